What follows belongs to an exercise in optimizing a design on an open flow for small area; a production flow would make more cautious choices. RTL that was checked went through simulation tests only; none was proved equivalent to the original. Runs are listed by start time; runs that overlapped did not see each other's results, and the first one shown may already differ from the original design. Some runs may be left out. An edit can pass the tests and still lose a function that they never use. No functional check of the RTL was part of runs 3, 4, 11 and 12. Power and IR drop assume default switching activity.

--- config.mk ---
export PLATFORM = sky130hd
export DESIGN_NAME = stopwatch
export DESIGN_NICKNAME = stopwatch
export VERILOG_FILES = /design/flow/design.v
export SDC_FILE = /design/flow/constraint.sdc
export NUM_CORES = 8
export LEC_CHECK = 0
export CAP_MARGIN = 20
export CORE_MARGIN = 2
export CORE_UTILIZATION = 40
export SLEW_MARGIN = 20
--- constraint.sdc ---
create_clock -name core_clock -period 10.0 [get_ports {clk}]
set_input_delay 2.0000 -clock core_clock [delete_from_list [all_inputs] [get_ports {clk}]]
set_output_delay 2.0000 -clock core_clock [all_outputs]
set_load 0.01 [all_outputs]
--- design.v ---
module stopwatch(clk, rst, key_reset, key_start_pause, key_display_stop,
 hex0, hex1, hex2, hex3, hex4, hex5, hex6, hex7,
 led0, led1, led2);
	input clk, rst, key_reset, key_start_pause, key_display_stop;
	output [6:0] hex0, hex1, hex2, hex3, hex4, hex5, hex6, hex7;
	output led0, led1, led2;
	reg counter_work;  
	reg display_work;  
	parameter TENMSECOND_TIME = 3;  
	parameter DELAY_TIME = 10;  
	reg [3:0] hour_display_high;
	reg [3:0] hour_display_low;
	reg [3:0] minute_display_high;
	reg [3:0] minute_display_low;
	reg [3:0] second_display_high;
	reg [3:0] second_display_low;
	reg [3:0] msecond_display_high;
	reg [3:0] msecond_display_low;
	reg [3:0] hour_counter_high;
	reg [3:0] hour_counter_low;
	reg [3:0] minute_counter_high;
	reg [3:0] minute_counter_low;
	reg [3:0] second_counter_high;
	reg [3:0] second_counter_low;
	reg [3:0] msecond_counter_high;
	reg [3:0] msecond_counter_low;
	reg [31:0] counter_50M;
	reg start;
	reg start_1_time;
	reg start_2_time;
	reg [31:0] counter_start;
	reg display;
	reg display_1_time;
	reg display_2_time;
	reg [31:0] counter_display;
	reg reset_time_1;
	reg reset_time_2;
	reg reset_1_time;
	reg reset_2_time;
	reg [31:0] counter_reset;
	sevenseg LED8_hour_display_high(hour_display_high, hex7);
	sevenseg LED8_hour_display_low(hour_display_low, hex6);
	sevenseg LED8_minute_display_high(minute_display_high, hex5);
	sevenseg LED8_minute_display_low(minute_display_low, hex4);
	sevenseg LED8_second_display_high(second_display_high, hex3);
	sevenseg LED8_second_display_low(second_display_low, hex2);
	sevenseg LED8_msecond_display_high(msecond_display_high, hex1);
	sevenseg LED8_msecond_display_low(msecond_display_low, hex0);
	always @ (posedge clk)
		begin
			if (rst) begin
				counter_start <= 0;
			end
			else begin
				if (counter_start == DELAY_TIME) counter_start <= 1;
				else counter_start <= counter_start + 1;
			end
		end
	always @ (posedge clk)
		begin
			if (rst) begin
				start_2_time <= 0;
				start <= 0;
			end
			else begin
				start_2_time <= start_1_time;
				if (!start_1_time && start_2_time) start <= ~start;
			end
		end
	always @ (posedge clk)
		begin
			if (rst) begin
				start_1_time <= 0;
			end
			else begin
				if (counter_start == DELAY_TIME) start_1_time <= key_start_pause;
			end
		end
	always @ (posedge clk)
		begin
			if (rst) begin
				counter_display <= 0;
			end
			else begin
				if (counter_display == DELAY_TIME) counter_display <= 1;
				else counter_display <= counter_display + 1;
			end
		end
	always @ (posedge clk)
		begin
			if (rst) begin
				display_2_time <= 0;
				display <= 0;
			end
			else begin
				display_2_time <= display_1_time;
				if (!display_1_time && display_2_time) begin
					display <= ~display;
				end
			end
		end
	always @ (posedge clk)
		begin
			if (rst) begin
				display_1_time <= 0;
			end
			else begin
				if (counter_display == DELAY_TIME) display_1_time <= key_display_stop;
			end
		end
	always @ (posedge clk)
		begin
			if (rst) begin
				counter_reset <= 0;
			end
			else begin
				if (counter_reset == DELAY_TIME) counter_reset <= 1;
				else counter_reset <= counter_reset + 1;
			end
		end
	always @ (posedge clk)
		begin
			if (rst) begin
				reset_2_time <= 0;
				reset_time_1 <= 0;
			end
			else begin
				reset_2_time <= reset_1_time;
				if (!reset_1_time && reset_2_time) begin
					if (!counter_work) reset_time_1 <= ~reset_time_1;
				end
			end
		end
	always @ (posedge clk)
		begin
			if (rst) begin
				reset_1_time <= 0;
			end
			else begin
				if (counter_reset == DELAY_TIME) reset_1_time <= key_reset;
			end
		end
	always @ (posedge clk)
		begin
			if (rst) begin
				counter_work <= 0;
				display_work <= 0;
				counter_50M <= 0;
				reset_time_2 <= 0;
				msecond_counter_low <= 0;
				msecond_counter_high <= 0;
				msecond_display_low <= 0;
				msecond_display_high <= 0;
				second_counter_low <= 0;
				second_counter_high <= 0;
				second_display_low <= 0;
				second_display_high <= 0;
				minute_counter_low <= 0;
				minute_counter_high <= 0;
				minute_display_low <= 0;
				minute_display_high <= 0;
				hour_counter_low <= 0;
				hour_counter_high <= 0;
				hour_display_low <= 0;
				hour_display_high <= 0;
			end
			else begin
				counter_work <= start;
				display_work <= display;
				if (reset_time_1 != reset_time_2) begin
					msecond_counter_low <= 0;
					msecond_counter_high <= 0;
					second_counter_low <= 0;
					second_counter_high <= 0;
					minute_counter_low <= 0;
					minute_counter_high <= 0;
					hour_counter_low <= 0;
					hour_counter_high <= 0;
					reset_time_2 <= reset_time_1;
				end
				if (counter_work) begin
					if (counter_50M == TENMSECOND_TIME - 1) begin
						counter_50M <= 0;
						if (msecond_counter_low == 9) begin
							msecond_counter_low <= 0;
							if (msecond_counter_high == 9) begin
								msecond_counter_high <= 0;
								if (second_counter_low == 9) begin
									second_counter_low <= 0;
									if (second_counter_high == 5) begin
										second_counter_high <= 0;
										if (minute_counter_low == 9) begin
											minute_counter_low <= 0;
											if (minute_counter_high == 5) begin
												minute_counter_high <= 0;
												if (hour_counter_low == 9) begin
													hour_counter_low <= 0;
													if (hour_counter_high == 5) begin
														hour_counter_high <= 0;
													end
													else
														hour_counter_high <= hour_counter_high + 1;
												end
												else
													hour_counter_low <= hour_counter_low + 1;
											end
											else
												minute_counter_high <= minute_counter_high + 1;
										end
										else
											minute_counter_low <= minute_counter_low + 1;
									end
									else
										second_counter_high <= second_counter_high + 1;
								end
								else
									second_counter_low <= second_counter_low + 1;
							end
							else
								msecond_counter_high <= msecond_counter_high + 1;
						end
						else
							msecond_counter_low <= msecond_counter_low + 1;
					end
					else
						counter_50M <= counter_50M + 1;
				end
				if (!display_work) begin
					msecond_display_low <= msecond_counter_low;
					msecond_display_high <= msecond_counter_high;
					second_display_low <= second_counter_low;
					second_display_high <= second_counter_high;
					minute_display_low <= minute_counter_low;
					minute_display_high <= minute_counter_high;
					hour_display_low <= hour_counter_low;
					hour_display_high <= hour_counter_high;
				end
			end
		end
	assign led0 = ~key_display_stop;  
	assign led1 = ~key_start_pause;
	assign led2 = ~key_reset;
endmodule
module sevenseg(data, ledsegments);
	input [3:0] data;
	output [6:0] ledsegments;
	reg [6:0] ledsegments;
	always @ (*)
		case(data)
			0:ledsegments = 7'b100_0000;
			1:ledsegments = 7'b111_1001;
			2:ledsegments = 7'b010_0100;
			3:ledsegments = 7'b011_0000;
			4:ledsegments = 7'b001_1001;
			5:ledsegments = 7'b001_0010;
			6:ledsegments = 7'b000_0010;
			7:ledsegments = 7'b111_1000;
			8:ledsegments = 7'b000_0000;
			9:ledsegments = 7'b001_0000;
			default:ledsegments = 7'b111_1111;
		endcase
endmodule
--- run.sh ---
#!/bin/bash
# synth_recipe.tcl (not shown) runs the flow's synth.tcl, then flattens the netlist and writes it again
# the make line also repeats each setting of config.mk as NAME=value (left out here)
make -C /OpenROAD-flow-scripts/flow DESIGN_CONFIG=/design/flow/config.mk WORK_HOME=/design/flow/orfs CLKGATE_MAP_FILE= SYNTH_SCRIPT=/design/flow/synth_recipe.tcl finish
==> results of run 1 <==
## worst max path at each step
stage / startpoint / cells past startpoint / endpoint
2_1_floorplan: key_display_stop / 1 / led0
3_3_place_gp: key_start_pause / 3 / led1
3_5_place_dp: key_start_pause / 3 / led1
4_1_cts: key_display_stop / 3 / led0
5_1_grt: key_start_pause / 3 / led1
6_report: key_display_stop / 3 / led0
## report_power, final
group          leakage [nW]  switching [mW]  internal (mW)
Sequential             2.10         0.00399           1.04
Combinational          2.39          0.0207        0.00830
Clock                 0.477           0.404          0.667
Total                  4.96           0.428           1.71
## layout by cell type, fill, tap and decap left out, drive strengths merged, types with 20 or more instances in the layout
cell type	Yosys	layout
dfxtp	260	260
nand2	116	116
mux2i	45	45
and3	20	20
clkbuf	41	40
nor4	42	42
o21ai	41	41
xnor2	56	56
nor2	193	193
inv	59	59
xor2	69	69
clkdlybuf4s50	0	62
nand3	54	54
a21oi	68	68
nand4	54	54
ha	48	48
nor3	34	34
## state kept, by name (all words and copies together), names as in the netlist, 7 cells and up
register         count
hex3                 7
hex0                 7
counter_start       32
hex1                 7
hex4                 7
hex7                 7
counter_display     32
counter_50M         32
hex5                 7
hex2                 7
hex6                 7
counter_reset       32
## routing by layer
| metal | up-vias | global-route usage [%] |
|---|---|---|
| met5 | - | 0 |
| met4 | 0 | 3.962 |
| met3 | 34 | 2.228 |
| met2 | 132 | 25.26 |
| met1 | 4328 | 20.24 |
| li1 | 4852 | - |
## worst register-to-register path, cell delays in order, from the launching register on
cell      delay [ns]
dfxtp_1         0.50
nor4b_2         0.28
nand4_1         0.38
or4_1           0.78
a31o_1          0.26
a211oi_2        0.20
## logic make-up after synthesis
kind of cell | Yosys count
multiplexers | 59
AND/OR/NAND/NOR | 601
AO/OA/AOI/OAI | 162
buffers and inverters | 115
adder cells (fa/ha/maj) | 48
XOR/XNOR | 125
flip-flops | 260
## cell type report
class | instances | area, µm²
clock inverters | 10 | 152.6
fillers | 2892 | 15700
clock buffers | 40 | 817.0
flip-flops and latches | 260 | 5206
inverters | 60 | 225.2
well taps | 390 | 488.0
repair buffers | 69 | 670.6
multi-input cells | 995 | 6377
## per-stage QoR
| step | hold slack [ns] | cell area, µm² |
|---|---|---|
| final | 0.4735 | 13940 |
| after global routing | 0.4969 | 13940 |
| after CTS | 0.4797 | 13930 |
| after detailed placement | 0.4701 | 12960 |
| after global placement | 0.4580 | 12960 |
| after floorplan | 0.4544 | 12010 |
==> run summary, run 1 <==
CTS tree=yes; top cell type by total area after synthesis=dfxtp_1; die area=0.03144 mm²; port bufs=63; Slew @ Worst Pin=0.9672 ns; adder-cell share of the synthesized area=4.999%; CTS H-tree lvls=1; share of cells above drive strength 1=7.252%; Min Clock Period, post-route=5.013 ns; Die Y=177.3 µm; GP Congestion=0.7615; CTS Sinks=260; yosys warns=2; largest net degree at the start of global routing=49; critical path's slowest cell=clkdlybuf4s50_1; crit share post-route=50.13%; Compound-Gate Fraction of Synth Area=7.988%; leak pwr=4.963 nW; Post-synth EDFFs=0; HP Class=register to register; Reg clk slew, reported paths=0.06 ns; Hold Fails Final Rpt=0; critical path class=primary input to output port; Seq/Total Area, Yosys=43.32%; flop-to-flop setup slack=7.52 ns; crit path DAT=3.01 ns; Top Layer Used=met4; mean area per synthesized cell=8.769 µm²; hold depth=1; Area contributors post-synth=dfxtp_1, nor2_1, xor2_1; largest family of logic cells by synthesized area=simple AND/OR/NAND/NOR gates; Slew Viols, Final=0; Vias=9,346; GRT Overall Usage=15.06%; Main synth FF type=dfxtp_1; RSZ-0062 raised after global routing=no; Synth Area in XOR/XNOR=9.113%; hold path start=display; num rows=63; capturing point of the worst reg2reg path=hour_counter_low[3]; Max clock buf depth=3; first-pass GRT wire length=40,700 µm; number of global-route vias before repair=8,625; core area=0.02964 mm²; Final Skew=0.01018 ns; Yosys reg bits=260; count leader, synth=dfxtp_1; critical path's most frequent cell=clkdlybuf4s50_1; Clock Latency Late Sink=0.54 ns; WL met3=706 µm; CP Cell Sequence=clkdlybuf4s50_1 -> inv_1 -> clkdlybuf4s50_1; Syn Nets=1,423; Via density=5.124; total grt overflow=0; initial antenna violation count=0; Max Cap Viol=0; met2 wire length=10,630 µm; cts hold-fix bufs=0; FMAX=199.5 MHz; outcome=no timing/DRC/antenna violations; Area growth, synth to finish=16.01%; Mapped Area=0.01201 mm²; Max stage delay on crit path=0.53 ns; setup TNS=0 ns; num ports=64; Starting Density=40.54%; worst setup margin=4.987 ns; pwr dens=153.8 mW/mm²; critical path's top delay family=buffers and inverters; number of diodes=0; Synth Instances=1,370; area share of the largest cell type after synthesis=43.32%; drt pass-1 iters=5; worst slack, placed=4.979 ns; DR WL/cell=12.70 µm; Synth cell types=64; Post-CTS Setup Bufs=0; synth cell count leaders=dfxtp_1, nor2_1, nand2_1; VDD IR max=121.2 µV; CP Capture Type=output port; Die Wd=177.3 µm; Required @ worst endpoint=8.00 ns; Nets=1,468; drt drc=0; Post-Synth Simple-Gate Area=25.81%; DP Wirelength=15,660 µm; CP bufs+invs=3; post-cts resize count=0; Slew headroom=34.98%; asr flop ratio synth=0%; WHS Endpoint=display_work; total power after layout=2.143 mW; Routed Antenna Nets=0; 1st-iter DRT viols=487; worst r2r src=counter_work; mux contribution to synthesized area=5.061%; Root Driver=clkbuf_16; final cell utilization of the core=47.02%; final WL=23,160 µm; Layout Cells excl Fill=1,824; dpl cells=1,774; R2R cell count=5; setup violators final=0; crit path max fanout=2; cts bufs inserted=29; Met1 Wirelength=11,310 µm; crit start category=primary input
==> run 2: changes to the inputs <==
==> design.v (replaced) <==
module stopwatch(clk, rst, key_reset, key_start_pause, key_display_stop,
 hex0, hex1, hex2, hex3, hex4, hex5, hex6, hex7,
 led0, led1, led2);
	input clk, rst, key_reset, key_start_pause, key_display_stop;
	output [6:0] hex0, hex1, hex2, hex3, hex4, hex5, hex6, hex7;
	output led0, led1, led2;
	reg [3:0] ph;
	wire smp = (ph == 4'd10);
	wire apl = (ph == 4'd2);
	always @(posedge clk)
		if (rst) ph <= 0;
		else ph <= smp ? 4'd1 : ph + 4'd1;
	reg s_s, s_d, s_r;
	reg p_s, p_d, p_r;
	always @(posedge clk)
		if (rst) begin
			s_s <= 0; s_d <= 0; s_r <= 0;
			p_s <= 0; p_d <= 0; p_r <= 0;
		end else if (smp) begin
			s_s <= key_start_pause; s_d <= key_display_stop; s_r <= key_reset;
			p_s <= s_s & ~key_start_pause;
			p_d <= s_d & ~key_display_stop;
			p_r <= s_r & ~key_reset;
		end
	reg run, frz;
	always @(posedge clk)
		if (rst) begin
			run <= 0; frz <= 0;
		end else if (apl) begin
			run <= run ^ p_s;
			frz <= frz ^ p_d;
		end
	wire clr = apl & p_r & ~run;
	reg [1:0] pre;
	always @(posedge clk)
		if (rst) pre <= 0;
		else if (run) pre <= (pre == 2'd2) ? 2'd0 : pre + 2'd1;
	reg [3:0] c0, c1, c2, c4, c6;
	reg [2:0] c3, c5, c7;
	wire e0 = run & (pre == 2'd2);
	wire e1 = e0 & (c0 == 4'd9);
	wire e2 = e1 & (c1 == 4'd9);
	wire e3 = e2 & (c2 == 4'd9);
	wire e4 = e3 & (c3 == 3'd5);
	wire e5 = e4 & (c4 == 4'd9);
	wire e6 = e5 & (c5 == 3'd5);
	wire e7 = e6 & (c6 == 4'd9);
	always @(posedge clk)
		if (rst | clr) begin
			c0 <= 0; c1 <= 0; c2 <= 0; c3 <= 0; c4 <= 0; c5 <= 0; c6 <= 0; c7 <= 0;
		end else begin
			if (e0) c0 <= (c0 == 4'd9) ? 4'd0 : c0 + 4'd1;
			if (e1) c1 <= (c1 == 4'd9) ? 4'd0 : c1 + 4'd1;
			if (e2) c2 <= (c2 == 4'd9) ? 4'd0 : c2 + 4'd1;
			if (e3) c3 <= (c3 == 3'd5) ? 3'd0 : c3 + 3'd1;
			if (e4) c4 <= (c4 == 4'd9) ? 4'd0 : c4 + 4'd1;
			if (e5) c5 <= (c5 == 3'd5) ? 3'd0 : c5 + 3'd1;
			if (e6) c6 <= (c6 == 4'd9) ? 4'd0 : c6 + 4'd1;
			if (e7) c7 <= (c7 == 3'd5) ? 3'd0 : c7 + 3'd1;
		end
	reg [3:0] d0, d1, d2, d4, d6;
	reg [2:0] d3, d5, d7;
	always @(posedge clk)
		if (rst) begin
			d0 <= 0; d1 <= 0; d2 <= 0; d3 <= 0; d4 <= 0; d5 <= 0; d6 <= 0; d7 <= 0;
		end else if (!frz) begin
			d0 <= c0; d1 <= c1; d2 <= c2; d3 <= c3; d4 <= c4; d5 <= c5; d6 <= c6; d7 <= c7;
		end
	sevenseg u0(d0, hex0);
	sevenseg u1(d1, hex1);
	sevenseg u2(d2, hex2);
	sevenseg u3({1'b0, d3}, hex3);
	sevenseg u4(d4, hex4);
	sevenseg u5({1'b0, d5}, hex5);
	sevenseg u6(d6, hex6);
	sevenseg u7({1'b0, d7}, hex7);
	assign led0 = ~key_display_stop;
	assign led1 = ~key_start_pause;
	assign led2 = ~key_reset;
endmodule
module sevenseg(data, ledsegments);
	input [3:0] data;
	output reg [6:0] ledsegments;
	always @(*)
		case (data)
			4'd0: ledsegments = 7'b100_0000;
			4'd1: ledsegments = 7'b111_1001;
			4'd2: ledsegments = 7'b010_0100;
			4'd3: ledsegments = 7'b011_0000;
			4'd4: ledsegments = 7'b001_1001;
			4'd5: ledsegments = 7'b001_0010;
			4'd6: ledsegments = 7'b000_0010;
			4'd7: ledsegments = 7'b111_1000;
			4'd8: ledsegments = 7'b000_0000;
			4'd9: ledsegments = 7'b001_0000;
			default: ledsegments = 7'bxxx_xxxx;
		endcase
endmodule
==> run 2 against run 1 <==
Effect of this change: via count shrank 57%; die area shrank 54%; sequential share of layout area grew 0.64 points; still clean; first-iteration DRC count shrank 69%; critical path depth is the same; highest routed layer unchanged; synthesized cell count shrank 58%; fmax shrank 0.45%; critical path type unchanged; clock power shrank 42%; design area shrank 52%; critical endpoint unchanged.
==> run summary, run 2 <==
cts hold-fix bufs=0 (unchanged); Nets=675 (was 1,468); asr flop ratio synth=0% (unchanged); number of diodes=0 (unchanged); critical path's top delay family=buffers and inverters (unchanged); Max Cap Viol=0 (unchanged); num rows=42 (was 63); Via density=4.879 (was 5.124); Hold Fails Final Rpt=0 (unchanged); stages on the worst setup path=3 (unchanged); Area growth, synth to finish=24.46% (was 16.01%); yosys warns=2 (unchanged); most frequent cells in the layout=dfxtp_1, clkdlybuf4s50_1, a21oi_1 (was dfxtp_1, nor2_1, nand2_1); crit start category=primary input (unchanged); crit path max fanout=2 (unchanged); critical path class=primary input to output port (unchanged); CP bufs+invs=3 (unchanged); largest net degree at the start of global routing=56 (was 49); outcome=no timing/DRC/antenna violations (unchanged); setup violators final=0 (unchanged); die area=0.01450 mm² (was 0.03144 mm²); Routed Antenna Nets=0 (unchanged); Comb pwr share=1.1% (was 1.4%); critical path's slowest cell=clkdlybuf4s50_1 (unchanged); Clock Latency Late Sink=0.41 ns (was 0.54 ns); share of cells above drive strength 1=8.607% (was 7.252%); core area=0.01324 mm² (was 0.02964 mm²); CTS tree=yes (unchanged); Max stage delay on crit path=0.53 ns (about the same); Clock power frac=54.3% (was 50.0%); drt pass-1 iters=4 (was 5); area share of the largest cell type after synthesis=47.27% (was 43.32%); final instance area=0.006748 mm² (was 0.01394 mm²); Sw Ratio=18.92% (was 19.99%); Max clock buf depth=2 (was 3); GP Congestion=0.7833 (was 0.7615); leak pwr=2.753 nW (was 4.963 nW); count leader, synth=dfxtp_1 (unchanged); number of global-route vias before repair=3,922 (was 8,625); Synth Instances=573 (was 1,370); R2R cell count=6 (was 5); port bufs=63 (unchanged); Die Y=120.4 µm (was 177.3 µm); RSZ-0062 raised after global routing=no (unchanged); Slew Viols, Final=0 (unchanged); HP Class=register to register (unchanged); Seq/Total Area, Yosys=47.27% (was 43.32%); internal power=930.9 µW (was 1.715 mW); DP Wirelength=6607 µm (was 15,660 µm); Reg clk slew, reported paths=0.05 ns (was 0.06 ns); drt drc=0 (unchanged); DR WL/cell=12.03 µm (was 12.70 µm); top cell type by total area after synthesis=dfxtp_1 (unchanged); Final Skew=0.007438 ns (was 0.01018 ns); setup TNS=0 ns (unchanged); crit share post-route=50.35% (was 50.13%); Main synth FF type=dfxtp_1 (unchanged); VDD IR max=108.7 µV (was 121.2 µV); Post-CTS Setup Bufs=0 (unchanged); CP Capture Type=output port (unchanged); Starting Density=40.94% (was 40.54%); Multi-input gate area=0.002575 mm² (was 0.006377 mm²); capturing point of the worst reg2reg path=hex1[3] (was hour_counter_low[3]); Die Wd=120.4 µm (was 177.3 µm); Yosys reg bits=128 (was 260); initial antenna violation count=0 (unchanged); CTS Sinks=128 (was 260); Synth cell types=46 (was 64); cts bufs inserted=17 (was 29); Fin Hold WS=0.4533 ns (was 0.4735 ns); FMAX=198.6 MHz (was 199.5 MHz); first-pass GRT wire length=17,290 µm (was 40,700 µm); crit path launch=key_display_stop (unchanged); num ports=64 (unchanged); mean area per synthesized cell=9.462 µm² (was 8.769 µm²); Min Clock Period, post-route=5.035 ns (was 5.013 ns); CP endpoint=led0 (unchanged); Net Sw Power=217.2 µW (was 428.4 µW); Seq pwr share=44.6% (was 48.7%); total grt overflow=0 (unchanged); Slew @ Worst Pin=0.9579 ns (was 0.9672 ns); FILL cells=1,259 (was 2,892); Root Driver=clkbuf_16 (unchanged); CTS H-tree lvls=4 (was 1); Syn Nets=620 (was 1,423); flop-to-flop setup slack=7.51 ns (was 7.52 ns); Area contributors post-synth=dfxtp_1, ha_1, mux2i_1 (was dfxtp_1, nor2_1, xor2_1); 1st-iter DRT viols=149 (was 487); final WL=9805 µm (was 23,160 µm); critical path's most frequent cell=clkdlybuf4s50_1 (unchanged); GRT Overall Usage=14.66% (was 15.06%); synth cell count leaders=dfxtp_1, a21oi_1, inv_1 (was dfxtp_1, nor2_1, nand2_1); total power after layout=1.148 mW (was 2.143 mW); Post-synth EDFFs=0 (unchanged); crit path DAT=3.04 ns (was 3.01 ns); Required @ worst endpoint=8.00 ns (about the same); Mapped Area=0.005421 mm² (was 0.01201 mm²); pwr dens=170.1 mW/mm² (was 153.8 mW/mm²); worst r2r src=frz (was counter_work); post-cts resize count=0 (unchanged); area taken by flip-flops and latches=0.002564 mm² (was 0.005206 mm²); commonest non-fill, non-tap cell in the layout=dfxtp_1 (unchanged); Vias=3,976 (was 9,346); Slew headroom=36.14% (was 34.98%); CP Cell Sequence=clkdlybuf4s50_1 -> inv_1 -> clkdlybuf4s50_1 (unchanged); placed inst area=0.006150 mm² (was 0.01296 mm²)
-- run 2: cell count changes after synthesis, moves of 46 or more --
cell     change
nand4_1     -49
dfxtp_1    -132
xnor2_1     -54
nor2_1     -155
xor2_1      -61
nand3_1     -46
nand2_1     -73
-- run 2: cell families (layout without fill, tap and decap cells) --
| kind of cell | after synthesis | after routing | synth area share (%) |
|---|---|---|---|
| buffers and inverters | 71 | 137 | 5.239 |
| adder cells (fa/ha/maj) | 42 | 42 | 9.693 |
| AND/OR/NAND/NOR | 198 | 198 | 20.56 |
| AO/OA/AOI/OAI | 88 | 88 | 8.955 |
| multiplexers | 36 | 36 | 6.670 |
| flip-flops | 128 | 128 | 47.27 |
| XOR/XNOR | 10 | 10 | 1.616 |
-- run 2: power by group through the flow --
stage / logic (mW) / clock network (mW) / registers (mW)
final: 0.0123 / 0.623 / 0.512
after floorplan: 0.00789 / 0 / 0.523
after detailed placement: 0.0127 / 0 / 0.523
after CTS: 0.0127 / 0.637 / 0.512
after global placement: 0.0121 / 0 / 0.523
after global routing: 0.0138 / 0.660 / 0.512
-- run 2: worst min path at each step --
stage          from  end  slack (ns)  depth (start not counted)
2_1_floorplan   p_r  p_r        0.43                          2
3_3_place_gp    s_s  s_s        0.44                          2
3_5_place_dp    p_r  p_r        0.45                          2
4_1_cts         p_r  p_r        0.45                          2
5_1_grt         p_d  p_d        0.48                          2
6_report        p_r  p_r        0.45                          2
-- run 2: layout make-up --
class                      instances  share of cell area, %
timing repair buffer              63                  9.271
sequential                       128                  37.99
clock inverter                     5                  1.520
multi-input combinational        374                  38.16
clock buffer                      25                  7.343
tap                              176                  3.263
inverter                          44                  2.448
-- run 2: per-stage QoR --
stage	cells	util, %	worst slack [ns]
global placement	785	46.44	4.982
global route	815	50.95	4.911
detailed placement	785	46.44	4.966
CTS	815	50.95	4.964
finish	815	50.95	4.965
floorplan	573	-	5.915
-- run 2: per-layer routing --
metal  track usage [%]  vias to the layer above  wire length, µm
li1                  -                     2050                -
met1             16.43                     1859             4466
met2             25.49                       50             4828
met3             4.434                       17              317
met4             6.686                        0              193
met5                 0                        -                0
-- run 2: worst reg2reg max path, cell delays in order, from the launching register on --
cell     delay, ns
dfxtp_2       0.96
mux2i_1       0.22
nor2_1        0.28
inv_1         0.15
ha_1          0.31
or3_1         0.35
a21oi_1       0.14
==> run 3: changes to the inputs <==
--- a/design.v
+++ b/design.v
@@ -82,17 +82,11 @@
 	input [3:0] data;
-	output reg [6:0] ledsegments;
-	always @(*)
-		case (data)
-			4'd0: ledsegments = 7'b100_0000;
-			4'd1: ledsegments = 7'b111_1001;
-			4'd2: ledsegments = 7'b010_0100;
-			4'd3: ledsegments = 7'b011_0000;
-			4'd4: ledsegments = 7'b001_1001;
-			4'd5: ledsegments = 7'b001_0010;
-			4'd6: ledsegments = 7'b000_0010;
-			4'd7: ledsegments = 7'b111_1000;
-			4'd8: ledsegments = 7'b000_0000;
-			4'd9: ledsegments = 7'b001_0000;
-			default: ledsegments = 7'bxxx_xxxx;
-		endcase
+	output [6:0] ledsegments;
+	wire A = data[3], B = data[2], C = data[1], D = data[0];
+	assign ledsegments[0] = ~(A | C | (B & D) | (~B & ~D));
+	assign ledsegments[1] = ~(~B | (~C & ~D) | (C & D));
+	assign ledsegments[2] = ~(B | ~C | D);
+	assign ledsegments[3] = ~(A | (~B & ~D) | (~B & C) | (C & ~D) | (B & ~C & D));
+	assign ledsegments[4] = ~((~B & ~D) | (C & ~D));
+	assign ledsegments[5] = ~(A | (~C & ~D) | (B & ~C) | (B & ~D));
+	assign ledsegments[6] = ~(A | (~B & C) | (B & ~C) | (C & ~D));
 endmodule
--- a/config.mk
+++ b/config.mk
@@ -7,2 +7,3 @@
 export LEC_CHECK = 0
+export ABC_AREA = 1
 export CAP_MARGIN = 20
==> run 3 against run 2 <==
Effect of this change: still clean on timing, DRC and antenna; global-route usage up 0.76 points; sequential cell count shrank 56; clock skew is 0.0050 ns higher; fmax increased by 0.28%; setup slack better by 0.014 ns; cell count is 16% lower; clock power is 65% lower; design area decreased by 34%; critical path type unchanged.
==> run summary, run 3 <==
outcome=no timing/DRC/antenna violations (unchanged); Required @ worst endpoint=8.00 ns (about the same); crit start category=primary input (unchanged); dpl cells=670 (was 785); crit path DAT=3.02 ns (was 3.04 ns); Slew Viols, Final=0 (unchanged); Post-synth EDFFs=0 (unchanged); setup violators final=0 (unchanged); HP Class=register to register (unchanged); R2R cell count=9 (was 6); Vias=3,330 (was 3,976); hold depth=2 (unchanged); top cell type by total area after synthesis=dfxtp_1 (unchanged); DR WL/cell=10.46 µm (was 12.03 µm); Min Clock Period, post-route=5.021 ns (was 5.035 ns); Die Wd=98.82 µm (was 120.4 µm); drt drc=0 (unchanged); Post-CTS Setup Bufs=0 (unchanged); commonest non-fill, non-tap cell in the layout=inv_1 (was dfxtp_1); setup TNS=0 ns (unchanged); worst r2r src=ph[0] (was frz); Area contributors post-synth=dfxtp_1, a21oi_1, inv_1 (was dfxtp_1, ha_1, mux2i_1); leak pwr=1.719 nW (was 2.753 nW); Yosys reg bits=72 (was 128); critical path's slowest cell=clkdlybuf4s50_1 (unchanged); placed inst area=0.004297 mm² (was 0.006150 mm²); CTS Sinks=72 (was 128); Via density=4.861 (was 4.879); crit share post-route=50.21% (was 50.35%); Sw Ratio=20.84% (was 18.92%); CP Capture Type=output port (unchanged); yosys warns=1 (was 2); Net Sw Power=108.7 µW (was 217.2 µW); GRT Overall Usage=15.42% (was 14.66%); Max Cap Viol=0 (unchanged); FMAX=199.2 MHz (was 198.6 MHz); Layout Cells excl Fill=685 (was 815); post-cts resize count=0 (unchanged); num ports=64 (unchanged); VDD IR max=88.90 µV (was 108.7 µV); flop-to-flop setup slack=7.67 ns (was 7.51 ns); CP Cell Sequence=clkdlybuf4s50_1 -> inv_1 -> clkdlybuf4s50_1 (unchanged); Max clock buf depth=2 (unchanged); CP bufs+invs=3 (unchanged); Main synth FF type=dfxtp_1 (unchanged); Slew @ Worst Pin=0.9476 ns (was 0.9579 ns); share of cells above drive strength 1=4.853% (was 8.607%); Slew headroom=36.83% (was 36.14%); crit path max fanout=2 (unchanged); critical path class=primary input to output port (unchanged); Synth Instances=514 (was 573); Final Skew=0.01247 ns (was 0.007438 ns); most frequent cells in the layout=inv_1, dfxtp_1, a21oi_1 (was dfxtp_1, clkdlybuf4s50_1, a21oi_1); drt pass-1 iters=5 (was 4); critical path's most frequent cell=clkdlybuf4s50_1 (unchanged); total grt overflow=0 (unchanged); Hold Fails Final Rpt=0 (unchanged); Root Driver=clkbuf_8 (was clkbuf_16); pwr dens=116.3 mW/mm² (was 170.1 mW/mm²); first-pass GRT wire length=12,920 µm (was 17,290 µm); hold path start=s_r (was p_r); initial antenna violation count=0 (unchanged); Mapped Area=0.003596 mm² (was 0.005421 mm²); GP Congestion=0.8240 (was 0.7833); Nets=586 (was 675); largest net degree at the start of global routing=61 (was 56); Reg clk slew, reported paths=0.07 ns (was 0.05 ns); Syn Nets=527 (was 620); Die Y=98.82 µm (was 120.4 µm); final WL=7168 µm (was 9805 µm); number of diodes=0 (unchanged); Seq/Total Area, Yosys=40.08% (was 47.27%); Starting Density=41.23% (was 40.94%); Max stage delay on crit path=0.53 ns (about the same); capturing point of the worst reg2reg path=c4[1] (was hex1[3]); count leader, synth=inv_1 (was dfxtp_1); total power after layout=521.6 µW (was 1.148 mW); synth cell count leaders=inv_1, dfxtp_1, a21oi_1 (was dfxtp_1, a21oi_1, inv_1); Clock power frac=42.3% (was 54.3%); area share of the largest cell type after synthesis=40.08% (was 47.27%); CTS tree=yes (unchanged); Area growth, synth to finish=24.70% (was 24.46%); final instance area=0.004484 mm² (was 0.006748 mm²); port bufs=63 (unchanged); die area=0.009764 mm² (was 0.01450 mm²); Seq pwr share=55.3% (was 44.6%); 1st-iter DRT viols=133 (was 149); core area=0.008721 mm² (was 0.01324 mm²); mean area per synthesized cell=6.996 µm² (was 9.462 µm²); num rows=34 (was 42); critical path's top delay family=buffers and inverters (unchanged); Synth cell types=34 (was 46); cts hold-fix bufs=0 (unchanged); Clock Latency Late Sink=0.33 ns (was 0.41 ns); Comb pwr share=2.4% (was 1.1%); asr flop ratio synth=0% (unchanged); number of global-route vias before repair=3,066 (was 3,922); RSZ-0062 raised after global routing=no (unchanged); CTS H-tree lvls=3 (was 4); cts bufs inserted=9 (was 17); DP Wirelength=5349 µm (was 6607 µm); WHS Endpoint=s_r (was p_r); internal power=412.9 µW (was 930.9 µW); Routed Antenna Nets=0 (unchanged)
==> run 3: changes by cell type in the layout (fill, tap and decap cells not counted), sizes merged, moves of 9 or more <==
cell	before	now
nor3	10	22
dfxtp	128	72
nand2	43	66
nand3	8	17
o21ai	23	60
nor2b	11	0
a21oi	45	67
ha	42	8
mux2i	35	0
nor2	38	59
inv	44	89
or2	20	2
clkbuf	25	12
==> run 3: how the worst max path moves through the flow <==
stage                          start  endpoint  slack, ns  cells past startpoint
finish               key_start_pause      led1       4.98                      3
global route         key_start_pause      led1       4.91                      3
CTS                 key_display_stop      led0       4.97                      3
detailed placement  key_display_stop      led0       4.98                      3
global placement     key_start_pause      led1       4.98                      3
floorplan           key_display_stop      led0       5.91                      1
==> run 3: power by group through the flow <==
| stage | sequential, mW | clock, mW | combinational, mW |
|---|---|---|---|
| after global routing | 0.289 | 0.241 | 0.0144 |
| after CTS | 0.288 | 0.229 | 0.0126 |
| after floorplan | 0.295 | 0 | 0.00824 |
| final | 0.289 | 0.221 | 0.0123 |
| after detailed placement | 0.295 | 0 | 0.0126 |
| after global placement | 0.295 | 0 | 0.0122 |
==> run 3: layer usage <==
layer  up-vias  wire, µm  share of wire [%]  GRT usage (%)
met5         -         0                  0              0
met3         4       296                4.1          2.482
met1      1458      3585                 50          20.13
met4         0        57               0.80          6.112
met2        62      3229                 45          25.52
li1       1806         -                  -              -
==> run 3: kinds of logic after synthesis <==
logic type,Yosys count,share of synthesized area [%]
AND/OR/NAND/NOR,176,22.55
AO/OA/AOI/OAI,150,22.48
buffers and inverters,104,11.13
XOR/XNOR,4,0.9744
adder cells (fa/ha/maj),8,2.784
flip-flops,72,40.08
==> run 3: layout make-up <==
type / instances / area [µm²]
fill: 879 / 4237
multi-input combinational: 338 / 1754
sequential: 72 / 1443
timing repair buffer: 63 / 630.6
inverter: 89 / 334.1
clock buffer: 12 / 145.1
tap: 108 / 135.1
clock inverter: 3 / 42.54
==> run 3: tightest hold or removal path, cell delays in order, from the launching register on <==
cell	delay (ns)
dfxtp_1	0.31
nand2_1	0.06
a21oi_1	0.05
==> run 3: per-stage QoR <==
| step | hold slack, ns | worst slack, ns | utilization [%] |
|---|---|---|---|
| detailed placement | 0.4553 | 4.977 | 49.27 |
| floorplan | 0.4415 | 5.915 | - |
| CTS | 0.4667 | 4.969 | 51.42 |
| finish | 0.4651 | 4.979 | 51.42 |
| global route | 0.4837 | 4.907 | 51.42 |
| global placement | 0.4524 | 4.982 | 49.27 |
==> run 4: changes to the inputs <==
==> flow/run.sh (new file) <==
#!/bin/bash
# Standard ORFS layout with smaller port buffers and a small-buffer clock tree.
set -euo pipefail
export BUFFER_PORTS_ARGS="-buffer_cell sky130_fd_sc_hd__buf_1"
export CTS_ARGS="-sink_clustering_enable -repair_clock_nets -buf_list sky130_fd_sc_hd__clkbuf_4 -dont_use_dummy_load"
bash standard.sh > make_flow.log 2>&1
==> standard.sh (new file) <==
#!/bin/bash
# synth_recipe.tcl (not shown) runs the flow's synth.tcl, then flattens the netlist and writes it again
# the make line also repeats each setting of config.mk as NAME=value (left out here)
make -C /OpenROAD-flow-scripts/flow DESIGN_CONFIG=/design/flow/config.mk WORK_HOME=/design/flow/orfs CLKGATE_MAP_FILE= SYNTH_SCRIPT=/design/flow/synth_recipe.tcl "${@:-finish}"
removed: run.sh
==> run 4 against run 3 <==
Effect of this change: still clean on timing, DRC and antenna; hold slack gained 0.0013 ns; sequential cell count unchanged; sequential share of layout area increased by 4.2 points; total power shrank 18%; register-to-register slack about the same; clock skew up 0.022 ns; critical endpoint is now led0; largest cell class unchanged; largest power group unchanged; highest routed layer unchanged.
==> run summary, run 4 <==
Mapped Area=0.003596 mm² (unchanged); VDD IR max=45.80 µV (was 88.90 µV); Clock Latency Late Sink=0.41 ns (was 0.33 ns); asr flop ratio synth=0% (unchanged); placed inst area=0.003902 mm² (was 0.004297 mm²); Fin Hold WS=0.4664 ns (was 0.4651 ns); crit share post-route=43.04% (was 50.21%); cts hold-fix bufs=0 (unchanged); drt drc=0 (unchanged); Area contributors post-synth=dfxtp_1, a21oi_1, inv_1 (unchanged); RSZ-0062 raised after global routing=no (unchanged); most frequent cells in the layout=inv_1, dfxtp_1, a21oi_1 (unchanged); initial antenna violation count=0 (unchanged); final instance area=0.003970 mm² (was 0.004484 mm²); Post-CTS Setup Bufs=0 (unchanged); leak pwr=1.517 nW (was 1.719 nW); die area=0.009764 mm² (unchanged); cts bufs inserted=9 (unchanged); CP Capture Type=output port (unchanged); GRT Overall Usage=14.93% (was 15.42%); top cell type by total area after synthesis=dfxtp_1 (unchanged); outcome=no timing/DRC/antenna violations (unchanged); Starting Density=41.23% (unchanged); Comb pwr share=2.5% (was 2.4%); DP Wirelength=5260 µm (was 5349 µm); synth cell count leaders=inv_1, dfxtp_1, a21oi_1 (unchanged); Die Y=98.82 µm (unchanged); Clock power frac=30.0% (was 42.3%); critical path's slowest cell=buf_1 (was clkdlybuf4s50_1); Root Driver=clkbuf_4 (was clkbuf_8); GP Congestion=0.7866 (was 0.8240); Synth cell types=34 (unchanged); final cell utilization of the core=45.52% (was 51.42%); drt pass-1 iters=4 (was 5); CP Cell Sequence=buf_1 -> inv_1 -> buf_1 (was clkdlybuf4s50_1 -> inv_1 -> clkdlybuf4s50_1); Nets=586 (unchanged); pwr dens=107.6 mW/mm² (was 116.3 mW/mm²); Slew @ Worst Pin=0.9398 ns (was 0.9476 ns); internal power=332.5 µW (was 412.9 µW); crit path DAT=2.30 ns (was 3.02 ns); commonest non-fill, non-tap cell in the layout=inv_1 (unchanged); Via density=4.943 (was 4.861); Required @ worst endpoint=8.00 ns (about the same); largest net degree at the start of global routing=61 (unchanged); mean area per synthesized cell=6.996 µm² (unchanged); num ports=64 (unchanged); setup violators final=0 (unchanged); Yosys reg bits=72 (unchanged); DR WL/cell=10.48 µm (was 10.46 µm); Max clock buf depth=2 (unchanged); Die Wd=98.82 µm (unchanged); number of diodes=0 (unchanged); CTS tree=yes (unchanged); Final Skew=0.03486 ns (was 0.01247 ns); yosys warns=1 (unchanged); Hold Fails Final Rpt=0 (unchanged); port bufs=63 (unchanged); Main synth FF type=dfxtp_1 (unchanged); crit path max fanout=2 (unchanged); HP Class=register to register (unchanged); 1st-iter DRT viols=107 (was 133); core area=0.008721 mm² (unchanged); CTS H-tree lvls=3 (unchanged); final WL=7116 µm (was 7168 µm); post-cts resize count=0 (unchanged); share of cells above drive strength 1=4.203% (was 4.853%); Synth Instances=514 (unchanged); critical path's most frequent cell=buf_1 (was clkdlybuf4s50_1); first-pass GRT wire length=12,350 µm (was 12,920 µm); FMAX=232.4 MHz (was 199.2 MHz); count leader, synth=inv_1 (unchanged); critical path class=primary input to output port (unchanged); Post-synth EDFFs=0 (unchanged); area share of the largest cell type after synthesis=40.08% (unchanged); Syn Nets=527 (unchanged); setup TNS=0 ns (unchanged); Slew Viols, Final=0 (unchanged); Area growth, synth to finish=10.40% (was 24.70%); Seq pwr share=67.6% (was 55.3%); Seq/Total Area, Yosys=40.08% (unchanged); crit start category=primary input (unchanged); Min Clock Period, post-route=4.304 ns (was 5.021 ns); Sw Ratio=22.15% (was 20.84%); Net Sw Power=94.61 µW (was 108.7 µW); total grt overflow=0 (unchanged); Max stage delay on crit path=0.15 ns (was 0.53 ns); Max Cap Viol=0 (unchanged); Routed Antenna Nets=0 (unchanged); num rows=34 (unchanged); Vias=3,356 (was 3,330); Reg clk slew, reported paths=0.08 ns (was 0.07 ns); CTS Sinks=72 (unchanged); Slew headroom=37.34% (was 36.83%); number of global-route vias before repair=2,985 (was 3,066)
## run 4: cell counts after synthesis
Identical to the previous run, type by type.
## run 4: metal layers
layer  vias to the layer above  global-route usage [%]  wire [µm]
met5                         -                       0          0
met4                         0                   6.322        121
met3                        11                   2.553        262
met2                        59                   25.68       3230
met1                      1482                   18.39       3502
li1                       1804                       -          -
## run 4: logic make-up (layout without fill, tap and decap cells)
kind of cell / Yosys count / in the layout / synth area share (%)
AO/OA/AOI/OAI: 150 / 150 / 22.48
XOR/XNOR: 4 / 4 / 0.9744
adder cells (fa/ha/maj): 8 / 8 / 2.784
buffers and inverters: 104 / 161 / 11.13
flip-flops: 72 / 72 / 40.08
AND/OR/NAND/NOR: 176 / 176 / 22.55
## run 4: power by group through the flow
stage          Sequential, mW  Combinational [mW]  Clock [mW]
3_5_place_dp            0.295              0.0106           0
5_1_grt                 0.289              0.0119       0.147
6_report                0.289              0.0105       0.128
3_3_place_gp            0.295              0.0102           0
4_1_cts                 0.289              0.0107       0.135
2_1_floorplan           0.295             0.00824           0
## run 4: final cells by class
class / count / area, µm²
Timing Repair Buffer: 63 / 236.5
Sequential cell: 72 / 1443
Fill cell: 907 / 4751
Clock buffer: 9 / 67.56
Tap cell: 108 / 135.1
Multi-Input combinational cell: 338 / 1754
Inverter: 89 / 334.1
## run 4: path summary, 6_finish.rpt
path,start,to,slack (ns),cells past startpoint
worst max-delay path,key_display_stop,led0,5.70,3
worst min-delay path,s_d,s_d,0.47,2
worst max register to register,ph[0],c4[1],7.67,9
worst min register to register,s_d,s_d,0.47,2
## run 4: metrics by stage
step	instances	worst slack [ns]	total power [mW]
final	679	5.696	0.4271
after CTS	679	5.693	0.4342
after global placement	670	5.691	0.3054
after floorplan	514	5.915	0.3032
after global routing	679	5.674	0.4483
after detailed placement	670	5.563	0.3058
## run 4: critical path: cells and delay by family
kind | cells | cell delay [ns]
buffers and inverters | 3 | 0.31
==> run 5: changes to the inputs <==
==> design.v (replaced) <==
module stopwatch(clk, rst, key_reset, key_start_pause, key_display_stop,
 hex0, hex1, hex2, hex3, hex4, hex5, hex6, hex7,
 led0, led1, led2);
	input clk, rst, key_reset, key_start_pause, key_display_stop;
	output [6:0] hex0, hex1, hex2, hex3, hex4, hex5, hex6, hex7;
	output led0, led1, led2;
	reg [3:0] ph;
	wire [3:0] ph_n;
	assign ph_n[0] = (~ph[0]);
	assign ph_n[1] = (~ph[1] & ph[0]) | (~ph[3] & ph[1] & ~ph[0]);
	assign ph_n[2] = (~ph[2] & ph[1] & ph[0]) | (ph[2] & ~ph[1]) | (ph[2] & ~ph[0]);
	assign ph_n[3] = (ph[3] & ~ph[1]) | (ph[2] & ph[1] & ph[0]);
	wire smp = (ph[3] & ph[1]);
	wire ph2 = (~ph[3] & ~ph[2] & ph[1] & ~ph[0]);
	wire ph3 = (~ph[2] & ph[1] & ph[0]);
	always @(posedge clk)
		if (rst) ph <= 4'b0000;
		else ph <= ph_n;
	reg s_s, s_d, s_r;
	reg p_s, p_d, p_r;
	always @(posedge clk)
		if (rst) begin
			s_s <= 1'b0; s_d <= 1'b0; s_r <= 1'b0;
			p_s <= 1'b0; p_d <= 1'b0; p_r <= 1'b0;
		end else if (smp) begin
			s_s <= key_start_pause; s_d <= key_display_stop; s_r <= key_reset;
			p_s <= s_s & ~key_start_pause;
			p_d <= s_d & ~key_display_stop;
			p_r <= s_r & ~key_reset;
		end
	reg frz, run;
	always @(posedge clk)
		if (rst) begin
			frz <= 1'b0; run <= 1'b0;
		end else begin
			if (ph2) frz <= frz ^ p_d;
			if (ph3) run <= run ^ p_s;
		end
	wire clr = ph3 & p_r & ~run;
	reg [1:0] pre;
	wire [1:0] pre_n;
	assign pre_n[0] = (~pre[1] & ~pre[0]);
	assign pre_n[1] = (pre[0]);
	always @(posedge clk)
		if (rst) pre <= 2'b00;
		else if (run) pre <= pre_n;
	wire e0 = run & ((pre[1]));
	wire z = rst | clr;
	wire hold = frz & ~rst;
	reg [3:0] c0, d0;
	wire [3:0] t0, n0;
	wire l0 = (c0[3] & c0[0]);
	wire e1 = e0 & l0;
	assign t0[0] = (~c0[0]);
	assign t0[1] = (~c0[3] & ~c0[1] & c0[0]) | (c0[1] & ~c0[0]);
	assign t0[2] = (~c0[2] & c0[1] & c0[0]) | (c0[2] & ~c0[1]) | (c0[2] & ~c0[0]);
	assign t0[3] = (c0[3] & ~c0[0]) | (c0[2] & c0[1] & c0[0]);
	assign n0 = z ? 4'b0000 : e0 ? t0 : c0;
	always @(posedge clk) c0 <= n0;
	always @(posedge clk) if (!hold) d0 <= n0;
	assign hex0[0] = (~d0[3] & ~d0[2] & ~d0[1] & d0[0]) | (d0[2] & ~d0[1] & ~d0[0]);
	assign hex0[1] = (d0[2] & ~d0[1] & d0[0]) | (d0[2] & d0[1] & ~d0[0]);
	assign hex0[2] = (~d0[2] & d0[1] & ~d0[0]);
	assign hex0[3] = (~d0[3] & ~d0[2] & ~d0[1] & d0[0]) | (d0[2] & ~d0[1] & ~d0[0]) | (d0[2] & d0[1] & d0[0]);
	assign hex0[4] = (d0[0]) | (d0[2] & ~d0[1]);
	assign hex0[5] = (~d0[3] & ~d0[2] & d0[0]) | (~d0[2] & d0[1]) | (d0[1] & d0[0]);
	assign hex0[6] = (~d0[3] & ~d0[2] & ~d0[1]) | (d0[2] & d0[1] & d0[0]);
	reg [3:0] c1, d1;
	wire [3:0] t1, n1;
	wire l1 = (c1[3] & c1[0]);
	wire e2 = e1 & l1;
	assign t1[0] = (~c1[0]);
	assign t1[1] = (~c1[3] & ~c1[1] & c1[0]) | (c1[1] & ~c1[0]);
	assign t1[2] = (~c1[2] & c1[1] & c1[0]) | (c1[2] & ~c1[1]) | (c1[2] & ~c1[0]);
	assign t1[3] = (c1[3] & ~c1[0]) | (c1[2] & c1[1] & c1[0]);
	assign n1 = z ? 4'b0000 : e1 ? t1 : c1;
	always @(posedge clk) c1 <= n1;
	always @(posedge clk) if (!hold) d1 <= n1;
	assign hex1[0] = (~d1[3] & ~d1[2] & ~d1[1] & d1[0]) | (d1[2] & ~d1[1] & ~d1[0]);
	assign hex1[1] = (d1[2] & ~d1[1] & d1[0]) | (d1[2] & d1[1] & ~d1[0]);
	assign hex1[2] = (~d1[2] & d1[1] & ~d1[0]);
	assign hex1[3] = (~d1[3] & ~d1[2] & ~d1[1] & d1[0]) | (d1[2] & ~d1[1] & ~d1[0]) | (d1[2] & d1[1] & d1[0]);
	assign hex1[4] = (d1[0]) | (d1[2] & ~d1[1]);
	assign hex1[5] = (~d1[3] & ~d1[2] & d1[0]) | (~d1[2] & d1[1]) | (d1[1] & d1[0]);
	assign hex1[6] = (~d1[3] & ~d1[2] & ~d1[1]) | (d1[2] & d1[1] & d1[0]);
	reg [3:0] c2, d2;
	wire [3:0] t2, n2;
	wire l2 = (c2[3] & c2[0]);
	wire e3 = e2 & l2;
	assign t2[0] = (~c2[0]);
	assign t2[1] = (~c2[3] & ~c2[1] & c2[0]) | (c2[1] & ~c2[0]);
	assign t2[2] = (~c2[2] & c2[1] & c2[0]) | (c2[2] & ~c2[1]) | (c2[2] & ~c2[0]);
	assign t2[3] = (c2[3] & ~c2[0]) | (c2[2] & c2[1] & c2[0]);
	assign n2 = z ? 4'b0000 : e2 ? t2 : c2;
	always @(posedge clk) c2 <= n2;
	always @(posedge clk) if (!hold) d2 <= n2;
	assign hex2[0] = (~d2[3] & ~d2[2] & ~d2[1] & d2[0]) | (d2[2] & ~d2[1] & ~d2[0]);
	assign hex2[1] = (d2[2] & ~d2[1] & d2[0]) | (d2[2] & d2[1] & ~d2[0]);
	assign hex2[2] = (~d2[2] & d2[1] & ~d2[0]);
	assign hex2[3] = (~d2[3] & ~d2[2] & ~d2[1] & d2[0]) | (d2[2] & ~d2[1] & ~d2[0]) | (d2[2] & d2[1] & d2[0]);
	assign hex2[4] = (d2[0]) | (d2[2] & ~d2[1]);
	assign hex2[5] = (~d2[3] & ~d2[2] & d2[0]) | (~d2[2] & d2[1]) | (d2[1] & d2[0]);
	assign hex2[6] = (~d2[3] & ~d2[2] & ~d2[1]) | (d2[2] & d2[1] & d2[0]);
	reg [2:0] c3, d3;
	wire [2:0] t3, n3;
	wire l3 = (c3[2] & c3[0]);
	wire e4 = e3 & l3;
	assign t3[0] = (~c3[0]);
	assign t3[1] = (~c3[2] & ~c3[1] & c3[0]) | (c3[1] & ~c3[0]);
	assign t3[2] = (c3[1] & c3[0]) | (c3[2] & ~c3[0]);
	assign n3 = z ? 3'b000 : e3 ? t3 : c3;
	always @(posedge clk) c3 <= n3;
	always @(posedge clk) if (!hold) d3 <= n3;
	assign hex3[0] = (~d3[2] & ~d3[1] & d3[0]) | (d3[2] & ~d3[0]);
	assign hex3[1] = (d3[2] & d3[0]);
	assign hex3[2] = (d3[1] & ~d3[0]);
	assign hex3[3] = (~d3[2] & ~d3[1] & d3[0]) | (d3[2] & ~d3[0]);
	assign hex3[4] = (d3[0]) | (d3[2]);
	assign hex3[5] = (~d3[2] & d3[0]) | (d3[1]);
	assign hex3[6] = (~d3[2] & ~d3[1]);
	reg [3:0] c4, d4;
	wire [3:0] t4, n4;
	wire l4 = (c4[3] & c4[0]);
	wire e5 = e4 & l4;
	assign t4[0] = (~c4[0]);
	assign t4[1] = (~c4[3] & ~c4[1] & c4[0]) | (c4[1] & ~c4[0]);
	assign t4[2] = (~c4[2] & c4[1] & c4[0]) | (c4[2] & ~c4[1]) | (c4[2] & ~c4[0]);
	assign t4[3] = (c4[3] & ~c4[0]) | (c4[2] & c4[1] & c4[0]);
	assign n4 = z ? 4'b0000 : e4 ? t4 : c4;
	always @(posedge clk) c4 <= n4;
	always @(posedge clk) if (!hold) d4 <= n4;
	assign hex4[0] = (~d4[3] & ~d4[2] & ~d4[1] & d4[0]) | (d4[2] & ~d4[1] & ~d4[0]);
	assign hex4[1] = (d4[2] & ~d4[1] & d4[0]) | (d4[2] & d4[1] & ~d4[0]);
	assign hex4[2] = (~d4[2] & d4[1] & ~d4[0]);
	assign hex4[3] = (~d4[3] & ~d4[2] & ~d4[1] & d4[0]) | (d4[2] & ~d4[1] & ~d4[0]) | (d4[2] & d4[1] & d4[0]);
	assign hex4[4] = (d4[0]) | (d4[2] & ~d4[1]);
	assign hex4[5] = (~d4[3] & ~d4[2] & d4[0]) | (~d4[2] & d4[1]) | (d4[1] & d4[0]);
	assign hex4[6] = (~d4[3] & ~d4[2] & ~d4[1]) | (d4[2] & d4[1] & d4[0]);
	reg [2:0] c5, d5;
	wire [2:0] t5, n5;
	wire l5 = (c5[2] & c5[0]);
	wire e6 = e5 & l5;
	assign t5[0] = (~c5[0]);
	assign t5[1] = (~c5[2] & ~c5[1] & c5[0]) | (c5[1] & ~c5[0]);
	assign t5[2] = (c5[1] & c5[0]) | (c5[2] & ~c5[0]);
	assign n5 = z ? 3'b000 : e5 ? t5 : c5;
	always @(posedge clk) c5 <= n5;
	always @(posedge clk) if (!hold) d5 <= n5;
	assign hex5[0] = (~d5[2] & ~d5[1] & d5[0]) | (d5[2] & ~d5[0]);
	assign hex5[1] = (d5[2] & d5[0]);
	assign hex5[2] = (d5[1] & ~d5[0]);
	assign hex5[3] = (~d5[2] & ~d5[1] & d5[0]) | (d5[2] & ~d5[0]);
	assign hex5[4] = (d5[0]) | (d5[2]);
	assign hex5[5] = (~d5[2] & d5[0]) | (d5[1]);
	assign hex5[6] = (~d5[2] & ~d5[1]);
	reg [3:0] c6, d6;
	wire [3:0] t6, n6;
	wire l6 = (c6[3] & c6[0]);
	wire e7 = e6 & l6;
	assign t6[0] = (~c6[0]);
	assign t6[1] = (~c6[3] & ~c6[1] & c6[0]) | (c6[1] & ~c6[0]);
	assign t6[2] = (~c6[2] & c6[1] & c6[0]) | (c6[2] & ~c6[1]) | (c6[2] & ~c6[0]);
	assign t6[3] = (c6[3] & ~c6[0]) | (c6[2] & c6[1] & c6[0]);
	assign n6 = z ? 4'b0000 : e6 ? t6 : c6;
	always @(posedge clk) c6 <= n6;
	always @(posedge clk) if (!hold) d6 <= n6;
	assign hex6[0] = (~d6[3] & ~d6[2] & ~d6[1] & d6[0]) | (d6[2] & ~d6[1] & ~d6[0]);
	assign hex6[1] = (d6[2] & ~d6[1] & d6[0]) | (d6[2] & d6[1] & ~d6[0]);
	assign hex6[2] = (~d6[2] & d6[1] & ~d6[0]);
	assign hex6[3] = (~d6[3] & ~d6[2] & ~d6[1] & d6[0]) | (d6[2] & ~d6[1] & ~d6[0]) | (d6[2] & d6[1] & d6[0]);
	assign hex6[4] = (d6[0]) | (d6[2] & ~d6[1]);
	assign hex6[5] = (~d6[3] & ~d6[2] & d6[0]) | (~d6[2] & d6[1]) | (d6[1] & d6[0]);
	assign hex6[6] = (~d6[3] & ~d6[2] & ~d6[1]) | (d6[2] & d6[1] & d6[0]);
	reg [2:0] c7, d7;
	wire [2:0] t7, n7;
	wire l7 = (c7[2] & c7[0]);
	wire e8 = e7 & l7;
	assign t7[0] = (~c7[0]);
	assign t7[1] = (~c7[2] & ~c7[1] & c7[0]) | (c7[1] & ~c7[0]);
	assign t7[2] = (c7[1] & c7[0]) | (c7[2] & ~c7[0]);
	assign n7 = z ? 3'b000 : e7 ? t7 : c7;
	always @(posedge clk) c7 <= n7;
	always @(posedge clk) if (!hold) d7 <= n7;
	assign hex7[0] = (~d7[2] & ~d7[1] & d7[0]) | (d7[2] & ~d7[0]);
	assign hex7[1] = (d7[2] & d7[0]);
	assign hex7[2] = (d7[1] & ~d7[0]);
	assign hex7[3] = (~d7[2] & ~d7[1] & d7[0]) | (d7[2] & ~d7[0]);
	assign hex7[4] = (d7[0]) | (d7[2]);
	assign hex7[5] = (~d7[2] & d7[0]) | (d7[1]);
	assign hex7[6] = (~d7[2] & ~d7[1]);
	assign led0 = ~key_display_stop;
	assign led1 = ~key_start_pause;
	assign led2 = ~key_reset;
endmodule
==> flow/run.sh (replaced) <==
#!/bin/bash
set -euo pipefail
export BUFFER_PORTS_ARGS="-buffer_cell sky130_fd_sc_hd__buf_1"
export CTS_ARGS="-sink_clustering_enable -repair_clock_nets -buf_list sky130_fd_sc_hd__clkbuf_4 -dont_use_dummy_load -sink_clustering_size 10 -sink_clustering_max_diameter 60"
bash standard.sh > make_flow.log 2>&1
==> run 5 against run 4 <==
Effect of this change: critical path depth unchanged; sequential cell count did not move; still clean; largest power group unchanged; highest routed layer unchanged; clock-buffer cell count is the same; hold slack lost 0.0022 ns; design area is 9.9% lower.
==> run summary, run 5 <==
Fin Hold WS=0.4642 ns (was 0.4664 ns); die area=0.008697 mm² (was 0.009764 mm²); area share of the largest cell type after synthesis=27.33% (was 40.08%); Comb pwr share=1.8% (was 2.5%); yosys warns=1 (unchanged); commonest non-fill, non-tap cell in the layout=nand2_1 (was inv_1); Starting Density=41.24% (was 41.23%); Layout Cells excl Fill=549 (was 679); Nets=454 (was 586); VDD IR max=73.67 µV (was 45.80 µV); post-cts resize count=0 (unchanged); CTS tree=yes (unchanged); Slew Viols, Final=0 (unchanged); first-pass GRT wire length=9798 µm (was 12,350 µm); num ports=64 (unchanged); crit share post-route=42.94% (was 43.04%); crit path max fanout=3 (was 2); 1st-iter DRT viols=152 (was 107); total grt overflow=0 (unchanged); leak pwr=1.459 nW (was 1.517 nW); num rows=32 (was 34); GRT Overall Usage=14.01% (was 14.93%); Mapped Area=0.003187 mm² (was 0.003596 mm²); drt drc=0 (unchanged); number of diodes=0 (unchanged); Die Y=93.26 µm (was 98.82 µm); largest net degree at the start of global routing=22 (was 61); initial antenna violation count=0 (unchanged); RSZ-0062 raised after global routing=no (unchanged); internal power=347.4 µW (was 332.5 µW); CTS H-tree lvls=3 (unchanged); Reg clk slew, reported paths=0.09 ns (was 0.08 ns); Final Skew=0.02631 ns (was 0.03486 ns); Yosys reg bits=72 (unchanged); GP Congestion=0.7870 (was 0.7866); Post-CTS Setup Bufs=0 (unchanged); Sw Ratio=20.74% (was 22.15%); Seq pwr share=69.4% (was 67.6%); critical path class=primary input to output port (unchanged); count leader, synth=nand2_1 (was inv_1); worst setup margin=5.706 ns (was 5.696 ns); setup violators final=0 (unchanged); DP Wirelength=4065 µm (was 5260 µm); placed inst area=0.003511 mm² (was 0.003902 mm²); DR WL/cell=10.11 µm (was 10.48 µm); final instance area=0.003578 mm² (was 0.003970 mm²); Max clock buf depth=2 (unchanged); synth cell count leaders=nand2_1, inv_1, dfxtp_1 (was inv_1, dfxtp_1, a21oi_1); Area contributors post-synth=edfxtp_1, dfxtp_1, nand2_1 (was dfxtp_1, a21oi_1, inv_1); drt pass-1 iters=4 (unchanged); Vias=2,627 (was 3,356); mean area per synthesized cell=8.364 µm² (was 6.996 µm²); Min Clock Period, post-route=4.294 ns (was 4.304 ns); crit start category=primary input (unchanged); Die Wd=93.26 µm (was 98.82 µm); Area growth, synth to finish=12.29% (was 10.40%); worst slack, placed=5.704 ns (was 5.563 ns); Hold Fails Final Rpt=0 (unchanged); port bufs=63 (unchanged); top cell type by total area after synthesis=edfxtp_1 (was dfxtp_1); critical path's most frequent cell=buf_1 (unchanged); Clock Latency Late Sink=0.41 ns (about the same); dpl cells=540 (was 670); FMAX=232.9 MHz (was 232.4 MHz); Post-synth EDFFs=29 (was 0); Slew headroom=66.02% (was 37.34%); Required @ worst endpoint=8.00 ns (about the same); Via density=4.785 (was 4.943); setup TNS=0 ns (unchanged); Root Driver=clkbuf_4 (unchanged); Max stage delay on crit path=0.15 ns (about the same); HP Class=register to register (unchanged); final WL=5549 µm (was 7116 µm); Net Sw Power=90.91 µW (was 94.61 µW); Max Cap Viol=0 (unchanged); share of cells above drive strength 1=5.593% (was 4.203%); number of global-route vias before repair=2,376 (was 2,985); cts bufs inserted=9 (unchanged); Routed Antenna Nets=0 (unchanged); critical path's slowest cell=buf_1 (unchanged); cts hold-fix bufs=0 (unchanged); most frequent cells in the layout=nand2_1, buf_1, inv_1 (was inv_1, dfxtp_1, a21oi_1); Synth Instances=381 (was 514); Syn Nets=386 (was 527); pwr dens=122.5 mW/mm² (was 107.6 mW/mm²); outcome=no timing/DRC/antenna violations (unchanged); CTS Sinks=72 (unchanged); asr flop ratio synth=0% (unchanged); crit path DAT=2.29 ns (was 2.30 ns); core area=0.007727 mm² (was 0.008721 mm²); CP Capture Type=output port (unchanged); Synth cell types=29 (was 34); CP Cell Sequence=buf_1 -> inv_1 -> buf_1 (unchanged); Clock power frac=28.8% (was 30.0%); Seq/Total Area, Yosys=54.34% (was 40.08%); Main synth FF type=dfxtp_1 (unchanged); Slew @ Worst Pin=0.5092 ns (was 0.9398 ns)
==> run 5: cell count changes in the layout (fill, tap and decap cells not counted), sizes merged, moves of 8 or more <==
cell | previous run | this run
a21oi | 67 | 27
inv | 89 | 56
dfxtp | 72 | 43
edfxtp | 0 | 29
o21ai | 60 | 34
nand3 | 17 | 33
nor2 | 59 | 45
a211oi | 14 | 2
nor3 | 22 | 13
ha | 8 | 0
==> run 5: cells by family (layout without fill, tap and decap cells) <==
group	after synthesis	in the layout	share of synthesized area [%]
AND/OR/NAND/NOR	169	169	24.11
flip-flops	72	72	54.34
XOR/XNOR	1	1	0.2749
buffers and inverters	63	129	8.088
AO/OA/AOI/OAI	76	76	13.19
==> run 5: layout make-up <==
type	count	area, µm²
tap	102	127.6
sequential	72	1732
clock buffer	9	67.56
fill	758	4149
timing repair buffer	64	244.0
inverter	56	210.2
multi-input combinational	246	1197
==> run 5: final timing paths <==
kind / start / to / slack, ns / cells past startpoint
hold reg to reg: ph[0] / ph[0] / 0.46 / 1
setup reg to reg: ph[1] / d6[0] / 8.05 / 7
hold / removal: ph[0] / ph[0] / 0.46 / 1
setup / recovery: key_start_pause / led1 / 5.71 / 3
==> run 5: layer usage <==
metal / vias up / share of wire [%] / routed length, µm / GRT usage [%]
met4: 0 / 2.3 / 125 / 7.353
met3: 13 / 3.6 / 198 / 2.417
met1: 1171 / 47 / 2606 / 17.72
met5: - / 0 / 0 / 0
met2: 47 / 47 / 2618 / 22.90
li1: 1396 / - / - / -
==> run 5: critical path, delay by kind of cell <==
kind | cells | cell delay (ns)
buf+inv | 3 | 0.30
==> run 5: stage by stage <==
stage	power [mW]	util, %
floorplan	0.3166	-
global placement	0.3188	45.43
detailed placement	0.3190	45.43
CTS	0.4429	46.31
global route	0.4541	46.31
finish	0.4383	46.31
==> run 5: power by group through the flow <==
| stage | combinational [mW] | sequential (mW) | clock (mW) |
|---|---|---|---|
| 4_1_cts | 0.00800 | 0.304 | 0.131 |
| 3_3_place_gp | 0.00780 | 0.311 | 0 |
| 2_1_floorplan | 0.00570 | 0.311 | 0 |
| 5_1_grt | 0.00905 | 0.305 | 0.140 |
| 3_5_place_dp | 0.00797 | 0.311 | 0 |
| 6_report | 0.00781 | 0.304 | 0.126 |
==> run 6: changes to the inputs <==
==> design.v (replaced) <==
module stopwatch(clk, rst, key_reset, key_start_pause, key_display_stop,
 hex0, hex1, hex2, hex3, hex4, hex5, hex6, hex7,
 led0, led1, led2);
	input clk, rst, key_reset, key_start_pause, key_display_stop;
	output [6:0] hex0, hex1, hex2, hex3, hex4, hex5, hex6, hex7;
	output led0, led1, led2;
	reg [3:0] ph;
	wire [3:0] ph_n;
	assign ph_n[0] = (~ph[3] & ph[0]) | (~ph[1] & ph[0]) | (ph[3] & ph[1] & ~ph[0]) | (~ph[2] & ~ph[0]);
	assign ph_n[1] = (ph[0]);
	assign ph_n[2] = (ph[1]);
	assign ph_n[3] = (ph[2]);
	wire smp = (~ph[3] & ~ph[1]);
	wire ph2 = (~ph[3] & ph[2] & ph[0]);
	wire ph3 = (ph[3] & ph[2] & ph[1] & ph[0]);
	always @(posedge clk)
		if (rst) ph <= 4'b1001;
		else ph <= ph_n;
	reg s_s, s_d, s_r;
	reg p_s, p_d, p_r;
	always @(posedge clk)
		if (rst) begin
			s_s <= 1'b0; s_d <= 1'b0; s_r <= 1'b0;
			p_s <= 1'b0; p_d <= 1'b0; p_r <= 1'b0;
		end else if (smp) begin
			s_s <= key_start_pause; s_d <= key_display_stop; s_r <= key_reset;
			p_s <= s_s & ~key_start_pause;
			p_d <= s_d & ~key_display_stop;
			p_r <= s_r & ~key_reset;
		end
	reg frz, run;
	always @(posedge clk)
		if (rst) begin
			frz <= 1'b0; run <= 1'b0;
		end else begin
			if (ph2) frz <= frz ^ p_d;
			if (ph3) run <= run ^ p_s;
		end
	wire clr = ph3 & p_r & ~run;
	reg [1:0] pre;
	wire [1:0] pre_n;
	assign pre_n[0] = (~pre[1] & ~pre[0]);
	assign pre_n[1] = (pre[0]);
	always @(posedge clk)
		if (rst) pre <= 2'b00;
		else if (run) pre <= pre_n;
	wire e0 = run & ((pre[1]));
	wire z = rst | clr;
	wire hold = frz & ~rst;
	reg [3:0] c0, d0;
	wire [3:0] t0, n0;
	wire l0 = (~c0[3] & ~c0[1] & ~c0[0]);
	wire e1 = e0 & l0;
	assign t0[0] = (~c0[3] & c0[0]) | (c0[3] & ~c0[1] & ~c0[0]);
	assign t0[1] = (c0[0]);
	assign t0[2] = (c0[1]);
	assign t0[3] = (c0[2]);
	assign n0 = z ? 4'b1000 : e0 ? t0 : c0;
	always @(posedge clk) c0 <= n0;
	always @(posedge clk) if (!hold) d0 <= n0;
	assign hex0[0] = (~d0[3] & ~d0[1] & d0[0]) | (d0[3] & d0[1] & d0[0]);
	assign hex0[1] = (d0[3] & d0[2] & ~d0[0]);
	assign hex0[2] = (~d0[2] & d0[1] & d0[0]);
	assign hex0[3] = (d0[3] & d0[0]) | (~d0[1] & d0[0]);
	assign hex0[4] = (~d0[1] & d0[0]) | (d0[2] & d0[1]) | (~d0[3] & ~d0[1]);
	assign hex0[5] = (~d0[1] & d0[0]) | (~d0[3] & d0[0]);
	assign hex0[6] = (~d0[2] & ~d0[1]);
	reg [3:0] c1, d1;
	wire [3:0] t1, n1;
	wire l1 = (~c1[3] & ~c1[1] & ~c1[0]);
	wire e2 = e1 & l1;
	assign t1[0] = (~c1[3] & c1[0]) | (c1[3] & ~c1[1] & ~c1[0]);
	assign t1[1] = (c1[0]);
	assign t1[2] = (c1[1]);
	assign t1[3] = (c1[2]);
	assign n1 = z ? 4'b1000 : e1 ? t1 : c1;
	always @(posedge clk) c1 <= n1;
	always @(posedge clk) if (!hold) d1 <= n1;
	assign hex1[0] = (~d1[3] & ~d1[1] & d1[0]) | (d1[3] & d1[1] & d1[0]);
	assign hex1[1] = (d1[3] & d1[2] & ~d1[0]);
	assign hex1[2] = (~d1[2] & d1[1] & d1[0]);
	assign hex1[3] = (d1[3] & d1[0]) | (~d1[1] & d1[0]);
	assign hex1[4] = (~d1[1] & d1[0]) | (d1[2] & d1[1]) | (~d1[3] & ~d1[1]);
	assign hex1[5] = (~d1[1] & d1[0]) | (~d1[3] & d1[0]);
	assign hex1[6] = (~d1[2] & ~d1[1]);
	reg [3:0] c2, d2;
	wire [3:0] t2, n2;
	wire l2 = (~c2[3] & ~c2[1] & ~c2[0]);
	wire e3 = e2 & l2;
	assign t2[0] = (~c2[3] & c2[0]) | (c2[3] & ~c2[1] & ~c2[0]);
	assign t2[1] = (c2[0]);
	assign t2[2] = (c2[1]);
	assign t2[3] = (c2[2]);
	assign n2 = z ? 4'b1000 : e2 ? t2 : c2;
	always @(posedge clk) c2 <= n2;
	always @(posedge clk) if (!hold) d2 <= n2;
	assign hex2[0] = (~d2[3] & ~d2[1] & d2[0]) | (d2[3] & d2[1] & d2[0]);
	assign hex2[1] = (d2[3] & d2[2] & ~d2[0]);
	assign hex2[2] = (~d2[2] & d2[1] & d2[0]);
	assign hex2[3] = (d2[3] & d2[0]) | (~d2[1] & d2[0]);
	assign hex2[4] = (~d2[1] & d2[0]) | (d2[2] & d2[1]) | (~d2[3] & ~d2[1]);
	assign hex2[5] = (~d2[1] & d2[0]) | (~d2[3] & d2[0]);
	assign hex2[6] = (~d2[2] & ~d2[1]);
	reg [2:0] c3, d3;
	wire [2:0] t3, n3;
	wire l3 = (~c3[2] & ~c3[0]);
	wire e4 = e3 & l3;
	assign t3[0] = (~c3[2]);
	assign t3[1] = (c3[0]);
	assign t3[2] = (c3[1]);
	assign n3 = z ? 3'b001 : e3 ? t3 : c3;
	always @(posedge clk) c3 <= n3;
	always @(posedge clk) if (!hold) d3 <= n3;
	assign hex3[0] = (~d3[2] & d3[1]) | (d3[2] & ~d3[1]);
	assign hex3[1] = (~d3[2] & ~d3[0]);
	assign hex3[2] = (d3[2] & d3[0]);
	assign hex3[3] = (~d3[2] & d3[1]) | (d3[2] & ~d3[1]);
	assign hex3[4] = (~d3[0]) | (~d3[2] & d3[1]);
	assign hex3[5] = (d3[1]);
	assign hex3[6] = (~d3[2] & d3[0]);
	reg [3:0] c4, d4;
	wire [3:0] t4, n4;
	wire l4 = (~c4[3] & ~c4[1] & ~c4[0]);
	wire e5 = e4 & l4;
	assign t4[0] = (~c4[3] & c4[0]) | (c4[3] & ~c4[1] & ~c4[0]);
	assign t4[1] = (c4[0]);
	assign t4[2] = (c4[1]);
	assign t4[3] = (c4[2]);
	assign n4 = z ? 4'b1000 : e4 ? t4 : c4;
	always @(posedge clk) c4 <= n4;
	always @(posedge clk) if (!hold) d4 <= n4;
	assign hex4[0] = (~d4[3] & ~d4[1] & d4[0]) | (d4[3] & d4[1] & d4[0]);
	assign hex4[1] = (d4[3] & d4[2] & ~d4[0]);
	assign hex4[2] = (~d4[2] & d4[1] & d4[0]);
	assign hex4[3] = (d4[3] & d4[0]) | (~d4[1] & d4[0]);
	assign hex4[4] = (~d4[1] & d4[0]) | (d4[2] & d4[1]) | (~d4[3] & ~d4[1]);
	assign hex4[5] = (~d4[1] & d4[0]) | (~d4[3] & d4[0]);
	assign hex4[6] = (~d4[2] & ~d4[1]);
	reg [2:0] c5, d5;
	wire [2:0] t5, n5;
	wire l5 = (~c5[2] & ~c5[0]);
	wire e6 = e5 & l5;
	assign t5[0] = (~c5[2]);
	assign t5[1] = (c5[0]);
	assign t5[2] = (c5[1]);
	assign n5 = z ? 3'b001 : e5 ? t5 : c5;
	always @(posedge clk) c5 <= n5;
	always @(posedge clk) if (!hold) d5 <= n5;
	assign hex5[0] = (~d5[2] & d5[1]) | (d5[2] & ~d5[1]);
	assign hex5[1] = (~d5[2] & ~d5[0]);
	assign hex5[2] = (d5[2] & d5[0]);
	assign hex5[3] = (~d5[2] & d5[1]) | (d5[2] & ~d5[1]);
	assign hex5[4] = (~d5[0]) | (~d5[2] & d5[1]);
	assign hex5[5] = (d5[1]);
	assign hex5[6] = (~d5[2] & d5[0]);
	reg [3:0] c6, d6;
	wire [3:0] t6, n6;
	wire l6 = (~c6[3] & ~c6[1] & ~c6[0]);
	wire e7 = e6 & l6;
	assign t6[0] = (~c6[3] & c6[0]) | (c6[3] & ~c6[1] & ~c6[0]);
	assign t6[1] = (c6[0]);
	assign t6[2] = (c6[1]);
	assign t6[3] = (c6[2]);
	assign n6 = z ? 4'b1000 : e6 ? t6 : c6;
	always @(posedge clk) c6 <= n6;
	always @(posedge clk) if (!hold) d6 <= n6;
	assign hex6[0] = (~d6[3] & ~d6[1] & d6[0]) | (d6[3] & d6[1] & d6[0]);
	assign hex6[1] = (d6[3] & d6[2] & ~d6[0]);
	assign hex6[2] = (~d6[2] & d6[1] & d6[0]);
	assign hex6[3] = (d6[3] & d6[0]) | (~d6[1] & d6[0]);
	assign hex6[4] = (~d6[1] & d6[0]) | (d6[2] & d6[1]) | (~d6[3] & ~d6[1]);
	assign hex6[5] = (~d6[1] & d6[0]) | (~d6[3] & d6[0]);
	assign hex6[6] = (~d6[2] & ~d6[1]);
	reg [2:0] c7, d7;
	wire [2:0] t7, n7;
	wire l7 = (~c7[2] & ~c7[0]);
	wire e8 = e7 & l7;
	assign t7[0] = (~c7[2]);
	assign t7[1] = (c7[0]);
	assign t7[2] = (c7[1]);
	assign n7 = z ? 3'b001 : e7 ? t7 : c7;
	always @(posedge clk) c7 <= n7;
	always @(posedge clk) if (!hold) d7 <= n7;
	assign hex7[0] = (~d7[2] & d7[1]) | (d7[2] & ~d7[1]);
	assign hex7[1] = (~d7[2] & ~d7[0]);
	assign hex7[2] = (d7[2] & d7[0]);
	assign hex7[3] = (~d7[2] & d7[1]) | (d7[2] & ~d7[1]);
	assign hex7[4] = (~d7[0]) | (~d7[2] & d7[1]);
	assign hex7[5] = (d7[1]);
	assign hex7[6] = (~d7[2] & d7[0]);
	assign led0 = ~key_display_stop;
	assign led1 = ~key_start_pause;
	assign led2 = ~key_reset;
endmodule
==> flow/run.sh (replaced) <==
#!/bin/bash
# Own layout flow: the standard ORFS flow (standard.sh) with these changes
#  - synthesis: the standard flow's synthesis script, but ABC maps for area only (no gate
#    up-sizing or buffering for an assumed load; timing at 10 ns has ample slack)
#    and no half-adder cells are extracted before ABC
#  - port buffers: sky130_fd_sc_hd__buf_1 instead of the resizer's default pick
#  - clock tree: clkbuf_4 buffers and no dummy loads
# Each tool's output goes to the ORFS logs under orfs/logs; make's own output
# goes to flow_make.log.
set -euo pipefail
W=$(pwd)
export BUFFER_PORTS_ARGS="-buffer_cell sky130_fd_sc_hd__buf_1"
export CTS_ARGS="-sink_clustering_enable -repair_clock_nets -buf_list sky130_fd_sc_hd__clkbuf_4 -dont_use_dummy_load -sink_clustering_size 8"
export OWN_ABC_SCRIPT="$W/flow/abc_area_only.script"
export OWN_WORK="$W"
# no half/full adder extraction before ABC: ABC maps that logic as well
export ADDER_MAP_FILE=
sed "s#SYNTH_SCRIPT=[^ ]*#SYNTH_SCRIPT=$W/flow/synth.tcl#" standard.sh > own_standard.sh
grep -q "SYNTH_SCRIPT=$W/flow/synth.tcl" own_standard.sh
bash own_standard.sh > flow_make.log 2>&1
==> flow/abc_area_only.script (new file) <==
strash
dch -f
map -a
topo
==> flow/synth.tcl (new file) <==
# The standard flow's synthesis script (synth_recipe.tcl), with ABC's script replaced.
proc abc {args} {
  set i [lsearch -exact $args -script]
  if { $i >= 0 } {
    lset args [expr { $i + 1 }] $::env(OWN_ABC_SCRIPT)
  }
  yosys abc {*}$args
}
source $::env(OWN_WORK)/synth_recipe.tcl
==> run 6 against run 5 <==
Effect of this change: still clean; sequential cell count is the same; utilization up 0.89 points; clock power fell by 3%; critical path depth is 14 higher; sequential power barely moved; critical path type is now register to register; largest power group unchanged.
==> run summary, run 6 <==
setup TNS=0 ns (unchanged); Vias=2,250 (was 2,627); CP Cell Sequence=clkinv_1 -> nor2_1 -> clkinv_1 -> nor2_1 -> nand2_1 -> clkinv_1 -> nand2_1 -> nor4_1 -> clkinv_1 -> nor3_1 -> nand2_1 -> nor3_1 -> clkinv_1 -> nor4_1 -> clkinv_1 -> a21oi_1 -> o21ai_0 (was buf_1 -> inv_1 -> buf_1); placed inst area=0.003174 mm² (was 0.003511 mm²); yosys warns=1 (unchanged); total power after layout=439.8 µW (was 438.3 µW); synth cell count leaders=clkinv_1, nand2_1, dfxtp_1, nor2_1, a21oi_1 (was nand2_1, inv_1, dfxtp_1); Yosys reg bits=72 (unchanged); commonest non-fill, non-tap cell in the layout=buf_1 (was nand2_1); crit path max fanout=8 (was 3); core area=0.006869 mm² (was 0.007727 mm²); asr flop ratio synth=0% (unchanged); pwr dens=135.7 mW/mm² (was 122.5 mW/mm²); first-pass GRT wire length=7721 µm (was 9798 µm); Synth Instances=314 (was 381); most frequent cells in the layout=buf_1, clkinv_1, nand2_1 (was nand2_1, buf_1, inv_1); critical path's slowest cell=nor3_1 (was buf_1); Via density=4.717 (was 4.785); dpl cells=468 (was 540); cts hold-fix bufs=0 (unchanged); post-cts resize count=0 (unchanged); gr busiest metal=met2 (unchanged); DP Wirelength=3581 µm (was 4065 µm); CTS tree=yes (unchanged); largest net degree at the start of global routing=21 (was 22); Syn Nets=319 (was 386); setup violators final=0 (unchanged); Sw Ratio=20.41% (was 20.74%); met3 Usage GRT=3.638% (was 2.417%); outcome=no timing/DRC/antenna violations (unchanged); Mapped Area=0.002855 mm² (was 0.003187 mm²); Starting Density=41.57% (was 41.24%); R2R cell count=17 (was 7); Die Wd=88.49 µm (was 93.26 µm); VDD IR max=66.66 µV (was 73.67 µV); Slew Viols, Final=0 (unchanged); FMAX=203.6 MHz (was 232.9 MHz); Seq pwr share=69.7% (was 69.4%); 1st-iter DRT viols=41 (was 152); initial antenna violation count=0 (unchanged); num ports=64 (unchanged); number of diodes=0 (unchanged); Post-CTS Setup Bufs=0 (unchanged); Slew @ Worst Pin=0.8292 ns (was 0.5092 ns); stages on the worst setup path=17 (was 3); num rows=30 (was 32); area share of the largest cell type after synthesis=30.50% (was 27.33%); Final Skew=0.02912 ns (was 0.02631 ns); Max clock buf depth=2 (unchanged); Clock Latency Late Sink=0.41 ns (about the same); Slew headroom=44.46% (was 66.02%); Reg clk slew, reported paths=0.11 ns (was 0.09 ns); HP Class=register to register (unchanged); Seq/Total Area, Yosys=60.65% (was 54.34%); drt pass-1 iters=4 (unchanged); Post-synth EDFFs=29 (unchanged); crit path DAT=5.07 ns (was 2.29 ns); drt drc=0 (unchanged); final WL=4872 µm (was 5549 µm); Clock power frac=27.8% (was 28.8%); top cell type by total area after synthesis=edfxtp_1 (unchanged); port bufs=63 (unchanged); CTS H-tree lvls=3 (unchanged); internal power=350.0 µW (was 347.4 µW); share of cells above drive strength 1=2.625% (was 5.593%); Die Y=88.49 µm (was 93.26 µm); crit share post-route=49.12% (was 42.94%); Max Cap Viol=0 (unchanged); Layout Cells excl Fill=477 (was 549); die area=0.007830 mm² (was 0.008697 mm²); Synth cell types=18 (was 29); Routed Antenna Nets=0 (unchanged); hold depth=2 (was 1); Net Sw Power=89.76 µW (was 90.91 µW); GRT Overall Usage=13.09% (was 14.01%); Root Driver=clkbuf_4 (unchanged); cts bufs inserted=9 (unchanged); CP bufs+invs=6 (was 3); Nets=388 (was 454); critical path's most frequent cell=clkinv_1 (was buf_1); mean area per synthesized cell=9.093 µm² (was 8.364 µm²); Min Clock Period, post-route=4.912 ns (was 4.294 ns); number of global-route vias before repair=1,803 (was 2,376); Main synth FF type=dfxtp_1 (unchanged); Required @ worst endpoint=10.16 ns (was 8.00 ns); DR WL/cell=10.21 µm (was 10.11 µm); Area contributors post-synth=edfxtp_1, dfxtp_1, clkinv_1 (was edfxtp_1, dfxtp_1, nand2_1); GR Util met2=20.30% (was 22.90%); Max stage delay on crit path=0.62 ns (was 0.15 ns); Comb pwr share=2.5% (was 1.8%); critical path class=register to register (was primary input to output port); total grt overflow=0 (unchanged); Hold Fails Final Rpt=0 (unchanged); critical path's top delay family=simple AND/OR/NAND/NOR gates (was buffers and inverters); leak pwr=1.169 nW (was 1.459 nW); GP Congestion=0.7944 (was 0.7870); crit start category=register (was primary input); CP Capture Type=register (was output port); Area growth, synth to finish=13.54% (was 12.29%); CTS Sinks=72 (unchanged); GR Util met1=15.95% (was 17.72%); RSZ-0062 raised after global routing=no (unchanged); final instance area=0.003242 mm² (was 0.003578 mm²)
run 6: changes by cell type after synthesis, sizes merged, moves of 3 or more:
cell / change
or2: -3
a21oi: +7
inv: -56
nand2: -22
clkinv: +49
o211ai: -5
a311oi: +4
nor4: +3
nand3: -28
o21ai: -24
a211oi: +4
a31oi: +10
run 6: worst register-to-register path, cell delays in order, from the launching register on:
cell,delay [ns]
dfxtp_1,0.37
clkinv_1,0.13
nor2_1,0.13
clkinv_1,0.15
nor2_1,0.20
nand2_1,0.13
clkinv_1,0.13
nand2_1,0.12
nor4_1,0.42
clkinv_1,0.25
nor3_1,0.62
nand2_1,0.26
nor3_1,0.61
clkinv_1,0.23
nor4_1,0.41
clkinv_1,0.22
a21oi_1,0.16
o21ai_0,0.13
run 6: cells by family (layout without fill, tap and decap cells):
kind of cell	after synthesis	count (layout)	synth area share, %
simple gates	114	114	16.13
flops	72	72	60.65
compound gates	70	70	14.29
buf+inv	55	122	8.019
xor+xnor	3	3	0.9204
run 6: cell type report:
cell class / count / area [µm²]
inverters: 49 / 183.9
flip-flops and latches: 72 / 1732
clock buffers: 9 / 67.56
fillers: 675 / 3627
well taps: 96 / 120.1
multi-input cells: 187 / 894.6
repair buffers: 64 / 244.0
run 6: path summary, 6_finish.rpt:
path	from	endpoint	slack (ns)
worst max-delay path	run	d7[0]	5.09
worst max register to register	run	d7[0]	5.09
worst min-delay path	frz	frz	0.46
worst min register to register	frz	frz	0.46
run 6: power groups by stage:
stage | logic [mW] | registers (mW) | clock network [mW]
after floorplan | 0.00751 | 0.313 | 0
after global placement | 0.0108 | 0.313 | 0
after detailed placement | 0.0110 | 0.313 | 0
after CTS | 0.0110 | 0.307 | 0.130
after global routing | 0.0128 | 0.307 | 0.141
final | 0.0108 | 0.307 | 0.122
run 6: routing by layer:
metal  share of wire [%]  routed length [µm]
met1                  46                2252
met2                  46                2234
met3                 5.0                 243
met4                 2.9                 143
met5                   0                   0
run 6: through the flow:
stage                     hold WS (ns)  worst slack (ns)  utilization, %
after floorplan                 0.4267             5.896               -
after global placement          0.4401             5.387           46.21
after detailed placement        0.4448             5.099           46.21
after CTS                       0.4570             5.113           47.19
after global routing            0.4815             4.359           47.19
final                           0.4568             5.088           47.19
==> run 7: changes to the inputs <==
==> flow/abc_area_only.script (replaced) <==
strash
dch -f
amap
topo
==> run 7 against run 6 <==
Effect of this change: register-to-register slack got worse by 1.8 ns; utilization fell by 0.18 points; non-clock buffer count increased by 1; total power is 0.45% lower; cell count is 8.4% lower; first-iteration DRC count rose by 66%; clock-buffer cell count stayed put; critical path type unchanged; sequential share of layout area rose by 0.80 points; largest power group unchanged; setup slack got worse by 1.8 ns.
==> run summary, run 7 <==
crit start category=register (unchanged); die area=0.007676 mm² (was 0.007830 mm²); outcome=no timing/DRC/antenna violations (unchanged); initial antenna violation count=0 (unchanged); Area growth, synth to finish=14.23% (was 13.54%); Via density=4.968 (was 4.717); Root Driver=clkbuf_4 (unchanged); final WL=4873 µm (was 4872 µm); Synth Instances=273 (was 314); largest net degree at the start of global routing=30 (was 21); share of cells above drive strength 1=3.519% (was 2.625%); Seq/Total Area, Yosys=61.92% (was 60.65%); Reg clk slew, reported paths=0.10 ns (was 0.11 ns); critical path's most frequent cell=clkinv_1 (unchanged); drt drc=0 (unchanged); commonest non-fill, non-tap cell in the layout=buf_1 (unchanged); num rows=30 (unchanged); CTS H-tree lvls=3 (unchanged); CP Capture Type=register (unchanged); Vias=2,171 (was 2,250); Main synth FF type=dfxtp_1 (unchanged); Synth cell types=27 (was 18); asr flop ratio synth=0% (unchanged); CTS Sinks=72 (unchanged); critical path class=register to register (unchanged); gr busiest metal=met2 (unchanged); capturing point of the worst reg2reg path=d7[0] (unchanged); post-cts resize count=0 (unchanged); number of diodes=0 (unchanged); WHS Endpoint=frz (unchanged); largest family of logic cells by synthesized area=compound AO/OA/AOI/OAI gates (was simple AND/OR/NAND/NOR gates); number of global-route vias before repair=1,881 (was 1,803); VDD IR max=91.01 µV (was 66.66 µV); Final Skew=0.02685 ns (was 0.02912 ns); Min Clock Period, post-route=6.755 ns (was 4.912 ns); crit path max fanout=5 (was 8); Max Cap Viol=0 (unchanged); CP bufs+invs=9 (was 6); area share of the largest cell type after synthesis=31.14% (was 30.50%); GP Congestion=0.8226 (was 0.7944); Layout Cells excl Fill=437 (was 477); Nets=348 (was 388); GR Util met2=22.38% (was 20.30%); Starting Density=41.16% (was 41.57%); CTS tree=yes (unchanged); Area contributors post-synth=edfxtp_1, dfxtp_1, clkinv_1 (unchanged); Fin Hold WS=0.4600 ns (was 0.4568 ns); Slew @ Worst Pin=0.7497 ns (was 0.8292 ns); crit path DAT=6.89 ns (was 5.07 ns); GR Util met1=14.92% (was 15.95%); R2R cell count=19 (was 17); mux contribution to synthesized area=0% (unchanged); worst r2r src=run (unchanged); drt pass-1 iters=4 (unchanged); mean area per synthesized cell=10.24 µm² (was 9.093 µm²); flop-to-flop setup slack=3.24 ns (was 5.09 ns); Clock Latency Late Sink=0.39 ns (was 0.41 ns); critical path's slowest cell=nor4_1 (was nor3_1); total grt overflow=0 (unchanged); Die Wd=87.61 µm (was 88.49 µm); Hold Fails Final Rpt=0 (unchanged); CP Cell Sequence=clkinv_1 -> nor2_1 -> clkinv_1 -> nor4_1 -> clkinv_1 -> nor4_1 -> clkinv_1 -> nor4_1 -> clkinv_1 -> nor3_1 -> clkinv_1 -> nor4_1 -> clkinv_1 -> nor3_1 -> clkinv_1 -> nor4_1 -> clkinv_1 -> a21oi_1 -> o21ai_0 (was clkinv_1 -> nor2_1 -> clkinv_1 -> nor2_1 -> nand2_1 -> clkinv_1 -> nand2_1 -> nor4_1 -> clkinv_1 -> nor3_1 -> nand2_1 -> nor3_1 -> clkinv_1 -> nor4_1 -> clkinv_1 -> a21oi_1 -> o21ai_0); hold depth=2 (unchanged); hold path start=frz (unchanged); top cell type by total area after synthesis=edfxtp_1 (unchanged); Slew Viols, Final=0 (unchanged); core area=0.006794 mm² (was 0.006869 mm²); Compound-Gate Fraction of Synth Area=18.75% (was 14.29%); DP Wirelength=3572 µm (was 3581 µm); DR WL/cell=11.15 µm (was 10.21 µm); synth cell count leaders=clkinv_1, dfxtp_1, nor2_1 (was clkinv_1, nand2_1, dfxtp_1, nor2_1, a21oi_1); Max clock buf depth=2 (unchanged); num ports=64 (unchanged); setup TNS=0 ns (unchanged); GRT Overall Usage=13.36% (was 13.09%); Post-synth EDFFs=29 (unchanged); RSZ-0062 raised after global routing=no (unchanged); Post-CTS Setup Bufs=0 (unchanged); critical path's top delay family=simple AND/OR/NAND/NOR gates (unchanged); met3 Usage GRT=5.749% (was 3.638%); cts bufs inserted=9 (unchanged); pwr dens=137.1 mW/mm² (was 135.7 mW/mm²); Max stage delay on crit path=0.63 ns (was 0.62 ns); crit share post-route=67.55% (was 49.12%); Required @ worst endpoint=10.13 ns (was 10.16 ns); count leader, synth=clkinv_1; Syn Nets=278 (was 319); HP Class=register to register (unchanged); setup violators final=0 (unchanged); dpl cells=428 (was 468); yosys warns=1 (unchanged); Mapped Area=0.002796 mm² (was 0.002855 mm²); adder-cell share of the synthesized area=0% (unchanged); leak pwr=1.100 nW (was 1.169 nW); 1st-iter DRT viols=68 (was 41); Routed Antenna Nets=0 (unchanged); Yosys reg bits=72 (unchanged); Post-Synth Simple-Gate Area=11.68% (was 16.13%); port bufs=63 (unchanged); Slew headroom=49.56% (was 44.46%); Synth Area in XOR/XNOR=0% (was 0.9202%); cts hold-fix bufs=0 (unchanged); first-pass GRT wire length=7900 µm (was 7721 µm); Die Y=87.61 µm (was 88.49 µm); most frequent cells in the layout=buf_1, clkinv_1, dfxtp_1 (was buf_1, clkinv_1, nand2_1); FMAX=148.0 MHz (was 203.6 MHz)
-- run 7: cell count changes after synthesis, sizes merged, moves of 3 or more --
cell,delta
xor2,-3
a21oi,-14
a22oi,+14
o32a,+4
nand3,-4
and3,+5
o22ai,+6
o221a,+3
a31oi,-10
nand2,-42
a211oi,-4
clkinv,-4
nor3,-3
a32oi,+3
-- run 7: tightest hold or removal path, delay by kind of cell (launching register included) --
| family | cells | cell delay (ns) |
|---|---|---|
| AOI/OAI and AO/OA | 1 | 0.05 |
| buffers and inverters | 1 | 0.05 |
| DFF | 1 | 0.33 |
-- run 7: worst max path at each step --
stage	startpoint	endpoint	slack, ns	cells after the start
floorplan	run	d7[1]	4.35	19
global placement	run	d7[0]	3.66	19
detailed placement	run	d7[0]	3.29	19
CTS	run	d7[0]	3.24	19
global route	run	d7[1]	2.36	19
finish	run	d7[0]	3.24	19
-- run 7: report_power, final --
| group | internal [mW] | switching [mW] | total [mW] |
|---|---|---|---|
| clock | 0.0419 | 0.0796 | 0.121 |
| sequential | 0.305 | 0.00165 | 0.307 |
| combinational | 0.00310 | 0.00667 | 0.00978 |
| total | 0.350 | 0.0879 | 0.438 |
-- run 7: cell families after synthesis --
logic type | Yosys count
AOI/OAI and AO/OA | 76
buffers and inverters | 51
and+or+nand+nor | 74
DFF | 72
-- run 7: final cells by class --
cell class	count	area [µm²]
multi-input combinational	150	854.6
fill	642	3600
clock buffer	9	67.56
inverter	45	168.9
sequential	72	1732
tap	96	120.1
timing repair buffer	65	251.5
-- run 7: layer usage --
layer,part of all wire (%),routed length (µm),vias up
li1,-,-,1133
met1,44,2130,974
met2,49,2411,54
met3,4.7,229,10
met4,2.1,102,0
met5,0,0,-
-- run 7: stage by stage --
step	cell area, µm²	setup slack, ns	total power, mW	utilization [%]
after floorplan	2796	4.351	0.3191	-
after global placement	3127	3.664	0.3231	46.02
after detailed placement	3127	3.289	0.3232	46.02
after CTS	3194	3.242	0.4454	47.02
after global routing	3194	2.362	0.4581	47.02
final	3194	3.245	0.4378	47.02
==> run 8: changes to the inputs <==
--- a/design.v
+++ b/design.v
@@ -8,11 +8,11 @@
 	wire [3:0] ph_n;
-	assign ph_n[0] = (~ph[3] & ph[0]) | (~ph[1] & ph[0]) | (ph[3] & ph[1] & ~ph[0]) | (~ph[2] & ~ph[0]);
-	assign ph_n[1] = (ph[0]);
-	assign ph_n[2] = (ph[1]);
-	assign ph_n[3] = (ph[2]);
-	wire smp = (~ph[3] & ~ph[1]);
-	wire ph2 = (~ph[3] & ph[2] & ph[0]);
-	wire ph3 = (ph[3] & ph[2] & ph[1] & ph[0]);
+	assign ph_n[0] = (~ph[3] & ph[0]) | (~ph[2] & ~ph[1] & ph[0]) | (ph[3] & ph[1] & ~ph[0]);
+	assign ph_n[1] = (~ph[0]);
+	assign ph_n[2] = (~ph[1]);
+	assign ph_n[3] = (~ph[2]);
+	wire smp = (ph[3] & ~ph[1] & ~ph[0]);
+	wire ph2 = (~ph[3] & ph[0]);
+	wire ph3 = (~ph[2] & ~ph[1] & ph[0]);
 	always @(posedge clk)
-		if (rst) ph <= 4'b1001;
+		if (rst) ph <= 4'b0000;
 		else ph <= ph_n;
--- a/config.mk
+++ b/config.mk
@@ -8,5 +8,5 @@
 export ABC_AREA = 1
-export CAP_MARGIN = 20
+export CAP_MARGIN = 0
 export CORE_MARGIN = 2
 export CORE_UTILIZATION = 40
-export SLEW_MARGIN = 20
+export SLEW_MARGIN = 0
==> run 8 against run 7 <==
Effect of this change: still clean on timing, DRC and antenna; die area is 0.89% lower; clock power hardly changed; cell count decreased by 4.8%; sequential power barely moved; sequential cell count is the same; critical path type unchanged; highest routed layer unchanged.
==> run summary, run 8 <==
outcome=no timing/DRC/antenna violations (unchanged); crit path DAT=6.93 ns (was 6.89 ns); area share of the largest cell type after synthesis=31.44% (was 31.14%); Clock power frac=27.7% (was 27.8%); top cell type by total area after synthesis=edfxtp_1 (unchanged); crit start category=register (unchanged); Post-synth EDFFs=29 (unchanged); Min Clock Period, post-route=6.801 ns (was 6.755 ns); Area growth, synth to finish=13.23% (was 14.23%); Main synth FF type=dfxtp_1 (unchanged); Final Skew=0.02429 ns (was 0.02685 ns); number of diodes=0 (unchanged); Net Sw Power=88.78 µW (was 87.94 µW); WL met3=249 µm (was 229 µm); synth cell count leaders=nor2_1, dfxtp_1, clkinv_1 (was clkinv_1, dfxtp_1, nor2_1); cts hold-fix bufs=0 (unchanged); yosys warns=1 (unchanged); Yosys reg bits=72 (unchanged); area taken by flip-flops and latches=0.001732 mm² (unchanged); critical path's top delay family=simple AND/OR/NAND/NOR gates (unchanged); HP Class=register to register (unchanged); Seq pwr share=70.0% (about the same); met2 wire length=2124 µm (was 2411 µm); Max Cap Viol=0 (unchanged); largest net degree at the start of global routing=30 (unchanged); Via density=5.147 (was 4.968); internal power=350.0 µW (was 349.9 µW); Required @ worst endpoint=10.13 ns (about the same); mean area per synthesized cell=10.30 µm² (was 10.24 µm²); final WL=4862 µm (was 4873 µm); total grt overflow=0 (unchanged); Top Layer Used=met4 (unchanged); Clock Latency Late Sink=0.40 ns (was 0.39 ns); DP Wirelength=3493 µm (was 3572 µm); cts bufs inserted=9 (unchanged); Hold Fails Final Rpt=0 (unchanged); CTS Sinks=72 (unchanged); Die Y=87.22 µm (was 87.61 µm); crit share post-route=68.01% (was 67.55%); first-pass GRT wire length=7928 µm (was 7900 µm); critical path's most frequent cell=clkinv_1 (unchanged); Starting Density=41.00% (was 41.16%); critical path's slowest cell=nor4_1 (unchanged); Slew @ Worst Pin=0.7861 ns (was 0.7497 ns); Sw Ratio=20.23% (was 20.09%); GRT Overall Usage=13.48% (was 13.36%); Multi-input gate area=839.6 µm² (was 854.6 µm²); Slew headroom=47.11% (was 49.56%); Met1 Wirelength=2372 µm (was 2130 µm); CP bufs+invs=9 (unchanged); FILL cells=655 (was 642); GP Congestion=0.7541 (was 0.8226); most frequent cells in the layout=buf_1, nor2_1, dfxtp_1 (was buf_1, clkinv_1, dfxtp_1); CTS tree=yes (unchanged); asr flop ratio synth=0% (unchanged); Fin Hold WS=0.4296 ns (was 0.4600 ns); Routed Antenna Nets=0 (unchanged); share of cells above drive strength 1=2.976% (was 3.519%); Reg clk slew, reported paths=0.09 ns (was 0.10 ns); initial antenna violation count=0 (unchanged); setup violators final=0 (unchanged); drt pass-1 iters=4 (unchanged); CP Cell Sequence=clkinv_1 -> nor2_1 -> clkinv_1 -> nor4_1 -> clkinv_1 -> nor4_1 -> clkinv_1 -> nor4_1 -> clkinv_1 -> nor3_1 -> clkinv_1 -> nor4_1 -> clkinv_1 -> nor3_1 -> clkinv_1 -> nor4_1 -> clkinv_1 -> a21oi_1 -> o21ai_0 (unchanged); pwr dens=139.9 mW/mm² (was 137.1 mW/mm²); num rows=30 (unchanged); VDD IR max=71.64 µV (was 91.01 µV); Area contributors post-synth=edfxtp_1, dfxtp_1, nor2_1 (was edfxtp_1, dfxtp_1, clkinv_1); Slew Viols, Final=0 (unchanged); Root Driver=clkbuf_4 (unchanged); Post-CTS Setup Bufs=0 (unchanged); Vias=2,141 (was 2,171); CP Capture Type=register (unchanged); Mapped Area=0.002770 mm² (was 0.002796 mm²); count leader, synth=nor2_1 (was clkinv_1); FMAX=147.0 MHz (was 148.0 MHz); Seq/Total Area, Yosys=62.51% (was 61.92%); number of global-route vias before repair=1,822 (was 1,881); Synth cell types=23 (was 27); Comb pwr share=2.3% (was 2.2%); CTS H-tree lvls=3 (unchanged); setup TNS=0 ns (unchanged); critical path class=register to register (unchanged); Max clock buf depth=2 (unchanged); RSZ-0062 raised after global routing=no (unchanged); Max stage delay on crit path=0.65 ns (was 0.63 ns); 1st-iter DRT viols=57 (was 68); port bufs=63 (unchanged); Syn Nets=274 (was 278); commonest non-fill, non-tap cell in the layout=buf_1 (unchanged); DR WL/cell=11.69 µm (was 11.15 µm); Synth Instances=269 (was 273); Die Wd=87.22 µm (was 87.61 µm); crit path max fanout=6 (was 5); Nets=343 (was 348); core area=0.006756 mm² (was 0.006794 mm²); drt drc=0 (unchanged); post-cts resize count=0 (unchanged); num ports=64 (unchanged); die area=0.007607 mm² (was 0.007676 mm²); leak pwr=1.089 nW (was 1.100 nW)
## run 8: cell count changes in the layout (fill, tap and decap cells not counted), sizes merged, moves of 2 or more
cell    previous run  this run
nor3              10        12
o21ai             10         6
clkinv            45        41
nand4              2         0
a21oi             20        22
nor2              42        46
a311oi             4         7
nor2b              2         0
## run 8: per-layer routing
| metal | GRT usage, % | vias up |
|---|---|---|
| li1 | - | 1105 |
| met1 | 17.27 | 961 |
| met2 | 20.61 | 64 |
| met3 | 3.507 | 11 |
| met4 | 7.832 | 0 |
| met5 | 0 | - |
## run 8: final timing paths
kind	startpoint	to	slack, ns	cells after the start
setup / recovery	run	d7[0]	3.20	19
hold / removal	ph[2]	ph[3]	0.43	1
setup reg to reg	run	d7[0]	3.20	19
hold reg to reg	ph[2]	ph[3]	0.43	1
## run 8: logic make-up (layout without fill, tap and decap cells)
logic type / Yosys count / in the layout / share of synthesized area (%)
and+or+nand+nor: 76 / 76 / 11.79
AOI/OAI and AO/OA: 74 / 74 / 18.52
DFF: 72 / 72 / 62.51
buffers and inverters: 47 / 114 / 7.182
## run 8: worst register-to-register path, delay by kind of cell (launching register included)
kind | cells | cell delay (ns)
AOI/OAI and AO/OA | 2 | 0.28
buffers and inverters | 9 | 2.11
DFF | 1 | 0.43
and+or+nand+nor | 8 | 3.73
## run 8: cell type report
class,instances,area share [%]
inverter,41,4.906
multi-input combinational,150,26.77
tap,80,3.191
clock buffer,9,2.154
sequential,72,55.21
timing repair buffer,64,7.778
## run 8: per-stage QoR
stage                     instance area (µm²)  setup slack, ns  util (%)  total power [mW]  std cells
after CTS                                3137            3.138     46.43            0.4435        416
after detailed placement                 3069            3.167     45.43            0.3238        407
final                                    3137            3.199     46.43            0.4388        416
after floorplan                          2770            4.398         -            0.3199        269
after global placement                   3069            3.678     45.43            0.3238        407
after global routing                     3137            1.930     46.43            0.4588        416
## run 8: power by group through the flow
| stage | clock network, mW | logic, mW | registers, mW |
|---|---|---|---|
| final | 0.122 | 0.0101 | 0.307 |
| after global routing | 0.140 | 0.0114 | 0.307 |
| after CTS | 0.126 | 0.0102 | 0.307 |
| after detailed placement | 0 | 0.0102 | 0.314 |
| after global placement | 0 | 0.0101 | 0.314 |
| after floorplan | 0 | 0.00658 | 0.313 |
==> run 9: changes to the inputs <==
--- a/config.mk
+++ b/config.mk
@@ -8,5 +8,5 @@
 export ABC_AREA = 1
-export CAP_MARGIN = 0
+export CAP_MARGIN = 20
 export CORE_MARGIN = 2
 export CORE_UTILIZATION = 40
-export SLEW_MARGIN = 0
+export SLEW_MARGIN = 20
==> run 9 against run 8 <==
Effect of this change: global-route usage is the same; sequential share of layout area is the same; combinational power is essentially flat; utilization is the same; sequential cell count is the same; cell count is the same; fmax is the same; sequential power is essentially flat.
==> run summary, run 9 <==
Synth cell types=23 (unchanged); Vias=2,141 (unchanged); port bufs=63 (unchanged); Slew Viols, Final=0 (unchanged); Max clock buf depth=2 (unchanged); core area=0.006756 mm² (unchanged); initial antenna violation count=0 (unchanged); cts hold-fix bufs=0 (unchanged); Post-CTS Setup Bufs=0 (unchanged); DR WL/cell=11.69 µm (unchanged); Reg clk slew, reported paths=0.09 ns (about the same); Final Skew=0.02429 ns (unchanged); Max stage delay on crit path=0.65 ns (about the same); setup violators final=0 (unchanged); area share of the largest cell type after synthesis=31.44% (unchanged); Post-synth EDFFs=29 (unchanged); Via density=5.147 (unchanged); Hold Fails Final Rpt=0 (unchanged); GR Util met2=20.61% (unchanged); 1st-iter DRT viols=57 (unchanged); Seq/Total Area, Yosys=62.51% (unchanged); Root Driver=clkbuf_4 (unchanged); number of global-route vias before repair=1,822 (unchanged); leak pwr=1.089 nW (unchanged); FILL cells=655 (unchanged); Fin Hold WS=0.4296 ns (unchanged); CP bufs+invs=9 (unchanged); most frequent cells in the layout=buf_1, nor2_1, dfxtp_1 (unchanged); drt pass-1 iters=4 (unchanged); Starting Density=41.00% (unchanged); crit path DAT=6.93 ns (about the same); RSZ-0062 raised after global routing=no (unchanged); share of cells above drive strength 1=2.976% (unchanged); num ports=64 (unchanged); outcome=no timing/DRC/antenna violations (unchanged); cts bufs inserted=9 (unchanged); Area contributors post-synth=edfxtp_1, dfxtp_1, nor2_1 (unchanged); VDD IR max=71.64 µV (unchanged); Mapped Area=0.002770 mm² (unchanged); drt drc=0 (unchanged); commonest non-fill, non-tap cell in the layout=buf_1 (unchanged); DP Wirelength=3493 µm (unchanged); setup TNS=0 ns (unchanged); Synth Instances=269 (unchanged); CP Capture Type=register (unchanged); post-cts resize count=0 (unchanged); Clock Latency Late Sink=0.40 ns (about the same); crit start category=register (unchanged); Syn Nets=274 (unchanged); stages on the worst setup path=19 (unchanged); Slew @ Worst Pin=0.7861 ns (unchanged); FMAX=147.0 MHz (unchanged); Main synth FF type=dfxtp_1 (unchanged); Yosys reg bits=72 (unchanged); number of diodes=0 (unchanged); asr flop ratio synth=0% (unchanged); critical path's top delay family=simple AND/OR/NAND/NOR gates (unchanged); CP Cell Sequence=clkinv_1 -> nor2_1 -> clkinv_1 -> nor4_1 -> clkinv_1 -> nor4_1 -> clkinv_1 -> nor4_1 -> clkinv_1 -> nor3_1 -> clkinv_1 -> nor4_1 -> clkinv_1 -> nor3_1 -> clkinv_1 -> nor4_1 -> clkinv_1 -> a21oi_1 -> o21ai_0 (unchanged); Die Y=87.22 µm (unchanged); Required @ worst endpoint=10.13 ns (about the same); CTS H-tree lvls=3 (unchanged); gr busiest metal=met2 (unchanged); yosys warns=1 (unchanged); critical path's slowest cell=nor4_1 (unchanged); num rows=30 (unchanged); Max Cap Viol=0 (unchanged); critical path's most frequent cell=clkinv_1 (unchanged); count leader, synth=nor2_1 (unchanged); mean area per synthesized cell=10.30 µm² (unchanged); GP Congestion=0.7541 (unchanged); final WL=4862 µm (unchanged); Multi-input gate area=839.6 µm² (unchanged); Routed Antenna Nets=0 (unchanged); Min Clock Period, post-route=6.801 ns (unchanged); CTS Sinks=72 (unchanged); pwr dens=139.9 mW/mm² (unchanged); HP Class=register to register (unchanged); Slew headroom=47.11% (unchanged); GRT Overall Usage=13.48% (unchanged); first-pass GRT wire length=7928 µm (unchanged); Nets=343 (unchanged); total grt overflow=0 (unchanged); area taken by flip-flops and latches=0.001732 mm² (unchanged); critical path class=register to register (unchanged); crit path max fanout=6 (unchanged); largest net degree at the start of global routing=30 (unchanged); Die Wd=87.22 µm (unchanged); CTS tree=yes (unchanged); hold depth=1 (unchanged); synth cell count leaders=nor2_1, dfxtp_1, clkinv_1 (unchanged); GR Util met1=17.27% (unchanged); met3 Usage GRT=3.507% (unchanged); R2R cell count=19 (unchanged); crit share post-route=68.01% (unchanged); die area=0.007607 mm² (unchanged); top cell type by total area after synthesis=edfxtp_1 (unchanged); Area growth, synth to finish=13.23% (unchanged)
[run 9: cell counts after synthesis]
Identical to the previous run, type by type.
[run 9: stage by stage]
stage | setup slack [ns] | total power [mW] | instance area [µm²] | cells | utilization (%)
2_1_floorplan | 4.398 | 0.3199 | 2770 | 269 | -
3_3_place_gp | 3.678 | 0.3238 | 3069 | 407 | 45.43
3_5_place_dp | 3.167 | 0.3238 | 3069 | 407 | 45.43
4_1_cts | 3.138 | 0.4435 | 3137 | 416 | 46.43
5_1_grt | 1.930 | 0.4588 | 3137 | 416 | 46.43
6_report | 3.199 | 0.4388 | 3137 | 416 | 46.43
[run 9: logic make-up (layout without fill, tap and decap cells)]
family,count (synthesis),in the layout,synth area share (%)
simple gates,76,76,11.79
compound gates,74,74,18.52
flops,72,72,62.51
buf+inv,47,114,7.182
[run 9: power by group]
| group | internal [mW] | switching [mW] |
|---|---|---|
| Clock | 0.0419 | 0.0799 |
| Combinational | 0.00292 | 0.00719 |
| Sequential | 0.305 | 0.00173 |
[run 9: final cells by class]
| type | count | share of cell area [%] |
|---|---|---|
| Sequential cell | 72 | 55.21 |
| Multi-Input combinational cell | 150 | 26.77 |
| Timing Repair Buffer | 64 | 7.778 |
| Inverter | 41 | 4.906 |
| Tap cell | 80 | 3.191 |
| Clock buffer | 9 | 2.154 |
[run 9: worst paths after layout]
check | slack, ns | end | from
worst max-delay path | 3.20 | d7[0] | run
worst min-delay path | 0.43 | ph[3] | ph[2]
worst max register to register | 3.20 | d7[0] | run
worst min register to register | 0.43 | ph[3] | ph[2]
[run 9: routing by layer]
layer  part of all wire [%]  wire (µm)
met1                     49       2372
met2                     44       2124
met3                    5.1        249
met4                    2.4        116
met5                      0          0
[run 9: worst register-to-register path, delay by kind of cell, from the launching register on]
family                 cells  cell delay, ns
and+or+nand+nor            8            3.73
buffers and inverters      9            2.11
DFF                        1            0.43
AOI/OAI and AO/OA          2            0.28
==> run 10: changes to the inputs <==
--- a/config.mk
+++ b/config.mk
@@ -8,5 +8,6 @@
 export ABC_AREA = 1
-export CAP_MARGIN = 20
+export CAP_MARGIN = 0
 export CORE_MARGIN = 2
 export CORE_UTILIZATION = 40
-export SLEW_MARGIN = 20
+export GPL_TIMING_DRIVEN = 0
+export SLEW_MARGIN = 0
==> run 10 against run 9 <==
Effect of this change: still clean on timing, DRC and antenna; cell count grew 1.2%; sequential power is essentially flat; hold slack lost 0.0058 ns; critical path depth is the same; area after synthesis is the same; wire length shrank 3.8%; largest cell class unchanged; largest power group unchanged.
==> run summary, run 10 <==
core area=0.006756 mm² (unchanged); drt pass-1 iters=5 (was 4); top cell type by total area after synthesis=edfxtp_1 (unchanged); setup violators final=0 (unchanged); Vias=2,118 (was 2,141); 1st-iter DRT viols=66 (was 57); Synth cell types=23 (unchanged); CTS tree=yes (unchanged); Max clock buf depth=2 (unchanged); number of global-route vias before repair=1,752 (was 1,822); final WL=4678 µm (was 4862 µm); share of cells above drive strength 1=4.399% (was 2.976%); Seq/Total Area, Yosys=62.51% (unchanged); num rows=30 (unchanged); most frequent cells in the layout=buf_1, nor2_1, dfxtp_1 (unchanged); mean area per synthesized cell=10.30 µm² (unchanged); synth cell count leaders=nor2_1, dfxtp_1, clkinv_1 (unchanged); Synth Instances=269 (unchanged); CTS H-tree lvls=3 (unchanged); Post-synth EDFFs=29 (unchanged); area share of the largest cell type after synthesis=31.44% (unchanged); Area contributors post-synth=edfxtp_1, dfxtp_1, nor2_1 (unchanged); cts hold-fix bufs=0 (unchanged); Via density=5.031 (was 5.147); Syn Nets=274 (unchanged); Mapped Area=0.002770 mm² (unchanged); number of diodes=0 (unchanged); hold depth=1 (unchanged); setup TNS=0 ns (unchanged); Required @ worst endpoint=10.13 ns (about the same); CP Capture Type=register (unchanged); FILL cells=644 (was 655); initial antenna violation count=0 (unchanged); port bufs=63 (unchanged); commonest non-fill, non-tap cell in the layout=buf_1 (unchanged); Hold Fails Final Rpt=0 (unchanged); Slew @ Worst Pin=1.186 ns (was 0.7861 ns); Min Clock Period, post-route=6.925 ns (was 6.801 ns); count leader, synth=nor2_1 (unchanged); final instance area=0.003174 mm² (was 0.003137 mm²); Die Wd=87.22 µm (unchanged); post-cts resize count=0 (unchanged); crit path max fanout=6 (unchanged); Post-CTS Setup Bufs=0 (unchanged); DR WL/cell=11.11 µm (was 11.69 µm); Starting Density=41.00% (unchanged); leak pwr=1.117 nW (was 1.089 nW); pwr dens=138.0 mW/mm² (was 139.9 mW/mm²); Nets=348 (was 343); R2R cell count=19 (unchanged); Die Y=87.22 µm (unchanged); CTS Sinks=72 (unchanged); first-pass GRT wire length=7541 µm (was 7928 µm); FMAX=144.4 MHz (was 147.0 MHz); RSZ-0062 raised after global routing=no (unchanged); crit share post-route=69.25% (was 68.01%); yosys warns=1 (unchanged); total grt overflow=0 (unchanged); drt drc=0 (unchanged); Routed Antenna Nets=0 (unchanged); Yosys reg bits=72 (unchanged); largest net degree at the start of global routing=30 (unchanged); Slew headroom=20.77% (was 47.11%); Clock Latency Late Sink=0.40 ns (about the same); num ports=64 (unchanged); GRT Overall Usage=12.88% (was 13.48%); Slew Viols, Final=0 (unchanged); crit path DAT=7.05 ns (was 6.93 ns); HP Class=register to register (unchanged); die area=0.007607 mm² (unchanged); Final Skew=0.03511 ns (was 0.02429 ns); Main synth FF type=dfxtp_1 (unchanged); outcome=no timing/DRC/antenna violations (unchanged); asr flop ratio synth=0% (unchanged); critical path class=register to register (unchanged); Reg clk slew, reported paths=0.10 ns (was 0.09 ns); VDD IR max=64.10 µV (was 71.64 µV); placed inst area=0.003107 mm² (was 0.003069 mm²); GP Congestion=0.7952 (was 0.7541); DP Wirelength=3341 µm (was 3493 µm); Area growth, synth to finish=14.59% (was 13.23%); Max Cap Viol=0 (unchanged); total power after layout=438.1 µW (was 438.8 µW); cts bufs inserted=9 (unchanged); crit start category=register (unchanged); Root Driver=clkbuf_4 (unchanged)
## run 10: cell count changes in the layout (fill, tap and decap cells not counted)
cell   previous run  this run
buf_4             1         6
## run 10: path summary, 6_finish.rpt
check | start | end | slack [ns]
min | ph[2] | ph[3] | 0.42
max reg2reg | run | d7[0] | 3.07
min reg2reg | ph[2] | ph[3] | 0.42
max | run | d7[0] | 3.07
## run 10: per-layer routing
layer / GRT usage (%) / up-vias / part of all wire [%]
met3: 3.128 / 6 / 5.4
met4: 8.112 / 0 / 1.5
met1: 17.28 / 924 / 50
met2: 18.67 / 59 / 43
li1: - / 1129 / -
met5: 0 / - / 0
## run 10: report_power, final
part	internal, mW	switching [mW]	total (mW)
sequential	0.305	0.00168	0.307
combinational	0.00296	0.00720	0.0102
clock	0.0419	0.0791	0.121
total	0.350	0.0880	0.438
## run 10: area by class of cell
cell class | instances | area (µm²) | area share [%]
Sequential cell | 72 | 1732 | 54.55
Inverter | 41 | 153.9 | 4.848
Timing Repair Buffer | 63 | 236.5 | 7.450
Buffer | 6 | 45.04 | 1.419
Tap cell | 80 | 100.1 | 3.153
Clock buffer | 9 | 67.56 | 2.129
Multi-Input combinational cell | 150 | 839.6 | 26.45
## run 10: through the flow
step / std cells / hold slack (ns) / setup WS, ns / util [%]
final: 421 / 0.4238 / 3.075 / 46.98
after global routing: 421 / 0.4479 / 1.791 / 46.98
after CTS: 421 / 0.4253 / 3.024 / 46.98
after detailed placement: 412 / 0.4162 / 3.025 / 45.98
after global placement: 412 / 0.4089 / 3.129 / 45.98
after floorplan: 269 / 0.3898 / 4.398 / -
## run 10: cells by family after synthesis
family | synth area share, %
and+or+nand+nor | 11.79
AOI/OAI and AO/OA | 18.52
DFF | 62.51
buffers and inverters | 7.182
## run 10: worst max-delay path, cell delays in order, from the launching register on
cell	delay (ns)
dfxtp_1	0.42
clkinv_1	0.13
nor2_1	0.29
clkinv_1	0.20
nor4_1	0.58
clkinv_1	0.28
nor4_1	0.68
clkinv_1	0.28
nor4_1	0.48
clkinv_1	0.26
nor3_1	0.43
clkinv_1	0.22
nor4_1	0.40
clkinv_1	0.25
nor3_1	0.49
clkinv_1	0.27
nor4_1	0.46
clkinv_1	0.23
a21oi_1	0.17
o21ai_0	0.15
==> run 11: changes to the inputs <==
--- a/design.v
+++ b/design.v
@@ -18,22 +18,34 @@
 		else ph <= ph_n;
-	reg s_s, s_d, s_r;
-	reg p_s, p_d, p_r;
-	always @(posedge clk)
-		if (rst) begin
-			s_s <= 1'b0; s_d <= 1'b0; s_r <= 1'b0;
-			p_s <= 1'b0; p_d <= 1'b0; p_r <= 1'b0;
-		end else if (smp) begin
-			s_s <= key_start_pause; s_d <= key_display_stop; s_r <= key_reset;
-			p_s <= s_s & ~key_start_pause;
-			p_d <= s_d & ~key_display_stop;
-			p_r <= s_r & ~key_reset;
-		end
-	reg frz, run;
-	always @(posedge clk)
-		if (rst) begin
-			frz <= 1'b0; run <= 1'b0;
-		end else begin
-			if (ph2) frz <= frz ^ p_d;
-			if (ph3) run <= run ^ p_s;
-		end
+	reg s_s;
+	reg s_d;
+	reg s_r;
+	reg p_s;
+	reg p_d;
+	reg p_r;
+	reg frz;
+	reg run;
+	always @(posedge clk)
+		if (rst) s_s <= 1'b0;
+		else if (smp) s_s <= key_start_pause;
+	always @(posedge clk)
+		if (rst) s_d <= 1'b0;
+		else if (smp) s_d <= key_display_stop;
+	always @(posedge clk)
+		if (rst) s_r <= 1'b0;
+		else if (smp) s_r <= key_reset;
+	always @(posedge clk)
+		if (rst) p_s <= 1'b0;
+		else if (smp) p_s <= s_s & ~key_start_pause;
+	always @(posedge clk)
+		if (rst) p_d <= 1'b0;
+		else if (smp) p_d <= s_d & ~key_display_stop;
+	always @(posedge clk)
+		if (rst) p_r <= 1'b0;
+		else if (smp) p_r <= s_r & ~key_reset;
+	always @(posedge clk)
+		if (rst) frz <= 1'b0;
+		else if (ph2) frz <= frz ^ p_d;
+	always @(posedge clk)
+		if (rst) run <= 1'b0;
+		else if (ph3) run <= run ^ p_s;
 	wire clr = ph3 & p_r & ~run;
--- a/flow/run.sh
+++ b/flow/run.sh
@@ -12,3 +12,3 @@
 export BUFFER_PORTS_ARGS="-buffer_cell sky130_fd_sc_hd__buf_1"
-export CTS_ARGS="-sink_clustering_enable -repair_clock_nets -buf_list sky130_fd_sc_hd__clkbuf_4 -dont_use_dummy_load -sink_clustering_size 8"
+export CTS_ARGS="-sink_clustering_enable -repair_clock_nets -buf_list sky130_fd_sc_hd__clkbuf_4 -dont_use_dummy_load -sink_clustering_size 12"
 export OWN_ABC_SCRIPT="$W/flow/abc_area_only.script"
--- a/config.mk
+++ b/config.mk
@@ -8,6 +8,6 @@
 export ABC_AREA = 1
-export CAP_MARGIN = 0
+export CAP_MARGIN = 20
 export CORE_MARGIN = 2
-export CORE_UTILIZATION = 40
-export GPL_TIMING_DRIVEN = 0
-export SLEW_MARGIN = 0
+export CORE_UTILIZATION = 70
+export PLACE_DENSITY = 0.85
+export SLEW_MARGIN = 20
==> run 11 against run 10 <==
Effect of this change: clock power about the same; total power is 0.33% lower; clock skew shrank 0.019 ns; sequential share of layout area up 1.2 points; combinational power down 4%; register-to-register slack worse by 0.26 ns; fmax down 3.7%; utilization grew 36 points.
==> run summary, run 11 <==
Required @ worst endpoint=10.11 ns (was 10.13 ns); leak pwr=1.085 nW (was 1.117 nW); first-pass GRT wire length=8059 µm (was 7541 µm); cts bufs inserted=9 (unchanged); Area growth, synth to finish=11.75% (was 14.59%); CTS tree=yes (unchanged); Mapped Area=0.002780 mm² (was 0.002770 mm²); initial antenna violation count=0 (unchanged); Syn Nets=279 (was 274); WHS Endpoint=ph[3] (unchanged); Min Clock Period, post-route=7.188 ns (was 6.925 ns); Max clock buf depth=2 (unchanged); Slew headroom=42.43% (was 20.77%); GR Util met1=28.15% (was 17.28%); area share of the largest cell type after synthesis=31.32% (was 31.44%); outcome=no timing/DRC/antenna violations (unchanged); cts hold-fix bufs=0 (unchanged); Yosys reg bits=72 (unchanged); Reg clk slew, reported paths=0.09 ns (was 0.10 ns); Synth cell types=22 (was 23); Slew @ Worst Pin=0.8557 ns (was 1.186 ns); Seq/Total Area, Yosys=62.29% (was 62.51%); most frequent cells in the layout=buf_1, nor2_1, clkinv_1 (was buf_1, nor2_1, dfxtp_1); met3 Usage GRT=5.236% (was 3.128%); yosys warns=1 (unchanged); Max Cap Viol=0 (unchanged); Area contributors post-synth=edfxtp_1, dfxtp_1, nor2_1 (unchanged); number of global-route vias before repair=1,944 (was 1,752); R2R cell count=19 (unchanged); Hold Fails Final Rpt=0 (unchanged); Die Y=67.02 µm (was 87.22 µm); critical path class=register to register (unchanged); drt drc=0 (unchanged); worst r2r src=run (unchanged); gr busiest metal=met2 (unchanged); crit start category=register (unchanged); final instance area=0.003107 mm² (was 0.003174 mm²); CP Capture Type=register (unchanged); drt pass-1 iters=4 (was 5); total grt overflow=0 (unchanged); RSZ-0062 raised after global routing=no (unchanged); DR WL/cell=12.75 µm (was 11.11 µm); Clock Latency Late Sink=0.39 ns (was 0.40 ns); number of diodes=0 (unchanged); asr flop ratio synth=0% (unchanged); Main synth FF type=dfxtp_1 (unchanged); 1st-iter DRT viols=113 (was 66); synth cell count leaders=nor2_1, clkinv_1, dfxtp_1 (was nor2_1, dfxtp_1, clkinv_1); hold depth=1 (unchanged); Slew Viols, Final=0 (unchanged); GRT Overall Usage=24.41% (was 12.88%); capturing point of the worst reg2reg path=d7[0] (unchanged); HP Class=register to register (unchanged); GP Congestion=0.8560 (was 0.7952); Vias=2,231 (was 2,118); Post-CTS Setup Bufs=0 (unchanged); placed inst area=0.003039 mm² (was 0.003107 mm²); count leader, synth=nor2_1 (unchanged); Die Wd=67.02 µm (was 87.22 µm); commonest non-fill, non-tap cell in the layout=buf_1 (unchanged); num ports=64 (unchanged); VDD IR max=131.2 µV (was 64.10 µV); die area=0.004492 mm² (was 0.007607 mm²); core area=0.003744 mm² (was 0.006756 mm²); Root Driver=clkbuf_4 (unchanged); hold path start=ph[2] (unchanged); Starting Density=74.26% (was 41.00%); final cell utilization of the core=82.99% (was 46.98%); Post-synth EDFFs=29 (unchanged); GR Util met2=40.84% (was 18.67%); share of cells above drive strength 1=2.933% (was 4.399%); CTS H-tree lvls=3 (unchanged); largest net degree at the start of global routing=26 (was 30); Via density=5.735 (was 5.031); port bufs=63 (unchanged); Routed Antenna Nets=0 (unchanged); DP Wirelength=3560 µm (was 3341 µm); crit path DAT=7.30 ns (was 7.05 ns); FMAX=139.1 MHz (was 144.4 MHz); num rows=22 (was 30); crit share post-route=71.89% (was 69.25%); crit path max fanout=6 (unchanged); CTS Sinks=72 (unchanged); Final Skew=0.01658 ns (was 0.03511 ns); flop-to-flop setup slack=2.81 ns (was 3.07 ns); setup violators final=0 (unchanged); mean area per synthesized cell=10.15 µm² (was 10.30 µm²); final WL=4961 µm (was 4678 µm); pwr dens=140.5 mW/mm² (was 138.0 mW/mm²); Synth Instances=274 (was 269); Nets=348 (unchanged); top cell type by total area after synthesis=edfxtp_1 (unchanged); post-cts resize count=0 (unchanged); setup TNS=0 ns (unchanged)
==> run 11: cell type report <==
class	count	area (µm²)
Sequential cell	72	1732
Fill cell	250	636.9
Inverter	45	168.9
Tap cell	48	60.06
Multi-Input combinational cell	151	834.6
Timing Repair Buffer	64	244.0
Clock buffer	9	67.56
==> run 11: stage by stage <==
step                setup WS [ns]  hold WS [ns]  cells  total power [mW]
CTS                         2.891        0.4285    389            0.4380
detailed placement          3.040        0.4181    380            0.3237
floorplan                   4.399        0.3898    274            0.3196
global placement            3.799        0.4048    380            0.3231
global route                1.744        0.4438    389            0.4546
finish                      2.812        0.4246    389            0.4366
==> run 11: how the worst max path moves through the flow <==
stage	start	to	cells after the start	slack [ns]
after floorplan	run	d7[0]	19	4.40
after global placement	run	d7[0]	19	3.80
after detailed placement	run	d7[0]	19	3.04
after CTS	run	d7[0]	19	2.89
after global routing	run	d7[0]	19	1.74
final	run	d7[0]	19	2.81
==> run 11: logic make-up after synthesis <==
logic type / after synthesis / synth area share (%)
flops: 72 / 62.29
compound gates: 73 / 17.78
buf+inv: 51 / 7.696
simple gates: 78 / 12.24
==> run 11: critical path: stages, from the launching register on <==
cell      delay, ns
dfxtp_1        0.44
clkinv_1       0.14
nor2_1         0.26
clkinv_1       0.19
nor4_1         0.64
clkinv_1       0.30
nor4_1         0.71
clkinv_1       0.31
nor4_1         0.48
clkinv_1       0.27
nor3_1         0.48
clkinv_1       0.25
nor4_1         0.41
clkinv_1       0.24
nor3_1         0.44
clkinv_1       0.25
nor4_1         0.49
clkinv_1       0.26
a21oi_1        0.19
o21ai_0        0.15
==> run 11: report_power, final <==
part           leakage [nW]  internal (mW)  switching, mW
Clock                0.0414         0.0418         0.0778
Sequential            0.671          0.305        0.00204
Combinational         0.373        0.00279        0.00704
Total                  1.09          0.350         0.0868
==> run 11: per-layer routing <==
layer | part of all wire (%) | up-vias
li1 | - | 1117
met1 | 41 | 1021
met2 | 50 | 79
met3 | 6.4 | 14
met4 | 2.3 | 0
met5 | 0 | -
==> run 12: changes to the inputs <==
--- a/flow/run.sh
+++ b/flow/run.sh
@@ -12,3 +12,3 @@
 export BUFFER_PORTS_ARGS="-buffer_cell sky130_fd_sc_hd__buf_1"
-export CTS_ARGS="-sink_clustering_enable -repair_clock_nets -buf_list sky130_fd_sc_hd__clkbuf_4 -dont_use_dummy_load -sink_clustering_size 12"
+export CTS_ARGS="-sink_clustering_enable -repair_clock_nets -buf_list sky130_fd_sc_hd__clkbuf_4 -dont_use_dummy_load -sink_clustering_size 8"
 export OWN_ABC_SCRIPT="$W/flow/abc_area_only.script"
==> run 12 against run 11 <==
Effect of this change: clock-buffer cell count did not move; utilization did not move; clock power barely moved; area after synthesis did not move; setup slack did not move; global-route usage did not move; synthesized cell count did not move; critical path depth did not move; wire length did not move; cell count did not move; critical path type unchanged; critical endpoint unchanged; largest cell class unchanged.
==> run summary, run 12 <==
WHS Endpoint=ph[3] (unchanged); CTS Sinks=72 (unchanged); pwr dens=140.5 mW/mm² (unchanged); Area contributors post-synth=edfxtp_1, dfxtp_1, nor2_1 (unchanged); worst setup margin=2.812 ns (unchanged); Yosys reg bits=72 (unchanged); Max stage delay on crit path=0.71 ns (about the same); core area=0.003744 mm² (unchanged); hold path start=ph[2] (unchanged); Max clock buf depth=2 (unchanged); Slew @ Worst Pin=0.8557 ns (unchanged); Via density=5.735 (unchanged); GP Congestion=0.8560 (unchanged); setup TNS=0 ns (unchanged); HP Class=register to register (unchanged); commonest non-fill, non-tap cell in the layout=buf_1 (unchanged); R2R cell count=19 (unchanged); asr flop ratio synth=0% (unchanged); largest net degree at the start of global routing=26 (unchanged); most frequent cells in the layout=buf_1, nor2_1, clkinv_1 (unchanged); first-pass GRT wire length=8059 µm (unchanged); Layout Cells excl Fill=389 (unchanged); post-cts resize count=0 (unchanged); mean area per synthesized cell=10.15 µm² (unchanged); DR WL/cell=12.75 µm (unchanged); setup violators final=0 (unchanged); Reg clk slew, reported paths=0.09 ns (about the same); Seq pwr share=70.4% (about the same); CTS tree=yes (unchanged); CP Capture Type=register (unchanged); critical path's slowest cell=nor4_1 (unchanged); crit path max fanout=6 (unchanged); crit start category=register (unchanged); cts bufs inserted=9 (unchanged); top cell type by total area after synthesis=edfxtp_1 (unchanged); hold depth=1 (unchanged); total grt overflow=0 (unchanged); area share of the largest cell type after synthesis=31.32% (unchanged); Area growth, synth to finish=11.75% (unchanged); dpl cells=380 (unchanged); placed inst area=0.003039 mm² (unchanged); critical path's top delay family=simple AND/OR/NAND/NOR gates (unchanged); crit share post-route=71.89% (unchanged); drt pass-1 iters=4 (unchanged); Main synth FF type=dfxtp_1 (unchanged); Comb pwr share=2.3% (about the same); Synth cell types=22 (unchanged); Mapped Area=0.002780 mm² (unchanged); Vias=2,231 (unchanged); yosys warns=1 (unchanged); cts hold-fix bufs=0 (unchanged); Max Cap Viol=0 (unchanged); Syn Nets=279 (unchanged); Clock power frac=27.4% (about the same); RSZ-0062 raised after global routing=no (unchanged); crit path DAT=7.30 ns (about the same); Net Sw Power=86.85 µW (unchanged); Slew Viols, Final=0 (unchanged); Post-CTS Setup Bufs=0 (unchanged); GRT Overall Usage=24.41% (unchanged); final instance area=0.003107 mm² (unchanged); Sw Ratio=19.89% (unchanged); number of diodes=0 (unchanged); flop-to-flop setup slack=2.81 ns (about the same); Nets=348 (unchanged); drt drc=0 (unchanged); die area=0.004492 mm² (unchanged); Seq/Total Area, Yosys=62.29% (unchanged); Synth Instances=274 (unchanged); synth cell count leaders=nor2_1, clkinv_1, dfxtp_1 (unchanged); leak pwr=1.085 nW (unchanged); FMAX=139.1 MHz (unchanged); number of global-route vias before repair=1,944 (unchanged); DP Wirelength=3560 µm (unchanged); outcome=no timing/DRC/antenna violations (unchanged); Post-synth EDFFs=29 (unchanged); num ports=64 (unchanged); Clock Latency Late Sink=0.39 ns (about the same); Slew headroom=42.43% (unchanged); Min Clock Period, post-route=7.188 ns (unchanged); internal power=349.8 µW (unchanged); share of cells above drive strength 1=2.933% (unchanged); Routed Antenna Nets=0 (unchanged); Fin Hold WS=0.4246 ns (unchanged); VDD IR max=131.2 µV (unchanged); CP bufs+invs=9 (unchanged); final WL=4961 µm (unchanged); worst r2r src=run (unchanged); count leader, synth=nor2_1 (unchanged); final cell utilization of the core=82.99% (unchanged); num rows=22 (unchanged); 1st-iter DRT viols=113 (unchanged); Die Wd=67.02 µm (unchanged); critical path's most frequent cell=clkinv_1 (unchanged); port bufs=63 (unchanged); initial antenna violation count=0 (unchanged); Final Skew=0.01658 ns (unchanged); worst slack, placed=3.040 ns (unchanged); capturing point of the worst reg2reg path=d7[0] (unchanged); total power after layout=436.6 µW (unchanged); Die Y=67.02 µm (unchanged); CP Cell Sequence=clkinv_1 -> nor2_1 -> clkinv_1 -> nor4_1 -> clkinv_1 -> nor4_1 -> clkinv_1 -> nor4_1 -> clkinv_1 -> nor3_1 -> clkinv_1 -> nor4_1 -> clkinv_1 -> nor3_1 -> clkinv_1 -> nor4_1 -> clkinv_1 -> a21oi_1 -> o21ai_0 (unchanged); Root Driver=clkbuf_4 (unchanged); critical path class=register to register (unchanged); Required @ worst endpoint=10.11 ns (about the same); Starting Density=74.26% (unchanged); CTS H-tree lvls=3 (unchanged); Hold Fails Final Rpt=0 (unchanged)
[run 12: kinds of logic after synthesis]
group | Yosys count | share of synthesized area [%]
flops | 72 | 62.29
buf+inv | 51 | 7.696
simple gates | 78 | 12.24
compound gates | 73 | 17.78
[run 12: cell type report]
class,count,area [µm²]
sequential,72,1732
multi-input combinational,151,834.6
fill,250,636.9
timing repair buffer,64,244.0
inverter,45,168.9
clock buffer,9,67.56
tap,48,60.06
[run 12: worst max path at each step]
stage                     slack, ns  cells past startpoint    end  from
final                          2.81                     19  d7[0]   run
after global routing           1.74                     19  d7[0]   run
after CTS                      2.89                     19  d7[0]   run
after detailed placement       3.04                     19  d7[0]   run
after global placement         3.80                     19  d7[0]   run
after floorplan                4.40                     19  d7[0]   run
[run 12: layer usage]
| layer | track usage (%) | up-vias | routed length [µm] |
|---|---|---|---|
| li1 | - | 1117 | - |
| met1 | 28.15 | 1021 | 2041 |
| met2 | 40.84 | 79 | 2490 |
| met3 | 5.236 | 14 | 316 |
| met4 | 15.56 | 0 | 112 |
| met5 | 0 | - | 0 |
[run 12: power groups by stage]
stage	Sequential [mW]	Clock [mW]	Combinational [mW]
2_1_floorplan	0.313	0	0.00617
3_3_place_gp	0.314	0	0.00928
3_5_place_dp	0.314	0	0.00978
4_1_cts	0.307	0.121	0.00991
5_1_grt	0.308	0.136	0.0113
6_report	0.307	0.120	0.00984
==> run 13: changes to the inputs <==
--- a/design.v
+++ b/design.v
@@ -25,3 +25,4 @@
 	reg frz;
-	reg run;
+	reg run_n;
+	wire run = ~run_n;
 	always @(posedge clk)
@@ -48,4 +49,4 @@
 	always @(posedge clk)
-		if (rst) run <= 1'b0;
-		else if (ph3) run <= run ^ p_s;
+		if (rst) run_n <= 1'b1;
+		else if (ph3) run_n <= ~(run ^ p_s);
 	wire clr = ph3 & p_r & ~run;
--- a/config.mk
+++ b/config.mk
@@ -10,4 +10,3 @@
 export CORE_MARGIN = 2
-export CORE_UTILIZATION = 70
-export PLACE_DENSITY = 0.85
+export CORE_UTILIZATION = 40
 export SLEW_MARGIN = 20
==> run 13 against run 12 <==
Effect of this change: still clean on timing, DRC and antenna; design area up 0.77%; clock skew grew 0.015 ns; critical path depth is 1 lower; setup slack better by 1.0 ns.
==> run summary, run 13 <==
outcome=no timing/DRC/antenna violations (unchanged); FMAX=161.5 MHz (was 139.1 MHz); Slew Viols, Final=0 (unchanged); final instance area=0.003131 mm² (was 0.003107 mm²); crit path max fanout=6 (unchanged); synth cell count leaders=nor2_1, dfxtp_1, clkinv_1 (was nor2_1, clkinv_1, dfxtp_1); yosys warns=1 (unchanged); DP Wirelength=3439 µm (was 3560 µm); most frequent cells in the layout=buf_1, nor2_1, dfxtp_1 (was buf_1, nor2_1, clkinv_1); CTS Sinks=72 (unchanged); dpl cells=409 (was 380); setup violators final=0 (unchanged); placed inst area=0.003063 mm² (was 0.003039 mm²); number of global-route vias before repair=1,802 (was 1,944); drt drc=0 (unchanged); Max clock buf depth=2 (unchanged); Via density=5.153 (was 5.735); Post-synth EDFFs=29 (unchanged); VDD IR max=88.15 µV (was 131.2 µV); largest net degree at the start of global routing=30 (was 26); Min Clock Period, post-route=6.193 ns (was 7.188 ns); asr flop ratio synth=0% (unchanged); setup TNS=0 ns (unchanged); Layout Cells excl Fill=418 (was 389); post-cts resize count=0 (unchanged); Area growth, synth to finish=13.26% (was 11.75%); count leader, synth=nor2_1 (unchanged); cts bufs inserted=9 (unchanged); Post-CTS Setup Bufs=0 (unchanged); Seq/Total Area, Yosys=62.65% (was 62.29%); GR Util met2=21.44% (was 40.84%); core area=0.006756 mm² (was 0.003744 mm²); met3 Usage GRT=3.697% (was 5.236%); Max Cap Viol=0 (unchanged); flop-to-flop setup slack=3.81 ns (was 2.81 ns); GP Congestion=0.8061 (was 0.8560); Clock Latency Late Sink=0.40 ns (was 0.39 ns); Vias=2,154 (was 2,231); num ports=64 (unchanged); gr busiest metal=met2 (unchanged); crit start category=register (unchanged); HP Class=register to register (unchanged); GR Util met1=15.80% (was 28.15%); Syn Nets=276 (was 279); port bufs=63 (unchanged); RSZ-0062 raised after global routing=no (unchanged); total power after layout=438.7 µW (was 436.6 µW); mean area per synthesized cell=10.20 µm² (was 10.15 µm²); first-pass GRT wire length=7762 µm (was 8059 µm); Final Skew=0.03151 ns (was 0.01658 ns); critical path class=register to register (unchanged); Area contributors post-synth=edfxtp_1, dfxtp_1, nor2_1 (unchanged); share of cells above drive strength 1=2.959% (was 2.933%); commonest non-fill, non-tap cell in the layout=buf_1 (unchanged); 1st-iter DRT viols=87 (was 113); total grt overflow=0 (unchanged); Synth Instances=271 (was 274); CP Capture Type=register (unchanged); drt pass-1 iters=4 (unchanged); DR WL/cell=11.48 µm (was 12.75 µm); crit path DAT=6.32 ns (was 7.30 ns); CTS H-tree lvls=3 (unchanged); Root Driver=clkbuf_4 (unchanged); initial antenna violation count=0 (unchanged); Nets=345 (was 348); Yosys reg bits=72 (unchanged); Die Wd=87.13 µm (was 67.02 µm); leak pwr=1.095 nW (was 1.085 nW); Slew headroom=48.65% (was 42.43%); final cell utilization of the core=46.33% (was 82.99%); final WL=4798 µm (was 4961 µm); GRT Overall Usage=13.23% (was 24.41%); Main synth FF type=dfxtp_1 (unchanged); area share of the largest cell type after synthesis=31.51% (was 31.32%); Slew @ Worst Pin=0.7631 ns (was 0.8557 ns); num rows=30 (was 22); crit share post-route=61.93% (was 71.89%); CTS tree=yes (unchanged); Required @ worst endpoint=10.13 ns (was 10.11 ns); Synth cell types=23 (was 22); cts hold-fix bufs=0 (unchanged); Hold Fails Final Rpt=0 (unchanged); number of diodes=0 (unchanged); Die Y=87.13 µm (was 67.02 µm); Starting Density=40.91% (was 74.26%); FILL cells=646 (was 250); pwr dens=140.1 mW/mm² (was 140.5 mW/mm²); Routed Antenna Nets=0 (unchanged); Mapped Area=0.002764 mm² (was 0.002780 mm²); die area=0.007591 mm² (was 0.004492 mm²); Reg clk slew, reported paths=0.10 ns (was 0.09 ns); top cell type by total area after synthesis=edfxtp_1 (unchanged)
==> run 13: cell families (layout without fill, tap and decap cells) <==
group / count (synthesis) / after routing / share of synthesized area, %
AND/OR/NAND/NOR: 83 / 83 / 12.95
buffers and inverters: 45 / 112 / 6.926
AO/OA/AOI/OAI: 71 / 71 / 17.47
flip-flops: 72 / 72 / 62.65
==> run 13: routing by layer <==
layer  vias to the layer above  wire length [µm]  part of all wire, %
li1                       1119                 -                    -
met4                         0               117                  2.4
met5                         -                 0                    0
met1                       972              2270                   47
met3                        10               202                  4.2
met2                        53              2206                   46
==> run 13: worst paths after layout <==
path | start | end | cells after the start
setup / recovery | run_n | d7[0] | 18
setup reg to reg | run_n | d7[0] | 18
hold / removal | ph[0] | ph[1] | 1
hold reg to reg | ph[0] | ph[1] | 1
==> run 13: layout make-up <==
class | count | area, µm² | area share [%]
Timing Repair Buffer | 64 | 244.0 | 7.794
Inverter | 39 | 146.4 | 4.676
Sequential cell | 72 | 1732 | 55.32
Multi-Input combinational cell | 154 | 840.8 | 26.86
Clock buffer | 9 | 67.56 | 2.158
Tap cell | 80 | 100.1 | 3.197
==> run 13: per-stage QoR <==
step / hold WS, ns / worst slack [ns]
final: 0.4008 / 3.807
after global routing: 0.4362 / 2.939
after CTS: 0.4155 / 3.797
after detailed placement: 0.4105 / 3.834
after global placement: 0.4053 / 4.115
after floorplan: 0.3898 / 4.772
==> run 13: report_power, final <==
group	total [mW]	switching, mW	leakage, nW	internal (mW)
Combinational	0.00999	0.00717	0.383	0.00282
Sequential	0.307	0.00154	0.671	0.305
Clock	0.122	0.0803	0.0414	0.0418
Total	0.439	0.0890	1.10	0.350
==> run 13: critical path, stage by stage (launching register included) <==
cell and delay, ns:
dfxtp_1 0.34, clkinv_1 0.11, nand2_1 0.12, nor4_1 0.60, clkinv_1 0.28, nor4_1 0.58, clkinv_1 0.27, nor4_1 0.42
clkinv_1 0.24, nor3_1 0.44, clkinv_1 0.23, nor4_1 0.40, clkinv_1 0.24, nor3_1 0.44, clkinv_1 0.25, nor4_1 0.42
clkinv_1 0.22, a21oi_1 0.17, o21ai_0 0.15
==> run 14: changes to the inputs <==
==> run.sh (new file) <==
#!/bin/bash
# synth_recipe.tcl (not shown) runs the flow's synth.tcl, then flattens the netlist and writes it again
# the make line also repeats each setting of config.mk as NAME=value (left out here)
make -C /OpenROAD-flow-scripts/flow DESIGN_CONFIG=/design/flow/config.mk WORK_HOME=/design/flow/orfs CLKGATE_MAP_FILE= SYNTH_SCRIPT=/design/flow/synth_recipe.tcl finish
--- a/config.mk
+++ b/config.mk
@@ -11,2 +11,3 @@
 export CORE_UTILIZATION = 40
+export CTS_BUF_LIST = sky130_fd_sc_hd__clkbuf_4
 export SLEW_MARGIN = 20
removed: flow/run.sh
removed: flow/abc_area_only.script
removed: flow/synth.tcl
removed: standard.sh
==> run 14 against run 13 <==
Effect of this change: clock power grew 65%; combinational power grew 27%; sequential power is essentially flat; global-route usage grew 0.74 points; first-iteration DRC count grew 5.7%; clock skew shrank 0.023 ns; critical path type is now primary input to output port; largest power group unchanged; highest routed layer unchanged.
==> run summary, run 14 <==
asr flop ratio synth=0% (unchanged); die area=0.008409 mm² (was 0.007591 mm²); Hold Fails Final Rpt=0 (unchanged); FILL cells=681 (was 646); mean area per synthesized cell=8.970 µm² (was 10.20 µm²); number of diodes=0 (unchanged); num ports=64 (unchanged); Clock power frac=38.6% (was 27.8%); share of cells above drive strength 1=7.729% (was 2.959%); Fin Hold WS=0.4271 ns (was 0.4008 ns); crit start category=primary input (was register); 1st-iter DRT viols=92 (was 87); final cell utilization of the core=53.40% (was 46.33%); Nets=417 (was 345); CTS Sinks=72 (unchanged); Starting Density=41.75% (was 40.91%); outcome=no timing/DRC/antenna violations (unchanged); DP Wirelength=4031 µm (was 3439 µm); most frequent cells in the layout=clkdlybuf4s50_1, inv_1, nand2_1 (was buf_1, nor2_1, dfxtp_1); cts hold-fix bufs=0 (unchanged); Max clock buf depth=2 (unchanged); pwr dens=132.2 mW/mm² (was 140.1 mW/mm²); Min Clock Period, post-route=5.018 ns (was 6.193 ns); setup TNS=0 ns (unchanged); internal power=415.4 µW (was 349.7 µW); port bufs=63 (unchanged); setup violators final=0 (unchanged); worst slack, placed=4.983 ns (was 3.834 ns); Slew Viols, Final=0 (unchanged); Main synth FF type=dfxtp_1 (unchanged); drt pass-1 iters=4 (unchanged); critical path class=primary input to output port (was register to register); yosys warns=1 (unchanged); worst setup margin=4.982 ns (was 3.807 ns); crit share post-route=50.18% (was 61.93%); post-cts resize count=0 (unchanged); core area=0.007370 mm² (was 0.006756 mm²); cts bufs inserted=9 (unchanged); GP Congestion=0.7533 (was 0.8061); area share of the largest cell type after synthesis=28.30% (was 31.51%); count leader, synth=inv_1 (was nor2_1); top cell type by total area after synthesis=edfxtp_1 (unchanged); drt drc=0 (unchanged); Sw Ratio=20.14% (was 20.29%); largest net degree at the start of global routing=22 (was 30); Post-synth EDFFs=29 (unchanged); Slew headroom=57.73% (was 48.65%); crit path DAT=3.02 ns (was 6.32 ns); dpl cells=497 (was 409); Slew @ Worst Pin=0.6317 ns (was 0.7631 ns); Die Y=91.70 µm (was 87.13 µm); FMAX=199.3 MHz (was 161.5 MHz); Seq/Total Area, Yosys=56.28% (was 62.65%); leak pwr=1.763 nW (was 1.095 nW); Post-CTS Setup Bufs=0 (unchanged); Layout Cells excl Fill=513 (was 418); Via density=4.634 (was 5.153); Reg clk slew, reported paths=0.10 ns (about the same); first-pass GRT wire length=9439 µm (was 7762 µm); GRT Overall Usage=13.97% (was 13.23%); area taken by flip-flops and latches=0.001732 mm² (unchanged); Die Wd=91.70 µm (was 87.13 µm); Syn Nets=351 (was 276); hold depth=1 (unchanged); num rows=31 (was 30); Area growth, synth to finish=27.90% (was 13.26%); Multi-input gate area=0.001069 mm² (was 840.8 µm²); Synth cell types=32 (was 23); total grt overflow=0 (unchanged); Mapped Area=0.003077 mm² (was 0.002764 mm²); Comb pwr share=2.4% (was 2.3%); Required @ worst endpoint=8.00 ns (was 10.13 ns); Synth Instances=343 (was 271); initial antenna violation count=0 (unchanged); CTS H-tree lvls=3 (unchanged); HP Class=register to register (unchanged); Area contributors post-synth=edfxtp_1, dfxtp_1, inv_1 (was edfxtp_1, dfxtp_1, nor2_1); CP Capture Type=output port (was register); Final Skew=0.008815 ns (was 0.03151 ns); synth cell count leaders=inv_1, nand2_1, nor2_1 (was nor2_1, dfxtp_1, clkinv_1); Root Driver=clkbuf_4 (unchanged); crit path max fanout=2 (was 6); Net Sw Power=104.8 µW (was 88.99 µW); VDD IR max=77.66 µV (was 88.15 µV); CTS tree=yes (unchanged); Yosys reg bits=72 (unchanged); number of global-route vias before repair=2,137 (was 1,802); Seq pwr share=59.0% (was 69.9%); Routed Antenna Nets=0 (unchanged); final WL=5500 µm (was 4798 µm); R2R cell count=7 (was 18); DR WL/cell=10.72 µm (was 11.48 µm); RSZ-0062 raised after global routing=no (unchanged); Vias=2,377 (was 2,154); Clock Latency Late Sink=0.41 ns (was 0.40 ns); commonest non-fill, non-tap cell in the layout=clkdlybuf4s50_1 (was buf_1); Max Cap Viol=0 (unchanged)
-- run 14: stage by stage --
step | cell area, µm² | total power [mW]
after detailed placement | 3780 | 0.3264
after global routing | 3935 | 0.5403
final | 3935 | 0.5202
after CTS | 3935 | 0.5251
after global placement | 3780 | 0.3262
after floorplan | 3077 | 0.3209
-- run 14: path summary, 6_finish.rpt --
check                              to  slack, ns  startpoint
worst min register to register  ph[3]       0.43       ph[2]
worst max register to register  d5[2]       7.97       ph[0]
worst max-delay path             led2       4.98   key_reset
worst min-delay path            ph[3]       0.43       ph[2]
-- run 14: cells by family (layout without fill, tap and decap cells) --
family | after synthesis | in the layout | share of synthesized area [%]
simple gates | 137 | 137 | 21.64
buf+inv | 67 | 138 | 8.987
fa+ha+maj | 3 | 3 | 1.220
compound gates | 63 | 63 | 11.59
flops | 72 | 72 | 56.28
xor+xnor | 1 | 1 | 0.2847
-- run 14: layer usage --
layer	vias up	share of wire, %	global-route usage, %
met5	-	0	0
met4	0	2.3	7.463
met3	13	4.3	2.958
met2	48	45	22.06
met1	1061	48	17.98
li1	1255	-	-
-- run 14: layout make-up --
| type | instances | share of cell area [%] |
|---|---|---|
| Clock buffer | 11 | 2.099 |
| Clock inverter | 5 | 1.844 |
| Inverter | 58 | 5.533 |
| Multi-Input combinational cell | 204 | 27.15 |
| Sequential cell | 72 | 44.01 |
| Tap cell | 99 | 3.148 |
| Timing Repair Buffer | 64 | 16.22 |
-- run 14: critical path, stage by stage --
cell and delay [ns]:
clkdlybuf4s50_1 0.41, inv_1 0.07, clkdlybuf4s50_1 0.53
-- run 14: power groups by stage --
stage | clock network, mW | logic (mW) | registers [mW]
after floorplan | 0 | 0.00801 | 0.313
after global placement | 0 | 0.0129 | 0.313
after detailed placement | 0 | 0.0131 | 0.313
after CTS | 0.205 | 0.0131 | 0.307
after global routing | 0.218 | 0.0147 | 0.307
final | 0.201 | 0.0127 | 0.307

-- port drivers added, routing unchanged --
No port has a modelled driver above. Below, the same layouts with a new extraction and two added sets of constraints. Step 1: set_driving_cell puts a clkbuf_16 on clk and a buf_2 on each other input, an assumption about the parent block. Step 2 also shifts input and output timing later by t, the mid clock arrival at the registers, as if the neighbouring blocks saw the same clock. a / b / c = no drivers / after step 1 / after step 2; a / b = the first two.
run	t, ns	slack for setup (ns)	worst slew at a driven data input, ns	pins driven straight from the clock port
run 1	0.582	4.987 / 4.965 / 4.965	0.03	1
run 2	0.449	4.965 / 4.944 / 4.944	0.03	1
run 3	0.351	4.979 / 4.955 / 4.955	0.03	1
run 4	0.417	5.696 / 5.677 / 5.621	0.03	1
run 5	0.417	5.706 / 5.686 / 5.686	0.03	1
run 6	0.421	5.088 / 5.088 / 5.088	0.03	1
run 7	0.403	3.245 / 3.245 / 3.245	0.03	1
run 8	0.409	3.199 / 3.199 / 3.199	0.03	1
run 9	0.409	3.199 / 3.199 / 3.199	0.03	1
run 10	0.404	3.075 / 3.075 / 3.075	0.03	1
run 11	0.409	2.812 / 2.812 / 2.812	0.03	1
run 12	0.409	2.812 / 2.812 / 2.812	0.03	1
run 13	0.413	3.807 / 3.807 / 3.807	0.03	1
run 14	0.430	4.982 / 4.962 / 4.962	0.03	1
After both steps every run listed still meets setup and hold. For run 4, which loses most, drivers alone change the setup slack by -0.019 ns; drivers and shift together by -0.075 ns.
